Context: an optimization exercise on an open-source flow, tuned for small area. The choices shown serve that exercise and are no tape-out recipe.
The RTL was checked by simulation tests, not by an equivalence proof against the original design.
Order is by start time. A run may have started before the one above it ended, and the first run may already hold edits.
The series may have gaps, and a smaller design here may also do less where the tests do not look.
Power is estimated from default activity; no workload was simulated.

==> design/flow/design.v <==
`timescale 1ns / 1ps
module signed_unsigned_converter #(parameter WIDTH = 16) (
    input wire [WIDTH-1:0] data_in,   
    input wire is_signed,             
    output reg [WIDTH-1:0] data_out   
);
    reg signed [WIDTH-1:0] signed_data;    
    reg [WIDTH-1:0] unsigned_data;         
    always @(*) begin
        if (is_signed) begin
            signed_data = data_in;   
            unsigned_data = signed_data + (1 << (WIDTH-1));   
            data_out = unsigned_data;
        end else begin
            unsigned_data = data_in;   
            signed_data = unsigned_data - (1 << (WIDTH-1));   
            data_out = signed_data;
        end
    end
endmodule
module clk_divider #(
	parameter FRE_DIV = 2499				 
)(
    input clk,
    input rst_n,               
    output reg sample_en       
);
    localparam W = $clog2(FRE_DIV + 1);
    localparam [W-1:0] LAST = FRE_DIV;
    reg [W-1:0] clk_div;
    always @(posedge clk or negedge rst_n) begin
        if (!rst_n) begin
            clk_div <= {W{1'b0}};
            sample_en <= 1'b0;
        end else begin
            if (clk_div == LAST) begin
                clk_div <= {W{1'b0}};
                sample_en <= 1'b1;
            end else begin
                clk_div <= clk_div + 1'b1;
                sample_en <= 1'b0;
            end
        end
    end
endmodule
module wave_cal #(
    parameter N = 8,                        
    parameter SAMPLE_POINTS = 64,           
    parameter LOG_2_SAMPLE_POINTS = 6,      
    parameter JUDGE_THRESHOLD = 700,        
    parameter FRE_DIV = 1249                
)(
    input wire clk,
    input wire rst_n,
    input wire [N-1:0] data_in_unsigned,
    output reg signed[N-1:0] signal_dc_removed,   
    output reg unsigned[N-1:0] vpp,               
    output reg unsigned[N-1:0] dc_offset,         
    output reg [N-1:0] papr,                      
    output reg is_sine_wave                       
);
    localparam L = LOG_2_SAMPLE_POINTS;
    localparam SW = 2*N - 2 + L;
    localparam [L-1:0] LAST = SAMPLE_POINTS - 1;
    localparam [2*N-3:0] THR = JUDGE_THRESHOLD;
    reg [L-1:0] sample_count_dc;
    reg unsigned[N-1:0] max_value;
    reg unsigned[N-1:0] min_value;
    wire [N:0] max_plus_min = {1'b0, max_value} + {1'b0, min_value};
    wire sample_clk;
    reg [SW-1:0] sum_squares;
    reg [L-1:0] sample_count_id;
    clk_divider #(.FRE_DIV (FRE_DIV)) clk_divider_inst(
        .clk(clk),
        .rst_n(rst_n),
        .sample_en(sample_clk)
    );
    always @(posedge clk or negedge rst_n) begin
        if (!rst_n) begin
            sample_count_dc <= {L{1'b0}};
            max_value <= {N{1'b0}};
            min_value <= {N{1'b1}};
            vpp <= {N{1'b0}};
            dc_offset <= {N{1'b0}};
        end else if (sample_clk) begin
            if (data_in_unsigned > max_value)
                max_value <= data_in_unsigned;
            if (data_in_unsigned < min_value)
                min_value <= data_in_unsigned;
            if (sample_count_dc == LAST) begin
                vpp <= max_value - min_value;
                dc_offset <= max_plus_min[N:1];    
                max_value <= {N{1'b0}};
                min_value <= {N{1'b1}};
                sample_count_dc <= {L{1'b0}};
            end else begin
                sample_count_dc <= sample_count_dc + 1'b1;
            end
        end
    end
    always @(posedge clk or negedge rst_n) begin
        if (!rst_n) begin
            signal_dc_removed <= {N{1'b0}};
        end else if (|dc_offset) begin
            signal_dc_removed <= data_in_unsigned - dc_offset;
        end
    end
    wire signed [2*N-1:0] dc_sq_full = signal_dc_removed * signal_dc_removed;
    wire [2*N-2:0] dc_sq = dc_sq_full[2*N-2:0];
    wire [2*N-1:0] vpp_squared = vpp * vpp;                      
    wire [2*N-4:0] vpp_squared_scaled = vpp_squared[2*N-1:3];    
    wire [SW-L-1:0] valid = sum_squares[SW-1:L];                  
    wire [SW-L-1:0] err_vpp_valid = (valid > vpp_squared_scaled) ?
                                    valid - vpp_squared_scaled :
                                    vpp_squared_scaled - valid;
    wire [2*N-1:0] papr_q = vpp_squared / valid;
    always @(posedge clk or negedge rst_n) begin
        if (!rst_n) begin
            sum_squares <= {SW{1'b0}};
            sample_count_id <= {L{1'b0}};
            is_sine_wave <= 1'b0;
            papr <= {N{1'b0}};
        end else if (sample_clk) begin
            sum_squares <= sum_squares + dc_sq;
            if (sample_count_id == LAST) begin
                if (|valid) papr <= papr_q[N-1:0];
                else papr <= {N{1'b0}};
                is_sine_wave <= (err_vpp_valid < THR);
                sum_squares <= {SW{1'b0}};
                sample_count_id <= {L{1'b0}};
            end else
                sample_count_id <= sample_count_id + 1'b1;
        end
    end
endmodule
module wave_rectifier #( parameter N = 8)(
    input clk,
    input rst_n,
    input signed[N-1:0] signal_dc_removed,
    output reg signal_rectified  	 
);
    always @(posedge clk or negedge rst_n) begin
        if (!rst_n) begin
            signal_rectified <= 1'b0;
        end else begin
			signal_rectified <= ~signal_dc_removed[N-1] & (|signal_dc_removed[N-2:0]);
        end
    end
endmodule
module frequency_counter  #(
	parameter MEASURE_CLK_CNT = 200,		 
	parameter MEASURE_CLK = 20000            
)(
    input clk,
    input sample_en,
    input rst_n,
    input signal_in,          	 
    output [15:0] freq_out 	     
);
    localparam CW = $clog2(MEASURE_CLK_CNT + 1);           
    localparam EW = $clog2(MEASURE_CLK_CNT / 2 + 1);       
    localparam MW = $clog2(MEASURE_CLK + 1);
    localparam PW = $clog2((MEASURE_CLK_CNT / 2) * MEASURE_CLK + 1);
    localparam QW = $clog2(MEASURE_CLK / 2 + 1);
    localparam [CW-1:0] CNT_LAST = MEASURE_CLK_CNT;
    localparam [MW-1:0] MCLK = MEASURE_CLK;
    reg signal_prev;           
    reg [CW-1:0] count_clk;    
    reg [EW-1:0] count_signal; 
    reg [CW-1:0] N1;           
    reg [EW-1:0] N2;           
    reg [QW-1:0] freq_q;
    assign freq_out = freq_q;
    always @(posedge clk or negedge rst_n) begin
        if (!rst_n) begin
            signal_prev <= 1'b0;
        end else if (sample_en) begin
            signal_prev <= signal_in;
        end
    end
    always @(posedge clk or negedge rst_n) begin
        if (!rst_n) begin
            count_clk <= {CW{1'b0}};
            count_signal <= {EW{1'b0}};
            N1 <= {CW{1'b0}};
            N2 <= {EW{1'b0}};
        end else if (sample_en) begin
            count_clk <= count_clk + 1'b1;
            if (signal_in && !signal_prev) begin
                count_signal <= count_signal + 1'b1;
            end
            if (count_clk == CNT_LAST) begin
                N1 <= count_clk;
                N2 <= count_signal;
                count_clk <= {CW{1'b0}};
                count_signal <= {EW{1'b0}};
            end
        end
    end
    wire [PW-1:0] num = N2 * MCLK;
    wire [PW-1:0] quo = num / N1;
    always @(posedge clk or negedge rst_n) begin
        if (!rst_n) begin
            freq_q <= {QW{1'b0}};
        end else if (sample_en && (|N1)) begin
            freq_q <= quo[QW-1:0];
        end
    end
endmodule
module ma_measure #(
	parameter N=8
)(
    input        clk,
    input        sample_en,
    input        rst_n,
	input        ma_measure_enable,
    input  		[N-1:0] vpp,       
    output  	[7:0] ma           
);
    reg [N+13:0] vpp_mult;    
    reg [N+13:0] sum;
    reg [N:0]    ma_temp;
    reg [6:0]    ma_r;
    assign ma = {1'b0, ma_r};
    wire [N+13:0] v = vpp;
    wire [N+17:0] sum22 = sum * 5'd22;
    always @(posedge clk or negedge rst_n) begin
        if (!rst_n) begin
            vpp_mult <= {(N+14){1'b0}};
            sum      <= {(N+14){1'b0}};
            ma_temp  <= {(N+1){1'b0}};
            ma_r     <= 7'd0;
        end else if (sample_en && ma_measure_enable)begin
            vpp_mult <= (v << 13) + (v << 10) + (v << 9) + (v << 8) + (v << 4);
            sum <= vpp_mult + 13'd7143;
            ma_temp <= sum22[N+17:17];
            if (ma_temp < 7'd30)
                ma_r <= 7'd30;
            else if (ma_temp > 7'd100)
                ma_r <= 7'd100;
            else
                ma_r <= ma_temp[6:0];
        end else if (sample_en) ma_r <= 7'd0;
    end
endmodule
module mf_measure#(
	parameter N=16,
	parameter FW=16
)(
    input        clk,
    input        sample_en,
    input        rst_n,
	input        mf_measure_enable,
	input       [FW-1:0] fm_freq,   
    input  		[N-1:0] vpp,        
    output 	    [7:0] mf            
);
    reg [N+9:0] vpp_mult;    
    reg [N+9:0] mf_temp;
    reg [5:0]   mf_r;
    assign mf = {2'b00, mf_r};
    wire [N+9:0] v = vpp;
    wire [N+9:0] quo = vpp_mult / fm_freq;
    always @(posedge clk or negedge rst_n) begin
        if (!rst_n) begin
            vpp_mult <= {(N+10){1'b0}};
            mf_temp  <= {(N+10){1'b0}};
            mf_r     <= 6'd0;
        end else if (sample_en && mf_measure_enable)begin
			vpp_mult <= (v << 10) - (v << 4) - (v << 3);
            mf_temp <= (|fm_freq) ? quo : {(N+10){1'b0}};
            if (mf_temp < 6'd10)
                mf_r <= 6'd10;
            else if (mf_temp > 6'd50)
                mf_r <= 6'd50;
            else
                mf_r <= mf_temp[5:0];
        end
    end
endmodule
module measure #(
	parameter N=8,
	parameter WAVE_DIV=249
	)(
	input clk,
	input sample_en,
	input rst_n,
	input [N-1:0] signal_in_unsigned,
	input ma_measure_enable,
	input mf_measure_enable,
    output is_sine_wave,      		 
	output [15:0] freq_out,
	output [N-1:0]papr,				 
	output unsigned[N-1:0] vpp,
	output unsigned[N-1:0] dc_offset,
	output [7:0] ma,
	output [7:0] mf
);
    wire signed[N-1:0] signal_dc_removed;   	 
 	wire signal_rectified;
	wave_cal #(
		.N(N),
		.SAMPLE_POINTS(512),
		.LOG_2_SAMPLE_POINTS(9),
		.JUDGE_THRESHOLD(700),
		.FRE_DIV(WAVE_DIV)
	)wave_cal_inst(
		.clk(clk),
	    .rst_n(rst_n),
	    .data_in_unsigned(signal_in_unsigned),
	    .signal_dc_removed(signal_dc_removed),
	    .vpp(vpp),
		.dc_offset(dc_offset),
		.papr(papr),
	    .is_sine_wave(is_sine_wave)
	);
 	wave_rectifier #(.N(N)) wave_rectifier_inst(
		.clk(clk),
		.rst_n(rst_n),
		.signal_dc_removed(signal_dc_removed),
		.signal_rectified(signal_rectified)
	);
	frequency_counter #(
		.MEASURE_CLK_CNT(400),
		.MEASURE_CLK(20000)
	)frequency_counter_inst(
		.clk(clk),
		.sample_en(sample_en),
		.rst_n(rst_n),
		.signal_in(signal_rectified),
		.freq_out(freq_out)
	);
	ma_measure #(
		.N(N)
	)ma_measure_inst(
		.clk(clk),
		.sample_en(sample_en),
		.rst_n(rst_n),
		.ma_measure_enable(is_sine_wave & ma_measure_enable),
		.vpp(vpp),
		.ma(ma)
	);
	mf_measure #(
		.N(N),
		.FW(14)
	)mf_measure_inst(
		.clk(clk),
		.sample_en(sample_en),
		.rst_n(rst_n),
		.mf_measure_enable(mf_measure_enable),
		.fm_freq(freq_out[13:0]),
		.vpp(vpp),
		.mf(mf)
	);
endmodule
module data_sele(
    input sys_clk,
    input sys_rst_n,
    input [7:0]askdemod_vpp,
    input [9:0]fskdemod_vpp,
    input [7:0]pskdemod_vpp,
    input [7:0]askdemod_dc_offset,
    input [7:0]ask_papr,
    input [9:0]fsk_papr,
    input [7:0]psk_papr,
    input ask_is_sine_wave,
	input fsk_is_sine_wave,
	input [7:0] askdemod_data,
	input [9:0] fskdemod_data,
	input [7:0] pskdemod_data,
	input [39:0] fir_data_out,
	input [15:0] ask_freq_out,
	input [15:0] fsk_freq_out,
	input [15:0] psk_freq_out,
	input [7:0] ma,
    output reg[7:0] demod_data,
    output [7:0] uart_mod_type,
    output [15:0] uart_demod_fre
);
    reg [2:0]  mod_type;
    reg [13:0] demod_fre;
    assign uart_mod_type = {5'd0, mod_type};
    assign uart_demod_fre = {2'd0, demod_fre};
    always @(posedge sys_clk or negedge sys_rst_n) begin
        if(!sys_rst_n)begin
            demod_data <= 8'd0;
            mod_type <= 3'd0;
            demod_fre <= 14'd0;
        end
        else begin
            if(askdemod_dc_offset < 8'd60) begin
                if(ask_papr > 8'd5)begin
                    if(ma >= 8'd30 && ma <= 8'd35)
                        demod_data <= {askdemod_data[6:0], 1'b0};
                    else demod_data <= askdemod_data;
                    demod_fre <= ask_freq_out[13:0];
                    mod_type <= 3'd1;                    
                end
                else begin
                    demod_data <= askdemod_data;
                    demod_fre <= ask_freq_out[13:0];
                    mod_type <= 3'd2;                    
                end
            end
            else if(fsk_papr >= 10'd20)begin
                demod_data <= pskdemod_data;
                mod_type <= 3'd5;                        
                demod_fre <= psk_freq_out[13:0];
            end
            else if(fsk_papr >= 10'd5)begin
                demod_fre <= fsk_freq_out[13:0];
                mod_type <= 3'd3;                        
                if(fsk_freq_out <= 16'd1500)begin
                    demod_data <= {~fskdemod_data[7], fskdemod_data[4:0], 2'b00};
                end
                else if(fsk_freq_out <= 16'd2500)begin
                    demod_data <= {~fskdemod_data[7], fskdemod_data[5:0], 1'b0};
                end
                else demod_data <= {~fskdemod_data[7], fskdemod_data[6:0]};
            end
            else if(|fsk_papr)begin
                demod_data <= fskdemod_data[9:2];
                demod_fre <= fsk_freq_out[13:0];
                mod_type <= 3'd4;                        
            end
            else begin
                mod_type <= 3'd6;                        
            end
        end
    end
endmodule
module measure_sys(
	input            sys_clk,
	input            sys_rst_n,
	input      [7:0] askdemod_data,    
	input      [9:0] fsk_demod,        
	input      [7:0] pskdemod_data,    
	output     [7:0] demod_data,
	output     [7:0] uart_mod_type,
	output    [15:0] uart_demod_fre,
	output     [7:0] uart_mod_depth,
	output reg [7:0] uart_delta_freq
);
	localparam SAMPLE_DIV = 249;   
	localparam WAVE_DIV   = 24;    
	wire [8:0] fskdemod_data_9;
	wire [9:0] fskdemod_data_10;
	wire [7:0] ma;
	wire [7:0] mf;
	wire ask_is_sine_wave;
	wire fsk_is_sine_wave;
	wire [7:0] askdemod_vpp;
	wire [9:0] fskdemod_vpp;
	wire [7:0] pskdemod_vpp;
	wire [7:0] askdemod_dc_offset;
	wire [7:0] ask_papr;
	wire [9:0] fsk_papr;
	wire [7:0] psk_papr;
	wire [15:0] ask_freq_out;
	wire [15:0] fsk_freq_out;
	wire [15:0] psk_freq_out;
	signed_unsigned_converter #(9) signed_unsigned_converter_fsk2(
		.data_in(fsk_demod[8:0]),
		.is_signed(1'b1),
		.data_out(fskdemod_data_9)
	);
	signed_unsigned_converter #(10) signed_unsigned_converter_fsk3(
		.data_in(fsk_demod),
		.is_signed(1'b1),
		.data_out(fskdemod_data_10)
	);
	wire sample_en;
	clk_divider #(.FRE_DIV(SAMPLE_DIV)) clk_divider_inst(
		.clk(sys_clk),
		.rst_n(sys_rst_n),
		.sample_en(sample_en)
	);
	measure #(.N(8), .WAVE_DIV(WAVE_DIV)) measure_ask(
		.clk(sys_clk),
		.sample_en(sample_en),
		.rst_n(sys_rst_n),
		.signal_in_unsigned(askdemod_data),
		.ma_measure_enable(1'b1),
		.mf_measure_enable(1'b0),
		.is_sine_wave(ask_is_sine_wave),
		.freq_out(ask_freq_out),
		.papr(ask_papr),
		.vpp(askdemod_vpp),
		.dc_offset(askdemod_dc_offset),
		.ma(ma),
		.mf()
	);
	measure #(.N(9), .WAVE_DIV(WAVE_DIV)) measure_fsk(
		.clk(sys_clk),
		.sample_en(sample_en),
		.rst_n(sys_rst_n),
		.signal_in_unsigned(fskdemod_data_9),
		.ma_measure_enable(1'b0),
		.mf_measure_enable(1'b1),
		.is_sine_wave(fsk_is_sine_wave),
		.freq_out(fsk_freq_out),
		.papr(fsk_papr[8:0]),
		.vpp(fskdemod_vpp[8:0]),
		.dc_offset(),
		.ma(),
		.mf(mf)
	);
	assign fsk_papr[9] = 1'b0;
	assign fskdemod_vpp[9] = 1'b0;
	measure #(.N(8), .WAVE_DIV(WAVE_DIV)) measure_psk(
		.clk(sys_clk),
		.sample_en(sample_en),
		.rst_n(sys_rst_n),
		.signal_in_unsigned(pskdemod_data),
		.ma_measure_enable(1'b0),
		.mf_measure_enable(1'b0),
		.is_sine_wave(),
		.freq_out(psk_freq_out),
		.papr(psk_papr),
		.vpp(pskdemod_vpp),
		.dc_offset(),
		.ma(),
		.mf()
	);
	data_sele data_sele_inst(
		.sys_clk(sys_clk),
		.sys_rst_n(sys_rst_n),
		.askdemod_vpp(askdemod_vpp),
		.fskdemod_vpp(fskdemod_vpp),
		.pskdemod_vpp(pskdemod_vpp),
		.ask_papr(ask_papr),
		.fsk_papr(fsk_papr),
		.psk_papr(psk_papr),
		.askdemod_dc_offset(askdemod_dc_offset),
		.ask_is_sine_wave(ask_is_sine_wave),
		.fsk_is_sine_wave(fsk_is_sine_wave),
		.askdemod_data(askdemod_data),
		.fskdemod_data(fskdemod_data_10),
		.pskdemod_data(pskdemod_data),
		.fir_data_out(40'd0),
		.ma(ma),
		.ask_freq_out(ask_freq_out),
		.fsk_freq_out(fsk_freq_out),
		.psk_freq_out(psk_freq_out),
		.demod_data(demod_data),
		.uart_mod_type(uart_mod_type),
		.uart_demod_fre(uart_demod_fre)
	);
	reg [6:0] mod_depth;
	assign uart_mod_depth = {1'b0, mod_depth};
	wire [2:0] mod_type = uart_mod_type[2:0];
	always @(posedge sys_clk or negedge sys_rst_n) begin
		if (!sys_rst_n) begin
			mod_depth <= 7'd0;
			uart_delta_freq <= 8'd0;
		end
		else if (mod_type == 3'd1)
			mod_depth <= ma[6:0];
		else if (mod_type == 3'd3 || mod_type == 3'd4) begin
			mod_depth <= mf[6:0];
			if (mod_type == 3'd3)
				uart_delta_freq <= fskdemod_vpp[7:0];
		end
		else begin
			mod_depth <= 7'd0;
			uart_delta_freq <= 8'd0;
		end
	end
endmodule
==> design/flow/run.sh <==
#!/bin/bash
# synth_recipe.tcl (not shown) runs the flow's synth.tcl, then flattens the netlist and writes it again
# the make line also repeats each setting of config.mk as NAME=value (left out here)
make -C /OpenROAD-flow-scripts/flow DESIGN_CONFIG=/design/flow/config.mk WORK_HOME=/design/flow/orfs CLKGATE_MAP_FILE= SYNTH_SCRIPT=/design/flow/synth_recipe.tcl finish
==> design/flow/config.mk <==
export PLATFORM = sky130hd
export DESIGN_NAME = measure_sys
export DESIGN_NICKNAME = measure_sys
export VERILOG_FILES = /design/flow/design.v
export SDC_FILE = /design/flow/constraint.sdc
export NUM_CORES = 4
export LEC_CHECK = 0
export CAP_MARGIN = 20
export CORE_MARGIN = 2
export CORE_UTILIZATION = 40
export SLEW_MARGIN = 20
==> design/flow/constraint.sdc <==
create_clock -name core_clock -period 100.0 [get_ports {sys_clk}]
set_input_delay 20.0000 -clock core_clock [delete_from_list [all_inputs] [get_ports {sys_clk}]]
set_output_delay 20.0000 -clock core_clock [all_outputs]
set_load 0.01 [all_outputs]
==> run summary, run 1 <==
Timing:
- After routing, the total negative slack on setup checks comes to 0 ns.
- The number of hold violations in the final report is 0.
- On the final layout, the worst clock skew is 0.0416 ns.
- The number of max-slew violations in the final report is 0.
- The maximum clock rate is 0.0164 GHz.
- For the pin with the worst max-slew slack, the measured transition is 1.09 ns.
- Setup repair after global routing left no endpoint under its margin.
- The number of setup violations in the final report is 0.
- The relative slew slack is 0.267.
- The minimum clock period after layout is 60.93 ns.
- The post-route fraction of the period consumed by the critical path is 0.609.
- Final hold analysis gives a worst-case slack of 0.472 ns.

Detailed routing:
- Before antenna repair, the detailed router went through 5 iterations.
- The count of nets left with antenna violations once routing finished came out at 0.
- The via density per instance is 5.78.
- For this run, design rule violations remaining after detail routing come to 0.
- The violation count after the first detailed-routing iteration is 4542.
- The aggregate routed wire length is 253000 um.
- The post-detailed-route wirelength per cell is 17.4 um.
- The overall via count from detail_route is 84200.

Critical path:
- In this design, the critical path's most frequently occurring cell is o21a_1.
- Data arrives at the worst endpoint at 61.49 ns.
- In this run the register-to-register setup slack is 39.07 ns.
- The worst register-to-register path begins at measure_fsk.frequency_counter_inst.N2[3].
- The capture point of the worst reg-to-reg path is measure_fsk.frequency_counter_inst.freq_q[0].
- On the critical path, the stage with the largest delay is an instance of a21oi_1.
- STA classifies the critical path endpoint as a flip-flop.
- For the worst flop-to-flop path, the logic depth is 239.
- At the worst endpoint, the required time is 100.56 ns.
- In this run the worst path has a maximum fanout of 23.
- The maximum single-stage delay on the critical path is 0.77 ns.
- The classification of the worst setup path is reg -> reg.
- The worst setup path is launched from a flip-flop.

Synth:
- After synthesis, the share of flip-flops with an asynchronous set or reset is 1.00.
- The share of synthesized area occupied by flip-flops and latches is 0.148.
- The instance count of the mapped netlist is 11600.
- The average instance area after synthesis is 7.90 um2.
- Yosys mapped a number of flops with a built-in enable equal to 0.
- Among all flip-flop cells after synthesis, the most frequent one is dfrtp_1.
- The post-synthesis cell area is 0.0915 mm2.
- The flop and latch count out of synthesis is 538.
- Synthesis instantiated 136 different standard cells from the library.
- The synthesis warning total is 15.

Clock tree:
- The clock slew at the register clock pins of the worst setup and hold paths is 0.06 ns.
- Clock latency on the worst-skew pair, taken at its later pin, is 0.70 ns.
- The clock buffer count from CTS is 74.
- The clock sink count is 538.
- The buffer depth of the longest clock path is 3.
- Post-CTS repair changed the size of 0 cells.
- The clock tree from TritonCTS is done.
- The count of hold-fix buffers inserted at cts is 0.
- After clock tree synthesis, the setup repair step added 0 buffers.
- The tree is rooted in a clkbuf_16.
- The number of H-tree levels is 3.

GRT:
- The global-route wire length before repair is 419000 um.
- The maximum number of pins on one net before global-route repair is 136.
- The total track usage is 0.213.
- The number of global-route vias before repair came to 82800.
- The initial antenna violation count is 2.
- The remaining global-route overflow is 0.

Worst hold path:
- The type of the tightest min-delay check is reg -> reg.
- The hold path startpoint is measure_ask.frequency_counter_inst.freq_q[4].
- For hold timing, the worst endpoint is measure_ask.frequency_counter_inst.freq_q[4].
- Counting instances, the worst hold path has a depth of 2.

Final layout:
- The sequential cell area is 0.0135 mm2.
- In the final design database the tool counted 13200 nets.
- The area growth from synthesis to layout is 7.35%.
- After routing the design area is 0.0982 mm2.
- In the layout the commonest cells are ha_1 (1470), nand2_1 (1091), nor2_1 (824).
- The number of filler cells placed in the layout is 22800.
- Of the cells placed in the final design, the portion with a size suffix greater than 1 is 0.0595.
- The area of the multi-input gates is 0.0737 mm2.
- The commonest non-fill, non-tap cell in the layout is ha_1.

Placed design:
- The post-DP HPWL is 201000 um.
- At the end of routability-driven placement, the weighted congestion stood at 0.892.
- The instance area after placement is 0.0955 mm2.
- The total of buffers placed on input and output ports is 67.

Floorplanning:
- The die width is 482 um.
- The top-level port count is 76.
- The floorplan die area is 0.233 mm2.
- The placeable core region is 0.227 mm2.
- For this configuration, the core starts out at a cell density of 0.403.
- The y dimension of the die is 482 um.
- After floorplanning, the core was divided into 175 placement rows.

Run:
- Max-cap violations in this run came to 0.

Outcome:
- The run finished with no timing, DRC or antenna violations.
-- cell type report --
| type | instances | area share |
|---|---|---|
| Antenna cell | 1 | 0.0000255 |
| Clock buffer | 99 | 0.0210 |
| Clock inverter | 35 | 0.00596 |
| Inverter | 797 | 0.0305 |
| Multi-Input combinational cell | 9910 | 0.751 |
| Sequential cell | 538 | 0.137 |
| Tap cell | 3009 | 0.0383 |
| Timing Repair Buffer | 187 | 0.0162 |
-- stage by stage --
step / util / worst slack [ns] / cells
after detailed placement: 0.420 / 39.96 / 14400
after global routing: 0.432 / 34.26 / 14600
final: 0.432 / 39.07 / 14600
after floorplan: - / 47.31 / 11600
after global placement: 0.420 / 41.13 / 14400
after CTS: 0.432 / 39.72 / 14600
-- registers in the layout, indices dropped and copies added (netlist names), 14 cells and up --
register and count:
measure_fsk.mf_measure_inst.vpp_mult 16, measure_fsk.mf_measure_inst.mf_temp 19, measure_ask.ma_measure_inst.sum 19, measure_ask.frequency_counter_inst.freq_q 14, measure_fsk.wave_cal_inst.sum_squares 25, measure_ask.ma_measure_inst.vpp_mult 18
measure_fsk.frequency_counter_inst.freq_q 14, data_sele_inst.demod_fre 14, measure_psk.frequency_counter_inst.freq_q 14, measure_ask.wave_cal_inst.sum_squares 23
-- worst max-delay path by stage --
stage	startpoint	end	slack [ns]
2_1_floorplan	measure_fsk.frequency_counter_inst.N2[2]	measure_fsk.frequency_counter_inst.freq_q[0]	47.31
3_3_place_gp	measure_fsk.frequency_counter_inst.N2[3]	measure_fsk.frequency_counter_inst.freq_q[0]	41.13
3_5_place_dp	measure_fsk.frequency_counter_inst.N2[3]	measure_fsk.frequency_counter_inst.freq_q[0]	39.96
6_report	measure_fsk.frequency_counter_inst.N2[3]	measure_fsk.frequency_counter_inst.freq_q[0]	39.07
5_1_grt	measure_psk.frequency_counter_inst.N2[3]	measure_psk.frequency_counter_inst.freq_q[0]	34.26
4_1_cts	measure_fsk.frequency_counter_inst.N2[3]	measure_fsk.frequency_counter_inst.freq_q[0]	39.72
-- kinds of logic after synthesis --
| group | after synthesis | share of synthesized area |
|---|---|---|
| compound gates | 3492 | 0.257 |
| flops | 538 | 0.148 |
| mux | 282 | 0.0337 |
| simple gates | 3838 | 0.204 |
| buf+inv | 1135 | 0.0479 |
| fa+ha+maj | 1710 | 0.254 |
| xor+xnor | 578 | 0.0554 |
| other cells | 2 | 0.0000821 |
-- routing by layer --
metal  wire length, um  GRT usage  up-vias
li1                  -          -    42200
met1            119000      0.283    40200
met2            119000      0.370     1451
met3              7970     0.0181      372
met4              6790     0.0581        2
met5                12          0        -
-- synthesized netlist by cell type (138+ instances only) --
cell	count	area, um2
o31ai_1	350	2630
clkbuf_1	278	1040
dfrtp_1	513	12800
nand3_1	204	1020
o21ai_0	748	3740
nor2b_1	138	863
nand2b_1	194	1210
ha_1	1470	18400
o21a_1	587	4410
a21o_1	230	1730
nand2_1	1092	4100
nor3_1	619	3100
and2_1	152	951
a21oi_1	645	3230
mux2_2	171	1930
inv_1	787	2950
fa_1	240	4800
xnor2_1	368	3220
nor2_1	826	3100
xor2_1	209	1830
-- critical path: cells and delay by family, from the launching register on --
family	cells	cell delay (ns)
AND/OR/NAND/NOR	55	14.08
XOR/XNOR	1	0.18
AO/OA/AOI/OAI	144	34.38
flip-flops	1	0.60
buffers and inverters	7	0.74
adder cells (fa/ha/maj)	28	9.07
multiplexers	4	1.58
Power of run 1 is not shown: the default activity estimate is doubtful for this run.
==> inputs of run 2 (changes only) <==
==> design/flow/design.v (replaced) <==
module papr_ask (
    input  wire        clk,
    input  wire        rst_n,
    input  wire [4:0]  p,
    input  wire        latch,
    input  wire        q,
    input  wire [13:0] valid,
    input  wire [15:0] sq,        
    output reg         papr,
    output reg         sine
);
    reg hi, t;
    always @(posedge clk) begin
        if (p == 5'd8) hi <= q;
        else if (p >= 5'd9 && p <= 5'd12) hi <= hi | q;
        else if (p == 5'd14) hi <= hi | (t & q);
        if (p == 5'd13) t <= q;
    end
    wire e_0 = valid[0] ^ ~sq[3];
    wire e_1 = valid[0] & ~sq[3];
    wire e_2 = valid[1] ^ ~sq[4] ^ e_1;
    wire e_3 = (valid[1] & ~sq[4]) | (valid[1] & e_1) | (~sq[4] & e_1);
    wire e_4 = valid[2] ^ ~sq[5] ^ e_3;
    wire e_5 = (valid[2] & ~sq[5]) | (valid[2] & e_3) | (~sq[5] & e_3);
    wire e_6 = ~e_4;
    wire e_7 = valid[3] ^ ~sq[6] ^ e_5;
    wire e_8 = (valid[3] & ~sq[6]) | (valid[3] & e_5) | (~sq[6] & e_5);
    wire e_9 = ~(e_4 ^ e_7);
    wire e_10 = e_4 | e_7;
    wire e_11 = valid[4] ^ ~sq[7] ^ e_8;
    wire e_12 = (valid[4] & ~sq[7]) | (valid[4] & e_8) | (~sq[7] & e_8);
    wire e_13 = ~(e_10 ^ e_11);
    wire e_14 = e_10 | e_11;
    wire e_15 = valid[5] ^ ~sq[8] ^ e_12;
    wire e_16 = (valid[5] & ~sq[8]) | (valid[5] & e_12) | (~sq[8] & e_12);
    wire e_17 = ~(e_14 ^ e_15);
    wire e_18 = e_14 | e_15;
    wire e_19 = valid[6] ^ ~sq[9] ^ e_16;
    wire e_20 = (valid[6] & ~sq[9]) | (valid[6] & e_16) | (~sq[9] & e_16);
    wire e_21 = e_18 ^ e_19;
    wire e_22 = e_18 & e_19;
    wire e_23 = valid[7] ^ ~sq[10] ^ e_20;
    wire e_24 = (valid[7] & ~sq[10]) | (valid[7] & e_20) | (~sq[10] & e_20);
    wire e_25 = ~(e_22 ^ e_23);
    wire e_26 = e_22 | e_23;
    wire e_27 = valid[8] ^ ~sq[11] ^ e_24;
    wire e_28 = (valid[8] & ~sq[11]) | (valid[8] & e_24) | (~sq[11] & e_24);
    wire e_29 = e_26 ^ e_27;
    wire e_30 = e_26 & e_27;
    wire e_31 = valid[9] ^ ~sq[12] ^ e_28;
    wire e_32 = (valid[9] & ~sq[12]) | (valid[9] & e_28) | (~sq[12] & e_28);
    wire e_33 = ~(e_30 ^ e_31);
    wire e_34 = e_30 | e_31;
    wire e_35 = valid[10] ^ ~sq[13] ^ e_32;
    wire e_36 = (valid[10] & ~sq[13]) | (valid[10] & e_32) | (~sq[13] & e_32);
    wire e_37 = e_34 ^ e_35;
    wire e_38 = e_34 & e_35;
    wire e_39 = valid[11] ^ ~sq[14] ^ e_36;
    wire e_40 = (valid[11] & ~sq[14]) | (valid[11] & e_36) | (~sq[14] & e_36);
    wire e_41 = e_38 ^ e_39;
    wire e_42 = e_38 & e_39;
    wire e_43 = valid[12] ^ ~sq[15] ^ e_40;
    wire e_44 = (valid[12] & ~sq[15]) | (valid[12] & e_40) | (~sq[15] & e_40);
    wire e_45 = e_42 ^ e_43;
    wire e_46 = e_42 & e_43;
    wire e_47 = valid[13] ^ e_44 ^ e_46;
    wire e_48 = (valid[13] & e_44) | (valid[13] & e_46) | (e_44 & e_46);
    wire e_49 = ~e_47;
    wire e_50 = ~(e_48 ^ e_47);
    wire e_51 = e_48 | e_47;
    wire e_52 = ~e_51;
    wire [15:0] e = {e_52, e_50, e_49, e_45, e_41, e_37, e_33, e_29, e_25, e_21, e_17, e_13, e_9, e_6, e_2, e_0};
    always @(posedge clk or negedge rst_n) begin
        if (!rst_n) begin
            papr <= 1'b0;
            sine <= 1'b0;
        end else if (latch) begin
            papr <= (|valid) & hi;
            sine <= ~e[15] & (e[14:0] < 15'd1399);
        end
    end
endmodule
module papr_fsk (
    input  wire        clk,
    input  wire        rst_n,
    input  wire [4:0]  p,
    input  wire        latch,
    input  wire        q,
    input  wire [15:0] valid,
    output wire        nz,
    output wire        ge5,
    output wire        ge20
);
    reg x, y, z, t;    
    always @(posedge clk) begin
        case (p)
        5'd9: begin x <= q; y <= q; z <= q; end
        5'd10, 5'd11, 5'd12: begin x <= x | q; y <= y | q; z <= z | q; end
        5'd13: begin x <= x | q; y <= y | q; t <= q; end
        5'd14: begin x <= x | q; y <= y | q; z <= z | (t & q); end
        5'd15: begin x <= x | q; z <= z | (t & q); t <= q; end
        5'd16, 5'd17: begin x <= x | q; y <= y | (t & q); end
        default: ;
        endcase
    end
    reg [1:0] c;
    always @(posedge clk or negedge rst_n) begin
        if (!rst_n)
            c <= 2'd0;
        else if (latch)
            c <= (|valid) ? {y, z | (x & ~y)} : 2'd0;
    end
    assign nz = |c;
    assign ge5 = c[1];
    assign ge20 = &c;
endmodule
module clk_divider (
    input  wire       clk,
    input  wire       rst_n,
    output reg  [4:0] p,
    output wire       sclk,
    output wire       sen,
    output wire       first,     
    output wire       last,      
    output wire       cc0,
    output wire       cc400
);
    reg [3:0] m;
    reg [8:0] w;
    reg [8:0] cc;
    assign sclk  = (p == 5'd24);
    assign sen   = sclk & (m == 4'd9);
    assign first = (w == 9'd0);
    assign last  = &w;
    assign cc0   = (cc == 9'd0);
    assign cc400 = (cc == 9'd400);
    wire pi_0 = ~p[0];
    wire pi_1 = p[1] ^ p[0];
    wire pi_2 = p[1] & p[0];
    wire pi_3 = p[2] ^ pi_2;
    wire pi_4 = p[2] & pi_2;
    wire pi_5 = p[3] ^ pi_4;
    wire pi_6 = p[3] & pi_4;
    wire pi_7 = p[4] ^ pi_6;
    wire pi_8 = p[4] & pi_6;
    wire mi_0 = ~m[0];
    wire mi_1 = m[1] ^ m[0];
    wire mi_2 = m[1] & m[0];
    wire mi_3 = m[2] ^ mi_2;
    wire mi_4 = m[2] & mi_2;
    wire mi_5 = m[3] ^ mi_4;
    wire mi_6 = m[3] & mi_4;
    wire wi_0 = ~w[0];
    wire wi_1 = w[1] ^ w[0];
    wire wi_2 = w[1] & w[0];
    wire wi_3 = w[2] ^ wi_2;
    wire wi_4 = w[2] & wi_2;
    wire wi_5 = w[3] ^ wi_4;
    wire wi_6 = w[3] & wi_4;
    wire wi_7 = w[4] ^ wi_6;
    wire wi_8 = w[4] & wi_6;
    wire wi_9 = w[5] ^ wi_8;
    wire wi_10 = w[5] & wi_8;
    wire wi_11 = w[6] ^ wi_10;
    wire wi_12 = w[6] & wi_10;
    wire wi_13 = w[7] ^ wi_12;
    wire wi_14 = w[7] & wi_12;
    wire wi_15 = w[8] ^ wi_14;
    wire wi_16 = w[8] & wi_14;
    wire ci_0 = ~cc[0];
    wire ci_1 = cc[1] ^ cc[0];
    wire ci_2 = cc[1] & cc[0];
    wire ci_3 = cc[2] ^ ci_2;
    wire ci_4 = cc[2] & ci_2;
    wire ci_5 = cc[3] ^ ci_4;
    wire ci_6 = cc[3] & ci_4;
    wire ci_7 = cc[4] ^ ci_6;
    wire ci_8 = cc[4] & ci_6;
    wire ci_9 = cc[5] ^ ci_8;
    wire ci_10 = cc[5] & ci_8;
    wire ci_11 = cc[6] ^ ci_10;
    wire ci_12 = cc[6] & ci_10;
    wire ci_13 = cc[7] ^ ci_12;
    wire ci_14 = cc[7] & ci_12;
    wire ci_15 = cc[8] ^ ci_14;
    wire ci_16 = cc[8] & ci_14;
    always @(posedge clk or negedge rst_n) begin
        if (!rst_n) begin
            p <= 5'd31;
            m <= 4'd0;
            w <= 9'd0;
            cc <= 9'd0;
        end else begin
            p <= sclk ? 5'd0 : {pi_7, pi_5, pi_3, pi_1, pi_0};
            if (sclk) begin
                m <= (m == 4'd9) ? 4'd0 : {mi_5, mi_3, mi_1, mi_0};
                w <= {wi_15, wi_13, wi_11, wi_9, wi_7, wi_5, wi_3, wi_1, wi_0};
            end
            if (sen)
                cc <= cc400 ? 9'd0 : {ci_15, ci_13, ci_11, ci_9, ci_7, ci_5, ci_3, ci_1, ci_0};
        end
    end
endmodule
module wave_cal8 (
    input  wire         clk,
    input  wire         rst_n,
    input  wire         sclk,
    input  wire         first,
    input  wire         last,
    input  wire [7:0] din,
    output reg  [7:0] vpp,
    output reg  [7:0] dc
);
    reg [7:0] mx, mn;
    wire gt_0 = ~(mx[0] ^ ~din[0]);
    wire gt_1 = mx[0] | ~din[0];
    wire gt_2 = mx[1] ^ ~din[1] ^ gt_1;
    wire gt_3 = (mx[1] & ~din[1]) | (mx[1] & gt_1) | (~din[1] & gt_1);
    wire gt_4 = mx[2] ^ ~din[2] ^ gt_3;
    wire gt_5 = (mx[2] & ~din[2]) | (mx[2] & gt_3) | (~din[2] & gt_3);
    wire gt_6 = mx[3] ^ ~din[3] ^ gt_5;
    wire gt_7 = (mx[3] & ~din[3]) | (mx[3] & gt_5) | (~din[3] & gt_5);
    wire gt_8 = mx[4] ^ ~din[4] ^ gt_7;
    wire gt_9 = (mx[4] & ~din[4]) | (mx[4] & gt_7) | (~din[4] & gt_7);
    wire gt_10 = mx[5] ^ ~din[5] ^ gt_9;
    wire gt_11 = (mx[5] & ~din[5]) | (mx[5] & gt_9) | (~din[5] & gt_9);
    wire gt_12 = mx[6] ^ ~din[6] ^ gt_11;
    wire gt_13 = (mx[6] & ~din[6]) | (mx[6] & gt_11) | (~din[6] & gt_11);
    wire gt_14 = mx[7] ^ ~din[7] ^ gt_13;
    wire gt_15 = (mx[7] & ~din[7]) | (mx[7] & gt_13) | (~din[7] & gt_13);
    wire gt_16 = ~gt_15;
    wire lt_0 = ~(din[0] ^ ~mn[0]);
    wire lt_1 = din[0] | ~mn[0];
    wire lt_2 = din[1] ^ ~mn[1] ^ lt_1;
    wire lt_3 = (din[1] & ~mn[1]) | (din[1] & lt_1) | (~mn[1] & lt_1);
    wire lt_4 = din[2] ^ ~mn[2] ^ lt_3;
    wire lt_5 = (din[2] & ~mn[2]) | (din[2] & lt_3) | (~mn[2] & lt_3);
    wire lt_6 = din[3] ^ ~mn[3] ^ lt_5;
    wire lt_7 = (din[3] & ~mn[3]) | (din[3] & lt_5) | (~mn[3] & lt_5);
    wire lt_8 = din[4] ^ ~mn[4] ^ lt_7;
    wire lt_9 = (din[4] & ~mn[4]) | (din[4] & lt_7) | (~mn[4] & lt_7);
    wire lt_10 = din[5] ^ ~mn[5] ^ lt_9;
    wire lt_11 = (din[5] & ~mn[5]) | (din[5] & lt_9) | (~mn[5] & lt_9);
    wire lt_12 = din[6] ^ ~mn[6] ^ lt_11;
    wire lt_13 = (din[6] & ~mn[6]) | (din[6] & lt_11) | (~mn[6] & lt_11);
    wire lt_14 = din[7] ^ ~mn[7] ^ lt_13;
    wire lt_15 = (din[7] & ~mn[7]) | (din[7] & lt_13) | (~mn[7] & lt_13);
    wire lt_16 = ~lt_15;
    wire vp_0 = ~(mx[0] ^ ~mn[0]);
    wire vp_1 = mx[0] | ~mn[0];
    wire vp_2 = mx[1] ^ ~mn[1] ^ vp_1;
    wire vp_3 = (mx[1] & ~mn[1]) | (mx[1] & vp_1) | (~mn[1] & vp_1);
    wire vp_4 = mx[2] ^ ~mn[2] ^ vp_3;
    wire vp_5 = (mx[2] & ~mn[2]) | (mx[2] & vp_3) | (~mn[2] & vp_3);
    wire vp_6 = mx[3] ^ ~mn[3] ^ vp_5;
    wire vp_7 = (mx[3] & ~mn[3]) | (mx[3] & vp_5) | (~mn[3] & vp_5);
    wire vp_8 = mx[4] ^ ~mn[4] ^ vp_7;
    wire vp_9 = (mx[4] & ~mn[4]) | (mx[4] & vp_7) | (~mn[4] & vp_7);
    wire vp_10 = mx[5] ^ ~mn[5] ^ vp_9;
    wire vp_11 = (mx[5] & ~mn[5]) | (mx[5] & vp_9) | (~mn[5] & vp_9);
    wire vp_12 = mx[6] ^ ~mn[6] ^ vp_11;
    wire vp_13 = (mx[6] & ~mn[6]) | (mx[6] & vp_11) | (~mn[6] & vp_11);
    wire vp_14 = mx[7] ^ ~mn[7] ^ vp_13;
    wire vp_15 = (mx[7] & ~mn[7]) | (mx[7] & vp_13) | (~mn[7] & vp_13);
    wire dc_0 = mx[0] ^ mn[0];
    wire dc_1 = mx[0] & mn[0];
    wire dc_2 = mx[1] ^ mn[1] ^ dc_1;
    wire dc_3 = (mx[1] & mn[1]) | (mx[1] & dc_1) | (mn[1] & dc_1);
    wire dc_4 = mx[2] ^ mn[2] ^ dc_3;
    wire dc_5 = (mx[2] & mn[2]) | (mx[2] & dc_3) | (mn[2] & dc_3);
    wire dc_6 = mx[3] ^ mn[3] ^ dc_5;
    wire dc_7 = (mx[3] & mn[3]) | (mx[3] & dc_5) | (mn[3] & dc_5);
    wire dc_8 = mx[4] ^ mn[4] ^ dc_7;
    wire dc_9 = (mx[4] & mn[4]) | (mx[4] & dc_7) | (mn[4] & dc_7);
    wire dc_10 = mx[5] ^ mn[5] ^ dc_9;
    wire dc_11 = (mx[5] & mn[5]) | (mx[5] & dc_9) | (mn[5] & dc_9);
    wire dc_12 = mx[6] ^ mn[6] ^ dc_11;
    wire dc_13 = (mx[6] & mn[6]) | (mx[6] & dc_11) | (mn[6] & dc_11);
    wire dc_14 = mx[7] ^ mn[7] ^ dc_13;
    wire dc_15 = (mx[7] & mn[7]) | (mx[7] & dc_13) | (mn[7] & dc_13);
    wire gt = gt_16;    
    wire lt = lt_16;    
    always @(posedge clk) begin
        if (sclk) begin
            if (first || gt) mx <= din;
            if (first || lt) mn <= din;
        end
    end
    always @(posedge clk or negedge rst_n) begin
        if (!rst_n) begin
            vpp <= 8'd0;
            dc  <= 8'd0;
        end else if (sclk && last) begin
            vpp <= {vp_14, vp_12, vp_10, vp_8, vp_6, vp_4, vp_2, vp_0};
            dc  <= {dc_15, dc_14, dc_12, dc_10, dc_8, dc_6, dc_4, dc_2};
        end
    end
endmodule
module wave_cal9 (
    input  wire         clk,
    input  wire         rst_n,
    input  wire         sclk,
    input  wire         first,
    input  wire         last,
    input  wire [8:0] din,
    output reg  [8:0] vpp,
    output reg  [8:0] dc
);
    reg [8:0] mx, mn;
    wire gt_0 = ~(mx[0] ^ ~din[0]);
    wire gt_1 = mx[0] | ~din[0];
    wire gt_2 = mx[1] ^ ~din[1] ^ gt_1;
    wire gt_3 = (mx[1] & ~din[1]) | (mx[1] & gt_1) | (~din[1] & gt_1);
    wire gt_4 = mx[2] ^ ~din[2] ^ gt_3;
    wire gt_5 = (mx[2] & ~din[2]) | (mx[2] & gt_3) | (~din[2] & gt_3);
    wire gt_6 = mx[3] ^ ~din[3] ^ gt_5;
    wire gt_7 = (mx[3] & ~din[3]) | (mx[3] & gt_5) | (~din[3] & gt_5);
    wire gt_8 = mx[4] ^ ~din[4] ^ gt_7;
    wire gt_9 = (mx[4] & ~din[4]) | (mx[4] & gt_7) | (~din[4] & gt_7);
    wire gt_10 = mx[5] ^ ~din[5] ^ gt_9;
    wire gt_11 = (mx[5] & ~din[5]) | (mx[5] & gt_9) | (~din[5] & gt_9);
    wire gt_12 = mx[6] ^ ~din[6] ^ gt_11;
    wire gt_13 = (mx[6] & ~din[6]) | (mx[6] & gt_11) | (~din[6] & gt_11);
    wire gt_14 = mx[7] ^ ~din[7] ^ gt_13;
    wire gt_15 = (mx[7] & ~din[7]) | (mx[7] & gt_13) | (~din[7] & gt_13);
    wire gt_16 = mx[8] ^ ~din[8] ^ gt_15;
    wire gt_17 = (mx[8] & ~din[8]) | (mx[8] & gt_15) | (~din[8] & gt_15);
    wire gt_18 = ~gt_17;
    wire lt_0 = ~(din[0] ^ ~mn[0]);
    wire lt_1 = din[0] | ~mn[0];
    wire lt_2 = din[1] ^ ~mn[1] ^ lt_1;
    wire lt_3 = (din[1] & ~mn[1]) | (din[1] & lt_1) | (~mn[1] & lt_1);
    wire lt_4 = din[2] ^ ~mn[2] ^ lt_3;
    wire lt_5 = (din[2] & ~mn[2]) | (din[2] & lt_3) | (~mn[2] & lt_3);
    wire lt_6 = din[3] ^ ~mn[3] ^ lt_5;
    wire lt_7 = (din[3] & ~mn[3]) | (din[3] & lt_5) | (~mn[3] & lt_5);
    wire lt_8 = din[4] ^ ~mn[4] ^ lt_7;
    wire lt_9 = (din[4] & ~mn[4]) | (din[4] & lt_7) | (~mn[4] & lt_7);
    wire lt_10 = din[5] ^ ~mn[5] ^ lt_9;
    wire lt_11 = (din[5] & ~mn[5]) | (din[5] & lt_9) | (~mn[5] & lt_9);
    wire lt_12 = din[6] ^ ~mn[6] ^ lt_11;
    wire lt_13 = (din[6] & ~mn[6]) | (din[6] & lt_11) | (~mn[6] & lt_11);
    wire lt_14 = din[7] ^ ~mn[7] ^ lt_13;
    wire lt_15 = (din[7] & ~mn[7]) | (din[7] & lt_13) | (~mn[7] & lt_13);
    wire lt_16 = din[8] ^ ~mn[8] ^ lt_15;
    wire lt_17 = (din[8] & ~mn[8]) | (din[8] & lt_15) | (~mn[8] & lt_15);
    wire lt_18 = ~lt_17;
    wire vp_0 = ~(mx[0] ^ ~mn[0]);
    wire vp_1 = mx[0] | ~mn[0];
    wire vp_2 = mx[1] ^ ~mn[1] ^ vp_1;
    wire vp_3 = (mx[1] & ~mn[1]) | (mx[1] & vp_1) | (~mn[1] & vp_1);
    wire vp_4 = mx[2] ^ ~mn[2] ^ vp_3;
    wire vp_5 = (mx[2] & ~mn[2]) | (mx[2] & vp_3) | (~mn[2] & vp_3);
    wire vp_6 = mx[3] ^ ~mn[3] ^ vp_5;
    wire vp_7 = (mx[3] & ~mn[3]) | (mx[3] & vp_5) | (~mn[3] & vp_5);
    wire vp_8 = mx[4] ^ ~mn[4] ^ vp_7;
    wire vp_9 = (mx[4] & ~mn[4]) | (mx[4] & vp_7) | (~mn[4] & vp_7);
    wire vp_10 = mx[5] ^ ~mn[5] ^ vp_9;
    wire vp_11 = (mx[5] & ~mn[5]) | (mx[5] & vp_9) | (~mn[5] & vp_9);
    wire vp_12 = mx[6] ^ ~mn[6] ^ vp_11;
    wire vp_13 = (mx[6] & ~mn[6]) | (mx[6] & vp_11) | (~mn[6] & vp_11);
    wire vp_14 = mx[7] ^ ~mn[7] ^ vp_13;
    wire vp_15 = (mx[7] & ~mn[7]) | (mx[7] & vp_13) | (~mn[7] & vp_13);
    wire vp_16 = mx[8] ^ ~mn[8] ^ vp_15;
    wire vp_17 = (mx[8] & ~mn[8]) | (mx[8] & vp_15) | (~mn[8] & vp_15);
    wire dc_0 = mx[0] ^ mn[0];
    wire dc_1 = mx[0] & mn[0];
    wire dc_2 = mx[1] ^ mn[1] ^ dc_1;
    wire dc_3 = (mx[1] & mn[1]) | (mx[1] & dc_1) | (mn[1] & dc_1);
    wire dc_4 = mx[2] ^ mn[2] ^ dc_3;
    wire dc_5 = (mx[2] & mn[2]) | (mx[2] & dc_3) | (mn[2] & dc_3);
    wire dc_6 = mx[3] ^ mn[3] ^ dc_5;
    wire dc_7 = (mx[3] & mn[3]) | (mx[3] & dc_5) | (mn[3] & dc_5);
    wire dc_8 = mx[4] ^ mn[4] ^ dc_7;
    wire dc_9 = (mx[4] & mn[4]) | (mx[4] & dc_7) | (mn[4] & dc_7);
    wire dc_10 = mx[5] ^ mn[5] ^ dc_9;
    wire dc_11 = (mx[5] & mn[5]) | (mx[5] & dc_9) | (mn[5] & dc_9);
    wire dc_12 = mx[6] ^ mn[6] ^ dc_11;
    wire dc_13 = (mx[6] & mn[6]) | (mx[6] & dc_11) | (mn[6] & dc_11);
    wire dc_14 = mx[7] ^ mn[7] ^ dc_13;
    wire dc_15 = (mx[7] & mn[7]) | (mx[7] & dc_13) | (mn[7] & dc_13);
    wire dc_16 = mx[8] ^ mn[8] ^ dc_15;
    wire dc_17 = (mx[8] & mn[8]) | (mx[8] & dc_15) | (mn[8] & dc_15);
    wire gt = gt_18;    
    wire lt = lt_18;    
    always @(posedge clk) begin
        if (sclk) begin
            if (first || gt) mx <= din;
            if (first || lt) mn <= din;
        end
    end
    always @(posedge clk or negedge rst_n) begin
        if (!rst_n) begin
            vpp <= 9'd0;
            dc  <= 9'd0;
        end else if (sclk && last) begin
            vpp <= {vp_16, vp_14, vp_12, vp_10, vp_8, vp_6, vp_4, vp_2, vp_0};
            dc  <= {dc_17, dc_16, dc_14, dc_12, dc_10, dc_8, dc_6, dc_4, dc_2};
        end
    end
endmodule
module wave_rectifier8 (
    input  wire         clk,
    input  wire         rst_n,
    input  wire [7:0] din,
    input  wire [7:0] dc,
    output reg  [7:0] sdr,
    output reg          rect
);
    wire d_0 = ~(din[0] ^ ~dc[0]);
    wire d_1 = din[0] | ~dc[0];
    wire d_2 = din[1] ^ ~dc[1] ^ d_1;
    wire d_3 = (din[1] & ~dc[1]) | (din[1] & d_1) | (~dc[1] & d_1);
    wire d_4 = din[2] ^ ~dc[2] ^ d_3;
    wire d_5 = (din[2] & ~dc[2]) | (din[2] & d_3) | (~dc[2] & d_3);
    wire d_6 = din[3] ^ ~dc[3] ^ d_5;
    wire d_7 = (din[3] & ~dc[3]) | (din[3] & d_5) | (~dc[3] & d_5);
    wire d_8 = din[4] ^ ~dc[4] ^ d_7;
    wire d_9 = (din[4] & ~dc[4]) | (din[4] & d_7) | (~dc[4] & d_7);
    wire d_10 = din[5] ^ ~dc[5] ^ d_9;
    wire d_11 = (din[5] & ~dc[5]) | (din[5] & d_9) | (~dc[5] & d_9);
    wire d_12 = din[6] ^ ~dc[6] ^ d_11;
    wire d_13 = (din[6] & ~dc[6]) | (din[6] & d_11) | (~dc[6] & d_11);
    wire d_14 = din[7] ^ ~dc[7] ^ d_13;
    wire d_15 = (din[7] & ~dc[7]) | (din[7] & d_13) | (~dc[7] & d_13);
    always @(posedge clk or negedge rst_n) begin
        if (!rst_n)
            sdr <= 8'd0;
        else if (|dc)
            sdr <= {d_14, d_12, d_10, d_8, d_6, d_4, d_2, d_0};
    end
    always @(posedge clk)
        rect <= ~sdr[7] & (|sdr[6:0]);
endmodule
module wave_rectifier9 (
    input  wire         clk,
    input  wire         rst_n,
    input  wire [8:0] din,
    input  wire [8:0] dc,
    output reg  [8:0] sdr,
    output reg          rect
);
    wire d_0 = ~(din[0] ^ ~dc[0]);
    wire d_1 = din[0] | ~dc[0];
    wire d_2 = din[1] ^ ~dc[1] ^ d_1;
    wire d_3 = (din[1] & ~dc[1]) | (din[1] & d_1) | (~dc[1] & d_1);
    wire d_4 = din[2] ^ ~dc[2] ^ d_3;
    wire d_5 = (din[2] & ~dc[2]) | (din[2] & d_3) | (~dc[2] & d_3);
    wire d_6 = din[3] ^ ~dc[3] ^ d_5;
    wire d_7 = (din[3] & ~dc[3]) | (din[3] & d_5) | (~dc[3] & d_5);
    wire d_8 = din[4] ^ ~dc[4] ^ d_7;
    wire d_9 = (din[4] & ~dc[4]) | (din[4] & d_7) | (~dc[4] & d_7);
    wire d_10 = din[5] ^ ~dc[5] ^ d_9;
    wire d_11 = (din[5] & ~dc[5]) | (din[5] & d_9) | (~dc[5] & d_9);
    wire d_12 = din[6] ^ ~dc[6] ^ d_11;
    wire d_13 = (din[6] & ~dc[6]) | (din[6] & d_11) | (~dc[6] & d_11);
    wire d_14 = din[7] ^ ~dc[7] ^ d_13;
    wire d_15 = (din[7] & ~dc[7]) | (din[7] & d_13) | (~dc[7] & d_13);
    wire d_16 = din[8] ^ ~dc[8] ^ d_15;
    wire d_17 = (din[8] & ~dc[8]) | (din[8] & d_15) | (~dc[8] & d_15);
    always @(posedge clk or negedge rst_n) begin
        if (!rst_n)
            sdr <= 9'd0;
        else if (|dc)
            sdr <= {d_16, d_14, d_12, d_10, d_8, d_6, d_4, d_2, d_0};
    end
    always @(posedge clk)
        rect <= ~sdr[8] & (|sdr[7:0]);
endmodule
module wave_rectifier_bit (
    input  wire       clk,
    input  wire       rst_n,
    input  wire [7:0] din,
    input  wire [7:0] dc,
    output reg        rect
);
    wire d_0 = ~(din[0] ^ ~dc[0]);
    wire d_1 = din[0] | ~dc[0];
    wire d_2 = din[1] ^ ~dc[1] ^ d_1;
    wire d_3 = (din[1] & ~dc[1]) | (din[1] & d_1) | (~dc[1] & d_1);
    wire d_4 = din[2] ^ ~dc[2] ^ d_3;
    wire d_5 = (din[2] & ~dc[2]) | (din[2] & d_3) | (~dc[2] & d_3);
    wire d_6 = din[3] ^ ~dc[3] ^ d_5;
    wire d_7 = (din[3] & ~dc[3]) | (din[3] & d_5) | (~dc[3] & d_5);
    wire d_8 = din[4] ^ ~dc[4] ^ d_7;
    wire d_9 = (din[4] & ~dc[4]) | (din[4] & d_7) | (~dc[4] & d_7);
    wire d_10 = din[5] ^ ~dc[5] ^ d_9;
    wire d_11 = (din[5] & ~dc[5]) | (din[5] & d_9) | (~dc[5] & d_9);
    wire d_12 = din[6] ^ ~dc[6] ^ d_11;
    wire d_13 = (din[6] & ~dc[6]) | (din[6] & d_11) | (~dc[6] & d_11);
    wire d_14 = din[7] ^ ~dc[7] ^ d_13;
    wire d_15 = (din[7] & ~dc[7]) | (din[7] & d_13) | (~dc[7] & d_13);
    reg pos;
    always @(posedge clk or negedge rst_n) begin
        if (!rst_n)
            pos <= 1'b0;
        else if (|dc)
            pos <= ~d_14 & (d_0 | d_2 | d_4 | d_6 | d_8 | d_10 | d_12);
    end
    always @(posedge clk)
        rect <= pos;
endmodule
module frequency_counter (
    input  wire       clk,
    input  wire       rst_n,
    input  wire       sen,
    input  wire       cc0,
    input  wire       cc400,
    input  wire       rect,
    output reg  [7:0] fr
);
    reg       prev;
    reg [7:0] cs;
    wire      rise = rect & ~prev;
    wire ci_0 = cs[0] ^ rise;
    wire ci_1 = cs[0] & rise;
    wire ci_2 = cs[1] ^ ci_1;
    wire ci_3 = cs[1] & ci_1;
    wire ci_4 = cs[2] ^ ci_3;
    wire ci_5 = cs[2] & ci_3;
    wire ci_6 = cs[3] ^ ci_5;
    wire ci_7 = cs[3] & ci_5;
    wire ci_8 = cs[4] ^ ci_7;
    wire ci_9 = cs[4] & ci_7;
    wire ci_10 = cs[5] ^ ci_9;
    wire ci_11 = cs[5] & ci_9;
    wire ci_12 = cs[6] ^ ci_11;
    wire ci_13 = cs[6] & ci_11;
    wire ci_14 = cs[7] ^ ci_13;
    wire ci_15 = cs[7] & ci_13;
    always @(posedge clk or negedge rst_n) begin
        if (!rst_n) begin
            prev <= 1'b0;
            cs   <= 8'd0;
            fr   <= 8'd0;
        end else if (sen) begin
            prev <= rect;
            if (cc0) begin
                fr <= cs;
                cs <= {7'd0, rise};
            end else if (!cc400)
                cs <= {ci_14, ci_12, ci_10, ci_8, ci_6, ci_4, ci_2, ci_0};
        end
    end
endmodule
module ma_measure (
    input  wire       clk,
    input  wire       rst_n,
    input  wire       sen,
    input  wire       en,
    input  wire [7:0] vpp,
    output wire [6:0] ma,
    output wire       ma_low     
);
    reg [6:0] ma_tab;
    always @* begin
        case (mu)
            6'd0: ma_tab = 7'd30;
            6'd1: ma_tab = 7'd30;
            6'd2: ma_tab = 7'd30;
            6'd3: ma_tab = 7'd30;
            6'd4: ma_tab = 7'd30;
            6'd5: ma_tab = 7'd30;
            6'd6: ma_tab = 7'd30;
            6'd7: ma_tab = 7'd30;
            6'd8: ma_tab = 7'd30;
            6'd9: ma_tab = 7'd30;
            6'd10: ma_tab = 7'd30;
            6'd11: ma_tab = 7'd30;
            6'd12: ma_tab = 7'd30;
            6'd13: ma_tab = 7'd30;
            6'd14: ma_tab = 7'd30;
            6'd15: ma_tab = 7'd30;
            6'd16: ma_tab = 7'd30;
            6'd17: ma_tab = 7'd30;
            6'd18: ma_tab = 7'd31;
            6'd19: ma_tab = 7'd33;
            6'd20: ma_tab = 7'd34;
            6'd21: ma_tab = 7'd36;
            6'd22: ma_tab = 7'd38;
            6'd23: ma_tab = 7'd39;
            6'd24: ma_tab = 7'd41;
            6'd25: ma_tab = 7'd43;
            6'd26: ma_tab = 7'd44;
            6'd27: ma_tab = 7'd46;
            6'd28: ma_tab = 7'd48;
            6'd29: ma_tab = 7'd49;
            6'd30: ma_tab = 7'd51;
            6'd31: ma_tab = 7'd53;
            6'd32: ma_tab = 7'd54;
            6'd33: ma_tab = 7'd56;
            6'd34: ma_tab = 7'd58;
            6'd35: ma_tab = 7'd59;
            6'd36: ma_tab = 7'd61;
            6'd37: ma_tab = 7'd63;
            6'd38: ma_tab = 7'd64;
            6'd39: ma_tab = 7'd66;
            6'd40: ma_tab = 7'd68;
            6'd41: ma_tab = 7'd70;
            6'd42: ma_tab = 7'd71;
            6'd43: ma_tab = 7'd73;
            6'd44: ma_tab = 7'd75;
            6'd45: ma_tab = 7'd76;
            6'd46: ma_tab = 7'd78;
            6'd47: ma_tab = 7'd80;
            6'd48: ma_tab = 7'd81;
            6'd49: ma_tab = 7'd83;
            6'd50: ma_tab = 7'd85;
            6'd51: ma_tab = 7'd86;
            6'd52: ma_tab = 7'd88;
            6'd53: ma_tab = 7'd90;
            6'd54: ma_tab = 7'd91;
            6'd55: ma_tab = 7'd93;
            6'd56: ma_tab = 7'd95;
            6'd57: ma_tab = 7'd96;
            6'd58: ma_tab = 7'd98;
            6'd59: ma_tab = 7'd100;
            6'd60: ma_tab = 7'd100;
            6'd61: ma_tab = 7'd100;
            6'd62: ma_tab = 7'd100;
            6'd63: ma_tab = 7'd100;
        endcase
    end
    wire [5:0] u = (|vpp[7:6]) ? 6'd63 : vpp[5:0];
    reg  [5:0] s1, s2, s3, mu;
    reg        nz;
    always @(posedge clk or negedge rst_n) begin
        if (!rst_n) begin
            s1 <= 6'd0;
            s2 <= 6'd0;
            s3 <= 6'd0;
            nz <= 1'b0;
        end else if (sen) begin
            if (en) begin
                s1 <= u;
                s2 <= s1;
                s3 <= s2;
            end
            nz <= en;
        end
    end
    always @(posedge clk)
        if (sen && en) mu <= s3;
    assign ma = nz ? ma_tab : 7'd0;
    assign ma_low = nz & (mu <= 6'd20);
endmodule
module mf_measure (
    input  wire       clk,
    input  wire       rst_n,
    input  wire       sen,
    input  wire [8:0] vpp,
    input  wire [7:0] n2,
    output reg  [5:0] mf
);
    reg  [13:0] mr;
    reg  [5:0]  mc;
    wire v20_0 = vpp[0] ^ vpp[2];
    wire v20_1 = vpp[0] & vpp[2];
    wire v20_2 = vpp[1] ^ vpp[3] ^ v20_1;
    wire v20_3 = (vpp[1] & vpp[3]) | (vpp[1] & v20_1) | (vpp[3] & v20_1);
    wire v20_4 = vpp[2] ^ vpp[4] ^ v20_3;
    wire v20_5 = (vpp[2] & vpp[4]) | (vpp[2] & v20_3) | (vpp[4] & v20_3);
    wire v20_6 = vpp[3] ^ vpp[5] ^ v20_5;
    wire v20_7 = (vpp[3] & vpp[5]) | (vpp[3] & v20_5) | (vpp[5] & v20_5);
    wire v20_8 = vpp[4] ^ vpp[6] ^ v20_7;
    wire v20_9 = (vpp[4] & vpp[6]) | (vpp[4] & v20_7) | (vpp[6] & v20_7);
    wire v20_10 = vpp[5] ^ vpp[7] ^ v20_9;
    wire v20_11 = (vpp[5] & vpp[7]) | (vpp[5] & v20_9) | (vpp[7] & v20_9);
    wire v20_12 = vpp[6] ^ vpp[8] ^ v20_11;
    wire v20_13 = (vpp[6] & vpp[8]) | (vpp[6] & v20_11) | (vpp[8] & v20_11);
    wire v20_14 = vpp[7] ^ v20_13;
    wire v20_15 = vpp[7] & v20_13;
    wire v20_16 = vpp[8] ^ v20_15;
    wire v20_17 = vpp[8] & v20_15;
    wire md_0 = ~(mr[0] ^ ~n2[0]);
    wire md_1 = mr[0] | ~n2[0];
    wire md_2 = mr[1] ^ ~n2[1] ^ md_1;
    wire md_3 = (mr[1] & ~n2[1]) | (mr[1] & md_1) | (~n2[1] & md_1);
    wire md_4 = mr[2] ^ ~n2[2] ^ md_3;
    wire md_5 = (mr[2] & ~n2[2]) | (mr[2] & md_3) | (~n2[2] & md_3);
    wire md_6 = mr[3] ^ ~n2[3] ^ md_5;
    wire md_7 = (mr[3] & ~n2[3]) | (mr[3] & md_5) | (~n2[3] & md_5);
    wire md_8 = mr[4] ^ ~n2[4] ^ md_7;
    wire md_9 = (mr[4] & ~n2[4]) | (mr[4] & md_7) | (~n2[4] & md_7);
    wire md_10 = mr[5] ^ ~n2[5] ^ md_9;
    wire md_11 = (mr[5] & ~n2[5]) | (mr[5] & md_9) | (~n2[5] & md_9);
    wire md_12 = mr[6] ^ ~n2[6] ^ md_11;
    wire md_13 = (mr[6] & ~n2[6]) | (mr[6] & md_11) | (~n2[6] & md_11);
    wire md_14 = mr[7] ^ ~n2[7] ^ md_13;
    wire md_15 = (mr[7] & ~n2[7]) | (mr[7] & md_13) | (~n2[7] & md_13);
    wire md_16 = ~(mr[8] ^ md_15);
    wire md_17 = mr[8] | md_15;
    wire md_18 = ~(mr[9] ^ md_17);
    wire md_19 = mr[9] | md_17;
    wire md_20 = ~(mr[10] ^ md_19);
    wire md_21 = mr[10] | md_19;
    wire md_22 = ~(mr[11] ^ md_21);
    wire md_23 = mr[11] | md_21;
    wire md_24 = ~(mr[12] ^ md_23);
    wire md_25 = mr[12] | md_23;
    wire md_26 = ~(mr[13] ^ md_25);
    wire md_27 = mr[13] | md_25;
    wire md_28 = ~md_27;
    wire mi_0 = ~mc[0];
    wire mi_1 = mc[1] ^ mc[0];
    wire mi_2 = mc[1] & mc[0];
    wire mi_3 = mc[2] ^ mi_2;
    wire mi_4 = mc[2] & mi_2;
    wire mi_5 = mc[3] ^ mi_4;
    wire mi_6 = mc[3] & mi_4;
    wire mi_7 = mc[4] ^ mi_6;
    wire mi_8 = mc[4] & mi_6;
    wire mi_9 = mc[5] ^ mi_8;
    wire mi_10 = mc[5] & mi_8;
    wire ge = ~md_28;    
    always @(posedge clk) begin
        if (sen) begin
            mr <= {v20_17, v20_16, v20_14, v20_12, v20_10, v20_8, v20_6, v20_4, v20_2, v20_0, vpp[1], vpp[0], 1'b0, 1'b0};
            mc <= 6'd0;
        end else if (ge && mc != 6'd50) begin
            mr <= {md_26, md_24, md_22, md_20, md_18, md_16, md_14, md_12, md_10, md_8, md_6, md_4, md_2, md_0};
            mc <= {mi_9, mi_7, mi_5, mi_3, mi_1, mi_0};
        end
    end
    reg [5:0] mt;
    always @(posedge clk or negedge rst_n) begin
        if (!rst_n) begin
            mt <= 6'd10;
            mf <= 6'd0;
        end else if (sen) begin
            mt <= (n2 == 8'd0 || mc < 6'd10) ? 6'd10 : mc;
            mf <= mt;
        end
    end
endmodule
module sqsum8 (
    input  wire         clk,
    input  wire         sclk,
    input  wire         first,
    input  wire         last,
    input  wire [7:0] sdr,
    input  wire [7:0] vpp,
    output wire [22:0] nsum,
    output wire [13:0] valid
);
    reg  [22:0] sum;
    wire ab_0 = (sdr[0] ^ sdr[7]) ^ sdr[7];
    wire ab_1 = (sdr[0] ^ sdr[7]) & sdr[7];
    wire ab_2 = (sdr[1] ^ sdr[7]) ^ ab_1;
    wire ab_3 = (sdr[1] ^ sdr[7]) & ab_1;
    wire ab_4 = (sdr[2] ^ sdr[7]) ^ ab_3;
    wire ab_5 = (sdr[2] ^ sdr[7]) & ab_3;
    wire ab_6 = (sdr[3] ^ sdr[7]) ^ ab_5;
    wire ab_7 = (sdr[3] ^ sdr[7]) & ab_5;
    wire ab_8 = (sdr[4] ^ sdr[7]) ^ ab_7;
    wire ab_9 = (sdr[4] ^ sdr[7]) & ab_7;
    wire ab_10 = (sdr[5] ^ sdr[7]) ^ ab_9;
    wire ab_11 = (sdr[5] ^ sdr[7]) & ab_9;
    wire ab_12 = (sdr[6] ^ sdr[7]) ^ ab_11;
    wire ab_13 = (sdr[6] ^ sdr[7]) & ab_11;
    wire ab_14 = (sdr[7] ^ sdr[7]) ^ ab_13;
    wire ab_15 = (sdr[7] ^ sdr[7]) & ab_13;
    wire [7:0] x = last ? vpp : {ab_14, ab_12, ab_10, ab_8, ab_6, ab_4, ab_2, ab_0};
    wire [22:0] acc = (first | last) ? 23'd0 : sum;
    wire sq_0 = acc[0] ^ x[0];
    wire sq_1 = acc[0] & x[0];
    wire sq_2 = acc[1] ^ sq_1;
    wire sq_3 = acc[1] & sq_1;
    wire sq_4 = acc[2] ^ (x[0] & x[1]) ^ x[1];
    wire sq_5 = (acc[2] & (x[0] & x[1])) | (acc[2] & x[1]) | ((x[0] & x[1]) & x[1]);
    wire sq_6 = sq_3 ^ sq_4;
    wire sq_7 = sq_3 & sq_4;
    wire sq_8 = acc[3] ^ (x[0] & x[2]) ^ sq_5;
    wire sq_9 = (acc[3] & (x[0] & x[2])) | (acc[3] & sq_5) | ((x[0] & x[2]) & sq_5);
    wire sq_10 = sq_7 ^ sq_8;
    wire sq_11 = sq_7 & sq_8;
    wire sq_12 = acc[4] ^ (x[0] & x[3]) ^ (x[1] & x[2]);
    wire sq_13 = (acc[4] & (x[0] & x[3])) | (acc[4] & (x[1] & x[2])) | ((x[0] & x[3]) & (x[1] & x[2]));
    wire sq_14 = x[2] ^ sq_9 ^ sq_11;
    wire sq_15 = (x[2] & sq_9) | (x[2] & sq_11) | (sq_9 & sq_11);
    wire sq_16 = sq_12 ^ sq_14;
    wire sq_17 = sq_12 & sq_14;
    wire sq_18 = acc[5] ^ (x[0] & x[4]) ^ (x[1] & x[3]);
    wire sq_19 = (acc[5] & (x[0] & x[4])) | (acc[5] & (x[1] & x[3])) | ((x[0] & x[4]) & (x[1] & x[3]));
    wire sq_20 = sq_13 ^ sq_15 ^ sq_17;
    wire sq_21 = (sq_13 & sq_15) | (sq_13 & sq_17) | (sq_15 & sq_17);
    wire sq_22 = sq_18 ^ sq_20;
    wire sq_23 = sq_18 & sq_20;
    wire sq_24 = acc[6] ^ (x[0] & x[5]) ^ (x[1] & x[4]);
    wire sq_25 = (acc[6] & (x[0] & x[5])) | (acc[6] & (x[1] & x[4])) | ((x[0] & x[5]) & (x[1] & x[4]));
    wire sq_26 = (x[2] & x[3]) ^ x[3] ^ sq_19;
    wire sq_27 = ((x[2] & x[3]) & x[3]) | ((x[2] & x[3]) & sq_19) | (x[3] & sq_19);
    wire sq_28 = sq_21 ^ sq_23 ^ sq_24;
    wire sq_29 = (sq_21 & sq_23) | (sq_21 & sq_24) | (sq_23 & sq_24);
    wire sq_30 = sq_26 ^ sq_28;
    wire sq_31 = sq_26 & sq_28;
    wire sq_32 = acc[7] ^ (x[0] & x[6]) ^ (x[1] & x[5]);
    wire sq_33 = (acc[7] & (x[0] & x[6])) | (acc[7] & (x[1] & x[5])) | ((x[0] & x[6]) & (x[1] & x[5]));
    wire sq_34 = (x[2] & x[4]) ^ sq_25 ^ sq_27;
    wire sq_35 = ((x[2] & x[4]) & sq_25) | ((x[2] & x[4]) & sq_27) | (sq_25 & sq_27);
    wire sq_36 = sq_29 ^ sq_31 ^ sq_32;
    wire sq_37 = (sq_29 & sq_31) | (sq_29 & sq_32) | (sq_31 & sq_32);
    wire sq_38 = sq_34 ^ sq_36;
    wire sq_39 = sq_34 & sq_36;
    wire sq_40 = acc[8] ^ (x[0] & x[7]) ^ (x[1] & x[6]);
    wire sq_41 = (acc[8] & (x[0] & x[7])) | (acc[8] & (x[1] & x[6])) | ((x[0] & x[7]) & (x[1] & x[6]));
    wire sq_42 = (x[2] & x[5]) ^ (x[3] & x[4]) ^ x[4];
    wire sq_43 = ((x[2] & x[5]) & (x[3] & x[4])) | ((x[2] & x[5]) & x[4]) | ((x[3] & x[4]) & x[4]);
    wire sq_44 = sq_33 ^ sq_35 ^ sq_37;
    wire sq_45 = (sq_33 & sq_35) | (sq_33 & sq_37) | (sq_35 & sq_37);
    wire sq_46 = sq_39 ^ sq_40 ^ sq_42;
    wire sq_47 = (sq_39 & sq_40) | (sq_39 & sq_42) | (sq_40 & sq_42);
    wire sq_48 = sq_44 ^ sq_46;
    wire sq_49 = sq_44 & sq_46;
    wire sq_50 = acc[9] ^ (x[1] & x[7]) ^ (x[2] & x[6]);
    wire sq_51 = (acc[9] & (x[1] & x[7])) | (acc[9] & (x[2] & x[6])) | ((x[1] & x[7]) & (x[2] & x[6]));
    wire sq_52 = (x[3] & x[5]) ^ sq_41 ^ sq_43;
    wire sq_53 = ((x[3] & x[5]) & sq_41) | ((x[3] & x[5]) & sq_43) | (sq_41 & sq_43);
    wire sq_54 = sq_45 ^ sq_47 ^ sq_49;
    wire sq_55 = (sq_45 & sq_47) | (sq_45 & sq_49) | (sq_47 & sq_49);
    wire sq_56 = sq_50 ^ sq_52 ^ sq_54;
    wire sq_57 = (sq_50 & sq_52) | (sq_50 & sq_54) | (sq_52 & sq_54);
    wire sq_58 = acc[10] ^ (x[2] & x[7]) ^ (x[3] & x[6]);
    wire sq_59 = (acc[10] & (x[2] & x[7])) | (acc[10] & (x[3] & x[6])) | ((x[2] & x[7]) & (x[3] & x[6]));
    wire sq_60 = (x[4] & x[5]) ^ x[5] ^ sq_51;
    wire sq_61 = ((x[4] & x[5]) & x[5]) | ((x[4] & x[5]) & sq_51) | (x[5] & sq_51);
    wire sq_62 = sq_53 ^ sq_55 ^ sq_57;
    wire sq_63 = (sq_53 & sq_55) | (sq_53 & sq_57) | (sq_55 & sq_57);
    wire sq_64 = sq_58 ^ sq_60 ^ sq_62;
    wire sq_65 = (sq_58 & sq_60) | (sq_58 & sq_62) | (sq_60 & sq_62);
    wire sq_66 = acc[11] ^ (x[3] & x[7]) ^ (x[4] & x[6]);
    wire sq_67 = (acc[11] & (x[3] & x[7])) | (acc[11] & (x[4] & x[6])) | ((x[3] & x[7]) & (x[4] & x[6]));
    wire sq_68 = sq_59 ^ sq_61 ^ sq_63;
    wire sq_69 = (sq_59 & sq_61) | (sq_59 & sq_63) | (sq_61 & sq_63);
    wire sq_70 = sq_65 ^ sq_66 ^ sq_68;
    wire sq_71 = (sq_65 & sq_66) | (sq_65 & sq_68) | (sq_66 & sq_68);
    wire sq_72 = acc[12] ^ (x[4] & x[7]) ^ (x[5] & x[6]);
    wire sq_73 = (acc[12] & (x[4] & x[7])) | (acc[12] & (x[5] & x[6])) | ((x[4] & x[7]) & (x[5] & x[6]));
    wire sq_74 = x[6] ^ sq_67 ^ sq_69;
    wire sq_75 = (x[6] & sq_67) | (x[6] & sq_69) | (sq_67 & sq_69);
    wire sq_76 = sq_71 ^ sq_72 ^ sq_74;
    wire sq_77 = (sq_71 & sq_72) | (sq_71 & sq_74) | (sq_72 & sq_74);
    wire sq_78 = acc[13] ^ (x[5] & x[7]) ^ sq_73;
    wire sq_79 = (acc[13] & (x[5] & x[7])) | (acc[13] & sq_73) | ((x[5] & x[7]) & sq_73);
    wire sq_80 = sq_75 ^ sq_77 ^ sq_78;
    wire sq_81 = (sq_75 & sq_77) | (sq_75 & sq_78) | (sq_77 & sq_78);
    wire sq_82 = acc[14] ^ (x[6] & x[7]) ^ x[7];
    wire sq_83 = (acc[14] & (x[6] & x[7])) | (acc[14] & x[7]) | ((x[6] & x[7]) & x[7]);
    wire sq_84 = sq_79 ^ sq_81 ^ sq_82;
    wire sq_85 = (sq_79 & sq_81) | (sq_79 & sq_82) | (sq_81 & sq_82);
    wire sq_86 = acc[15] ^ sq_83 ^ sq_85;
    wire sq_87 = (acc[15] & sq_83) | (acc[15] & sq_85) | (sq_83 & sq_85);
    wire sq_88 = acc[16] ^ sq_87;
    wire sq_89 = acc[16] & sq_87;
    wire sq_90 = acc[17] ^ sq_89;
    wire sq_91 = acc[17] & sq_89;
    wire sq_92 = acc[18] ^ sq_91;
    wire sq_93 = acc[18] & sq_91;
    wire sq_94 = acc[19] ^ sq_93;
    wire sq_95 = acc[19] & sq_93;
    wire sq_96 = acc[20] ^ sq_95;
    wire sq_97 = acc[20] & sq_95;
    wire sq_98 = acc[21] ^ sq_97;
    wire sq_99 = acc[21] & sq_97;
    wire sq_100 = acc[22] ^ sq_99;
    wire sq_101 = acc[22] & sq_99;
    assign nsum = {sq_100, sq_98, sq_96, sq_94, sq_92, sq_90, sq_88, sq_86, sq_84, sq_80, sq_76, sq_70, sq_64, sq_56, sq_48, sq_38, sq_30, sq_22, sq_16, sq_10, sq_6, sq_2, sq_0};
    always @(posedge clk)
        if (sclk)
            sum <= nsum;
    assign valid = sum[22:9];
endmodule
module sqsum9 (
    input  wire         clk,
    input  wire         sclk,
    input  wire         first,
    input  wire         last,
    input  wire [8:0] sdr,
    input  wire [8:0] vpp,
    output wire [24:0] nsum,
    output wire [15:0] valid
);
    reg  [24:0] sum;
    wire ab_0 = (sdr[0] ^ sdr[8]) ^ sdr[8];
    wire ab_1 = (sdr[0] ^ sdr[8]) & sdr[8];
    wire ab_2 = (sdr[1] ^ sdr[8]) ^ ab_1;
    wire ab_3 = (sdr[1] ^ sdr[8]) & ab_1;
    wire ab_4 = (sdr[2] ^ sdr[8]) ^ ab_3;
    wire ab_5 = (sdr[2] ^ sdr[8]) & ab_3;
    wire ab_6 = (sdr[3] ^ sdr[8]) ^ ab_5;
    wire ab_7 = (sdr[3] ^ sdr[8]) & ab_5;
    wire ab_8 = (sdr[4] ^ sdr[8]) ^ ab_7;
    wire ab_9 = (sdr[4] ^ sdr[8]) & ab_7;
    wire ab_10 = (sdr[5] ^ sdr[8]) ^ ab_9;
    wire ab_11 = (sdr[5] ^ sdr[8]) & ab_9;
    wire ab_12 = (sdr[6] ^ sdr[8]) ^ ab_11;
    wire ab_13 = (sdr[6] ^ sdr[8]) & ab_11;
    wire ab_14 = (sdr[7] ^ sdr[8]) ^ ab_13;
    wire ab_15 = (sdr[7] ^ sdr[8]) & ab_13;
    wire ab_16 = (sdr[8] ^ sdr[8]) ^ ab_15;
    wire ab_17 = (sdr[8] ^ sdr[8]) & ab_15;
    wire [8:0] x = last ? vpp : {ab_16, ab_14, ab_12, ab_10, ab_8, ab_6, ab_4, ab_2, ab_0};
    wire [24:0] acc = (first | last) ? 25'd0 : sum;
    wire sq_0 = acc[0] ^ x[0];
    wire sq_1 = acc[0] & x[0];
    wire sq_2 = acc[1] ^ sq_1;
    wire sq_3 = acc[1] & sq_1;
    wire sq_4 = acc[2] ^ (x[0] & x[1]) ^ x[1];
    wire sq_5 = (acc[2] & (x[0] & x[1])) | (acc[2] & x[1]) | ((x[0] & x[1]) & x[1]);
    wire sq_6 = sq_3 ^ sq_4;
    wire sq_7 = sq_3 & sq_4;
    wire sq_8 = acc[3] ^ (x[0] & x[2]) ^ sq_5;
    wire sq_9 = (acc[3] & (x[0] & x[2])) | (acc[3] & sq_5) | ((x[0] & x[2]) & sq_5);
    wire sq_10 = sq_7 ^ sq_8;
    wire sq_11 = sq_7 & sq_8;
    wire sq_12 = acc[4] ^ (x[0] & x[3]) ^ (x[1] & x[2]);
    wire sq_13 = (acc[4] & (x[0] & x[3])) | (acc[4] & (x[1] & x[2])) | ((x[0] & x[3]) & (x[1] & x[2]));
    wire sq_14 = x[2] ^ sq_9 ^ sq_11;
    wire sq_15 = (x[2] & sq_9) | (x[2] & sq_11) | (sq_9 & sq_11);
    wire sq_16 = sq_12 ^ sq_14;
    wire sq_17 = sq_12 & sq_14;
    wire sq_18 = acc[5] ^ (x[0] & x[4]) ^ (x[1] & x[3]);
    wire sq_19 = (acc[5] & (x[0] & x[4])) | (acc[5] & (x[1] & x[3])) | ((x[0] & x[4]) & (x[1] & x[3]));
    wire sq_20 = sq_13 ^ sq_15 ^ sq_17;
    wire sq_21 = (sq_13 & sq_15) | (sq_13 & sq_17) | (sq_15 & sq_17);
    wire sq_22 = sq_18 ^ sq_20;
    wire sq_23 = sq_18 & sq_20;
    wire sq_24 = acc[6] ^ (x[0] & x[5]) ^ (x[1] & x[4]);
    wire sq_25 = (acc[6] & (x[0] & x[5])) | (acc[6] & (x[1] & x[4])) | ((x[0] & x[5]) & (x[1] & x[4]));
    wire sq_26 = (x[2] & x[3]) ^ x[3] ^ sq_19;
    wire sq_27 = ((x[2] & x[3]) & x[3]) | ((x[2] & x[3]) & sq_19) | (x[3] & sq_19);
    wire sq_28 = sq_21 ^ sq_23 ^ sq_24;
    wire sq_29 = (sq_21 & sq_23) | (sq_21 & sq_24) | (sq_23 & sq_24);
    wire sq_30 = sq_26 ^ sq_28;
    wire sq_31 = sq_26 & sq_28;
    wire sq_32 = acc[7] ^ (x[0] & x[6]) ^ (x[1] & x[5]);
    wire sq_33 = (acc[7] & (x[0] & x[6])) | (acc[7] & (x[1] & x[5])) | ((x[0] & x[6]) & (x[1] & x[5]));
    wire sq_34 = (x[2] & x[4]) ^ sq_25 ^ sq_27;
    wire sq_35 = ((x[2] & x[4]) & sq_25) | ((x[2] & x[4]) & sq_27) | (sq_25 & sq_27);
    wire sq_36 = sq_29 ^ sq_31 ^ sq_32;
    wire sq_37 = (sq_29 & sq_31) | (sq_29 & sq_32) | (sq_31 & sq_32);
    wire sq_38 = sq_34 ^ sq_36;
    wire sq_39 = sq_34 & sq_36;
    wire sq_40 = acc[8] ^ (x[0] & x[7]) ^ (x[1] & x[6]);
    wire sq_41 = (acc[8] & (x[0] & x[7])) | (acc[8] & (x[1] & x[6])) | ((x[0] & x[7]) & (x[1] & x[6]));
    wire sq_42 = (x[2] & x[5]) ^ (x[3] & x[4]) ^ x[4];
    wire sq_43 = ((x[2] & x[5]) & (x[3] & x[4])) | ((x[2] & x[5]) & x[4]) | ((x[3] & x[4]) & x[4]);
    wire sq_44 = sq_33 ^ sq_35 ^ sq_37;
    wire sq_45 = (sq_33 & sq_35) | (sq_33 & sq_37) | (sq_35 & sq_37);
    wire sq_46 = sq_39 ^ sq_40 ^ sq_42;
    wire sq_47 = (sq_39 & sq_40) | (sq_39 & sq_42) | (sq_40 & sq_42);
    wire sq_48 = sq_44 ^ sq_46;
    wire sq_49 = sq_44 & sq_46;
    wire sq_50 = acc[9] ^ (x[0] & x[8]) ^ (x[1] & x[7]);
    wire sq_51 = (acc[9] & (x[0] & x[8])) | (acc[9] & (x[1] & x[7])) | ((x[0] & x[8]) & (x[1] & x[7]));
    wire sq_52 = (x[2] & x[6]) ^ (x[3] & x[5]) ^ sq_41;
    wire sq_53 = ((x[2] & x[6]) & (x[3] & x[5])) | ((x[2] & x[6]) & sq_41) | ((x[3] & x[5]) & sq_41);
    wire sq_54 = sq_43 ^ sq_45 ^ sq_47;
    wire sq_55 = (sq_43 & sq_45) | (sq_43 & sq_47) | (sq_45 & sq_47);
    wire sq_56 = sq_49 ^ sq_50 ^ sq_52;
    wire sq_57 = (sq_49 & sq_50) | (sq_49 & sq_52) | (sq_50 & sq_52);
    wire sq_58 = sq_54 ^ sq_56;
    wire sq_59 = sq_54 & sq_56;
    wire sq_60 = acc[10] ^ (x[1] & x[8]) ^ (x[2] & x[7]);
    wire sq_61 = (acc[10] & (x[1] & x[8])) | (acc[10] & (x[2] & x[7])) | ((x[1] & x[8]) & (x[2] & x[7]));
    wire sq_62 = (x[3] & x[6]) ^ (x[4] & x[5]) ^ x[5];
    wire sq_63 = ((x[3] & x[6]) & (x[4] & x[5])) | ((x[3] & x[6]) & x[5]) | ((x[4] & x[5]) & x[5]);
    wire sq_64 = sq_51 ^ sq_53 ^ sq_55;
    wire sq_65 = (sq_51 & sq_53) | (sq_51 & sq_55) | (sq_53 & sq_55);
    wire sq_66 = sq_57 ^ sq_59 ^ sq_60;
    wire sq_67 = (sq_57 & sq_59) | (sq_57 & sq_60) | (sq_59 & sq_60);
    wire sq_68 = sq_62 ^ sq_64 ^ sq_66;
    wire sq_69 = (sq_62 & sq_64) | (sq_62 & sq_66) | (sq_64 & sq_66);
    wire sq_70 = acc[11] ^ (x[2] & x[8]) ^ (x[3] & x[7]);
    wire sq_71 = (acc[11] & (x[2] & x[8])) | (acc[11] & (x[3] & x[7])) | ((x[2] & x[8]) & (x[3] & x[7]));
    wire sq_72 = (x[4] & x[6]) ^ sq_61 ^ sq_63;
    wire sq_73 = ((x[4] & x[6]) & sq_61) | ((x[4] & x[6]) & sq_63) | (sq_61 & sq_63);
    wire sq_74 = sq_65 ^ sq_67 ^ sq_69;
    wire sq_75 = (sq_65 & sq_67) | (sq_65 & sq_69) | (sq_67 & sq_69);
    wire sq_76 = sq_70 ^ sq_72 ^ sq_74;
    wire sq_77 = (sq_70 & sq_72) | (sq_70 & sq_74) | (sq_72 & sq_74);
    wire sq_78 = acc[12] ^ (x[3] & x[8]) ^ (x[4] & x[7]);
    wire sq_79 = (acc[12] & (x[3] & x[8])) | (acc[12] & (x[4] & x[7])) | ((x[3] & x[8]) & (x[4] & x[7]));
    wire sq_80 = (x[5] & x[6]) ^ x[6] ^ sq_71;
    wire sq_81 = ((x[5] & x[6]) & x[6]) | ((x[5] & x[6]) & sq_71) | (x[6] & sq_71);
    wire sq_82 = sq_73 ^ sq_75 ^ sq_77;
    wire sq_83 = (sq_73 & sq_75) | (sq_73 & sq_77) | (sq_75 & sq_77);
    wire sq_84 = sq_78 ^ sq_80 ^ sq_82;
    wire sq_85 = (sq_78 & sq_80) | (sq_78 & sq_82) | (sq_80 & sq_82);
    wire sq_86 = acc[13] ^ (x[4] & x[8]) ^ (x[5] & x[7]);
    wire sq_87 = (acc[13] & (x[4] & x[8])) | (acc[13] & (x[5] & x[7])) | ((x[4] & x[8]) & (x[5] & x[7]));
    wire sq_88 = sq_79 ^ sq_81 ^ sq_83;
    wire sq_89 = (sq_79 & sq_81) | (sq_79 & sq_83) | (sq_81 & sq_83);
    wire sq_90 = sq_85 ^ sq_86 ^ sq_88;
    wire sq_91 = (sq_85 & sq_86) | (sq_85 & sq_88) | (sq_86 & sq_88);
    wire sq_92 = acc[14] ^ (x[5] & x[8]) ^ (x[6] & x[7]);
    wire sq_93 = (acc[14] & (x[5] & x[8])) | (acc[14] & (x[6] & x[7])) | ((x[5] & x[8]) & (x[6] & x[7]));
    wire sq_94 = x[7] ^ sq_87 ^ sq_89;
    wire sq_95 = (x[7] & sq_87) | (x[7] & sq_89) | (sq_87 & sq_89);
    wire sq_96 = sq_91 ^ sq_92 ^ sq_94;
    wire sq_97 = (sq_91 & sq_92) | (sq_91 & sq_94) | (sq_92 & sq_94);
    wire sq_98 = acc[15] ^ (x[6] & x[8]) ^ sq_93;
    wire sq_99 = (acc[15] & (x[6] & x[8])) | (acc[15] & sq_93) | ((x[6] & x[8]) & sq_93);
    wire sq_100 = sq_95 ^ sq_97 ^ sq_98;
    wire sq_101 = (sq_95 & sq_97) | (sq_95 & sq_98) | (sq_97 & sq_98);
    wire sq_102 = acc[16] ^ (x[7] & x[8]) ^ x[8];
    wire sq_103 = (acc[16] & (x[7] & x[8])) | (acc[16] & x[8]) | ((x[7] & x[8]) & x[8]);
    wire sq_104 = sq_99 ^ sq_101 ^ sq_102;
    wire sq_105 = (sq_99 & sq_101) | (sq_99 & sq_102) | (sq_101 & sq_102);
    wire sq_106 = acc[17] ^ sq_103 ^ sq_105;
    wire sq_107 = (acc[17] & sq_103) | (acc[17] & sq_105) | (sq_103 & sq_105);
    wire sq_108 = acc[18] ^ sq_107;
    wire sq_109 = acc[18] & sq_107;
    wire sq_110 = acc[19] ^ sq_109;
    wire sq_111 = acc[19] & sq_109;
    wire sq_112 = acc[20] ^ sq_111;
    wire sq_113 = acc[20] & sq_111;
    wire sq_114 = acc[21] ^ sq_113;
    wire sq_115 = acc[21] & sq_113;
    wire sq_116 = acc[22] ^ sq_115;
    wire sq_117 = acc[22] & sq_115;
    wire sq_118 = acc[23] ^ sq_117;
    wire sq_119 = acc[23] & sq_117;
    wire sq_120 = acc[24] ^ sq_119;
    wire sq_121 = acc[24] & sq_119;
    assign nsum = {sq_120, sq_118, sq_116, sq_114, sq_112, sq_110, sq_108, sq_106, sq_104, sq_100, sq_96, sq_90, sq_84, sq_76, sq_68, sq_58, sq_48, sq_38, sq_30, sq_22, sq_16, sq_10, sq_6, sq_2, sq_0};
    always @(posedge clk)
        if (sclk)
            sum <= nsum;
    assign valid = sum[24:9];
endmodule
module sdiv14 (
    input  wire        clk,
    input  wire        start,
    input  wire        abit,
    input  wire [13:0] b,
    output wire        q
);
    reg  [13:0] r;
    wire [13:0] rp = start ? 14'd0 : r;
    wire df_0 = ~(abit ^ ~b[0]);
    wire df_1 = abit | ~b[0];
    wire df_2 = rp[0] ^ ~b[1] ^ df_1;
    wire df_3 = (rp[0] & ~b[1]) | (rp[0] & df_1) | (~b[1] & df_1);
    wire df_4 = rp[1] ^ ~b[2] ^ df_3;
    wire df_5 = (rp[1] & ~b[2]) | (rp[1] & df_3) | (~b[2] & df_3);
    wire df_6 = rp[2] ^ ~b[3] ^ df_5;
    wire df_7 = (rp[2] & ~b[3]) | (rp[2] & df_5) | (~b[3] & df_5);
    wire df_8 = rp[3] ^ ~b[4] ^ df_7;
    wire df_9 = (rp[3] & ~b[4]) | (rp[3] & df_7) | (~b[4] & df_7);
    wire df_10 = rp[4] ^ ~b[5] ^ df_9;
    wire df_11 = (rp[4] & ~b[5]) | (rp[4] & df_9) | (~b[5] & df_9);
    wire df_12 = rp[5] ^ ~b[6] ^ df_11;
    wire df_13 = (rp[5] & ~b[6]) | (rp[5] & df_11) | (~b[6] & df_11);
    wire df_14 = rp[6] ^ ~b[7] ^ df_13;
    wire df_15 = (rp[6] & ~b[7]) | (rp[6] & df_13) | (~b[7] & df_13);
    wire df_16 = rp[7] ^ ~b[8] ^ df_15;
    wire df_17 = (rp[7] & ~b[8]) | (rp[7] & df_15) | (~b[8] & df_15);
    wire df_18 = rp[8] ^ ~b[9] ^ df_17;
    wire df_19 = (rp[8] & ~b[9]) | (rp[8] & df_17) | (~b[9] & df_17);
    wire df_20 = rp[9] ^ ~b[10] ^ df_19;
    wire df_21 = (rp[9] & ~b[10]) | (rp[9] & df_19) | (~b[10] & df_19);
    wire df_22 = rp[10] ^ ~b[11] ^ df_21;
    wire df_23 = (rp[10] & ~b[11]) | (rp[10] & df_21) | (~b[11] & df_21);
    wire df_24 = rp[11] ^ ~b[12] ^ df_23;
    wire df_25 = (rp[11] & ~b[12]) | (rp[11] & df_23) | (~b[12] & df_23);
    wire df_26 = rp[12] ^ ~b[13] ^ df_25;
    wire df_27 = (rp[12] & ~b[13]) | (rp[12] & df_25) | (~b[13] & df_25);
    wire df_28 = ~(rp[13] ^ df_27);
    wire df_29 = rp[13] | df_27;
    wire df_30 = ~df_29;
    assign q = ~df_30;
    always @(posedge clk)
        r <= q ? {df_26, df_24, df_22, df_20, df_18, df_16, df_14, df_12, df_10, df_8, df_6, df_4, df_2, df_0} : {rp[12:0], abit};
endmodule
module sdiv16 (
    input  wire        clk,
    input  wire        start,
    input  wire        abit,
    input  wire [15:0] b,
    output wire        q
);
    reg  [15:0] r;
    wire [15:0] rp = start ? 16'd0 : r;
    wire df_0 = ~(abit ^ ~b[0]);
    wire df_1 = abit | ~b[0];
    wire df_2 = rp[0] ^ ~b[1] ^ df_1;
    wire df_3 = (rp[0] & ~b[1]) | (rp[0] & df_1) | (~b[1] & df_1);
    wire df_4 = rp[1] ^ ~b[2] ^ df_3;
    wire df_5 = (rp[1] & ~b[2]) | (rp[1] & df_3) | (~b[2] & df_3);
    wire df_6 = rp[2] ^ ~b[3] ^ df_5;
    wire df_7 = (rp[2] & ~b[3]) | (rp[2] & df_5) | (~b[3] & df_5);
    wire df_8 = rp[3] ^ ~b[4] ^ df_7;
    wire df_9 = (rp[3] & ~b[4]) | (rp[3] & df_7) | (~b[4] & df_7);
    wire df_10 = rp[4] ^ ~b[5] ^ df_9;
    wire df_11 = (rp[4] & ~b[5]) | (rp[4] & df_9) | (~b[5] & df_9);
    wire df_12 = rp[5] ^ ~b[6] ^ df_11;
    wire df_13 = (rp[5] & ~b[6]) | (rp[5] & df_11) | (~b[6] & df_11);
    wire df_14 = rp[6] ^ ~b[7] ^ df_13;
    wire df_15 = (rp[6] & ~b[7]) | (rp[6] & df_13) | (~b[7] & df_13);
    wire df_16 = rp[7] ^ ~b[8] ^ df_15;
    wire df_17 = (rp[7] & ~b[8]) | (rp[7] & df_15) | (~b[8] & df_15);
    wire df_18 = rp[8] ^ ~b[9] ^ df_17;
    wire df_19 = (rp[8] & ~b[9]) | (rp[8] & df_17) | (~b[9] & df_17);
    wire df_20 = rp[9] ^ ~b[10] ^ df_19;
    wire df_21 = (rp[9] & ~b[10]) | (rp[9] & df_19) | (~b[10] & df_19);
    wire df_22 = rp[10] ^ ~b[11] ^ df_21;
    wire df_23 = (rp[10] & ~b[11]) | (rp[10] & df_21) | (~b[11] & df_21);
    wire df_24 = rp[11] ^ ~b[12] ^ df_23;
    wire df_25 = (rp[11] & ~b[12]) | (rp[11] & df_23) | (~b[12] & df_23);
    wire df_26 = rp[12] ^ ~b[13] ^ df_25;
    wire df_27 = (rp[12] & ~b[13]) | (rp[12] & df_25) | (~b[13] & df_25);
    wire df_28 = rp[13] ^ ~b[14] ^ df_27;
    wire df_29 = (rp[13] & ~b[14]) | (rp[13] & df_27) | (~b[14] & df_27);
    wire df_30 = rp[14] ^ ~b[15] ^ df_29;
    wire df_31 = (rp[14] & ~b[15]) | (rp[14] & df_29) | (~b[15] & df_29);
    wire df_32 = ~(rp[15] ^ df_31);
    wire df_33 = rp[15] | df_31;
    wire df_34 = ~df_33;
    assign q = ~df_34;
    always @(posedge clk)
        r <= q ? {df_30, df_28, df_26, df_24, df_22, df_20, df_18, df_16, df_14, df_12, df_10, df_8, df_6, df_4, df_2, df_0} : {rp[14:0], abit};
endmodule
module data_sele (
    input  wire       clk,
    input  wire       rst_n,
    input  wire [7:0] ask_dc,
    input  wire       ask_papr,     
    input  wire       ma_low,       
    input  wire [6:0] ma,
    input  wire [5:0] mf,
    input  wire       f_nz,         
    input  wire       f_ge5,        
    input  wire       f_ge20,       
    input  wire [7:0] fr_a,
    input  wire [7:0] fr_f,
    input  wire [7:0] fr_p,
    input  wire [7:0] fsk_vpp,
    input  wire [7:0] ask,
    input  wire [9:0] f10,
    input  wire [7:0] psk,
    output reg  [7:0] demod_data,
    output reg  [2:0] mod_type,
    output reg  [7:0] fre,
    output reg  [6:0] mod_depth,
    output reg  [7:0] delta
);
    always @(posedge clk or negedge rst_n) begin
        if (!rst_n) begin
            demod_data <= 8'd0;
            mod_type <= 3'd0;
            fre <= 8'd0;
        end else if (ask_dc < 8'd60) begin
            if (ask_papr) begin
                demod_data <= ma_low ? {ask[6:0], 1'b0} : ask;
                mod_type <= 3'd1;                    
            end else begin
                demod_data <= ask;
                mod_type <= 3'd2;                    
            end
            fre <= fr_a;
        end else if (f_ge20) begin
            demod_data <= psk;
            mod_type <= 3'd5;                        
            fre <= fr_p;
        end else if (f_ge5) begin
            fre <= fr_f;
            mod_type <= 3'd3;                        
            if (fr_f <= 8'd30)
                demod_data <= {~f10[7], f10[4:0], 2'b00};
            else if (fr_f <= 8'd50)
                demod_data <= {~f10[7], f10[5:0], 1'b0};
            else
                demod_data <= {~f10[7], f10[6:0]};
        end else if (f_nz) begin
            demod_data <= f10[9:2];
            fre <= fr_f;
            mod_type <= 3'd4;                        
        end else
            mod_type <= 3'd6;                        
    end
    always @(posedge clk or negedge rst_n) begin
        if (!rst_n) begin
            mod_depth <= 7'd0;
            delta <= 8'd0;
        end else if (mod_type == 3'd1)
            mod_depth <= ma;
        else if (mod_type == 3'd3 || mod_type == 3'd4) begin
            mod_depth <= {1'b0, mf};
            if (mod_type == 3'd3)
                delta <= fsk_vpp;
        end else begin
            mod_depth <= 7'd0;
            delta <= 8'd0;
        end
    end
endmodule
module measure_sys(
	input            sys_clk,
	input            sys_rst_n,
	input      [7:0] askdemod_data,    
	input      [9:0] fsk_demod,        
	input      [7:0] pskdemod_data,    
	output     [7:0] demod_data,
	output     [7:0] uart_mod_type,
	output    [15:0] uart_demod_fre,
	output     [7:0] uart_mod_depth,
	output     [7:0] uart_delta_freq
);
	wire clk = sys_clk;
	wire rst_n = sys_rst_n;
	wire [4:0] p;
	wire sclk, sen, first, last, cc0, cc400;
	clk_divider tm(.clk(clk), .rst_n(rst_n), .p(p), .sclk(sclk), .sen(sen),
		.first(first), .last(last), .cc0(cc0), .cc400(cc400));
	wire latch = sclk & last;
	wire [8:0] fsk9 = {~fsk_demod[8], fsk_demod[7:0]};    
	wire [9:0] f10  = {~fsk_demod[9], fsk_demod[8:0]};    
	wire [7:0] vpp_a, dc_a, vpp_p, dc_p;
	wire [8:0] vpp_f, dc_f;
	wave_cal8 st_a(.clk(clk), .rst_n(rst_n), .sclk(sclk), .first(first), .last(last),
		.din(askdemod_data), .vpp(vpp_a), .dc(dc_a));
	wave_cal9 st_f(.clk(clk), .rst_n(rst_n), .sclk(sclk), .first(first), .last(last),
		.din(fsk9), .vpp(vpp_f), .dc(dc_f));
	wave_cal8 st_p(.clk(clk), .rst_n(rst_n), .sclk(sclk), .first(first), .last(last),
		.din(pskdemod_data), .vpp(vpp_p), .dc(dc_p));
	wire [7:0] sdr_a;
	wire [8:0] sdr_f;
	wire rect_a, rect_f, rect_p;
	wave_rectifier8 rc_a(.clk(clk), .rst_n(rst_n), .din(askdemod_data), .dc(dc_a),
		.sdr(sdr_a), .rect(rect_a));
	wave_rectifier9 rc_f(.clk(clk), .rst_n(rst_n), .din(fsk9), .dc(dc_f),
		.sdr(sdr_f), .rect(rect_f));
	wave_rectifier_bit rc_p(.clk(clk), .rst_n(rst_n), .din(pskdemod_data), .dc(dc_p),
		.rect(rect_p));
	wire [7:0] fr_a, fr_f, fr_p;
	frequency_counter fc_a(.clk(clk), .rst_n(rst_n), .sen(sen), .cc0(cc0), .cc400(cc400),
		.rect(rect_a), .fr(fr_a));
	frequency_counter fc_f(.clk(clk), .rst_n(rst_n), .sen(sen), .cc0(cc0), .cc400(cc400),
		.rect(rect_f), .fr(fr_f));
	frequency_counter fc_p(.clk(clk), .rst_n(rst_n), .sen(sen), .cc0(cc0), .cc400(cc400),
		.rect(rect_p), .fr(fr_p));
	wire [22:0] nsum_a;
	wire [13:0] val_a;
	sqsum8 ss_a(.clk(clk), .sclk(sclk), .first(first), .last(last),
		.sdr(sdr_a), .vpp(vpp_a), .nsum(nsum_a), .valid(val_a));
	wire [24:0] nsum_f;
	wire [15:0] val_f;
	sqsum9 ss_f(.clk(clk), .sclk(sclk), .first(first), .last(last),
		.sdr(sdr_f), .vpp(vpp_f), .nsum(nsum_f), .valid(val_f));
	reg abit_a, abit_f;
	always @* begin
		case (p)
            5'd0: abit_a = nsum_a[15];
            5'd1: abit_a = nsum_a[14];
            5'd2: abit_a = nsum_a[13];
            5'd3: abit_a = nsum_a[12];
            5'd4: abit_a = nsum_a[11];
            5'd5: abit_a = nsum_a[10];
            5'd6: abit_a = nsum_a[9];
            5'd7: abit_a = nsum_a[8];
            5'd8: abit_a = nsum_a[7];
            5'd9: abit_a = nsum_a[6];
            5'd10: abit_a = nsum_a[5];
            5'd11: abit_a = nsum_a[4];
            5'd12: abit_a = nsum_a[3];
            5'd13: abit_a = nsum_a[2];
            5'd14: abit_a = nsum_a[1];
            5'd15: abit_a = nsum_a[0];
			default: abit_a = 1'b0;
		endcase
		case (p)
            5'd0: abit_f = nsum_f[17];
            5'd1: abit_f = nsum_f[16];
            5'd2: abit_f = nsum_f[15];
            5'd3: abit_f = nsum_f[14];
            5'd4: abit_f = nsum_f[13];
            5'd5: abit_f = nsum_f[12];
            5'd6: abit_f = nsum_f[11];
            5'd7: abit_f = nsum_f[10];
            5'd8: abit_f = nsum_f[9];
            5'd9: abit_f = nsum_f[8];
            5'd10: abit_f = nsum_f[7];
            5'd11: abit_f = nsum_f[6];
            5'd12: abit_f = nsum_f[5];
            5'd13: abit_f = nsum_f[4];
            5'd14: abit_f = nsum_f[3];
            5'd15: abit_f = nsum_f[2];
            5'd16: abit_f = nsum_f[1];
            5'd17: abit_f = nsum_f[0];
			default: abit_f = 1'b0;
		endcase
	end
	wire start = (p == 5'd0);
	wire q_a, q_f;
	sdiv14 dv_a(.clk(clk), .start(start), .abit(abit_a), .b(val_a), .q(q_a));
	sdiv16 dv_f(.clk(clk), .start(start), .abit(abit_f), .b(val_f), .q(q_f));
	wire papr_a, sine_a, f_nz, f_ge5, f_ge20;
	papr_ask pa(.clk(clk), .rst_n(rst_n), .p(p), .latch(latch), .q(q_a), .valid(val_a),
		.sq(nsum_a[15:0]), .papr(papr_a), .sine(sine_a));
	papr_fsk pf(.clk(clk), .rst_n(rst_n), .p(p), .latch(latch), .q(q_f), .valid(val_f),
		.nz(f_nz), .ge5(f_ge5), .ge20(f_ge20));
	wire [6:0] ma;
	wire ma_low;
	ma_measure mam(.clk(clk), .rst_n(rst_n), .sen(sen), .en(sine_a), .vpp(vpp_a),
		.ma(ma), .ma_low(ma_low));
	wire [5:0] mf;
	mf_measure mfm(.clk(clk), .rst_n(rst_n), .sen(sen), .vpp(vpp_f), .n2(fr_f), .mf(mf));
	wire [2:0] mod_type;
	wire [7:0] fre;
	wire [6:0] mod_depth;
	data_sele sel(.clk(clk), .rst_n(rst_n), .ask_dc(dc_a), .ask_papr(papr_a), .ma_low(ma_low),
		.ma(ma), .mf(mf), .f_nz(f_nz), .f_ge5(f_ge5), .f_ge20(f_ge20),
		.fr_a(fr_a), .fr_f(fr_f), .fr_p(fr_p), .fsk_vpp(vpp_f[7:0]),
		.ask(askdemod_data), .f10(f10), .psk(pskdemod_data),
		.demod_data(demod_data), .mod_type(mod_type), .fre(fre),
		.mod_depth(mod_depth), .delta(uart_delta_freq));
    wire f50_0 = fre[0] ^ fre[3];
    wire f50_1 = fre[0] & fre[3];
    wire f50_2 = fre[0] ^ fre[1] ^ fre[4];
    wire f50_3 = (fre[0] & fre[1]) | (fre[0] & fre[4]) | (fre[1] & fre[4]);
    wire f50_4 = f50_1 ^ f50_2;
    wire f50_5 = f50_1 & f50_2;
    wire f50_6 = fre[1] ^ fre[2] ^ fre[5];
    wire f50_7 = (fre[1] & fre[2]) | (fre[1] & fre[5]) | (fre[2] & fre[5]);
    wire f50_8 = f50_3 ^ f50_5 ^ f50_6;
    wire f50_9 = (f50_3 & f50_5) | (f50_3 & f50_6) | (f50_5 & f50_6);
    wire f50_10 = fre[2] ^ fre[3] ^ fre[6];
    wire f50_11 = (fre[2] & fre[3]) | (fre[2] & fre[6]) | (fre[3] & fre[6]);
    wire f50_12 = f50_7 ^ f50_9 ^ f50_10;
    wire f50_13 = (f50_7 & f50_9) | (f50_7 & f50_10) | (f50_9 & f50_10);
    wire f50_14 = fre[3] ^ fre[4] ^ fre[7];
    wire f50_15 = (fre[3] & fre[4]) | (fre[3] & fre[7]) | (fre[4] & fre[7]);
    wire f50_16 = f50_11 ^ f50_13 ^ f50_14;
    wire f50_17 = (f50_11 & f50_13) | (f50_11 & f50_14) | (f50_13 & f50_14);
    wire f50_18 = fre[4] ^ fre[5] ^ f50_15;
    wire f50_19 = (fre[4] & fre[5]) | (fre[4] & f50_15) | (fre[5] & f50_15);
    wire f50_20 = f50_17 ^ f50_18;
    wire f50_21 = f50_17 & f50_18;
    wire f50_22 = fre[5] ^ fre[6] ^ f50_19;
    wire f50_23 = (fre[5] & fre[6]) | (fre[5] & f50_19) | (fre[6] & f50_19);
    wire f50_24 = f50_21 ^ f50_22;
    wire f50_25 = f50_21 & f50_22;
    wire f50_26 = fre[6] ^ fre[7] ^ f50_23;
    wire f50_27 = (fre[6] & fre[7]) | (fre[6] & f50_23) | (fre[7] & f50_23);
    wire f50_28 = f50_25 ^ f50_26;
    wire f50_29 = f50_25 & f50_26;
    wire f50_30 = fre[7] ^ f50_27 ^ f50_29;
    wire f50_31 = (fre[7] & f50_27) | (fre[7] & f50_29) | (f50_27 & f50_29);
	assign uart_mod_type = {5'd0, mod_type};
	assign uart_demod_fre = {2'd0, {f50_31, f50_30, f50_28, f50_24, f50_20, f50_16, f50_12, f50_8, f50_4, f50_0, fre[2], fre[1], fre[0], 1'b0}};
	assign uart_mod_depth = {1'b0, mod_depth};
endmodule
==> run 2 against run 1 <==
Effect of this change: via count shrank 81%; area after synthesis down 74%; worst hold slack lost 0.042 ns; register-to-register slack improved by 41 ns; clock-buffer cell count down 28; critical endpoint is now uart_demod_fre[12]; highest routed layer is now met4.
==> run summary, run 2 <==
Timing:
- Setup repair after global routing left no endpoint under its margin.
- The post-route fraction of the period consumed by the critical path is 0.242.
- The number of setup violations in the final report is 0.
- After routing, the total negative slack on setup checks comes to 0 ns.
- The number of hold violations in the final report is 0.
- The slew at the pin with the worst max-slew slack is 0.995 ns.
- Derived from the worst setup path, the maximum achievable clock frequency is 0.0413 GHz.
- The relative slew slack is 0.318.
- Clock skew on the completed layout was measured at 0.0155 ns.
- The minimum clock period after layout is 24.19 ns.
- The number of max-slew violations in the final report was 0.
- The hold slack is 0.431 ns.

Detailed routing:
- The pre-antenna-repair detailed-routing pass consisted of 6 iterations.
- Using the TritonRoute via totals, the vias-per-cell ratio works out to 5.12.
- The aggregate routed wire length is 53200 um.
- The total met3 wirelength after detailed routing is 2290 um.
- The detailed-route DRC error count is 0.
- The amount of wire on met2 after detailed routing is 25800 um.
- Dividing the detail-routed wire length by the instance count gives 16.9 um.
- Signal routing reaches up to met4.
- The remaining antenna violation count is 0.
- The overall via count from detail_route is 16100.
- After the first detailed-routing iteration, the DRC count stood at 1127.
- The routed metal-1 wirelength is 24100 um.

GRT:
- The remaining global-route overflow is 0.
- The global-route wire length before repair is 87600 um.
- The number of global-route vias before repair was 16500.
- The total track usage is 0.180.
- Entering global routing, the biggest net connects 92 pins.
- The initial antenna violation count was 0.

Placed design:
- The HPWL after detailed placement is 38600 um.
- The placer congestion estimate is 0.879.
- After detailed placement, the total cell area comes to 0.0250 mm2.
- The total of buffers placed on input and output ports is 66.

Final layout:
- The net total in the final layout is 2697.
- The register ranked first by flip-flop count is ss_f.sum.
- The number of filler cells placed in the layout is 5431.
- The top cell types in the final layout, fill and taps aside, are nand2_1 (392), inv_1 (226), dfrtp_1 (200).
- The sequential cell area is 0.00981 mm2.
- The commonest non-fill, non-tap cell in the layout is nand2_1.
- At the end of the flow the core is filled with cells to 0.453.
- The antenna cell count is 0.
- The synthesis-to-finish area growth is 12.5%.
- In the final layout, the registers with the most flip-flops are ss_f.sum (25), ss_a.sum (23), dv_f.r (16).
- After routing the design area is 0.0266 mm2.
- The flip-flop count of the largest register after layout is 25.
- The area of the multi-input gates is 0.0125 mm2.
- In the final layout, the share of cells above drive strength 1 is 0.0699.

Critical path:
- The signal on the critical path passes through fa_1 -> ha_1 -> inv_1 -> fa_1 -> fa_1 -> inv_1 -> fa_1 -> ha_1 -> ha_1 -> ha_1 -> fa_1 -> clkdlybuf4s50_1.
- For this design, the slowest cell found on the critical path is clkdlybuf4s50_1.
- The classification of the worst setup path is reg -> out.
- The kind of start point of the critical path is a flip-flop.
- The most numerous cell type found on the critical path is fa_1.
- The launching point of the worst reg2reg path is tm.w[0].
- The arrival time reported for the critical path endpoint is 4.19 ns.
- The sort of element at the end of the critical path is a primary output.
- The maximum single-stage delay on the critical path is 0.54 ns.
- The worst register-to-register path has a depth of 74.
- The maximum fanout along the worst path is 4.
- Data on the critical path is required at its endpoint by 80.00 ns.
- The capture point of the worst reg-to-reg path is pf.y.
- For flop-to-flop paths, the worst setup slack is 80.13 ns.
- The most critical setup path has its startpoint at sel.fre[0].

Floorplanning:
- The initialized floorplan defines 89 standard-cell rows.
- The y dimension of the die is 247 um.
- The floorplan step defined a die boundary enclosing 0.0610 mm2.
- The top-level port count is 76.
- In this run the standard cell core region covers 0.0587 mm2.
- The die width is 247 um.
- For this configuration, the core starts out at a cell density of 0.403.

Worst hold path:
- The worst hold path terminates at sel.mod_depth[6].
- The type of the tightest min-delay check is reg -> reg.
- In this run the most critical hold path is launched from mam.ma_tab[6].
- The worst hold path stage count is 2.

Synth:
- In the synthesized netlist the dominant register cell turns out to be dfrtp_1.
- For this run, asynchronously set or reset flops after synthesis account for 0.549.
- The count of flip-flops with a built-in enable after synthesis is 122.
- The share of synthesized area in the top cell type comes to 0.212.
- Ranked by total cell area, the synthesized netlist is headed by dfrtp_1 (21%), fa_1 (16%), edfxtp_1 (16%).
- After synthesis the cells add up to 0.0236 mm2.
- The flop and latch count out of synthesis is 377.
- After synthesis, the most frequently instantiated cells are nand2_1 (393), inv_1 (226), dfrtp_1 (200), fa_1 (187), nor2_1 (155).
- The synthesis warning total is 17.
- For this run, the register share of the synthesized area comes to 0.415.
- The dominant cell by count in the synthesized netlist is nand2_1.
- The top cell type by total area after synthesis is dfrtp_1.
- The number of unique standard cell types used by synthesis is 80.
- The average instance area after synthesis is 10.3 um2.
- Synthesis produced a netlist whose cell count is 2305.

Clock tree:
- After clock tree synthesis, the clock-pin slew on the worst setup and hold paths is 0.06 ns.
- The clock reaches the later pin of the worst-skew pair after 0.59 ns.
- The tree is rooted in a clkbuf_16.
- CTS saw 377 sinks.
- The number of H-tree levels is 2.
- TritonCTS built the clock tree.
- Buffers inserted to repair hold after CTS numbered 0.
- The longest clock path from root to sink contains 3 buffers.
- The clock buffer count from CTS is 45.
- The post-CTS setup-driven buffer insertion count is 0.
- In this run, post-CTS repair resized a total of 0 instances.

Run:
- Across the run, the number of max-cap violations was 0.

Power:
- After layout, the design draws a total of 338 uW.
- Across the VDD grid, the largest voltage drop is 13.4 uV.
- The leakage power is 11.7 nW.
- The cell area power density is 12.7 mW/mm2.

Outcome:
- The flow ran to the end and the layout has no timing, DRC or antenna violations.
-- run 2: how the worst max path moves through the flow --
stage                     cells after the start                 end
after global routing                         12  uart_demod_fre[12]
after global placement                       13         rc_f.sdr[8]
after detailed placement                     13         rc_f.sdr[8]
final                                        12  uart_demod_fre[12]
after floorplan                              12         rc_f.sdr[8]
after CTS                                    12  uart_demod_fre[12]
-- run 2: kinds of logic after synthesis --
group           count (synthesis)  share of synthesized area
compound gates                383                     0.0986
xor+xnor                       48                     0.0178
fa+ha+maj                     336                      0.237
buf+inv                       339                     0.0587
flops                         377                      0.415
mux                            78                     0.0371
other cells                     1                   0.000159
simple gates                  743                      0.136
-- run 2: critical path: cells and delay by family, from the launching register on --
kind	cells	cell delay (ns)
adders and majority gates	9	2.55
buffers and inverters	3	0.66
DFF	1	0.43
-- run 2: area by class of cell --
type / count / share of cell area
Sequential cell: 377 / 0.369
Clock inverter: 13 / 0.00513
Clock buffer: 71 / 0.0542
Inverter: 227 / 0.0321
Timing Repair Buffer: 89 / 0.0315
Multi-Input combinational cell: 1597 / 0.471
Tap cell: 773 / 0.0364
-- run 2: stage by stage --
stage	setup WS, ns	std cells
CTS	75.75	3147
finish	75.81	3147
global route	75.65	3147
global placement	75.79	3063
floorplan	76.61	2313
detailed placement	75.78	3063
-- run 2: layer usage --
metal / vias up / track usage
met1: 7990 / 0.241
met4: 0 / 0.0510
met5: - / 0
li1: 7764 / -
met3: 59 / 0.0273
met2: 309 / 0.304
-- run 2: power breakdown --
group	total (mW)	switching (mW)	internal, mW	leakage (nW)
Clock	0.172	0.0669	0.105	0.780
Sequential	0.159	0.000107	0.159	4.27
Combinational	0.00750	0.00503	0.00246	6.63
==> inputs of run 3 (changes only) <==
--- a/design/flow/config.mk
+++ b/design/flow/config.mk
@@ -9,3 +9,4 @@
 export CORE_MARGIN = 2
-export CORE_UTILIZATION = 40
+export CORE_UTILIZATION = 60
+export CTS_BUF_LIST = sky130_fd_sc_hd__clkbuf_4
 export SLEW_MARGIN = 20
==> run 3 against run 2 <==
Effect of this change: clock-buffer cell count up 98; critical path depth stayed put; still clean; non-clock buffer count decreased by 2; largest power group is now registers; worst setup slack worse by 0.22 ns; largest cell class unchanged; worst hold slack improved by 0.017 ns; core utilization increased by 22 points; clock power decreased by 16%; synthesized cell count did not move; via count is 2.6% higher; flip-flop and latch count did not move.
==> run summary, run 3 <==
GRT:
- Across every metal layer, demand over resource in global routing totals 0.272.
- The first global-routing pass estimated 88500 um of wire.
- For this run the aggregate overflow at the end of global routing stands at 0.
- The maximum number of pins on one net before global-route repair is 93.
- The met3 usage in global routing is 0.0602.
- The number of global-route vias before repair is 17100.
- For met1 alone, demand over resource in global routing was 0.374.
- The met2 layer usage reported by global route is 0.433.
- The initial antenna violation count came to 1.
- The most used routing layer is met2.

Placed design:
- The worst setup slack before clock tree synthesis is 75.78 ns.
- During placement, the flow inserted port buffers numbering 66.
- At the end of routability-driven placement, the weighted congestion stood at 0.890.
- The post-DP HPWL is 38700 um.
- The instance area after placement is 0.0246 mm2.

Final layout:
- The commonest non-fill, non-tap cell in the layout is nand2_1.
- The net count of the finished layout is 2750.
- The layout cell share with drive strength beyond 1 is 0.109.
- The register with the most flip-flops in the layout has 25 of them.
- Relative to the synthesized area, the layout overhead comes to 10.3%.
- The largest registers in the layout are ss_f.sum (25), ss_a.sum (23), dv_f.r (16).
- The library cells used most frequently in the layout, excluding fill and tap cells, are nand2_1 (392), inv_1 (226), dfrtp_1 (200).
- Counting flops per register, the top entry is ss_f.sum.
- After routing the design area is 0.0261 mm2.
- Once layout is complete, the utilization of the core stands at 0.673.

Synth:
- The fraction of synthesized cell area in xor and xnor cells is 0.0178.
- The share of synthesized area in the top cell type comes to 0.212.
- Of the total synthesized cell area, the portion taken by full adders, half adders and majority gates is 0.237.
- Ranked by total cell area, the synthesized netlist is headed by dfrtp_1 (21%), fa_1 (16%), edfxtp_1 (16%).
- For this run, asynchronously set or reset flops after synthesis account for 0.549.
- The flop and latch count out of synthesis is 377.
- The synthesized design contains 122 enable-type register cells.
- Ranked by instance count, the synthesized netlist is headed by nand2_1 (393), inv_1 (226), dfrtp_1 (200), fa_1 (187), nor2_1 (155).
- The synthesis warning total is 17.
- For this run, the register share of the synthesized area comes to 0.415.
- After synthesis, the mean cell area works out to 10.3 um2.
- Measured against the total synthesized area, the mux share comes to 0.0371.
- The simple-gate share of the synthesized area is 0.136.
- The mapped netlist covers 0.0236 mm2.
- The dominant cell by count in the synthesized netlist is nand2_1.
- In this run, distinct cell masters in the synthesized netlist total 80.
- The share of the synthesized area in compound gates (AO/OA/AOI/OAI) was 0.0986.
- The prevailing post-synth register cell is dfrtp_1.
- The dominant combinational cell family by area after synthesis is adder cells.
- The cell count after synthesis came out at 2305.
- The top cell type by total area after synthesis is dfrtp_1.

Detailed routing:
- The aggregate routed wire length is 53100 um.
- The detailed-route DRC error count is 0.
- The remaining antenna violation count is 0.
- The via density per instance is 5.52.
- For this block, the initial DRC count from the detailed router was 1017.
- The detailed router placed 16500 vias in this run.
- The post-detailed-route wirelength per cell is 17.7 um.
- The first-pass iteration count of the detailed router is 5.

Floorplanning:
- The total area inside the core boundary comes to 0.0387 mm2.
- The floorplan has 72 rows.
- In this run the horizontal extent of the chip is 202 um.
- The top-level port count is 76.
- The floorplan step set the die height to 202 um.
- The floorplan step defined a die boundary enclosing 0.0410 mm2.
- The starting utilization of the core area is 0.610.

Worst hold path:
- Along the worst hold path, the cell count comes to 2.
- The type of the tightest min-delay check is reg -> reg.

Timing:
- The post-route fraction of the period consumed by the critical path is 0.244.
- Clock skew on the completed layout was measured at 0.0426 ns.
- The summed negative setup slack over all endpoints is 0 ns.
- The minimum clock period after layout is 24.42 ns.
- The maximum clock rate is 0.0410 GHz.
- The number of hold violations in the final report is 0.
- The number of max-slew violations in the final report is 0.
- At the pin with the least slew margin, the transition time is 1.03 ns.
- Headroom to the max-slew limit came out at 0.292.
- Setup slack closes at 75.58 ns.
- Setup repair after global routing left no endpoint under its margin.
- Setup violations remaining at the end of the flow were counted as 0.

Clock tree:
- The number of H-tree levels is 3.
- TritonCTS built the clock tree.
- Hold repair after CTS inserted 0 buffers.
- The clock reaches the later pin of the worst-skew pair after 0.82 ns.
- The clock root buffer is clkbuf_4.
- The clock buffer count from CTS is 100.
- For this design, the sink count on the clock tree is 377.
- Counting along the longest clock path gives a buffer depth of 3.
- After clock tree synthesis, the clock-pin slew on the worst setup and hold paths is 0.07 ns.
- Buffers added to address setup during post-CTS repair amount to 0.
- Once the clock tree was built, the resizer swapped 0 gates to a different size.

Critical path:
- The maximum fanout along the worst path is 4.
- The setup slack of the most critical reg-to-reg path is 80.16 ns.
- The count of cells along the worst register-to-register path is 74.
- The instance count on the critical path is 12.
- Data on the critical path is required at its endpoint by 80.00 ns.
- The sum of buffers and inverters on the critical path is 3.
- The cell type of the slowest stage on the worst timing path is clkdlybuf4s50_1.
- The signal on the critical path passes through fa_1 -> ha_1 -> inv_1 -> fa_1 -> fa_1 -> inv_1 -> fa_1 -> ha_1 -> ha_1 -> ha_1 -> fa_1 -> clkdlybuf4s50_1.
- STA classifies the critical path endpoint as a primary output.
- For this run, the slowest stage of the critical path takes 0.53 ns.
- The kind of start point of the critical path is a flip-flop.
- Data arrives at the worst endpoint at 4.42 ns.
- The cell family contributing the most delay on the critical path is adder cells.
- The cell seen most often among critical-path stages is fa_1.
- The critical path is of the reg -> out type.

Outcome:
- The flow ran to the end and the layout has no timing, DRC or antenna violations.

Power:
- The cell area power density is 11.9 mW/mm2.
- The analysis attributes to cell leakage a power of 11.7 nW.
- The overall power of the completed layout is 311 uW.
- The worst IR drop on VDD is 11.2 uV.

Run:
- The count of max-cap constraint violations is 0.
==> run 3: kinds of logic (layout without fill, tap and decap cells) <==
group           count (synthesis)  after routing
other cells                     1             11
mux                            78             78
compound gates                383            383
xor+xnor                       48             48
flops                         377            377
fa+ha+maj                     336            336
buf+inv                       339            504
simple gates                  743            743
==> run 3: cell type report <==
cell class | instances | area [um2]
Timing Repair Buffer | 87 | 823
Sequential cell | 377 | 9810
Inverter | 227 | 852
Clock buffer | 169 | 1270
Fill cell | 3146 | 12700
Antenna cell | 2 | 5.00
Tap cell | 518 | 648
Clock inverter | 21 | 121
Multi-Input combinational cell | 1597 | 12500
==> run 3: final timing paths <==
kind                            startpoint                  to
worst max-delay path            sel.fre[0]  uart_demod_fre[12]
worst min-delay path             rc_p.rect           fc_p.prev
worst max register to register     tm.w[0]                pf.y
worst min register to register   rc_p.rect           fc_p.prev
max in group asynchronous        sys_rst_n           mfm.mf[2]
min in group asynchronous        sys_rst_n   sel.demod_data[0]
==> run 3: routing by layer <==
| metal | up-vias | share of wire |
|---|---|---|
| li1 | 7957 | - |
| met1 | 8133 | 0.45 |
| met2 | 370 | 0.47 |
| met3 | 87 | 0.053 |
| met4 | 0 | 0.029 |
| met5 | - | 0 |
==> run 3: per-stage QoR <==
step,std cells,hold slack (ns)
6_report,2998,0.448
5_1_grt,2997,0.443
4_1_cts,2996,0.447
3_5_place_dp,2806,0.432
3_3_place_gp,2805,0.423
2_1_floorplan,2313,0.348
==> run 3: worst register-to-register path, delay by kind of cell (launching register included) <==
| kind | cells | cell delay (ns) |
|---|---|---|
| fa+ha+maj | 44 | 15.18 |
| compound gates | 5 | 1.14 |
| flops | 1 | 0.36 |
| simple gates | 4 | 0.52 |
| buf+inv | 20 | 2.41 |
| mux | 1 | 0.15 |
==> run 3: report_power, final <==
| part | total, mW | switching [mW] | internal, mW |
|---|---|---|---|
| registers | 0.159 | 0.0000949 | 0.159 |
| clock network | 0.145 | 0.0660 | 0.0786 |
| logic | 0.00742 | 0.00497 | 0.00245 |
==> inputs of run 4 (changes only) <==
--- a/design/flow/design.v
+++ b/design/flow/design.v
@@ -130,8 +130,10 @@
     reg [8:0] cc;
+    wire wz = ~|w[7:0];
+    wire cz = ~|cc[7:0];
     assign sclk  = (p == 5'd24);
     assign sen   = sclk & (m == 4'd9);
-    assign first = (w == 9'd0);
-    assign last  = &w;
-    assign cc0   = (cc == 9'd0);
-    assign cc400 = (cc == 9'd400);
+    assign first = wz & ~w[8];
+    assign last  = wz & w[8];
+    assign cc0   = cz & ~cc[8];
+    assign cc400 = (cc == 9'd248);
     wire pi_0 = ~p[0];
@@ -152,36 +154,2 @@
     wire mi_6 = m[3] & mi_4;
-    wire wi_0 = ~w[0];
-    wire wi_1 = w[1] ^ w[0];
-    wire wi_2 = w[1] & w[0];
-    wire wi_3 = w[2] ^ wi_2;
-    wire wi_4 = w[2] & wi_2;
-    wire wi_5 = w[3] ^ wi_4;
-    wire wi_6 = w[3] & wi_4;
-    wire wi_7 = w[4] ^ wi_6;
-    wire wi_8 = w[4] & wi_6;
-    wire wi_9 = w[5] ^ wi_8;
-    wire wi_10 = w[5] & wi_8;
-    wire wi_11 = w[6] ^ wi_10;
-    wire wi_12 = w[6] & wi_10;
-    wire wi_13 = w[7] ^ wi_12;
-    wire wi_14 = w[7] & wi_12;
-    wire wi_15 = w[8] ^ wi_14;
-    wire wi_16 = w[8] & wi_14;
-    wire ci_0 = ~cc[0];
-    wire ci_1 = cc[1] ^ cc[0];
-    wire ci_2 = cc[1] & cc[0];
-    wire ci_3 = cc[2] ^ ci_2;
-    wire ci_4 = cc[2] & ci_2;
-    wire ci_5 = cc[3] ^ ci_4;
-    wire ci_6 = cc[3] & ci_4;
-    wire ci_7 = cc[4] ^ ci_6;
-    wire ci_8 = cc[4] & ci_6;
-    wire ci_9 = cc[5] ^ ci_8;
-    wire ci_10 = cc[5] & ci_8;
-    wire ci_11 = cc[6] ^ ci_10;
-    wire ci_12 = cc[6] & ci_10;
-    wire ci_13 = cc[7] ^ ci_12;
-    wire ci_14 = cc[7] & ci_12;
-    wire ci_15 = cc[8] ^ ci_14;
-    wire ci_16 = cc[8] & ci_14;
     always @(posedge clk or negedge rst_n) begin
@@ -196,6 +164,6 @@
                 m <= (m == 4'd9) ? 4'd0 : {mi_5, mi_3, mi_1, mi_0};
-                w <= {wi_15, wi_13, wi_11, wi_9, wi_7, wi_5, wi_3, wi_1, wi_0};
+                w <= {w[7:0], w[8] ^ w[4] ^ wz};
             end
             if (sen)
-                cc <= cc400 ? 9'd0 : {ci_15, ci_13, ci_11, ci_9, ci_7, ci_5, ci_3, ci_1, ci_0};
+                cc <= cc400 ? 9'd0 : {cc[7:0], cc[8] ^ cc[4] ^ cz};
         end
@@ -554,2 +522,25 @@
 );
+    wire [5:0] u = (|vpp[7:6]) ? 6'd63 : vpp[5:0];
+    reg  [5:0] ra, rb;
+    reg  [1:0] n;
+    reg        nz;
+    always @(posedge clk or negedge rst_n) begin
+        if (!rst_n) begin
+            ra <= 6'd0;
+            rb <= 6'd0;
+            n <= 2'd3;
+            nz <= 1'b0;
+        end else if (sen) begin
+            if (en) begin
+                if (u != rb) begin
+                    ra <= rb;
+                    rb <= u;
+                    n <= 2'd0;
+                end else if (n != 2'd3)
+                    n <= n + 2'd1;
+            end
+            nz <= en;
+        end
+    end
+    wire [5:0] mu = (n == 2'd3) ? rb : ra;    
     reg [6:0] ma_tab;
@@ -623,22 +614,2 @@
     end
-    wire [5:0] u = (|vpp[7:6]) ? 6'd63 : vpp[5:0];
-    reg  [5:0] s1, s2, s3, mu;
-    reg        nz;
-    always @(posedge clk or negedge rst_n) begin
-        if (!rst_n) begin
-            s1 <= 6'd0;
-            s2 <= 6'd0;
-            s3 <= 6'd0;
-            nz <= 1'b0;
-        end else if (sen) begin
-            if (en) begin
-                s1 <= u;
-                s2 <= s1;
-                s3 <= s2;
-            end
-            nz <= en;
-        end
-    end
-    always @(posedge clk)
-        if (sen && en) mu <= s3;
     assign ma = nz ? ma_tab : 7'd0;
--- a/design/flow/config.mk
+++ b/design/flow/config.mk
@@ -10,3 +10,5 @@
 export CORE_UTILIZATION = 60
-export CTS_BUF_LIST = sky130_fd_sc_hd__clkbuf_4
+export CTS_BUF_LIST = sky130_fd_sc_hd__clkbuf_8
+export CTS_CLUSTER_DIAMETER = 60
+export CTS_CLUSTER_SIZE = 14
 export SLEW_MARGIN = 20
==> run 4 against run 3 <==
Effect of this change: core utilization decreased by 1.4 points; global-route usage shrank 0.41 points; sequential power down 4%; wire length fell by 2.0%; first-iteration DRC count up 5.4%; flip-flop and latch count fell by 17; worst setup slack improved by 0.12 ns; clock power decreased by 25%; area after synthesis is 2.3% lower; sequential share of layout area rose by 0.12 points; clock-buffer cell count down 127; critical endpoint unchanged.
==> run summary, run 4 <==
GRT:
- The maximum number of pins on one net before global-route repair is 80.
- The global-route wire length before repair is 85600 um.
- The initial antenna violation count is 1.
- After global routing the overflow that remains totals 0.
- The total track usage is 0.268.
- The number of global-route vias before repair is 15900.

Floorplanning:
- For this configuration, the core starts out at a cell density of 0.611.
- Row generation in the floorplan step produced 71 rows.
- The die covers 0.0401 mm2.
- The top-level port count is 76.
- In this run the horizontal extent of the chip is 200 um.
- In this run the standard cell core region covers 0.0378 mm2.
- In this run the vertical extent of the chip is 200 um.

Detailed routing:
- The routed design has 52000 um of wire.
- The overall via count from detail_route is 15600.
- The first detailed-routing pass took 6 iterations.
- In the routed design, unresolved DRC markers number 0.
- The via density per instance is 5.72.
- After detailed routing, the average wire length per cell comes to 19.1 um.
- The detail route stage leaves a number of antenna-violating nets equal to 0.
- The violation count after the first detailed-routing iteration is 1072.

Clock tree:
- The count of hold-fix buffers inserted at cts is 0.
- The clock sink count is 360.
- The clock tree synthesis step divided the H-tree into 2 levels.
- Once the clock tree was built, the resizer swapped 0 gates to a different size.
- The clock root buffer is clkbuf_8.
- The clock slew at the register clock pins of the worst setup and hold paths is 0.09 ns.
- The clock buffer count from CTS is 37.
- The clock tree from TritonCTS is done.
- Once the clock tree was built, the setup fixing pass inserted 0 buffers.
- The clock passes through at most 3 buffers.
- Clock latency on the worst-skew pair, taken at its later pin, is 0.63 ns.

Final layout:
- Leaving out filler cells and counting taps, the final layout contains 2724.
- The number of antenna diodes in the final layout is 0.
- In the layout the commonest cells are nand2_1 (262), inv_1 (231), dfrtp_1 (194).
- Leaving out fill and tap cells, the most frequent cell in the layout is nand2_1.
- The synthesis-to-finish area growth is 7.77%.
- Fill cells in the final layout number 3035.
- The register with the most flip-flops in the layout has 25 of them.
- The cell area after layout is 0.0249 mm2.
- The fraction of the core area covered by cells at the end of the flow is 0.659.
- The register with the most flip-flops in the final layout is ss_f.sum.
- The largest registers in the layout are ss_f.sum (25), ss_a.sum (23), dv_f.r (16).
- The net count of the finished layout is 2530.
- The layout cell share with drive strength beyond 1 is 0.0809.

Timing:
- The relative slew slack is 0.303.
- The summed negative setup slack over all endpoints is 0 ns.
- The final worst setup slack is 75.70 ns.
- The maximum clock rate is 0.0412 GHz.
- Setup repair after global routing left no endpoint under its margin.
- The worst path in the final design needs a cycle of 24.30 ns, including I/O delays and setup.
- The hold slack is 0.396 ns.
- The number of hold violations in the final report was 0.
- The post-route fraction of the period consumed by the critical path is 0.243.
- The number of max-slew violations in the final report was 0.
- On the final layout, the worst clock skew is 0.0420 ns.
- The slew at the pin with the worst max-slew slack is 1.04 ns.
- The number of setup violations in the final report is 0.

Critical path:
- The classification of the worst setup path is reg -> out.
- Of all nets on the critical path, the largest fanout is 4.
- Tracing the worst setup path back leads to its startpoint at sel.fre[0].
- The startpoint identified for the worst register-to-register timing path is tm.w[1].
- The worst setup path is launched from a flip-flop.
- The sort of element at the end of the critical path is a primary output.
- For the worst setup path, the data required time is 80.00 ns.
- Data arrives at the worst endpoint at 4.30 ns.

Placed design:
- The total of buffers placed on input and output ports is 66.
- In this run the cell area measured after placement is 0.0240 mm2.
- Routability-driven placement finished with a final weighted congestion of 0.866.
- Detailed placement finished with a half-perimeter wire length of 38200 um.
- The worst setup slack before clock tree synthesis is 75.72 ns.
- The number of placed instances, taps included is 2659.

Synth:
- The instance count of the mapped netlist is 2167.
- Counting flops with a built-in enable in the synthesized netlist gives 116.
- The synthesized design contains 360 register bits.
- By instance count, the leading cell after synthesis is nand2_1.
- In the synthesized netlist, the cells that appear most often are nand2_1 (262), inv_1 (223), dfrtp_1 (194), fa_1 (187), nor2_1 (142).
- The synthesis warning total is 17.
- The share of synthesized area occupied by flip-flops and latches is 0.407.
- The cell area that synthesis handed to floorplanning was 0.0231 mm2.
- The most used flip-flop cell after synthesis is dfrtp_1.
- The number of unique standard cell types used by synthesis is 80.
- After synthesis, the share of flip-flops with an asynchronous set or reset is 0.564.
- The top cell type by total area after synthesis is dfrtp_1.
- The average instance area after synthesis is 10.7 um2.
- The area share of the largest cell type after synthesis is 0.210.
- Yosys attributes the largest share of cell area to dfrtp_1 (21%), fa_1 (16%), edfxtp_1 (15%).

Power:
- The completed layout was analyzed and its total power is 269 uW.
- The switching part of the total power is 0.229.
- The part of the power in the clock network is 0.407.
- The internal cell power is 207 uW.
- The combinational power share is 0.027.
- For this design the ratio of total power to cell area is 10.8 mW/mm2.
- For this design the static power due to leakage is 11.1 nW.
- The worst IR drop on VDD is 10.5 uV.
- Of the total power, registers draw 0.566.
- In this run the power spent charging and discharging nets is 61.6 uW.

Worst hold path:
- The path class of the tightest hold or removal check is reg -> reg.
- The hold path startpoint is rc_p.pos.

Outcome:
- The run finished with no timing, DRC or antenna violations.

Run:
- The count of max-cap constraint violations is 0.
==> run 4: cell type report <==
class	count	area (um2)	share of cell area
clock buffers	42	578	0.0232
flip-flops and latches	360	9400	0.378
inverters	223	837	0.0336
well taps	511	639	0.0257
multi-input cells	1481	12400	0.497
clock inverters	23	260	0.0105
repair buffers	84	800	0.0321
==> run 4: per-layer routing <==
layer | share of wire | GRT usage | up-vias | wire [um]
met4 | 0.023 | 0.0693 | 0 | 1210
met5 | 0 | 0 | - | 0
met1 | 0.45 | 0.382 | 7777 | 23400
met3 | 0.055 | 0.0473 | 78 | 2840
met2 | 0.47 | 0.431 | 379 | 24600
li1 | - | - | 7339 | -
==> run 4: final timing paths <==
| check | end | slack, ns | cells after the start |
|---|---|---|---|
| min in group asynchronous | pa.sine | 19.40 | 1 |
| hold reg to reg | rc_p.rect | 0.40 | 0 |
| setup reg to reg | dv_f.r[2] | 79.37 | 74 |
| hold / removal | rc_p.rect | 0.40 | 0 |
| setup / recovery | uart_demod_fre[12] | 75.70 | 12 |
| max in group asynchronous | fc_p.cs[4] | 79.19 | 2 |
==> run 4: power groups by stage <==
stage          registers, mW  logic [mW]  clock network (mW)
4_1_cts                0.152     0.00747               0.112
6_report               0.152     0.00734               0.109
2_1_floorplan          0.155     0.00284                   0
5_1_grt                0.152     0.00823               0.118
3_3_place_gp           0.155     0.00732                   0
3_5_place_dp           0.155     0.00746                   0
==> run 4: kinds of logic (layout without fill, tap and decap cells) <==
| logic type | after synthesis | count (layout) | share of synthesized area |
|---|---|---|---|
| simple gates | 604 | 604 | 0.119 |
| compound gates | 377 | 377 | 0.104 |
| flops | 360 | 360 | 0.407 |
| buf+inv | 334 | 372 | 0.0595 |
| fa+ha+maj | 331 | 331 | 0.238 |
| mux | 110 | 110 | 0.0538 |
| xor+xnor | 50 | 50 | 0.0190 |
| other cells | 1 | 9 | 0.000162 |
==> run 4: worst max-delay path, stage by stage (launching register included) <==
cell and delay, ns:
dfrtp_1 0.45, fa_1 0.50, ha_1 0.19, inv_1 0.07
fa_1 0.20, fa_1 0.18, inv_1 0.05, fa_1 0.40
ha_1 0.21, ha_1 0.19, ha_1 0.21, fa_1 0.49
clkdlybuf4s50_1 0.53
==> inputs of run 5 (changes only) <==
--- a/design/flow/config.mk
+++ b/design/flow/config.mk
@@ -10,5 +10,5 @@
 export CORE_UTILIZATION = 60
-export CTS_BUF_LIST = sky130_fd_sc_hd__clkbuf_8
-export CTS_CLUSTER_DIAMETER = 60
-export CTS_CLUSTER_SIZE = 14
+export CTS_BUF_LIST = sky130_fd_sc_hd__clkbuf_16
+export CTS_CLUSTER_DIAMETER = 80
+export CTS_CLUSTER_SIZE = 24
 export SLEW_MARGIN = 20
==> run 5 against run 4 <==
Effect of this change: critical path depth unchanged; sequential power is essentially flat; critical endpoint unchanged; wire length is 1.0% lower; non-clock buffer count unchanged; final cell count is 0.70% lower.
==> run summary, run 5 <==
Power:
- The leakage power is 11.0 nW.
- The combinational power share is 0.027.
- VDD sags by at most 14.9 uV.
- The internal cell power is 204 uW.
- Of the total power, the share spent switching nets is 0.242.
- Dividing total power by cell area gives a power density of 10.8 mW/mm2.
- The sequential fraction of design power is 0.565.
- The part of the power in the clock network is 0.408.
- The overall power of the completed layout is 269 uW.
- The net switching power figure is 65.1 uW.

Floorplanning:
- The floorplan step set the die width to 200 um.
- For this configuration, the core starts out at a cell density of 0.611.
- Measured along the y axis, the die boundary spans 200 um.
- The floorplan has 71 rows.
- The core region is 0.0378 mm2.
- The top-level port count is 76.
- The floorplan die area is 0.0401 mm2.

Timing:
- The relative slew slack is 0.323.
- The minimum clock period after layout is 24.26 ns.
- The number of max-slew violations in the final report is 0.
- Dividing the final minimum period by the clock period gives 0.243.
- Setup repair after global routing left no endpoint under its margin.
- For the pin with the worst max-slew slack, the measured transition is 1.01 ns.
- The number of hold violations in the final report was 0.
- The summed negative setup slack over all endpoints is 0 ns.
- Setup violations remaining at the end of the flow were counted as 0.
- The maximum clock rate is 0.0412 GHz.
- On the final layout, the worst clock skew is 0.0261 ns.
- The final worst setup slack is 75.74 ns.

Final layout:
- The commonest non-fill, non-tap cell in the layout is nand2_1.
- The sequential cell area is 0.00940 mm2.
- The register with the most flip-flops in the layout has 25 of them.
- Fill cells in the final layout number 3027.
- In the final design database the tool counted 2518 nets.
- The area growth from synthesis to layout is 7.81%.
- Once layout is complete, the cells apart from fillers number 2705.
- In the layout the commonest cells are nand2_1 (262), inv_1 (227), dfrtp_1 (194).
- In the final layout, the multi-input gates occupy 0.0124 mm2.
- More flip-flops sit in one register than any other, and that register is ss_f.sum.
- The largest registers in the layout are ss_f.sum (25), ss_a.sum (23), dv_f.r (16).
- The antenna cell count is 0.
- Of the cells placed in the final design, the portion with a size suffix greater than 1 is 0.0743.

Synth:
- The instance count of the mapped netlist is 2167.
- The proportion of synthesized flip-flops having asynchronous set or reset is 0.564.
- After synthesis, the most frequently instantiated cells are nand2_1 (262), inv_1 (223), dfrtp_1 (194), fa_1 (187), nor2_1 (142).
- dfrtp_1 takes more of the synthesized area than any other cell.
- The number of unique standard cell types used by synthesis is 80.
- The synthesized design contains 360 register bits.
- Yosys printed 17 warnings.
- For this run, the register share of the synthesized area comes to 0.407.
- The dominant cell by count in the synthesized netlist is nand2_1.
- In the synthesized netlist the dominant register cell turns out to be dfrtp_1.
- In this run the mean area of a mapped cell was 10.7 um2.
- The post-synthesis cell area is 0.0231 mm2.
- The count of flip-flops with a built-in enable after synthesis is 116.
- In the post-synthesis netlist, the biggest area contributors are dfrtp_1 (21%), fa_1 (16%), edfxtp_1 (15%).
- Of the post-synthesis cell area, the dominant cell type holds 0.210.

Placed design:
- The post-DP HPWL is 38200 um.
- The worst setup slack before clock tree synthesis is 75.72 ns.
- At the end of routability-driven placement, the weighted congestion stood at 0.866.
- Once placement completed, the tool counted placed cells totaling 2659.
- Port buffering added 66 buffers.

Detailed routing:
- The first detailed-routing pass took 6 iterations.
- The violation count after the first detailed-routing iteration is 1021.
- In the routed layout, each cell is associated on average with a via count of 5.72.
- The overall via count from detail_route is 15500.
- In the final routed layout, each cell accounts on average for 19.0 um.
- The remaining antenna violation count is 0.
- The detailed-route DRC error count is 0.
- The aggregate routed wire length is 51500 um.

Critical path:
- Counting stages on the worst path, the most repeated cell is fa_1.
- The launching point of the worst reg2reg path is tm.w[1].
- The cell type of the slowest stage on the worst timing path is clkdlybuf4s50_1.
- The count of cells along the worst register-to-register path is 74.
- Across all register-to-register paths, the minimum setup slack is 79.31 ns.
- The required time of the worst setup path is 80.00 ns.
- In this run the critical register-to-register path is captured at dv_f.r[11].
- The family with the most delay on the worst path is adder cells.
- The instance count on the critical path is 12.
- The sum of buffers and inverters on the critical path is 3.
- STA classifies the critical path endpoint as a primary output.
- Walking the worst path, the cells encountered are fa_1 -> ha_1 -> inv_1 -> fa_1 -> fa_1 -> inv_1 -> fa_1 -> ha_1 -> ha_1 -> ha_1 -> fa_1 -> clkdlybuf4s50_1.
- The classification of the worst setup path is reg -> out.
- The maximum fanout along the worst path is 4.
- On the worst path, the slowest cell contributes a delay of 0.53 ns.
- The kind of start point of the critical path is a flip-flop.
- For the worst setup path, the data arrival time is 4.26 ns.

Clock tree:
- The count of hold-fix buffers inserted at cts is 0.
- The clock buffer count from CTS is 25.
- The clock tree from TritonCTS is done.
- The clock sink count is 360.
- The insertion delay to the later sink of the worst-skew pair is 0.58 ns.
- CTS built an H-tree with a depth of 1.
- The clock passes through at most 3 buffers.
- The number of setup buffers added after CTS is 0.
- The clock root buffer is clkbuf_16.
- The number of resized instances in the post-cts repair step is 0.
- Clock-pin slew was measured on the worst setup and hold paths at 0.10 ns.

GRT:
- After global routing the overflow that remains totals 0.
- The first global-routing pass estimated 85000 um of wire.
- The number of global-route vias before repair is 15800.
- The total track usage is 0.264.
- The initial antenna violation count is 1.
- The maximum number of pins on one net before global-route repair is 80.

Worst hold path:
- The type of the tightest min-delay check is reg -> reg.
- The hold path startpoint is rc_p.pos.
- The worst hold path stage count is 0.
- The path with the worst hold slack has its endpoint at rc_p.rect.

Run:
- Max-cap violations in this run came to 0.

Outcome:
- The run finished with no timing, DRC or antenna violations.
run 5: how the worst max path moves through the flow:
stage	slack (ns)	from	to
final	75.74	sel.fre[0]	uart_demod_fre[12]
after global routing	75.55	sel.fre[0]	uart_demod_fre[12]
after CTS	75.71	sel.fre[0]	uart_demod_fre[12]
after detailed placement	75.72	fsk_demod[0]	rc_f.sdr[8]
after global placement	75.84	fsk_demod[0]	rc_f.sdr[8]
after floorplan	76.62	fsk_demod[0]	rc_f.sdr[8]
run 5: stage by stage:
stage	instance area [um2]	util	hold slack [ns]
after floorplan	23100	-	0.348
after global placement	24000	0.637	0.357
after detailed placement	24000	0.637	0.366
after CTS	24900	0.659	0.389
after global routing	24900	0.659	0.406
final	24900	0.659	0.400
run 5: kinds of logic after synthesis:
| logic type | share of synthesized area |
|---|---|
| xor gates and xnor gates | 0.0190 |
| buffers and inverters | 0.0595 |
| AOI/OAI and AO/OA | 0.104 |
| muxes | 0.0538 |
| other | 0.000162 |
| and+or+nand+nor | 0.119 |
| adders and majority gates | 0.238 |
| DFF | 0.407 |
run 5: final cells by class:
| cell class | instances | area share |
|---|---|---|
| well taps | 511 | 0.0257 |
| flip-flops and latches | 360 | 0.378 |
| repair buffers | 84 | 0.0321 |
| clock inverters | 21 | 0.00890 |
| clock buffers | 25 | 0.0251 |
| multi-input cells | 1481 | 0.497 |
| inverters | 223 | 0.0336 |
run 5: power groups by stage:
stage / Sequential (mW) / Combinational (mW) / Clock (mW)
floorplan: 0.155 / 0.00284 / 0
global placement: 0.155 / 0.00732 / 0
detailed placement: 0.155 / 0.00746 / 0
CTS: 0.152 / 0.00748 / 0.113
global route: 0.152 / 0.00825 / 0.118
finish: 0.152 / 0.00733 / 0.110
run 5: routing by layer:
layer  share of wire  global-route usage
met1            0.45               0.381
met4           0.021              0.0642
met3           0.053              0.0332
met5               0                   0
met2            0.48               0.429
==> inputs of run 6 (changes only) <==
==> design/flow/flow/run.sh (new file) <==
#!/bin/bash
# Layout flow: the standard flow (standard.sh, unchanged synthesis,
# floorplan, power grid and routing) with two changes:
#  - ports are buffered with sky130_fd_sc_hd__buf_1 instead of the cell
#    buffer_ports picks by default (every port still gets its buffer);
#  - clock tree: clkbuf_8 buffers, sink clusters of at most 14 flops within
#    60 um, and no dummy loads.
# The full make output goes to flow.log in this folder; ORFS's per-step
# logs stay under orfs/logs/.
set -euo pipefail
bash standard.sh \
  "BUFFER_PORTS_ARGS=-buffer_cell sky130_fd_sc_hd__buf_1" \
  "CTS_ARGS=-sink_clustering_enable -repair_clock_nets -buf_list sky130_fd_sc_hd__clkbuf_8 -sink_clustering_size 14 -sink_clustering_max_diameter 60 -dont_use_dummy_load" \
  finish > flow.log 2>&1
==> design/flow/standard.sh (new file) <==
#!/bin/bash
# synth_recipe.tcl (not shown) runs the flow's synth.tcl, then flattens the netlist and writes it again
# the make line also repeats each setting of config.mk as NAME=value (left out here)
make -C /OpenROAD-flow-scripts/flow DESIGN_CONFIG=/design/flow/config.mk WORK_HOME=/design/flow/orfs CLKGATE_MAP_FILE= SYNTH_SCRIPT=/design/flow/synth_recipe.tcl "${@:-finish}"
--- a/design/flow/config.mk
+++ b/design/flow/config.mk
@@ -10,5 +10,2 @@
 export CORE_UTILIZATION = 60
-export CTS_BUF_LIST = sky130_fd_sc_hd__clkbuf_16
-export CTS_CLUSTER_DIAMETER = 80
-export CTS_CLUSTER_SIZE = 24
 export SLEW_MARGIN = 20
removed: design/flow/run.sh
==> run 6 against run 5 <==
Effect of this change: flip-flop and latch count is the same; worst setup slack improved by 0.42 ns; largest power group unchanged; power down 11%; worst hold slack got worse by 0.0089 ns; critical path type unchanged; area after synthesis stayed put; via count decreased by 0.23%; critical path depth unchanged; register-to-register slack improved by 0.14 ns; die area unchanged; synthesized cell count unchanged; highest routed layer unchanged; clock power is 26% lower; clock skew is 0.029 ns higher; still clean.
==> run summary, run 6 <==
GRT:
- The initial antenna violation count came to 1.
- Entering global routing, the biggest net connects 72 pins.
- The total track usage is 0.265.
- The global-route wire length before repair is 84600 um.
- The remaining global-route overflow is 0.
- The number of global-route vias before repair is 15800.

Floorplanning:
- The top-level port count is 76.
- The region available for standard cell placement spans 0.0378 mm2.
- The floorplan die area is 0.0401 mm2.
- The die width is 200 um.
- The y dimension of the die is 200 um.
- The starting utilization of the core area is 0.611.
- In this run the core area contains 71 standard-cell rows.

Clock tree:
- The clock root buffer is clkbuf_8.
- The clock tree from TritonCTS is done.
- The number of resized instances in the post-cts repair step is 0.
- The clock sink count is 360.
- The clock buffer count from CTS is 37.
- The post-CTS setup-driven buffer insertion count is 0.
- The count of hold-fix buffers inserted at cts is 0.
- The insertion delay to the later sink of the worst-skew pair is 0.62 ns.
- No sink is reached through more buffers than the 3 on the longest clock path.
- CTS built an H-tree with a depth of 2.
- Clock-pin slew was measured on the worst setup and hold paths at 0.09 ns.

Worst hold path:
- The type of the tightest min-delay check is reg -> reg.
- Along the worst hold path, the cell count comes to 0.

Placed design:
- The congestion estimate from routability-driven global placement came to 0.908.
- The HPWL after detailed placement is 38100 um.
- Input and output buffers added on the ports amount to 66.
- The instance area after placement is 0.0236 mm2.

Synth:
- The synthesis warning total is 17.
- Of the total synthesized cell area, the portion taken by full adders, half adders and majority gates is 0.238.
- For this run, the register share of the synthesized area comes to 0.407.
- The share of the synthesized area in compound gates (AO/OA/AOI/OAI) is 0.104.
- By area the synthesized netlist is led by dfrtp_1 (21%), fa_1 (16%), edfxtp_1 (15%).
- After synthesis, the most frequently instantiated cells are nand2_1 (262), inv_1 (223), dfrtp_1 (194), fa_1 (187), nor2_1 (142).
- Counting distinct cell types in the post-synthesis netlist gives 80.
- The synthesized design contains 116 enable-type register cells.
- The average instance area after synthesis is 10.7 um2.
- The top cell type by total area after synthesis is dfrtp_1.
- Of the total synthesized cell area, the portion taken by AND, OR, NAND and NOR gates is 0.119.
- Synthesis produced a netlist whose cell count is 2167.
- In the synthesized netlist the async set-or-reset flop fraction comes to 0.564.
- The dominant cell by count in the synthesized netlist is nand2_1.
- The prevailing post-synth register cell is dfrtp_1.
- Of the total synthesized cell area, the portion taken by XOR and XNOR cells is 0.0190.
- The dominant combinational cell family by area after synthesis is adder cells.
- After synthesis the netlist holds a flip-flop and latch count of 360.
- The portion of synthesized area spent on multiplexers is 0.0538.
- The post-synthesis cell area is 0.0231 mm2.
- The area share of the largest cell type after synthesis is 0.210.

Critical path:
- The kind of start point of the critical path is a flip-flop.
- The cell that appears most often on the critical path is fa_1.
- The sort of element at the end of the critical path is a primary output.
- The required time of the worst setup path is 80.00 ns.
- The classification of the worst setup path is reg -> out.
- For the worst flop-to-flop path, the logic depth is 75.
- The maximum fanout along the worst path is 4.
- Traced cell by cell, the critical path runs through fa_1 -> ha_1 -> inv_1 -> fa_1 -> fa_1 -> inv_1 -> fa_1 -> ha_1 -> ha_1 -> ha_1 -> fa_1 -> buf_1.
- The slowest stage of the critical path is the fa_1 cell.
- The arrival time reported for the critical path endpoint is 3.84 ns.
- The maximum single-stage delay on the critical path is 0.50 ns.

Run:
- The count of max-cap constraint violations is 0.

Power:
- The overall power of the completed layout is 240 uW.
- Of the total power, registers draw 0.632.
- The net switching power figure is 54.0 uW.
- The share of total power dissipated in the clock network is 0.341.
- The leakage power is 10.7 nW.
- The combinational power share is 0.027.
- The internal portion of the total power is 186 uW.
- Of the total power, the share spent switching nets is 0.225.
- VDD sags by at most 10.8 uV.
- In this run the power density over the cells is 9.96 mW/mm2.

Timing:
- The number of max-slew violations in the final report was 0.
- The largest clock skew in the final design is 0.0546 ns.
- The maximum clock rate is 0.0419 GHz.
- Setup repair after global routing left no endpoint under its margin.
- The minimum clock period after layout is 23.84 ns.
- Across all hold checks on the routed design, the worst slack comes to 0.391 ns.
- The number of setup violations in the final report is 0.
- The slew at the pin with the worst max-slew slack is 1.03 ns.
- Setup total negative slack on the finished layout was measured at 0 ns.
- In this run the tightest slew margin relative to its limit is 0.313.
- The post-route fraction of the period consumed by the critical path is 0.238.
- The number of hold violations in the final report is 0.

Detailed routing:
- The via density per instance is 5.72.
- In the routed design, unresolved DRC markers number 0.
- The detailed router placed 15400 vias in this run.
- The remaining antenna violation count is 0.
- The violation count after the first detailed-routing iteration is 885.
- The aggregate routed wire length is 51300 um.
- Dividing the detail-routed wire length by the instance count gives 19.0 um.
- The first detailed-routing pass ran for 7 iterations.

Final layout:
- The library cells used most frequently in the layout, excluding fill and tap cells, are nand2_1 (262), inv_1 (222), dfrtp_1 (194).
- The commonest non-fill, non-tap cell in the layout is nand2_1.
- The largest registers in the layout are ss_f.sum (25), ss_a.sum (23), dv_f.r (16).
- From synthesis to final layout, the design area changed by 4.61%.
- The register with the most flip-flops in the layout has 25 of them.
- The net count of the finished layout is 2529.
- The cell area after layout is 0.0241 mm2.
- The layout cell share with drive strength beyond 1 is 0.0733.
- At the end of the flow the core is filled with cells to 0.640.
- The register ranked first by flip-flop count is ss_f.sum.

Outcome:
- The run finished with no timing, DRC or antenna violations.
## run 6: changes by cell type in the layout (fill, tap and decap cells not counted), moves of 3 or more
cell             before  now
buf_1                 0   65
inv_16                3    0
inv_8                 3    0
inv_12                3    0
inv_1               227  222
clkbuf_16            25    0
clkdlybuf4s50_1      65    0
clkbuf_8              1   37
clkinv_4              3    0
## run 6: path summary, 6_finish.rpt
| path | start | end | slack [ns] |
|---|---|---|---|
| min | rc_p.pos | rc_p.rect | 0.39 |
| min in group asynchronous | sys_rst_n | sel.mod_depth[1] | 19.38 |
| max in group asynchronous | sys_rst_n | fc_p.cs[4] | 79.12 |
| max | sel.fre[0] | uart_demod_fre[12] | 76.16 |
| min reg2reg | rc_p.pos | rc_p.rect | 0.39 |
| max reg2reg | tm.w[4] | dv_f.r[4] | 79.45 |
## run 6: per-stage QoR
| stage | cells | setup WS (ns) |
|---|---|---|
| 4_1_cts | 2694 | 76.09 |
| 3_3_place_gp | 2657 | 76.20 |
| 5_1_grt | 2696 | 75.95 |
| 6_report | 2696 | 76.16 |
| 2_1_floorplan | 2175 | 76.62 |
| 3_5_place_dp | 2657 | 76.10 |
## run 6: critical path, delay by kind of cell (launching register included)
family | cells | cell delay (ns)
adder cells (fa/ha/maj) | 9 | 2.52
buffers and inverters | 3 | 0.27
flip-flops | 1 | 0.46
## run 6: final cells by class
cell class	instances	area, um2
Antenna cell	1	2.50
Clock buffer	37	509
Fill cell	3082	13600
Inverter	223	837
Multi-Input combinational cell	1481	12400
Sequential cell	360	9400
Tap cell	511	639
Timing Repair Buffer	83	392
## run 6: cells by family after synthesis
kind of cell             Yosys count
flip-flops                       360
adder cells (fa/ha/maj)          331
AND/OR/NAND/NOR                  604
XOR/XNOR                          50
other                              1
buffers and inverters            334
multiplexers                     110
AO/OA/AOI/OAI                    377
## run 6: layer usage
layer  global-route usage  up-vias  wire length [um]
met3               0.0384       82              2390
met2                0.431      346             24100
met4               0.0850        0              1500
met1                0.371     7700             23400
met5                    0        -                 0
li1                     -     7300                 -
## run 6: power groups by stage
stage               clock [mW]  sequential (mW)  combinational (mW)
floorplan                    0            0.155             0.00284
global placement             0            0.155             0.00642
detailed placement           0            0.155             0.00657
CTS                     0.0856            0.152             0.00658
global route            0.0904            0.152             0.00745
finish                  0.0819            0.152             0.00653

## afterwards: timing with drivers on the ports
Ports are ideal in the flow. The routed layouts listed here were re-timed in OpenROAD.
Step 1, drivers: a clkbuf_16 drives sys_clk and a buf_2 each remaining input, both assumed.
Step 2 times the ports against the registers' clock, not the clock port: input delays grow and output delays shrink by t, the midpoint of the rising clock arrivals with the driver on.
Slacks: ideal / step 1 / step 2; pairs: ideal / step 1.
run | t, ns | setup WS [ns] | worst setup path at the end
run 1 | 0.770 | 39.070 / 39.070 / 39.070 | register to register
run 2 | 0.638 | 75.809 / 75.749 / 75.745 | input to register
run 3 | 0.851 | 75.584 / 75.529 / 75.725 | input to register
run 4 | 0.668 | 75.705 / 75.648 / 75.710 | input to register
run 5 | 0.622 | 75.741 / 75.683 / 75.675 | input to register
run 6 | 0.643 | 76.159 / 76.107 / 76.033 | input to register
After both steps every run listed still meets setup and hold. The setup slack of run 6, which loses most, moves by -0.052 ns with the drivers and by -0.126 ns with both steps.
